What follows belongs to an exercise in optimizing a design on an open flow for small area; a production flow would make more cautious choices. At most, simulation tests tie the RTL to the original design; equivalence was not proved. Runs are listed by start time; runs that overlapped did not see each other's results, and the first one shown may already differ from the original design. Some runs may be left out. An edit can pass the tests and still lose a function that they never use. Function not checked in runs 2 to 5 and 8: the RTL went through the layout flow alone. Power is estimated from default activity; no workload was simulated.

`flow/design.v`:
```
`timescale 1ns / 1ps
module adder#(parameter WIDTH = 9, parameter DW = 2 * WIDTH)
(
	input clk,
	input rst_n,
    input signed [DW - 1:0] a,
    input signed [DW - 1:0] b,
    output wire signed [DW - 1:0] out
);
reg [DW - 1:0] sum;
always@(posedge clk)
begin
	if(rst_n)
	begin
		if(a[DW - 1] ^ b[DW - 1] == 0)
		begin
			sum[DW - 2:0] <= b[DW - 2:0] + a[DW - 2:0];
			sum[DW - 1] <= a[DW - 1];
		end
		if(a[DW - 1] ^ b[DW - 1] == 1)
		begin
			sum[DW - 2:0] <= (b[DW - 2:0] > a[DW - 2:0])?(b[DW - 2:0] - a[DW - 2:0]):(a[DW - 2:0] - b[DW - 2:0]);
			sum[DW - 1] <= (b[DW - 2:0] > a[DW - 2:0])?(b[DW - 1]):(a[DW - 1]);
		end
	end
end
assign out = sum;
endmodule
`timescale 1ns / 1ps
module mul#(parameter WIDTH = 9)
(
	input clk,
	input rst_n,
    input signed [WIDTH - 1 : 0] a,
	input signed [WIDTH - 1 : 0] b,
	output wire [2 * WIDTH -1 : 0] out
);
wire [WIDTH - 1 : 0] mag_a = a[WIDTH - 1] ? (~a + 1'b1) : a;
wire [WIDTH - 1 : 0] mag_b = b[WIDTH - 1] ? (~b + 1'b1) : b;
wire [2 * WIDTH - 2 : 0] mag_p = mag_a * mag_b;
reg [2 * WIDTH -1 : 0] product;
always@(posedge clk)
begin
	if(rst_n)
		product <= {a[WIDTH - 1] ^ b[WIDTH - 1], mag_p};
end
assign out = product;
endmodule
`timescale 1ns / 1ps
module adder_tree#(parameter WIDTH = 9, parameter DW = 2 * WIDTH + 3)
(
    input clk,
    input rst_n,
    input [2 * WIDTH - 1:0] a0,
    input [2 * WIDTH - 1:0] a1,
    input [2 * WIDTH - 1:0] b0,
    input [2 * WIDTH - 1:0] b1,
    input [2 * WIDTH - 1:0] c0,
    input [2 * WIDTH - 1:0] c1,
    input [2 * WIDTH - 1:0] d0,
    input [2 * WIDTH - 1:0] d1,
    input [2 * WIDTH - 1:0] e,
    output [DW - 1:0] sum
);
function [DW - 1:0] ext;
    input [2 * WIDTH - 1:0] p;
    begin
        ext = {p[2 * WIDTH - 1], {(DW - 2 * WIDTH){1'b0}}, p[2 * WIDTH - 2:0]};
    end
endfunction
wire [DW - 1:0] s10;
wire [DW - 1:0] s11;
wire [DW - 1:0] s12;
wire [DW - 1:0] s13;
wire [DW - 1:0] s20;
wire [DW - 1:0] s21;
wire [DW - 1:0] s3;
reg [2 * WIDTH - 1:0] e_d1;
reg [2 * WIDTH - 1:0] e_d2;
reg [2 * WIDTH - 1:0] e_d3;
always@(posedge clk)
begin
    if(rst_n)
    begin
        e_d1 <= e;
        e_d2 <= e_d1;
        e_d3 <= e_d2;
    end
end
wire [DW - 1:0] out_buffer;
adder #(.WIDTH(WIDTH),.DW(DW)) adder_a(.clk(clk),.rst_n(rst_n),.a(ext(a0)),.b(ext(a1)),.out(s10));
adder #(.WIDTH(WIDTH),.DW(DW)) adder_b(.clk(clk),.rst_n(rst_n),.a(ext(b0)),.b(ext(b1)),.out(s11));
adder #(.WIDTH(WIDTH),.DW(DW)) adder_c(.clk(clk),.rst_n(rst_n),.a(ext(c0)),.b(ext(c1)),.out(s12));
adder #(.WIDTH(WIDTH),.DW(DW)) adder_d(.clk(clk),.rst_n(rst_n),.a(ext(d0)),.b(ext(d1)),.out(s13));
adder #(.WIDTH(WIDTH),.DW(DW)) adder_s20(.clk(clk),.rst_n(rst_n),.a(s10),.b(s11),.out(s20));
adder #(.WIDTH(WIDTH),.DW(DW)) adder_s21(.clk(clk),.rst_n(rst_n),.a(s12),.b(s13),.out(s21));
adder #(.WIDTH(WIDTH),.DW(DW)) adder_s3(.clk(clk),.rst_n(rst_n),.a(s20),.b(s21),.out(s3));
adder #(.WIDTH(WIDTH),.DW(DW)) adder_sum(.clk(clk),.rst_n(rst_n),.a(s3),.b(ext(e_d3)),.out(out_buffer));
assign sum = out_buffer;
endmodule
`timescale 1ns / 1ps
module conv_unit#(parameter WIDTH = 9, parameter DW = 2 * WIDTH + 3)
(
    input clk,
    input rst_n,
    input [WIDTH - 1:0] a00, input [WIDTH - 1:0] a01, input [WIDTH - 1:0] a02,
    input [WIDTH - 1:0] a10, input [WIDTH - 1:0] a11, input [WIDTH - 1:0] a12,
    input [WIDTH - 1:0] a20, input [WIDTH - 1:0] a21, input [WIDTH - 1:0] a22,
    input [WIDTH - 1:0] b00, input [WIDTH - 1:0] b01, input [WIDTH - 1:0] b02,
    input [WIDTH - 1:0] b10, input [WIDTH - 1:0] b11, input [WIDTH - 1:0] b12,
    input [WIDTH - 1:0] b20, input [WIDTH - 1:0] b21, input [WIDTH - 1:0] b22,
    output [DW - 1:0] out
);
wire [2 * WIDTH - 1:0] p0;
wire [2 * WIDTH - 1:0] p1;
wire [2 * WIDTH - 1:0] p2;
wire [2 * WIDTH - 1:0] p3;
wire [2 * WIDTH - 1:0] p4;
wire [2 * WIDTH - 1:0] p5;
wire [2 * WIDTH - 1:0] p6;
wire [2 * WIDTH - 1:0] p7;
wire [2 * WIDTH - 1:0] p8;
wire [DW - 1:0] out_buffer;
mul #(.WIDTH(WIDTH)) mul0(.clk(clk),.rst_n(rst_n),.a(a00),.b(b00),.out(p0));
mul #(.WIDTH(WIDTH)) mul1(.clk(clk),.rst_n(rst_n),.a(a01),.b(b01),.out(p1));
mul #(.WIDTH(WIDTH)) mul2(.clk(clk),.rst_n(rst_n),.a(a02),.b(b02),.out(p2));
mul #(.WIDTH(WIDTH)) mul3(.clk(clk),.rst_n(rst_n),.a(a10),.b(b10),.out(p3));
mul #(.WIDTH(WIDTH)) mul4(.clk(clk),.rst_n(rst_n),.a(a11),.b(b11),.out(p4));
mul #(.WIDTH(WIDTH)) mul5(.clk(clk),.rst_n(rst_n),.a(a12),.b(b12),.out(p5));
mul #(.WIDTH(WIDTH)) mul6(.clk(clk),.rst_n(rst_n),.a(a20),.b(b20),.out(p6));
mul #(.WIDTH(WIDTH)) mul7(.clk(clk),.rst_n(rst_n),.a(a21),.b(b21),.out(p7));
mul #(.WIDTH(WIDTH)) mul8(.clk(clk),.rst_n(rst_n),.a(a22),.b(b22),.out(p8));
adder_tree #(.WIDTH(WIDTH),.DW(DW)) adder_tree0(.clk(clk),.rst_n(rst_n),.a0(p0),.a1(p1),.b0(p2),.b1(p3),.c0(p4),.c1(p5),.d0(p6),.d1(p7),.e(p8),.sum(out_buffer));
assign out = out_buffer;
endmodule
`timescale 1ns / 1ps
module shift_reg#(parameter WIDTH = 9)
(
    input clk,
    input rst_n,
    input en,                
    input [WIDTH-1:0] data_in,
    output [WIDTH-1:0] data_out0,
    output [WIDTH-1:0] data_out1,
    output [WIDTH-1:0] data_out2,
    output [WIDTH-1:0] data_out3,
    output [WIDTH-1:0] data_out4,
    output [WIDTH-1:0] data_out5,
    output [WIDTH-1:0] data_out6,
    output [WIDTH-1:0] data_out7,
    output [WIDTH-1:0] data_out8
);
reg [WIDTH-1:0] r0 [31:0];
reg [WIDTH-1:0] r1 [31:0];
reg [WIDTH-1:0] r2 [31:0];
reg [WIDTH-1:0] input_buffer;
always@(posedge clk) if(rst_n && en) input_buffer <= data_in;
always@(posedge clk)
begin
	if(rst_n && en)
    begin
        r0[0] <= r0[1];     r0[1] <= r0[2];     r0[2] <= r0[3];     r0[3] <= r0[4];
        r0[4] <= r0[5];     r0[5] <= r0[6];     r0[6] <= r0[7];     r0[7] <= r0[8];
        r0[8] <= r0[9];     r0[9] <= r0[10];    r0[10] <= r0[11];   r0[11] <= r0[12];
        r0[12] <= r0[13];   r0[13] <= r0[14];   r0[14] <= r0[15];   r0[15] <= r0[16];
        r0[16] <= r0[17];   r0[17] <= r0[18];   r0[18] <= r0[19];   r0[19] <= r0[20];
        r0[20] <= r0[21];   r0[21] <= r0[22];   r0[22] <= r0[23];   r0[23] <= r0[24];
        r0[24] <= r0[25];   r0[25] <= r0[26];   r0[26] <= r0[27];   r0[27] <= r0[28];
        r0[28] <= r0[29];   r0[29] <= r0[30];   r0[30] <= r0[31];   r0[31] <= r1[0];
        r1[0] <= r1[1];     r1[1] <= r1[2];     r1[2] <= r1[3];     r1[3] <= r1[4];
        r1[4] <= r1[5];     r1[5] <= r1[6];     r1[6] <= r1[7];     r1[7] <= r1[8];
        r1[8] <= r1[9];     r1[9] <= r1[10];    r1[10] <= r1[11];   r1[11] <= r1[12];
        r1[12] <= r1[13];   r1[13] <= r1[14];   r1[14] <= r1[15];   r1[15] <= r1[16];
        r1[16] <= r1[17];   r1[17] <= r1[18];   r1[18] <= r1[19];   r1[19] <= r1[20];
        r1[20] <= r1[21];   r1[21] <= r1[22];   r1[22] <= r1[23];   r1[23] <= r1[24];
        r1[24] <= r1[25];   r1[25] <= r1[26];   r1[26] <= r1[27];   r1[27] <= r1[28];
        r1[28] <= r1[29];   r1[29] <= r1[30];   r1[30] <= r1[31];   r1[31] <= r2[0];
        r2[0] <= r2[1];     r2[1] <= r2[2];     r2[2] <= r2[3];     r2[3] <= r2[4];
        r2[4] <= r2[5];     r2[5] <= r2[6];     r2[6] <= r2[7];     r2[7] <= r2[8];
        r2[8] <= r2[9];     r2[9] <= r2[10];    r2[10] <= r2[11];   r2[11] <= r2[12];
        r2[12] <= r2[13];   r2[13] <= r2[14];   r2[14] <= r2[15];   r2[15] <= r2[16];
        r2[16] <= r2[17];   r2[17] <= r2[18];   r2[18] <= r2[19];   r2[19] <= r2[20];
        r2[20] <= r2[21];   r2[21] <= r2[22];   r2[22] <= r2[23];   r2[23] <= r2[24];
        r2[24] <= r2[25];   r2[25] <= r2[26];   r2[26] <= r2[27];   r2[27] <= r2[28];
        r2[28] <= r2[29];   r2[29] <= r2[30];   r2[30] <= r2[31];
        r2[31] <= input_buffer;
    end
end
wire [WIDTH-1:0] w0;
wire [WIDTH-1:0] w1;
wire [WIDTH-1:0] w2;
wire [WIDTH-1:0] w3;
wire [WIDTH-1:0] w4;
wire [WIDTH-1:0] w5;
wire [WIDTH-1:0] w6;
wire [WIDTH-1:0] w7;
wire [WIDTH-1:0] w8;
reg [9*WIDTH-1:0] out_buffer;
assign w0 = r0[0];
assign w1 = r0[1];
assign w2 = r0[2];
assign w3 = r1[0];
assign w4 = r1[1];
assign w5 = r1[2];
assign w6 = r2[0];
assign w7 = r2[1];
assign w8 = r2[2];
always@(*)
begin
	out_buffer = {w0,w1,w2,w3,w4,w5,w6,w7,w8};
end
assign {data_out0,data_out1,data_out2,data_out3,data_out4,data_out5,data_out6,data_out7,data_out8} = out_buffer;
endmodule
`timescale 1ns / 1ps
module conv_pe_sr#(parameter WIDTH = 9, parameter DW = 2 * WIDTH + 3)
(
    input clk,
    input rst_n,
    input [WIDTH-1:0] data_in,
    input data_valid,
    input [WIDTH-1:0] weight_in,
    input weight_valid,
    output [DW-1:0] data_out,
    output out_valid
);
reg [3:0] weight_counter;
reg [WIDTH-1:0] weight_buffer0;
reg [WIDTH-1:0] weight_buffer1;
reg [WIDTH-1:0] weight_buffer2;
reg [WIDTH-1:0] weight_buffer3;
reg [WIDTH-1:0] weight_buffer4;
reg [WIDTH-1:0] weight_buffer5;
reg [WIDTH-1:0] weight_buffer6;
reg [WIDTH-1:0] weight_buffer7;
reg [WIDTH-1:0] weight_buffer8;
reg [4:0] col_counter;
reg [1:0] row_counter;
reg [5:0] valid;
always@(posedge clk)
begin
    if(!rst_n)
        weight_counter <= 0;
    else if(weight_valid)
    begin
        case (weight_counter)
            0: weight_buffer0 <= weight_in;
            1: weight_buffer1 <= weight_in;
            2: weight_buffer2 <= weight_in;
            3: weight_buffer3 <= weight_in;
            4: weight_buffer4 <= weight_in;
            5: weight_buffer5 <= weight_in;
            6: weight_buffer6 <= weight_in;
            7: weight_buffer7 <= weight_in;
            8: weight_buffer8 <= weight_in;
            default: ;
        endcase
        weight_counter <= (weight_counter == 8) ? 0 : (weight_counter + 1);
    end
end
always@(posedge clk)
begin
    if(!rst_n)
    begin
        col_counter <= 0;
        row_counter <= 0;
    end
    else if(data_valid)
    begin
        col_counter <= col_counter + 1;
        if(col_counter == 31 && row_counter != 3)
            row_counter <= row_counter + 1;
    end
end
always@(posedge clk)
begin
    if(!rst_n)
        valid <= 6'b000000;
    else
        valid <= {valid[4:0], data_valid && (row_counter == 3) && (col_counter < 30)};
end
assign out_valid = valid[5];
wire [WIDTH-1:0] sr_out0; 
wire [WIDTH-1:0] sr_out1;
wire [WIDTH-1:0] sr_out2;
wire [WIDTH-1:0] sr_out3;
wire [WIDTH-1:0] sr_out4;
wire [WIDTH-1:0] sr_out5;
wire [WIDTH-1:0] sr_out6;
wire [WIDTH-1:0] sr_out7;
wire [WIDTH-1:0] sr_out8;
shift_reg #(.WIDTH(WIDTH)) sr0(.clk(clk),
              .rst_n(rst_n),
              .en(data_valid),
              .data_in(data_in),
              .data_out0(sr_out0),
              .data_out1(sr_out1),
              .data_out2(sr_out2),
              .data_out3(sr_out3),
              .data_out4(sr_out4),
              .data_out5(sr_out5),
              .data_out6(sr_out6),
              .data_out7(sr_out7),
              .data_out8(sr_out8));
wire [DW-1:0] sm_out;
conv_unit #(.WIDTH(WIDTH),.DW(DW)) cu0(.clk(clk),
              .rst_n(rst_n),
              .a00(sr_out0),.a01(sr_out1),.a02(sr_out2),
              .a10(sr_out3),.a11(sr_out4),.a12(sr_out5),
              .a20(sr_out6),.a21(sr_out7),.a22(sr_out8),
              .b00(weight_buffer0),.b01(weight_buffer1),.b02(weight_buffer2),
              .b10(weight_buffer3),.b11(weight_buffer4),.b12(weight_buffer5),
              .b20(weight_buffer6),.b21(weight_buffer7),.b22(weight_buffer8),
              .out(sm_out));
assign data_out = sm_out[DW-1] ? (~{1'b0, sm_out[DW-2:0]} + 1'b1) : {1'b0, sm_out[DW-2:0]};
endmodule
```
`flow/constraint.sdc`:
```
create_clock -name core_clock -period 10.0 [get_ports {clk}]
set_input_delay 2.0000 -clock core_clock [delete_from_list [all_inputs] [get_ports {clk}]]
set_output_delay 2.0000 -clock core_clock [all_outputs]
set_load 0.01 [all_outputs]
```
`flow/config.mk`:
```
export PLATFORM = sky130hd
export DESIGN_NAME = conv_pe_sr
export DESIGN_NICKNAME = conv_pe_sr
export VERILOG_FILES = /design/flow/design.v
export SDC_FILE = /design/flow/constraint.sdc
export NUM_CORES = 8
export LEC_CHECK = 0
export CAP_MARGIN = 20
export CORE_MARGIN = 2
export CORE_UTILIZATION = 40
export SLEW_MARGIN = 20
```
`flow/run.sh`:
```
#!/bin/bash
# synth_recipe.tcl (not shown) runs the flow's synth.tcl, then flattens the netlist and writes it again
# the make line also repeats each setting of config.mk as NAME=value (left out here)
make -C /OpenROAD-flow-scripts/flow DESIGN_CONFIG=/design/flow/config.mk WORK_HOME=/design/flow/orfs CLKGATE_MAP_FILE= SYNTH_SCRIPT=/design/flow/synth_recipe.tcl finish
```
==> key figures, run 1 <==
Power and ir drop
  – Sw frac: between 30 and 40%
  – Logic gate share of total power: 45.1%
  – Peak VDD IR: 0.000213 V
  – Pwr Density: 260 nW/um2
  – Static Leakage: 40.2 nW
  – Pint: between 15 and 20 mW
  – Sequential share of power: 32.4%
  – P_sw: 9.80 mW
  – Final Power: 24.8 mW
  – Clock network fraction of design power: 22.5%

Logic synthesis
  – Syn. warnings: 8
  – Synth top area share: a little under half
  – Sequential-to-total area share from yosys stat: approximately 47%
  – Synth Register Bits: 1351
  – Asr flop ratio synth: 0%
  – Number of synthesized flops with an enable pin: 1334
  – Synth Flop Type: edfxtp_1
  – Synth area leaders: edfxtp_1, ha_1, fa_1
  – Library cells used by synthesis: 93
  – Yosys top cell by area: edfxtp_1
  – Area of the mapped netlist: 86800 um2
  – Synth Instances: 7693
  – Syn Area/Cell: 11.3 um2

STA
  – Worst hold margin: around 0.38 ns
  – Post-route setup slack: 3.49 ns
  – Worst-Margin Slew: 1.07 ns
  – Tmin final: 6.51 ns
  – Setup violators final: 0
  – Slew headroom: around 29%
  – Max-slew violation count: 0
  – Fin. Hold Viols: 0
  – RSZ-0062 raised after global routing: false
  – TNS Setup: 0 ns
  – Maximum clock rate: ~150 MHz
  – Final cycle utilization of the critical path: 65.1%
  – Clock skew: 0.0734 ns

Worst setup path
  – CP required: roughly 11 ns
  – R2R Setup Slk: 3.49 ns
  – Crit. Startpoint: sr0.r1[0][0]
  – CP Cell Sequence: clkinv_1 -> ha_1 -> nand2_1 -> or3_1 -> or4b_2 -> or2_2 -> fa_1 -> inv_1 -> fa_1 -> fa_1 -> inv_1 -> fa_1 -> inv_1 -> ha_1 -> a21boi_0 -> o21ai_0 -> nand2b_1 -> a21o_1 -> a41o_1 -> o41a_1 -> xnor2_1
  – Crit path top cell by count: fa_1
  – CP max-delay cell: or4b_2
  – Crit path DAT: 7.07 ns
  – CP Capture Point: cu0.mul3.product[16]
  – Critical path peak fanout: 9
  – R2r endpoint: cu0.mul3.product[16]
  – Worst Path Class, Setup: flip-flop to flip-flop
  – Worst Reg-to-Reg Cells: 21
  – Slowest Stage Delay on Critical Path: just under 0.8 ns
  – Worst Setup Start Kind: flip-flop
  – FF-to-FF Start: sr0.r1[0][0]
  – Crit end category: flip-flop

Cells and area
  – Final Util: 44.1%
  – Synthesis-to-finish area growth: 10.0%
  – Share of layout cells above drive strength 1: 5.36%
  – Final nets: around 9000

Drt
  – Routed Antenna Nets: 0
  – Routed vias: 54900
  – Wire per inst: 17.5 um
  – WL final: 187000 um
  – DR DRC count: 0
  – Initial DRC count: 4545
  – DR vias/cell: between 5 and 6
  – Drt first pass iters: 6

Clock network
  – Clock Latency Late Sink: 0.85 ns
  – Clk root buf: clkbuf_16
  – Clock-pin slew on the worst setup and hold paths: 0.06 ns
  – Max clock buf depth: 3
  – Hold_buf cts: 0
  – H-Tree Depth: 4
  – CTS Buf Count: between 150 and 200
  – Setup Buffers After CTS: 0
  – CTS tree: built
  – Clock sinks: 1351
  – Post-CTS Resized: 0

Worst hold path
  – Worst Hold Class: flip-flop to flip-flop

Floorplan
  – Starting Density: 40.1%
  – Die area: approximately 220000 um2
  – Die width: between 400 and 500 um
  – Die Span Y: between 400 and 500 um
  – CORE AREA: 217000 um2
  – Std-Cell Rows: 171
  – IO Count: 44

Place
  – Port Buffers: 43
  – GP Congestion: 0.888
  – Pre-CTS setup slack: 3.54 ns
  – Dpl hpwl: ~140000 um

Global route
  – Largest net degree at the start of global routing: 204
  – Initial antenna violation count: 9
  – Global-route wire length before repair: between 200000 and 300000 um
  – Total track usage: 16.8%
  – Number of global-route vias before repair: 54800
  – Total congestion overflow: 0

Status
  – Status: finished clean

Run
  – Max_cap viols: 0
Yosys cell counts (14+ instances only):
| library cell | number |
|---|---|
| or3_1 | 37 |
| or2_2 | 62 |
| nor2_1 | 749 |
| o22ai_1 | 14 |
| a21o_1 | 103 |
| nor2b_1 | 90 |
| nor4_1 | 18 |
| o31a_1 | 17 |
| edfxtp_1 | 1334 |
| clkbuf_1 | 163 |
| xnor2_1 | 295 |
| o211ai_1 | 36 |
| fa_1 | 465 |
| a21boi_0 | 17 |
| a21oi_1 | 301 |
| nand4_1 | 26 |
| buf_2 | 24 |
| nand2b_1 | 126 |
| o41ai_1 | 15 |
| inv_1 | 1165 |
| nor3_1 | 118 |
| o311ai_0 | 16 |
| o31ai_1 | 56 |
| mux2_2 | 22 |
| o41a_1 | 15 |
| a221oi_1 | 24 |
| nand2_1 | 521 |
| a2111oi_0 | 15 |
| or4b_2 | 15 |
| xor2_1 | 162 |
| ha_1 | 779 |
| o21bai_1 | 49 |
| nand3_1 | 77 |
| nand3b_1 | 20 |
| o21ai_0 | 220 |
| and3_1 | 24 |
| a31oi_1 | 63 |
| dfxtp_1 | 17 |
| and2_1 | 54 |
| mux2i_1 | 64 |
| a211oi_1 | 45 |
| o21a_1 | 35 |
layer usage:
metal | up-vias | routed length [um] | global-route usage (%) | part of all wire (%)
met3 | 279 | 8810 | 2.43 | 4.7
li1 | 26300 | - | - | -
met4 | 2 | 4620 | 4.91 | 2.5
met5 | - | 13 | 0 | 0.0069
met1 | 27000 | 88800 | 24.0 | 47
met2 | 1307 | 85000 | 26.5 | 45
cell type report:
| cell class | instances | area [um2] |
|---|---|---|
| fill | 20000 | 121000 |
| antenna | 4 | 10.0 |
| multi-input combinational | 4974 | 41300 |
| timing repair buffer | 73 | 728 |
| clock buffer | 163 | 3840 |
| inverter | 1169 | 4390 |
| sequential | 1351 | 40400 |
| tap | 2854 | 3570 |
| clock inverter | 108 | 1280 |
sequential cells by signal, indices dropped and copies added (netlist names), 20 cells and up:
signal	cells
cu0.adder_tree0.adder_s21.sum	21
sr0.r2	288
cu0.adder_tree0.adder_c.sum	20
sr0.r1	288
cu0.adder_tree0.adder_sum.sum	21
cu0.adder_tree0.adder_b.sum	20
cu0.adder_tree0.adder_s20.sum	21
cu0.adder_tree0.adder_s3.sum	21
cu0.adder_tree0.adder_a.sum	20
sr0.r0	288
cu0.adder_tree0.adder_d.sum	20
power by group through the flow:
| stage | combinational, mW | sequential (mW) | clock (mW) |
|---|---|---|---|
| 6_report | 11.2 | 8.04 | 5.59 |
| 5_1_grt | 12.5 | 8.13 | 6.01 |
| 4_1_cts | 11.2 | 8.06 | 5.80 |
| 3_5_place_dp | 11.1 | 8.17 | 0 |
| 3_3_place_gp | 11.0 | 8.15 | 0 |
| 2_1_floorplan | 8.34 | 7.87 | 0 |
critical path, delay by kind of cell (launching register included):
kind	cells	cell delay, ns
adder cells (fa/ha/maj)	6	2.53
AND/OR/NAND/NOR	5	1.63
AO/OA/AOI/OAI	5	1.13
flip-flops	1	0.50
buffers and inverters	4	0.36
XOR/XNOR	1	0.14
per-stage QoR:
step,cell area [um2],cells
floorplan,86800,7693
global placement,90300,10400
detailed placement,90300,10400
CTS,95500,10700
global route,95500,10700
finish,95500,10700
worst min-delay path by stage:
stage / slack (ns) / cells past startpoint / start / to
6_report: 0.38 / 0 / sr0.r0[11][8] / sr0.r0[10][8]
5_1_grt: 0.39 / 0 / sr0.r0[31][6] / sr0.r0[30][6]
4_1_cts: 0.36 / 0 / sr0.r0[11][8] / sr0.r0[10][8]
3_5_place_dp: 0.40 / 0 / cu0.mul8.product[2] / cu0.adder_tree0.e_d1[2]
3_3_place_gp: 0.40 / 0 / sr0.r2[11][0] / sr0.r2[10][0]
2_1_floorplan: 0.40 / 0 / cu0.mul8.product[0] / cu0.adder_tree0.e_d1[0]
logic make-up after synthesis:
group	Yosys count	synth area share, %
simple gates	1980	10.5
buf+inv	1368	5.99
flops	1351	46.5
fa+ha+maj	1244	21.9
compound gates	1206	9.34
xor+xnor	457	4.61
mux	87	1.04
cells in the final DEF, fill, tap and decap left out, types with 63 or more instances in the layout:
| cell | count |
|---|---|
| nand2b_1 | 126 |
| nor2_1 | 749 |
| a21o_1 | 103 |
| nand3_1 | 77 |
| edfxtp_1 | 1334 |
| nand2_1 | 521 |
| nor2b_1 | 90 |
| xnor2_1 | 294 |
| ha_1 | 779 |
| fa_1 | 465 |
| inv_1 | 1165 |
| nor3_1 | 118 |
| a21oi_1 | 301 |
| xor2_1 | 159 |
| a31oi_1 | 63 |
| clkbuf_16 | 152 |
| mux2i_1 | 64 |
| o21ai_0 | 219 |
==> run 2: changes to the inputs <==
==> flow/design.v (replaced) <==
`timescale 1ns / 1ps
module conv_pe_sr#(parameter WIDTH = 9, parameter DW = 2 * WIDTH + 3)
(
    input clk,
    input rst_n,
    input [WIDTH-1:0] data_in,
    input data_valid,
    input [WIDTH-1:0] weight_in,
    input weight_valid,
    output [DW-1:0] data_out,
    output out_valid
);
localparam NPIX = 67;
reg [9*WIDTH-1:0] wreg;
always @(posedge clk)
    if (weight_valid)
        wreg <= {weight_in, wreg[9*WIDTH-1:WIDTH]};
reg [NPIX*WIDTH-1:0] pix;
always @(posedge clk)
    if (data_valid)
        pix <= {pix[(NPIX-1)*WIDTH-1:0], data_in};
reg [4:0] col;
reg [1:0] row;
reg ov;
always @(posedge clk)
begin
    if (!rst_n)
    begin
        col <= 0;
        row <= 0;
        ov <= 1'b0;
    end
    else
    begin
        ov <= data_valid && row[1] && (col >= 2);
        if (data_valid)
        begin
            col <= col + 1'b1;
            if (col == 31 && !row[1])
                row <= row + 1'b1;
        end
    end
end
assign out_valid = ov;
function signed [DW-1:0] prod;
    input [WIDTH-1:0] x;
    input [WIDTH-1:0] w;
    begin
        prod = $signed(x) * $signed(w);
    end
endfunction
wire signed [WIDTH-1:0] x [0:8];
wire signed [WIDTH-1:0] w [0:8];
genvar g;
generate
    for (g = 0; g < 9; g = g + 1)
    begin : taps
        assign x[g] = pix[(32*(2-g/3) + (2-g%3))*WIDTH +: WIDTH];
        assign w[g] = wreg[g*WIDTH +: WIDTH];
    end
endgenerate
wire [DW-1:0] acc =
    {1'b0, 1'b0, 1'b0, 1'b0, 1'b0, 1'b0, 1'b0, 1'b0, 1'b0, 1'b0, 1'b0, 1'b0, ~(x[0][8] & w[0][0]), (x[0][7] & w[0][0]), (x[0][6] & w[0][0]), (x[0][5] & w[0][0]), (x[0][4] & w[0][0]), (x[0][3] & w[0][0]), (x[0][2] & w[0][0]), (x[0][1] & w[0][0]), (x[0][0] & w[0][0])}
  + {1'b0, 1'b0, 1'b0, 1'b0, 1'b0, 1'b0, 1'b0, 1'b0, 1'b0, 1'b0, 1'b0, ~(x[0][8] & w[0][1]), (x[0][7] & w[0][1]), (x[0][6] & w[0][1]), (x[0][5] & w[0][1]), (x[0][4] & w[0][1]), (x[0][3] & w[0][1]), (x[0][2] & w[0][1]), (x[0][1] & w[0][1]), (x[0][0] & w[0][1]), 1'b0}
  + {1'b0, 1'b0, 1'b0, 1'b0, 1'b0, 1'b0, 1'b0, 1'b0, 1'b0, 1'b0, ~(x[0][8] & w[0][2]), (x[0][7] & w[0][2]), (x[0][6] & w[0][2]), (x[0][5] & w[0][2]), (x[0][4] & w[0][2]), (x[0][3] & w[0][2]), (x[0][2] & w[0][2]), (x[0][1] & w[0][2]), (x[0][0] & w[0][2]), 1'b0, 1'b0}
  + {1'b0, 1'b0, 1'b0, 1'b0, 1'b0, 1'b0, 1'b0, 1'b0, 1'b0, ~(x[0][8] & w[0][3]), (x[0][7] & w[0][3]), (x[0][6] & w[0][3]), (x[0][5] & w[0][3]), (x[0][4] & w[0][3]), (x[0][3] & w[0][3]), (x[0][2] & w[0][3]), (x[0][1] & w[0][3]), (x[0][0] & w[0][3]), 1'b0, 1'b0, 1'b0}
  + {1'b0, 1'b0, 1'b0, 1'b0, 1'b0, 1'b0, 1'b0, 1'b0, ~(x[0][8] & w[0][4]), (x[0][7] & w[0][4]), (x[0][6] & w[0][4]), (x[0][5] & w[0][4]), (x[0][4] & w[0][4]), (x[0][3] & w[0][4]), (x[0][2] & w[0][4]), (x[0][1] & w[0][4]), (x[0][0] & w[0][4]), 1'b0, 1'b0, 1'b0, 1'b0}
  + {1'b0, 1'b0, 1'b0, 1'b0, 1'b0, 1'b0, 1'b0, ~(x[0][8] & w[0][5]), (x[0][7] & w[0][5]), (x[0][6] & w[0][5]), (x[0][5] & w[0][5]), (x[0][4] & w[0][5]), (x[0][3] & w[0][5]), (x[0][2] & w[0][5]), (x[0][1] & w[0][5]), (x[0][0] & w[0][5]), 1'b0, 1'b0, 1'b0, 1'b0, 1'b0}
  + {1'b0, 1'b0, 1'b0, 1'b0, 1'b0, 1'b0, ~(x[0][8] & w[0][6]), (x[0][7] & w[0][6]), (x[0][6] & w[0][6]), (x[0][5] & w[0][6]), (x[0][4] & w[0][6]), (x[0][3] & w[0][6]), (x[0][2] & w[0][6]), (x[0][1] & w[0][6]), (x[0][0] & w[0][6]), 1'b0, 1'b0, 1'b0, 1'b0, 1'b0, 1'b0}
  + {1'b0, 1'b0, 1'b0, 1'b0, 1'b0, ~(x[0][8] & w[0][7]), (x[0][7] & w[0][7]), (x[0][6] & w[0][7]), (x[0][5] & w[0][7]), (x[0][4] & w[0][7]), (x[0][3] & w[0][7]), (x[0][2] & w[0][7]), (x[0][1] & w[0][7]), (x[0][0] & w[0][7]), 1'b0, 1'b0, 1'b0, 1'b0, 1'b0, 1'b0, 1'b0}
  + {1'b0, 1'b0, 1'b0, 1'b0, (x[0][8] & w[0][8]), ~(x[0][7] & w[0][8]), ~(x[0][6] & w[0][8]), ~(x[0][5] & w[0][8]), ~(x[0][4] & w[0][8]), ~(x[0][3] & w[0][8]), ~(x[0][2] & w[0][8]), ~(x[0][1] & w[0][8]), ~(x[0][0] & w[0][8]), 1'b0, 1'b0, 1'b0, 1'b0, 1'b0, 1'b0, 1'b0, 1'b0}
  + {1'b0, 1'b0, 1'b0, 1'b0, 1'b0, 1'b0, 1'b0, 1'b0, 1'b0, 1'b0, 1'b0, 1'b0, ~(x[1][8] & w[1][0]), (x[1][7] & w[1][0]), (x[1][6] & w[1][0]), (x[1][5] & w[1][0]), (x[1][4] & w[1][0]), (x[1][3] & w[1][0]), (x[1][2] & w[1][0]), (x[1][1] & w[1][0]), (x[1][0] & w[1][0])}
  + {1'b0, 1'b0, 1'b0, 1'b0, 1'b0, 1'b0, 1'b0, 1'b0, 1'b0, 1'b0, 1'b0, ~(x[1][8] & w[1][1]), (x[1][7] & w[1][1]), (x[1][6] & w[1][1]), (x[1][5] & w[1][1]), (x[1][4] & w[1][1]), (x[1][3] & w[1][1]), (x[1][2] & w[1][1]), (x[1][1] & w[1][1]), (x[1][0] & w[1][1]), 1'b0}
  + {1'b0, 1'b0, 1'b0, 1'b0, 1'b0, 1'b0, 1'b0, 1'b0, 1'b0, 1'b0, ~(x[1][8] & w[1][2]), (x[1][7] & w[1][2]), (x[1][6] & w[1][2]), (x[1][5] & w[1][2]), (x[1][4] & w[1][2]), (x[1][3] & w[1][2]), (x[1][2] & w[1][2]), (x[1][1] & w[1][2]), (x[1][0] & w[1][2]), 1'b0, 1'b0}
  + {1'b0, 1'b0, 1'b0, 1'b0, 1'b0, 1'b0, 1'b0, 1'b0, 1'b0, ~(x[1][8] & w[1][3]), (x[1][7] & w[1][3]), (x[1][6] & w[1][3]), (x[1][5] & w[1][3]), (x[1][4] & w[1][3]), (x[1][3] & w[1][3]), (x[1][2] & w[1][3]), (x[1][1] & w[1][3]), (x[1][0] & w[1][3]), 1'b0, 1'b0, 1'b0}
  + {1'b0, 1'b0, 1'b0, 1'b0, 1'b0, 1'b0, 1'b0, 1'b0, ~(x[1][8] & w[1][4]), (x[1][7] & w[1][4]), (x[1][6] & w[1][4]), (x[1][5] & w[1][4]), (x[1][4] & w[1][4]), (x[1][3] & w[1][4]), (x[1][2] & w[1][4]), (x[1][1] & w[1][4]), (x[1][0] & w[1][4]), 1'b0, 1'b0, 1'b0, 1'b0}
  + {1'b0, 1'b0, 1'b0, 1'b0, 1'b0, 1'b0, 1'b0, ~(x[1][8] & w[1][5]), (x[1][7] & w[1][5]), (x[1][6] & w[1][5]), (x[1][5] & w[1][5]), (x[1][4] & w[1][5]), (x[1][3] & w[1][5]), (x[1][2] & w[1][5]), (x[1][1] & w[1][5]), (x[1][0] & w[1][5]), 1'b0, 1'b0, 1'b0, 1'b0, 1'b0}
  + {1'b0, 1'b0, 1'b0, 1'b0, 1'b0, 1'b0, ~(x[1][8] & w[1][6]), (x[1][7] & w[1][6]), (x[1][6] & w[1][6]), (x[1][5] & w[1][6]), (x[1][4] & w[1][6]), (x[1][3] & w[1][6]), (x[1][2] & w[1][6]), (x[1][1] & w[1][6]), (x[1][0] & w[1][6]), 1'b0, 1'b0, 1'b0, 1'b0, 1'b0, 1'b0}
  + {1'b0, 1'b0, 1'b0, 1'b0, 1'b0, ~(x[1][8] & w[1][7]), (x[1][7] & w[1][7]), (x[1][6] & w[1][7]), (x[1][5] & w[1][7]), (x[1][4] & w[1][7]), (x[1][3] & w[1][7]), (x[1][2] & w[1][7]), (x[1][1] & w[1][7]), (x[1][0] & w[1][7]), 1'b0, 1'b0, 1'b0, 1'b0, 1'b0, 1'b0, 1'b0}
  + {1'b0, 1'b0, 1'b0, 1'b0, (x[1][8] & w[1][8]), ~(x[1][7] & w[1][8]), ~(x[1][6] & w[1][8]), ~(x[1][5] & w[1][8]), ~(x[1][4] & w[1][8]), ~(x[1][3] & w[1][8]), ~(x[1][2] & w[1][8]), ~(x[1][1] & w[1][8]), ~(x[1][0] & w[1][8]), 1'b0, 1'b0, 1'b0, 1'b0, 1'b0, 1'b0, 1'b0, 1'b0}
  + {1'b0, 1'b0, 1'b0, 1'b0, 1'b0, 1'b0, 1'b0, 1'b0, 1'b0, 1'b0, 1'b0, 1'b0, ~(x[2][8] & w[2][0]), (x[2][7] & w[2][0]), (x[2][6] & w[2][0]), (x[2][5] & w[2][0]), (x[2][4] & w[2][0]), (x[2][3] & w[2][0]), (x[2][2] & w[2][0]), (x[2][1] & w[2][0]), (x[2][0] & w[2][0])}
  + {1'b0, 1'b0, 1'b0, 1'b0, 1'b0, 1'b0, 1'b0, 1'b0, 1'b0, 1'b0, 1'b0, ~(x[2][8] & w[2][1]), (x[2][7] & w[2][1]), (x[2][6] & w[2][1]), (x[2][5] & w[2][1]), (x[2][4] & w[2][1]), (x[2][3] & w[2][1]), (x[2][2] & w[2][1]), (x[2][1] & w[2][1]), (x[2][0] & w[2][1]), 1'b0}
  + {1'b0, 1'b0, 1'b0, 1'b0, 1'b0, 1'b0, 1'b0, 1'b0, 1'b0, 1'b0, ~(x[2][8] & w[2][2]), (x[2][7] & w[2][2]), (x[2][6] & w[2][2]), (x[2][5] & w[2][2]), (x[2][4] & w[2][2]), (x[2][3] & w[2][2]), (x[2][2] & w[2][2]), (x[2][1] & w[2][2]), (x[2][0] & w[2][2]), 1'b0, 1'b0}
  + {1'b0, 1'b0, 1'b0, 1'b0, 1'b0, 1'b0, 1'b0, 1'b0, 1'b0, ~(x[2][8] & w[2][3]), (x[2][7] & w[2][3]), (x[2][6] & w[2][3]), (x[2][5] & w[2][3]), (x[2][4] & w[2][3]), (x[2][3] & w[2][3]), (x[2][2] & w[2][3]), (x[2][1] & w[2][3]), (x[2][0] & w[2][3]), 1'b0, 1'b0, 1'b0}
  + {1'b0, 1'b0, 1'b0, 1'b0, 1'b0, 1'b0, 1'b0, 1'b0, ~(x[2][8] & w[2][4]), (x[2][7] & w[2][4]), (x[2][6] & w[2][4]), (x[2][5] & w[2][4]), (x[2][4] & w[2][4]), (x[2][3] & w[2][4]), (x[2][2] & w[2][4]), (x[2][1] & w[2][4]), (x[2][0] & w[2][4]), 1'b0, 1'b0, 1'b0, 1'b0}
  + {1'b0, 1'b0, 1'b0, 1'b0, 1'b0, 1'b0, 1'b0, ~(x[2][8] & w[2][5]), (x[2][7] & w[2][5]), (x[2][6] & w[2][5]), (x[2][5] & w[2][5]), (x[2][4] & w[2][5]), (x[2][3] & w[2][5]), (x[2][2] & w[2][5]), (x[2][1] & w[2][5]), (x[2][0] & w[2][5]), 1'b0, 1'b0, 1'b0, 1'b0, 1'b0}
  + {1'b0, 1'b0, 1'b0, 1'b0, 1'b0, 1'b0, ~(x[2][8] & w[2][6]), (x[2][7] & w[2][6]), (x[2][6] & w[2][6]), (x[2][5] & w[2][6]), (x[2][4] & w[2][6]), (x[2][3] & w[2][6]), (x[2][2] & w[2][6]), (x[2][1] & w[2][6]), (x[2][0] & w[2][6]), 1'b0, 1'b0, 1'b0, 1'b0, 1'b0, 1'b0}
  + {1'b0, 1'b0, 1'b0, 1'b0, 1'b0, ~(x[2][8] & w[2][7]), (x[2][7] & w[2][7]), (x[2][6] & w[2][7]), (x[2][5] & w[2][7]), (x[2][4] & w[2][7]), (x[2][3] & w[2][7]), (x[2][2] & w[2][7]), (x[2][1] & w[2][7]), (x[2][0] & w[2][7]), 1'b0, 1'b0, 1'b0, 1'b0, 1'b0, 1'b0, 1'b0}
  + {1'b0, 1'b0, 1'b0, 1'b0, (x[2][8] & w[2][8]), ~(x[2][7] & w[2][8]), ~(x[2][6] & w[2][8]), ~(x[2][5] & w[2][8]), ~(x[2][4] & w[2][8]), ~(x[2][3] & w[2][8]), ~(x[2][2] & w[2][8]), ~(x[2][1] & w[2][8]), ~(x[2][0] & w[2][8]), 1'b0, 1'b0, 1'b0, 1'b0, 1'b0, 1'b0, 1'b0, 1'b0}
  + {1'b0, 1'b0, 1'b0, 1'b0, 1'b0, 1'b0, 1'b0, 1'b0, 1'b0, 1'b0, 1'b0, 1'b0, ~(x[3][8] & w[3][0]), (x[3][7] & w[3][0]), (x[3][6] & w[3][0]), (x[3][5] & w[3][0]), (x[3][4] & w[3][0]), (x[3][3] & w[3][0]), (x[3][2] & w[3][0]), (x[3][1] & w[3][0]), (x[3][0] & w[3][0])}
  + {1'b0, 1'b0, 1'b0, 1'b0, 1'b0, 1'b0, 1'b0, 1'b0, 1'b0, 1'b0, 1'b0, ~(x[3][8] & w[3][1]), (x[3][7] & w[3][1]), (x[3][6] & w[3][1]), (x[3][5] & w[3][1]), (x[3][4] & w[3][1]), (x[3][3] & w[3][1]), (x[3][2] & w[3][1]), (x[3][1] & w[3][1]), (x[3][0] & w[3][1]), 1'b0}
  + {1'b0, 1'b0, 1'b0, 1'b0, 1'b0, 1'b0, 1'b0, 1'b0, 1'b0, 1'b0, ~(x[3][8] & w[3][2]), (x[3][7] & w[3][2]), (x[3][6] & w[3][2]), (x[3][5] & w[3][2]), (x[3][4] & w[3][2]), (x[3][3] & w[3][2]), (x[3][2] & w[3][2]), (x[3][1] & w[3][2]), (x[3][0] & w[3][2]), 1'b0, 1'b0}
  + {1'b0, 1'b0, 1'b0, 1'b0, 1'b0, 1'b0, 1'b0, 1'b0, 1'b0, ~(x[3][8] & w[3][3]), (x[3][7] & w[3][3]), (x[3][6] & w[3][3]), (x[3][5] & w[3][3]), (x[3][4] & w[3][3]), (x[3][3] & w[3][3]), (x[3][2] & w[3][3]), (x[3][1] & w[3][3]), (x[3][0] & w[3][3]), 1'b0, 1'b0, 1'b0}
  + {1'b0, 1'b0, 1'b0, 1'b0, 1'b0, 1'b0, 1'b0, 1'b0, ~(x[3][8] & w[3][4]), (x[3][7] & w[3][4]), (x[3][6] & w[3][4]), (x[3][5] & w[3][4]), (x[3][4] & w[3][4]), (x[3][3] & w[3][4]), (x[3][2] & w[3][4]), (x[3][1] & w[3][4]), (x[3][0] & w[3][4]), 1'b0, 1'b0, 1'b0, 1'b0}
  + {1'b0, 1'b0, 1'b0, 1'b0, 1'b0, 1'b0, 1'b0, ~(x[3][8] & w[3][5]), (x[3][7] & w[3][5]), (x[3][6] & w[3][5]), (x[3][5] & w[3][5]), (x[3][4] & w[3][5]), (x[3][3] & w[3][5]), (x[3][2] & w[3][5]), (x[3][1] & w[3][5]), (x[3][0] & w[3][5]), 1'b0, 1'b0, 1'b0, 1'b0, 1'b0}
  + {1'b0, 1'b0, 1'b0, 1'b0, 1'b0, 1'b0, ~(x[3][8] & w[3][6]), (x[3][7] & w[3][6]), (x[3][6] & w[3][6]), (x[3][5] & w[3][6]), (x[3][4] & w[3][6]), (x[3][3] & w[3][6]), (x[3][2] & w[3][6]), (x[3][1] & w[3][6]), (x[3][0] & w[3][6]), 1'b0, 1'b0, 1'b0, 1'b0, 1'b0, 1'b0}
  + {1'b0, 1'b0, 1'b0, 1'b0, 1'b0, ~(x[3][8] & w[3][7]), (x[3][7] & w[3][7]), (x[3][6] & w[3][7]), (x[3][5] & w[3][7]), (x[3][4] & w[3][7]), (x[3][3] & w[3][7]), (x[3][2] & w[3][7]), (x[3][1] & w[3][7]), (x[3][0] & w[3][7]), 1'b0, 1'b0, 1'b0, 1'b0, 1'b0, 1'b0, 1'b0}
  + {1'b0, 1'b0, 1'b0, 1'b0, (x[3][8] & w[3][8]), ~(x[3][7] & w[3][8]), ~(x[3][6] & w[3][8]), ~(x[3][5] & w[3][8]), ~(x[3][4] & w[3][8]), ~(x[3][3] & w[3][8]), ~(x[3][2] & w[3][8]), ~(x[3][1] & w[3][8]), ~(x[3][0] & w[3][8]), 1'b0, 1'b0, 1'b0, 1'b0, 1'b0, 1'b0, 1'b0, 1'b0}
  + {1'b0, 1'b0, 1'b0, 1'b0, 1'b0, 1'b0, 1'b0, 1'b0, 1'b0, 1'b0, 1'b0, 1'b0, ~(x[4][8] & w[4][0]), (x[4][7] & w[4][0]), (x[4][6] & w[4][0]), (x[4][5] & w[4][0]), (x[4][4] & w[4][0]), (x[4][3] & w[4][0]), (x[4][2] & w[4][0]), (x[4][1] & w[4][0]), (x[4][0] & w[4][0])}
  + {1'b0, 1'b0, 1'b0, 1'b0, 1'b0, 1'b0, 1'b0, 1'b0, 1'b0, 1'b0, 1'b0, ~(x[4][8] & w[4][1]), (x[4][7] & w[4][1]), (x[4][6] & w[4][1]), (x[4][5] & w[4][1]), (x[4][4] & w[4][1]), (x[4][3] & w[4][1]), (x[4][2] & w[4][1]), (x[4][1] & w[4][1]), (x[4][0] & w[4][1]), 1'b0}
  + {1'b0, 1'b0, 1'b0, 1'b0, 1'b0, 1'b0, 1'b0, 1'b0, 1'b0, 1'b0, ~(x[4][8] & w[4][2]), (x[4][7] & w[4][2]), (x[4][6] & w[4][2]), (x[4][5] & w[4][2]), (x[4][4] & w[4][2]), (x[4][3] & w[4][2]), (x[4][2] & w[4][2]), (x[4][1] & w[4][2]), (x[4][0] & w[4][2]), 1'b0, 1'b0}
  + {1'b0, 1'b0, 1'b0, 1'b0, 1'b0, 1'b0, 1'b0, 1'b0, 1'b0, ~(x[4][8] & w[4][3]), (x[4][7] & w[4][3]), (x[4][6] & w[4][3]), (x[4][5] & w[4][3]), (x[4][4] & w[4][3]), (x[4][3] & w[4][3]), (x[4][2] & w[4][3]), (x[4][1] & w[4][3]), (x[4][0] & w[4][3]), 1'b0, 1'b0, 1'b0}
  + {1'b0, 1'b0, 1'b0, 1'b0, 1'b0, 1'b0, 1'b0, 1'b0, ~(x[4][8] & w[4][4]), (x[4][7] & w[4][4]), (x[4][6] & w[4][4]), (x[4][5] & w[4][4]), (x[4][4] & w[4][4]), (x[4][3] & w[4][4]), (x[4][2] & w[4][4]), (x[4][1] & w[4][4]), (x[4][0] & w[4][4]), 1'b0, 1'b0, 1'b0, 1'b0}
  + {1'b0, 1'b0, 1'b0, 1'b0, 1'b0, 1'b0, 1'b0, ~(x[4][8] & w[4][5]), (x[4][7] & w[4][5]), (x[4][6] & w[4][5]), (x[4][5] & w[4][5]), (x[4][4] & w[4][5]), (x[4][3] & w[4][5]), (x[4][2] & w[4][5]), (x[4][1] & w[4][5]), (x[4][0] & w[4][5]), 1'b0, 1'b0, 1'b0, 1'b0, 1'b0}
  + {1'b0, 1'b0, 1'b0, 1'b0, 1'b0, 1'b0, ~(x[4][8] & w[4][6]), (x[4][7] & w[4][6]), (x[4][6] & w[4][6]), (x[4][5] & w[4][6]), (x[4][4] & w[4][6]), (x[4][3] & w[4][6]), (x[4][2] & w[4][6]), (x[4][1] & w[4][6]), (x[4][0] & w[4][6]), 1'b0, 1'b0, 1'b0, 1'b0, 1'b0, 1'b0}
  + {1'b0, 1'b0, 1'b0, 1'b0, 1'b0, ~(x[4][8] & w[4][7]), (x[4][7] & w[4][7]), (x[4][6] & w[4][7]), (x[4][5] & w[4][7]), (x[4][4] & w[4][7]), (x[4][3] & w[4][7]), (x[4][2] & w[4][7]), (x[4][1] & w[4][7]), (x[4][0] & w[4][7]), 1'b0, 1'b0, 1'b0, 1'b0, 1'b0, 1'b0, 1'b0}
  + {1'b0, 1'b0, 1'b0, 1'b0, (x[4][8] & w[4][8]), ~(x[4][7] & w[4][8]), ~(x[4][6] & w[4][8]), ~(x[4][5] & w[4][8]), ~(x[4][4] & w[4][8]), ~(x[4][3] & w[4][8]), ~(x[4][2] & w[4][8]), ~(x[4][1] & w[4][8]), ~(x[4][0] & w[4][8]), 1'b0, 1'b0, 1'b0, 1'b0, 1'b0, 1'b0, 1'b0, 1'b0}
  + {1'b0, 1'b0, 1'b0, 1'b0, 1'b0, 1'b0, 1'b0, 1'b0, 1'b0, 1'b0, 1'b0, 1'b0, ~(x[5][8] & w[5][0]), (x[5][7] & w[5][0]), (x[5][6] & w[5][0]), (x[5][5] & w[5][0]), (x[5][4] & w[5][0]), (x[5][3] & w[5][0]), (x[5][2] & w[5][0]), (x[5][1] & w[5][0]), (x[5][0] & w[5][0])}
  + {1'b0, 1'b0, 1'b0, 1'b0, 1'b0, 1'b0, 1'b0, 1'b0, 1'b0, 1'b0, 1'b0, ~(x[5][8] & w[5][1]), (x[5][7] & w[5][1]), (x[5][6] & w[5][1]), (x[5][5] & w[5][1]), (x[5][4] & w[5][1]), (x[5][3] & w[5][1]), (x[5][2] & w[5][1]), (x[5][1] & w[5][1]), (x[5][0] & w[5][1]), 1'b0}
  + {1'b0, 1'b0, 1'b0, 1'b0, 1'b0, 1'b0, 1'b0, 1'b0, 1'b0, 1'b0, ~(x[5][8] & w[5][2]), (x[5][7] & w[5][2]), (x[5][6] & w[5][2]), (x[5][5] & w[5][2]), (x[5][4] & w[5][2]), (x[5][3] & w[5][2]), (x[5][2] & w[5][2]), (x[5][1] & w[5][2]), (x[5][0] & w[5][2]), 1'b0, 1'b0}
  + {1'b0, 1'b0, 1'b0, 1'b0, 1'b0, 1'b0, 1'b0, 1'b0, 1'b0, ~(x[5][8] & w[5][3]), (x[5][7] & w[5][3]), (x[5][6] & w[5][3]), (x[5][5] & w[5][3]), (x[5][4] & w[5][3]), (x[5][3] & w[5][3]), (x[5][2] & w[5][3]), (x[5][1] & w[5][3]), (x[5][0] & w[5][3]), 1'b0, 1'b0, 1'b0}
  + {1'b0, 1'b0, 1'b0, 1'b0, 1'b0, 1'b0, 1'b0, 1'b0, ~(x[5][8] & w[5][4]), (x[5][7] & w[5][4]), (x[5][6] & w[5][4]), (x[5][5] & w[5][4]), (x[5][4] & w[5][4]), (x[5][3] & w[5][4]), (x[5][2] & w[5][4]), (x[5][1] & w[5][4]), (x[5][0] & w[5][4]), 1'b0, 1'b0, 1'b0, 1'b0}
  + {1'b0, 1'b0, 1'b0, 1'b0, 1'b0, 1'b0, 1'b0, ~(x[5][8] & w[5][5]), (x[5][7] & w[5][5]), (x[5][6] & w[5][5]), (x[5][5] & w[5][5]), (x[5][4] & w[5][5]), (x[5][3] & w[5][5]), (x[5][2] & w[5][5]), (x[5][1] & w[5][5]), (x[5][0] & w[5][5]), 1'b0, 1'b0, 1'b0, 1'b0, 1'b0}
  + {1'b0, 1'b0, 1'b0, 1'b0, 1'b0, 1'b0, ~(x[5][8] & w[5][6]), (x[5][7] & w[5][6]), (x[5][6] & w[5][6]), (x[5][5] & w[5][6]), (x[5][4] & w[5][6]), (x[5][3] & w[5][6]), (x[5][2] & w[5][6]), (x[5][1] & w[5][6]), (x[5][0] & w[5][6]), 1'b0, 1'b0, 1'b0, 1'b0, 1'b0, 1'b0}
  + {1'b0, 1'b0, 1'b0, 1'b0, 1'b0, ~(x[5][8] & w[5][7]), (x[5][7] & w[5][7]), (x[5][6] & w[5][7]), (x[5][5] & w[5][7]), (x[5][4] & w[5][7]), (x[5][3] & w[5][7]), (x[5][2] & w[5][7]), (x[5][1] & w[5][7]), (x[5][0] & w[5][7]), 1'b0, 1'b0, 1'b0, 1'b0, 1'b0, 1'b0, 1'b0}
  + {1'b0, 1'b0, 1'b0, 1'b0, (x[5][8] & w[5][8]), ~(x[5][7] & w[5][8]), ~(x[5][6] & w[5][8]), ~(x[5][5] & w[5][8]), ~(x[5][4] & w[5][8]), ~(x[5][3] & w[5][8]), ~(x[5][2] & w[5][8]), ~(x[5][1] & w[5][8]), ~(x[5][0] & w[5][8]), 1'b0, 1'b0, 1'b0, 1'b0, 1'b0, 1'b0, 1'b0, 1'b0}
  + {1'b0, 1'b0, 1'b0, 1'b0, 1'b0, 1'b0, 1'b0, 1'b0, 1'b0, 1'b0, 1'b0, 1'b0, ~(x[6][8] & w[6][0]), (x[6][7] & w[6][0]), (x[6][6] & w[6][0]), (x[6][5] & w[6][0]), (x[6][4] & w[6][0]), (x[6][3] & w[6][0]), (x[6][2] & w[6][0]), (x[6][1] & w[6][0]), (x[6][0] & w[6][0])}
  + {1'b0, 1'b0, 1'b0, 1'b0, 1'b0, 1'b0, 1'b0, 1'b0, 1'b0, 1'b0, 1'b0, ~(x[6][8] & w[6][1]), (x[6][7] & w[6][1]), (x[6][6] & w[6][1]), (x[6][5] & w[6][1]), (x[6][4] & w[6][1]), (x[6][3] & w[6][1]), (x[6][2] & w[6][1]), (x[6][1] & w[6][1]), (x[6][0] & w[6][1]), 1'b0}
  + {1'b0, 1'b0, 1'b0, 1'b0, 1'b0, 1'b0, 1'b0, 1'b0, 1'b0, 1'b0, ~(x[6][8] & w[6][2]), (x[6][7] & w[6][2]), (x[6][6] & w[6][2]), (x[6][5] & w[6][2]), (x[6][4] & w[6][2]), (x[6][3] & w[6][2]), (x[6][2] & w[6][2]), (x[6][1] & w[6][2]), (x[6][0] & w[6][2]), 1'b0, 1'b0}
  + {1'b0, 1'b0, 1'b0, 1'b0, 1'b0, 1'b0, 1'b0, 1'b0, 1'b0, ~(x[6][8] & w[6][3]), (x[6][7] & w[6][3]), (x[6][6] & w[6][3]), (x[6][5] & w[6][3]), (x[6][4] & w[6][3]), (x[6][3] & w[6][3]), (x[6][2] & w[6][3]), (x[6][1] & w[6][3]), (x[6][0] & w[6][3]), 1'b0, 1'b0, 1'b0}
  + {1'b0, 1'b0, 1'b0, 1'b0, 1'b0, 1'b0, 1'b0, 1'b0, ~(x[6][8] & w[6][4]), (x[6][7] & w[6][4]), (x[6][6] & w[6][4]), (x[6][5] & w[6][4]), (x[6][4] & w[6][4]), (x[6][3] & w[6][4]), (x[6][2] & w[6][4]), (x[6][1] & w[6][4]), (x[6][0] & w[6][4]), 1'b0, 1'b0, 1'b0, 1'b0}
  + {1'b0, 1'b0, 1'b0, 1'b0, 1'b0, 1'b0, 1'b0, ~(x[6][8] & w[6][5]), (x[6][7] & w[6][5]), (x[6][6] & w[6][5]), (x[6][5] & w[6][5]), (x[6][4] & w[6][5]), (x[6][3] & w[6][5]), (x[6][2] & w[6][5]), (x[6][1] & w[6][5]), (x[6][0] & w[6][5]), 1'b0, 1'b0, 1'b0, 1'b0, 1'b0}
  + {1'b0, 1'b0, 1'b0, 1'b0, 1'b0, 1'b0, ~(x[6][8] & w[6][6]), (x[6][7] & w[6][6]), (x[6][6] & w[6][6]), (x[6][5] & w[6][6]), (x[6][4] & w[6][6]), (x[6][3] & w[6][6]), (x[6][2] & w[6][6]), (x[6][1] & w[6][6]), (x[6][0] & w[6][6]), 1'b0, 1'b0, 1'b0, 1'b0, 1'b0, 1'b0}
  + {1'b0, 1'b0, 1'b0, 1'b0, 1'b0, ~(x[6][8] & w[6][7]), (x[6][7] & w[6][7]), (x[6][6] & w[6][7]), (x[6][5] & w[6][7]), (x[6][4] & w[6][7]), (x[6][3] & w[6][7]), (x[6][2] & w[6][7]), (x[6][1] & w[6][7]), (x[6][0] & w[6][7]), 1'b0, 1'b0, 1'b0, 1'b0, 1'b0, 1'b0, 1'b0}
  + {1'b0, 1'b0, 1'b0, 1'b0, (x[6][8] & w[6][8]), ~(x[6][7] & w[6][8]), ~(x[6][6] & w[6][8]), ~(x[6][5] & w[6][8]), ~(x[6][4] & w[6][8]), ~(x[6][3] & w[6][8]), ~(x[6][2] & w[6][8]), ~(x[6][1] & w[6][8]), ~(x[6][0] & w[6][8]), 1'b0, 1'b0, 1'b0, 1'b0, 1'b0, 1'b0, 1'b0, 1'b0}
  + {1'b0, 1'b0, 1'b0, 1'b0, 1'b0, 1'b0, 1'b0, 1'b0, 1'b0, 1'b0, 1'b0, 1'b0, ~(x[7][8] & w[7][0]), (x[7][7] & w[7][0]), (x[7][6] & w[7][0]), (x[7][5] & w[7][0]), (x[7][4] & w[7][0]), (x[7][3] & w[7][0]), (x[7][2] & w[7][0]), (x[7][1] & w[7][0]), (x[7][0] & w[7][0])}
  + {1'b0, 1'b0, 1'b0, 1'b0, 1'b0, 1'b0, 1'b0, 1'b0, 1'b0, 1'b0, 1'b0, ~(x[7][8] & w[7][1]), (x[7][7] & w[7][1]), (x[7][6] & w[7][1]), (x[7][5] & w[7][1]), (x[7][4] & w[7][1]), (x[7][3] & w[7][1]), (x[7][2] & w[7][1]), (x[7][1] & w[7][1]), (x[7][0] & w[7][1]), 1'b0}
  + {1'b0, 1'b0, 1'b0, 1'b0, 1'b0, 1'b0, 1'b0, 1'b0, 1'b0, 1'b0, ~(x[7][8] & w[7][2]), (x[7][7] & w[7][2]), (x[7][6] & w[7][2]), (x[7][5] & w[7][2]), (x[7][4] & w[7][2]), (x[7][3] & w[7][2]), (x[7][2] & w[7][2]), (x[7][1] & w[7][2]), (x[7][0] & w[7][2]), 1'b0, 1'b0}
  + {1'b0, 1'b0, 1'b0, 1'b0, 1'b0, 1'b0, 1'b0, 1'b0, 1'b0, ~(x[7][8] & w[7][3]), (x[7][7] & w[7][3]), (x[7][6] & w[7][3]), (x[7][5] & w[7][3]), (x[7][4] & w[7][3]), (x[7][3] & w[7][3]), (x[7][2] & w[7][3]), (x[7][1] & w[7][3]), (x[7][0] & w[7][3]), 1'b0, 1'b0, 1'b0}
  + {1'b0, 1'b0, 1'b0, 1'b0, 1'b0, 1'b0, 1'b0, 1'b0, ~(x[7][8] & w[7][4]), (x[7][7] & w[7][4]), (x[7][6] & w[7][4]), (x[7][5] & w[7][4]), (x[7][4] & w[7][4]), (x[7][3] & w[7][4]), (x[7][2] & w[7][4]), (x[7][1] & w[7][4]), (x[7][0] & w[7][4]), 1'b0, 1'b0, 1'b0, 1'b0}
  + {1'b0, 1'b0, 1'b0, 1'b0, 1'b0, 1'b0, 1'b0, ~(x[7][8] & w[7][5]), (x[7][7] & w[7][5]), (x[7][6] & w[7][5]), (x[7][5] & w[7][5]), (x[7][4] & w[7][5]), (x[7][3] & w[7][5]), (x[7][2] & w[7][5]), (x[7][1] & w[7][5]), (x[7][0] & w[7][5]), 1'b0, 1'b0, 1'b0, 1'b0, 1'b0}
  + {1'b0, 1'b0, 1'b0, 1'b0, 1'b0, 1'b0, ~(x[7][8] & w[7][6]), (x[7][7] & w[7][6]), (x[7][6] & w[7][6]), (x[7][5] & w[7][6]), (x[7][4] & w[7][6]), (x[7][3] & w[7][6]), (x[7][2] & w[7][6]), (x[7][1] & w[7][6]), (x[7][0] & w[7][6]), 1'b0, 1'b0, 1'b0, 1'b0, 1'b0, 1'b0}
  + {1'b0, 1'b0, 1'b0, 1'b0, 1'b0, ~(x[7][8] & w[7][7]), (x[7][7] & w[7][7]), (x[7][6] & w[7][7]), (x[7][5] & w[7][7]), (x[7][4] & w[7][7]), (x[7][3] & w[7][7]), (x[7][2] & w[7][7]), (x[7][1] & w[7][7]), (x[7][0] & w[7][7]), 1'b0, 1'b0, 1'b0, 1'b0, 1'b0, 1'b0, 1'b0}
  + {1'b0, 1'b0, 1'b0, 1'b0, (x[7][8] & w[7][8]), ~(x[7][7] & w[7][8]), ~(x[7][6] & w[7][8]), ~(x[7][5] & w[7][8]), ~(x[7][4] & w[7][8]), ~(x[7][3] & w[7][8]), ~(x[7][2] & w[7][8]), ~(x[7][1] & w[7][8]), ~(x[7][0] & w[7][8]), 1'b0, 1'b0, 1'b0, 1'b0, 1'b0, 1'b0, 1'b0, 1'b0}
  + {1'b0, 1'b0, 1'b0, 1'b0, 1'b0, 1'b0, 1'b0, 1'b0, 1'b0, 1'b0, 1'b0, 1'b0, ~(x[8][8] & w[8][0]), (x[8][7] & w[8][0]), (x[8][6] & w[8][0]), (x[8][5] & w[8][0]), (x[8][4] & w[8][0]), (x[8][3] & w[8][0]), (x[8][2] & w[8][0]), (x[8][1] & w[8][0]), (x[8][0] & w[8][0])}
  + {1'b0, 1'b0, 1'b0, 1'b0, 1'b0, 1'b0, 1'b0, 1'b0, 1'b0, 1'b0, 1'b0, ~(x[8][8] & w[8][1]), (x[8][7] & w[8][1]), (x[8][6] & w[8][1]), (x[8][5] & w[8][1]), (x[8][4] & w[8][1]), (x[8][3] & w[8][1]), (x[8][2] & w[8][1]), (x[8][1] & w[8][1]), (x[8][0] & w[8][1]), 1'b0}
  + {1'b0, 1'b0, 1'b0, 1'b0, 1'b0, 1'b0, 1'b0, 1'b0, 1'b0, 1'b0, ~(x[8][8] & w[8][2]), (x[8][7] & w[8][2]), (x[8][6] & w[8][2]), (x[8][5] & w[8][2]), (x[8][4] & w[8][2]), (x[8][3] & w[8][2]), (x[8][2] & w[8][2]), (x[8][1] & w[8][2]), (x[8][0] & w[8][2]), 1'b0, 1'b0}
  + {1'b0, 1'b0, 1'b0, 1'b0, 1'b0, 1'b0, 1'b0, 1'b0, 1'b0, ~(x[8][8] & w[8][3]), (x[8][7] & w[8][3]), (x[8][6] & w[8][3]), (x[8][5] & w[8][3]), (x[8][4] & w[8][3]), (x[8][3] & w[8][3]), (x[8][2] & w[8][3]), (x[8][1] & w[8][3]), (x[8][0] & w[8][3]), 1'b0, 1'b0, 1'b0}
  + {1'b0, 1'b0, 1'b0, 1'b0, 1'b0, 1'b0, 1'b0, 1'b0, ~(x[8][8] & w[8][4]), (x[8][7] & w[8][4]), (x[8][6] & w[8][4]), (x[8][5] & w[8][4]), (x[8][4] & w[8][4]), (x[8][3] & w[8][4]), (x[8][2] & w[8][4]), (x[8][1] & w[8][4]), (x[8][0] & w[8][4]), 1'b0, 1'b0, 1'b0, 1'b0}
  + {1'b0, 1'b0, 1'b0, 1'b0, 1'b0, 1'b0, 1'b0, ~(x[8][8] & w[8][5]), (x[8][7] & w[8][5]), (x[8][6] & w[8][5]), (x[8][5] & w[8][5]), (x[8][4] & w[8][5]), (x[8][3] & w[8][5]), (x[8][2] & w[8][5]), (x[8][1] & w[8][5]), (x[8][0] & w[8][5]), 1'b0, 1'b0, 1'b0, 1'b0, 1'b0}
  + {1'b0, 1'b0, 1'b0, 1'b0, 1'b0, 1'b0, ~(x[8][8] & w[8][6]), (x[8][7] & w[8][6]), (x[8][6] & w[8][6]), (x[8][5] & w[8][6]), (x[8][4] & w[8][6]), (x[8][3] & w[8][6]), (x[8][2] & w[8][6]), (x[8][1] & w[8][6]), (x[8][0] & w[8][6]), 1'b0, 1'b0, 1'b0, 1'b0, 1'b0, 1'b0}
  + {1'b0, 1'b0, 1'b0, 1'b0, 1'b0, ~(x[8][8] & w[8][7]), (x[8][7] & w[8][7]), (x[8][6] & w[8][7]), (x[8][5] & w[8][7]), (x[8][4] & w[8][7]), (x[8][3] & w[8][7]), (x[8][2] & w[8][7]), (x[8][1] & w[8][7]), (x[8][0] & w[8][7]), 1'b0, 1'b0, 1'b0, 1'b0, 1'b0, 1'b0, 1'b0}
  + {1'b0, 1'b0, 1'b0, 1'b0, (x[8][8] & w[8][8]), ~(x[8][7] & w[8][8]), ~(x[8][6] & w[8][8]), ~(x[8][5] & w[8][8]), ~(x[8][4] & w[8][8]), ~(x[8][3] & w[8][8]), ~(x[8][2] & w[8][8]), ~(x[8][1] & w[8][8]), ~(x[8][0] & w[8][8]), 1'b0, 1'b0, 1'b0, 1'b0, 1'b0, 1'b0, 1'b0, 1'b0}
  + 21'd922112;
assign data_out = acc;
endmodule
==> run 2 against run 1 <==
Compared with the run above:
- the layout now fails its checks (negative setup slack)
- synthesized cell count decreased by 61%
- first-iteration DRC count down 67%
- via count shrank 58%
- sequential cell count shrank 659
- clock skew shrank 0.044 ns
- register-to-register slack better by 5.0 ns
- critical endpoint is now data_out[18]
- largest cell class is now sequential cells
- highest routed layer is now met4
==> key figures, run 2 <==
STA
  – Max-slew violation count: 0 (unchanged)
  – Clock skew: 0.0292 ns (-0.0442 ns)
  – Post-route setup slack: -0.415 ns (-3.90 ns)
  – Setup violators final: 9 (+9)
  – RSZ-0062 raised after global routing: true
  – Tmin final: 10.41 ns (+3.90 ns)
  – Worst-Margin Slew: 1.07 ns (+0.0000517 ns)
  – Slew headroom: 28.6% (about the same)
  – Final cycle utilization of the critical path: 104% (+39 points)
  – Maximum clock rate: 96.0 MHz (-37%)
  – Fin. Hold Viols: 0 (unchanged)

Logic synthesis
  – Top cells by count, synth: fa_1, edfxtp_1, inv_1, nand2_1, and2_1
  – Asr flop ratio synth: 0% (unchanged)
  – Syn. warnings: 1 (-7)
  – Yosys top cell by area: edfxtp_1
  – Most numerous cell in the Yosys netlist: fa_1
  – Sequential-to-total area share from yosys stat: 48.5% (+2.0 points)
  – Synth area leaders: edfxtp_1, fa_1, inv_1
  – Number of synthesized flops with an enable pin: 684 (-49%)
  – Library cells used by synthesis: 36 (-61%)
  – Synth Instances: 3019 (-61%)
  – Synth Flop Type: edfxtp_1
  – Syn Area/Cell: 14.1 um2 (+25%)
  – Synth Register Bits: 692 (-49%)
  – Area of the mapped netlist: 42600 um2 (-51%)
  – Synth top area share: 48.2% (+2.0 points)

Global route
  – Initial antenna violation count: 1 (-8)
  – Total congestion overflow: 0 (unchanged)
  – Number of global-route vias before repair: 25500 (-54%)
  – Total track usage: 18.2% (+1.4 points)
  – Largest net degree at the start of global routing: 169 (-17%)
  – Global-route wire length before repair: 149000 um (-50%)

Cells and area
  – Most frequent cells in the layout: edfxtp_1, fa_1, inv_1
  – Synthesis-to-finish area growth: 19.0%
  – Final nets: 4313 (-52%)
  – Final Util: 48.1% (+4.0 points)
  – Max reg flops: ~600
  – # diodes: 0 (-4)
  – Largest registers: pix x603, wreg x81, col x5
  – Share of layout cells above drive strength 1: 18.0% (+13 points)
  – Commonest non-fill, non-tap cell in the layout: edfxtp_1
  – Largest register by flop count: pix

Drt
  – Routed Antenna Nets: 0 (unchanged)
  – Wire per inst: 19.1 um (+9.3%)
  – DR DRC count: 0 (unchanged)
  – Routed vias: 22900 (-58%)
  – WL final: 94600 um (-49%)
  – Drt first pass iters: 5 (-1)
  – Initial DRC count: 1500 (-67%)
  – DR vias/cell: 4.63 (-9.8%)

Clock network
  – CTS Buf Count: 76 (-50%)
  – Clock sinks: 692 (-49%)
  – Hold_buf cts: 0 (unchanged)
  – CTS tree: built
  – Max clock buf depth: 3 (unchanged)
  – Clock-pin slew on the worst setup and hold paths: 0.06 ns (about the same)
  – H-Tree Depth: 3 (-1)
  – Clock Latency Late Sink: 0.66 ns (-0.19 ns)
  – Clk root buf: clkbuf_16

Worst setup path
  – R2R Setup Slk: 8.46 ns (+4.97 ns)
  – Worst Reg-to-Reg Cells: 6 (-71%)
  – Critical path peak fanout: 5 (-4)
  – FF-to-FF Start: col[1]
  – Worst Setup Start Kind: flip-flop
  – R2r endpoint: row[0]
  – Worst Path Class, Setup: flip-flop to output pin
  – Crit path DAT: 8.41 ns (+1.34 ns)
  – CP required: 8.00 ns (-2.56 ns)
  – Crit end category: output pin

Run
  – Max_cap viols: 0 (unchanged)

Worst hold path
  – Worst min-delay path startpoint: pix[427]
  – Hold endpoint: pix[436]
  – Hold Crit Depth: 0 (unchanged)
  – Worst Hold Class: flip-flop to flip-flop

Floorplan
  – CORE AREA: 106000 um2 (-51%)
  – Starting Density: 40.4% (+0.31 points)
  – Die Span Y: 331 um (-30%)
  – Std-Cell Rows: 119 (-30%)
  – Die width: 331 um (-30%)
  – Die area: 109000 um2 (-51%)
  – IO Count: 44 (unchanged)

Place
  – Dpl hpwl: 74200 um (-47%)
  – GP Congestion: 0.877 (-1.2%)
  – Port Buffers: 43 (unchanged)
  – Pre-CTS setup slack: -0.593 ns (-4.14 ns)

Status
  – Status: complete, but fails checks
  – Fail Reasons: negative setup slack
## run 2: worst max-delay path, stage by stage, from the launching register on
cell      delay, ns
edfxtp_1       0.45
buf_6          0.17
and2_1         0.14
fa_1           0.54
inv_2          0.06
fa_1           0.54
inv_1          0.05
fa_1           0.48
fa_1           0.58
inv_2          0.05
fa_1           0.49
inv_2          0.04
fa_1           0.51
fa_2           0.63
fa_2           0.44
fa_1           0.61
ha_4           0.23
ha_4           0.23
a21oi_2        0.16
buf_4          0.15
nand4b_1       0.20
a21oi_2        0.11
buf_4          0.15
o2111a_1       0.22
a311oi_1       0.24
buf_4          0.16
buf_6          0.09
## run 2: logic make-up (layout without fill, tap and decap cells)
family | count (synthesis) | count (layout) | synth area share [%]
adder cells (fa/ha/maj) | 797 | 797 | 35.6
AND/OR/NAND/NOR | 767 | 767 | 8.70
buffers and inverters | 706 | 1240 | 6.21
flip-flops | 692 | 692 | 48.5
AO/OA/AOI/OAI | 40 | 40 | 0.607
XOR/XNOR | 16 | 16 | 0.329
multiplexers | 1 | 1 | 0.0235
## run 2: stage by stage
step	area [um2]	hold slack (ns)	std cells	TNS, ns
2_1_floorplan	42600	0.400	3019	0
3_3_place_gp	47200	0.400	4728	-3.30
3_5_place_dp	47200	0.405	4728	-3.49
4_1_cts	50400	0.393	4918	-3.75
5_1_grt	50800	0.412	4944	-4.75
6_report	50800	0.402	4944	-2.62
## run 2: timing repair
item | CTS | global route
endpoints found under the setup margin | 13 | 13
pin swaps | 52 | 69
endpoints found under the hold margin | 0 | 0
gates resized for setup | 127 | 55
buffers inserted | 57 | 26
gates cloned | 0 | 1
## run 2: metal layers
metal | routed length (um) | GRT usage [%] | vias to the layer above
met1 | 42000 | 25.1 | 12000
li1 | - | - | 10300
met5 | 0 | 0 | -
met4 | 3030 | 6.03 | 0
met2 | 45100 | 29.6 | 472
met3 | 4500 | 3.23 | 156
## run 2: worst max path at each step
stage / from / to / cells past startpoint
6_report: pix[295] / data_out[18] / 26
5_1_grt: pix[295] / data_out[20] / 26
4_1_cts: wreg[2] / data_out[18] / 24
3_5_place_dp: pix[288] / data_out[13] / 25
3_3_place_gp: pix[288] / data_out[13] / 25
2_1_floorplan: wreg[56] / data_out[17] / 24
## run 2: layout make-up
type	count	area (um2)
fillers	9174	54800
flip-flops and latches	692	20700
multi-input cells	1621	19700
repair buffers	471	3760
inverters	632	2370
clock buffers	88	1950
well taps	1391	1740
clock inverters	49	564
Power of run 2 is not shown: default switching activity piles up to over one toggle a cycle in this logic, so the estimate is an artifact.
## Run 3: large edit since run 2, in outline
flow/design.v: 146 -> 1538 lines; modules unchanged: 0
  fa: new, 4 lines
  ha: new, 4 lines
  conv_pe_sr: edited, 145 -> 1528 lines, shown in part
  code outside the modules changed too, not shown
==> module fa as of run 3 <==
module fa(input a, input b, input ci, output s, output co);
assign s = a ^ b ^ ci;
assign co = (a & b) | (a & ci) | (b & ci);
endmodule
==> module ha as of run 3 <==
module ha(input a, input b, output s, output co);
assign s = a ^ b;
assign co = a & b;
endmodule
==> module conv_pe_sr, changes in run 3, first 57 of 1600 lines <==
@@ -9,7 +9,7 @@
     output [DW-1:0] data_out,
     output out_valid
 );
-localparam NPIX = 67;
+localparam NPIX = 66;
 reg [9*WIDTH-1:0] wreg;
 always @(posedge clk)
     if (weight_valid)
@@ -40,106 +40,1489 @@
         end
     end
 end
+wire [WIDTH-1:0] x0 = pix[585 +: WIDTH];
+wire [WIDTH-1:0] w0 = wreg[0 +: WIDTH];
+wire [WIDTH-1:0] x1 = pix[576 +: WIDTH];
+wire [WIDTH-1:0] w1 = wreg[9 +: WIDTH];
+wire [WIDTH-1:0] x2 = pix[567 +: WIDTH];
+wire [WIDTH-1:0] w2 = wreg[18 +: WIDTH];
+wire [WIDTH-1:0] x3 = pix[297 +: WIDTH];
+wire [WIDTH-1:0] w3 = wreg[27 +: WIDTH];
+wire [WIDTH-1:0] x4 = pix[288 +: WIDTH];
+wire [WIDTH-1:0] w4 = wreg[36 +: WIDTH];
+wire [WIDTH-1:0] x5 = pix[279 +: WIDTH];
+wire [WIDTH-1:0] w5 = wreg[45 +: WIDTH];
+wire [WIDTH-1:0] x6 = pix[9 +: WIDTH];
+wire [WIDTH-1:0] w6 = wreg[54 +: WIDTH];
+wire [WIDTH-1:0] x7 = pix[0 +: WIDTH];
+wire [WIDTH-1:0] w7 = wreg[63 +: WIDTH];
+wire [WIDTH-1:0] x8 = data_in;
+wire [WIDTH-1:0] w8 = wreg[72 +: WIDTH];
+wire pp1 = ~(x0[0] & w0[0]);
+wire pp2 = ~(x0[1] & w0[0]);
+wire pp3 = ~(x0[2] & w0[0]);
+wire pp4 = ~(x0[3] & w0[0]);
+wire pp5 = ~(x0[4] & w0[0]);
+wire pp6 = ~(x0[5] & w0[0]);
+wire pp7 = ~(x0[6] & w0[0]);
+wire pp8 = ~(x0[7] & w0[0]);
+wire pp9 = ~(x0[8] & w0[0]);
+wire pp10 = ~(x0[0] & w0[1]);
+wire pp11 = ~(x0[1] & w0[1]);
+wire pp12 = ~(x0[2] & w0[1]);
+wire pp13 = ~(x0[3] & w0[1]);
+wire pp14 = ~(x0[4] & w0[1]);
+wire pp15 = ~(x0[5] & w0[1]);
+wire pp16 = ~(x0[6] & w0[1]);
+wire pp17 = ~(x0[7] & w0[1]);
+wire pp18 = ~(x0[8] & w0[1]);
+wire pp19 = ~(x0[0] & w0[2]);
+wire pp20 = ~(x0[1] & w0[2]);
+wire pp21 = ~(x0[2] & w0[2]);
+wire pp22 = ~(x0[3] & w0[2]);
+wire pp23 = ~(x0[4] & w0[2]);
+wire pp24 = ~(x0[5] & w0[2]);
+wire pp25 = ~(x0[6] & w0[2]);
+wire pp26 = ~(x0[7] & w0[2]);
--- a/flow/config.mk
+++ b/flow/config.mk
@@ -9,3 +9,5 @@
 export CORE_MARGIN = 2
 export CORE_UTILIZATION = 40
 export SLEW_MARGIN = 20
+export SYNTH_HIERARCHICAL = 1
+export SYNTH_MINIMUM_KEEP_SIZE = 0
==> run 3 against run 2 <==
Compared with the run above:
- now clean on timing, DRC and antenna
- setup slack gained 1.2 ns
- final area shrank 14%
- maximum frequency up 13%
- sequential share of layout area is 6.9 points higher
- count of clock-buffer cells in the layout shrank 3
- core utilization shrank 3.3 points
- register-to-register slack got worse by 7.7 ns
- first-iteration DRC count increased by 37%
- highest routed layer is now met5
==> key figures, run 3 <==
Status
  – Status: finished clean

STA
  – Slew headroom: 35.2% (+6.5 points)
  – Tmin final: 9.23 ns (-1.18 ns)
  – RSZ-0062 raised after global routing: false
  – TNS Setup: 0 ns (+2.62 ns)
  – Setup violators final: 0 (-9)
  – Maximum clock rate: 108 MHz (+13%)
  – Clock skew: 0.0352 ns (+0.00602 ns)
  – Worst-Margin Slew: 0.973 ns (-0.0978 ns)
  – Fin. Hold Viols: 0 (unchanged)
  – Max-slew violation count: 0 (unchanged)
  – Final cycle utilization of the critical path: 92.3% (-12 points)

Clock network
  – Clk root buf: clkbuf_16
  – CTS Buf Count: 73 (-3.9%)
  – Post-CTS Resized: 0 (-100%)
  – Max clock buf depth: 3 (unchanged)
  – Clock sinks: 707 (+2.2%)
  – Clock-pin slew on the worst setup and hold paths: 0.06 ns (about the same)
  – Setup Buffers After CTS: 0 (-100%)
  – Clock Latency Late Sink: 0.65 ns (about the same)
  – CTS tree: built
  – H-Tree Depth: 3 (unchanged)
  – Hold_buf cts: 0 (unchanged)

Drt
  – WL final: 107000 um (+14%)
  – Initial DRC count: 2055 (+37%)
  – Routed Antenna Nets: 0 (unchanged)
  – DR vias/cell: 5.27 (+14%)
  – Drt first pass iters: 6 (+1)
  – DR DRC count: 0 (unchanged)
  – Wire per inst: 28.0 um (+47%)
  – Routed vias: 20200 (-12%)

Global route
  – Largest net degree at the start of global routing: 188 (+11%)
  – Global-route wire length before repair: 158000 um (+5.9%)
  – Number of global-route vias before repair: 22700 (-11%)
  – Initial antenna violation count: 1 (unchanged)
  – Total congestion overflow: 0 (unchanged)
  – Total track usage: 21.9% (+3.7 points)

Logic synthesis
  – Combinational family with the most area after synthesis: adder cells
  – Synth Area in Compound Gates: 0.108% (-0.50 points)
  – Simple-gate portion of the synthesized area: 7.22% (-1.5 points)
  – Adder-Cell Fraction of Synth Area: 36.7% (+1.1 points)
  – Synth Area in XOR/XNOR: 0.0223% (-0.31 points)
  – Synth Instances: 2417 (-20%)
  – Syn Area/Cell: 16.3 um2 (+15%)
  – Syn. warnings: 7 (+6)
  – Asr flop ratio synth: 0% (unchanged)
  – Most numerous cell in the Yosys netlist: nand2_1
  – Number of synthesized flops with an enable pin: 675 (-1.3%)
  – Sequential-to-total area share from yosys stat: 53.2% (+4.6 points)
  – Mux share of post-synthesis cell area: 0.0764% (+0.053 points)
  – Synth Flop Type: edfxtp_1
  – Top cells by count, synth: nand2_1, fa_1, edfxtp_1, buf_2, inv_1
  – Library cells used by synthesis: 26 (-28%)
  – Area of the mapped netlist: 39300 um2 (-7.8%)
  – Synth Register Bits: 707 (+2.2%)
  – Yosys top cell by area: edfxtp_1
  – Synth top area share: 51.5% (+3.4 points)
  – Synth area leaders: edfxtp_1, fa_1, nand2_1

Run
  – Max_cap viols: 0 (unchanged)

Worst setup path
  – Crit path top cell by count: fa_1
  – Crit path DAT: 9.76 ns (+1.35 ns)
  – CP top delay family: adder cells
  – Worst Path Class, Setup: flip-flop to flip-flop
  – Critical path peak fanout: 10 (+5)
  – Buf+Inv Stages, Crit Path: 5 (-4)
  – CP required: 10.53 ns (+2.53 ns)
  – CP max-delay cell: edfxtp_1
  – Crit end category: flip-flop
  – Worst Setup Start Kind: flip-flop
  – Slowest Stage Delay on Critical Path: 0.72 ns (+0.09 ns)

Cells and area
  – # diodes: 0 (unchanged)
  – Commonest non-fill, non-tap cell in the layout: nand2_1
  – Largest register by flop count: pix
  – Share of layout cells above drive strength 1: 8.73% (-9.3 points)
  – Filler Cell Count: 8526 (-7.1%)
  – Max reg flops: 594 (-1.5%)
  – Synthesis-to-finish area growth: 11.5%
  – Final nets: 3237 (-25%)
  – Most frequent cells in the layout: nand2_1, fa_1, edfxtp_1
  – Largest registers: pix x594, wreg x81, res_lo x16

Place
  – Port Buffers: 43 (unchanged)
  – GP Congestion: 1.00 (+14%)
  – Dpl hpwl: 81700 um (+10%)

Floorplan
  – Die area: 101000 um2 (-7.7%)
  – IO Count: 44 (unchanged)
  – Die width: 318 um (-3.9%)
  – Std-Cell Rows: 115 (-3.4%)
  – Starting Density: 40.2% (-0.21 points)
  – Die Span Y: 318 um (-3.9%)
  – CORE AREA: 97800 um2 (-7.3%)

Worst hold path
  – Worst Hold Class: flip-flop to flip-flop
==> run 3: metal layers <==
metal / global-route usage, % / routed length, um / vias up / share of wire, %
met3: 4.49 / 8400 / 267 / 7.8
met2: 33.3 / 49200 / 986 / 46
met5: 0 / 13 / - / 0.012
li1: - / - / 7955 / -
met1: 30.3 / 43800 / 11000 / 41
met4: 10.9 / 6020 / 2 / 5.6
==> run 3: per-stage QoR <==
step                hold WS [ns]  setup WS [ns]  util (%)  cell area, um2  std cells
global route               0.413          0.478      44.8           43900       3830
floorplan                  0.400           1.48         -           39300       2419
detailed placement         0.405          0.462      42.3           41400       3701
global placement           0.401          0.452      42.3           41400       3701
finish                     0.409          0.765      44.8           43900       3830
CTS                        0.406          0.695      44.8           43900       3830
==> run 3: per-module statistics from Yosys, one instance, submodules excluded <==
module	area, um2	flops+latches	copies in the design	cells inside
conv_pe_sr	25000	707	1	1702
fa	20.0	0	710	1
ha	12.5	0	5	1
==> run 3: area by class of cell <==
type / count / area, um2 / share of cell area [%]
sequential: 707 / 20900 / 47.7
multi-input combinational: 1482 / 17300 / 39.5
clock buffer: 85 / 1870 / 4.27
tap: 1287 / 1610 / 3.67
timing repair buffer: 158 / 1310 / 2.98
clock inverter: 44 / 562 / 1.28
inverter: 67 / 251 / 0.573
==> run 3: logic make-up (layout without fill, tap and decap cells) <==
group                    Yosys count  count (layout)
XOR/XNOR                           1               1
other                              1               3
adder cells (fa/ha/maj)          726             726
AND/OR/NAND/NOR                  744             744
flip-flops                       707             707
buffers and inverters            230             354
AO/OA/AOI/OAI                      5               5
multiplexers                       3               3
==> run 3: final timing paths <==
path / from / end / slack, ns / cells after the start
worst min-delay path: pix[191] / pix[200] / 0.41 / 0
worst max register to register: pix[577] / res_lo[15] / 0.77 / 25
worst min register to register: pix[191] / pix[200] / 0.41 / 0
worst max-delay path: pix[577] / res_lo[15] / 0.77 / 25
==> run 3: worst reg2reg max path, stage by stage (launching register included) <==
cell      delay (ns)
edfxtp_1        0.72
nand2_1         0.18
fa_1            0.54
fa_1            0.47
fa_1            0.45
fa_1            0.45
fa_1            0.51
fa_1            0.46
fa_1            0.54
fa_1            0.43
fa_1            0.40
fa_1            0.53
fa_1            0.42
inv_1           0.07
ha_1            0.15
inv_1           0.05
fa_1            0.38
fa_1            0.42
fa_1            0.39
inv_1           0.07
ha_1            0.14
inv_1           0.05
fa_1            0.38
fa_1            0.39
fa_1            0.49
inv_1           0.04
Power of run 3 is left out for the same reason.
==> run 4: changes to the inputs <==
--- a/flow/config.mk
+++ b/flow/config.mk
@@ -7,7 +7,8 @@
 export LEC_CHECK = 0
 export CAP_MARGIN = 20
 export CORE_MARGIN = 2
-export CORE_UTILIZATION = 40
+export CORE_UTILIZATION = 60
+export CTS_BUF_LIST = sky130_fd_sc_hd__clkbuf_4
 export SLEW_MARGIN = 20
 export SYNTH_HIERARCHICAL = 1
 export SYNTH_MINIMUM_KEEP_SIZE = 0
==> run 4 against run 3 <==
Compared with the run above:
- still clean on timing, DRC and antenna
- non-clock buffer count is 11 lower
- via count is 5.3% higher
- synthesized area stayed put
- global-route usage is 12 points higher
- first-iteration DRC count is 26% higher
- sequential cell count stayed put
==> key figures, run 4 <==
Status
  – Status: finished clean

Worst setup path
  – Buf+Inv Stages, Crit Path: 5 (unchanged)
  – Slowest Stage Delay on Critical Path: 0.84 ns (+0.12 ns)
  – Crit. Startpoint: wreg[36]
  – R2r endpoint: res_lo[15]
  – CP required: 10.90 ns (+0.37 ns)
  – CP top delay family: adder cells
  – R2R Setup Slk: 0.69 ns (-0.08 ns)
  – Crit path DAT: 10.21 ns (+0.45 ns)
  – Crit path top cell by count: fa_1
  – Critical Path Stages: 25 (unchanged)
  – CP max-delay cell: edfxtp_1
  – Worst Setup Start Kind: flip-flop
  – Critical path peak fanout: 10 (unchanged)
  – CP Capture Point: res_lo[15]
  – Worst Reg-to-Reg Cells: 25 (unchanged)
  – Worst Path Class, Setup: flip-flop to flip-flop
  – FF-to-FF Start: wreg[36]
  – Crit end category: flip-flop

Cells and area
  – Most frequent cells in the layout: nand2_1, fa_1, edfxtp_1
  – Largest register by flop count: pix
  – Synthesis-to-finish area growth: 9.70%
  – Final nets: 3326 (+2.7%)
  – Reg area: 20900 um2 (unchanged)
  – Area occupied by multi-input gates: 17300 um2 (unchanged)
  – Share of layout cells above drive strength 1: 14.1% (+5.4 points)
  – Commonest non-fill, non-tap cell in the layout: nand2_1
  – Max reg flops: 594 (unchanged)
  – Largest registers: pix x594, wreg x81, res_lo x16
  – Filler Cell Count: 4436 (-48%)

Drt
  – WL final: 106000 um (-0.93%)
  – Drt first pass iters: 6 (unchanged)
  – DR vias/cell: 5.93 (+13%)
  – Initial DRC count: 2581 (+26%)
  – Wire per inst: 29.7 um (+5.9%)
  – Routed vias: 21200 (+5.3%)
  – DR DRC count: 0 (unchanged)
  – Routed Antenna Nets: 0 (unchanged)

Clock network
  – Clock sinks: 707 (unchanged)
  – Hold_buf cts: 0 (unchanged)
  – Clock Latency Late Sink: 1.05 ns (+0.40 ns)
  – Post-CTS Resized: 0 (unchanged)
  – CTS tree: built
  – Setup Buffers After CTS: 0 (unchanged)
  – CTS Buf Count: 173 (+140%)
  – Max clock buf depth: 3 (unchanged)
  – H-Tree Depth: 4 (+1)
  – Clk root buf: clkbuf_4
  – Clock-pin slew on the worst setup and hold paths: 0.07 ns (about the same)

Global route
  – Number of global-route vias before repair: 24200 (+6.6%)
  – Total track usage: 33.7% (+12 points)
  – Initial antenna violation count: 1 (unchanged)
  – Global-route wire length before repair: 157000 um (-0.40%)
  – Largest net degree at the start of global routing: 162 (-14%)
  – Total congestion overflow: 0 (unchanged)

Logic synthesis
  – Synth Area in Compound Gates: 0.108% (unchanged)
  – Synth top area share: 51.5% (unchanged)
  – Asr flop ratio synth: 0% (unchanged)
  – Adder-Cell Fraction of Synth Area: 36.7% (unchanged)
  – Yosys top cell by area: edfxtp_1
  – Sequential-to-total area share from yosys stat: 53.2% (unchanged)
  – Synth Register Bits: 707 (unchanged)
  – Synth Instances: 2417 (unchanged)
  – Syn Area/Cell: 16.3 um2 (unchanged)
  – Top cells by count, synth: nand2_1, fa_1, edfxtp_1, buf_2, inv_1
  – Synth area leaders: edfxtp_1, fa_1, nand2_1
  – Combinational family with the most area after synthesis: adder cells
  – Synth Flop Type: edfxtp_1
  – Synth Area in XOR/XNOR: 0.0223% (unchanged)
  – Mux share of post-synthesis cell area: 0.0764% (unchanged)
  – Library cells used by synthesis: 26 (unchanged)
  – Most numerous cell in the Yosys netlist: nand2_1
  – Number of synthesized flops with an enable pin: 675 (unchanged)
  – Simple-gate portion of the synthesized area: 7.22% (unchanged)
  – Area of the mapped netlist: 39300 um2 (unchanged)
  – Syn. warnings: 7 (unchanged)

Place
  – Port Buffers: 43 (unchanged)
  – Dpl hpwl: 77700 um (-4.9%)
  – GP Congestion: 1.03 (+2.4%)

STA
  – Worst-Margin Slew: 0.991 ns (+0.0179 ns)
  – Setup violators final: 0 (unchanged)
  – Maximum clock rate: 107 MHz (-0.82%)
  – Final cycle utilization of the critical path: 93.1% (+0.76 points)
  – Clock skew: 0.0994 ns (+0.0642 ns)
  – Max-slew violation count: 0 (unchanged)
  – Slew headroom: 34.0% (-1.2 points)
  – RSZ-0062 raised after global routing: false
  – Fin. Hold Viols: 0 (unchanged)
  – TNS Setup: 0 ns (unchanged)
  – Tmin final: 9.31 ns (+0.0759 ns)

Floorplan
  – Starting Density: 60.9% (+21 points)
  – Die width: 260 um (-18%)
  – Std-Cell Rows: 93 (-19%)
  – CORE AREA: 64600 um2 (-34%)
  – Die area: 67600 um2 (-33%)
  – Die Span Y: 260 um (-18%)
  – IO Count: 44 (unchanged)

Run
  – Max_cap viols: 0 (unchanged)

Worst hold path
  – Worst Hold Class: flip-flop to flip-flop
## run 4: worst register-to-register path: cells and delay by family, from the launching register on
kind / cells / cell delay, ns
fa+ha+maj: 19 / 7.86
buf+inv: 5 / 0.29
flops: 1 / 0.84
simple gates: 1 / 0.23
## run 4: cell families after synthesis
group / after synthesis
flip-flops: 707
AO/OA/AOI/OAI: 5
adder cells (fa/ha/maj): 726
other: 1
buffers and inverters: 230
XOR/XNOR: 1
multiplexers: 3
AND/OR/NAND/NOR: 744
## run 4: worst min path at each step
stage / startpoint / endpoint / slack, ns / cells after the start
after floorplan: pix[91] / pix[100] / 0.40 / 0
after global placement: pix[158] / pix[167] / 0.40 / 0
after detailed placement: pix[176] / pix[185] / 0.40 / 0
after CTS: pix[171] / pix[180] / 0.34 / 0
after global routing: pix[155] / pix[164] / 0.35 / 0
final: pix[355] / pix[364] / 0.34 / 0
## run 4: final cells by class
| class | count | area share, % |
|---|---|---|
| Tap cell | 855 | 2.48 |
| Sequential cell | 707 | 48.5 |
| Clock inverter | 69 | 0.972 |
| Antenna cell | 4 | 0.0232 |
| Inverter | 67 | 0.583 |
| Multi-Input combinational cell | 1482 | 40.2 |
| Timing Repair Buffer | 147 | 2.87 |
| Clock buffer | 252 | 4.39 |
## run 4: layer usage
metal  share of wire [%]  wire (um)  track usage [%]  up-vias
li1                    -          -                -     8277
met1                  36      38600             44.6    11000
met2                  44      46500             47.6     1524
met3                  12      12700             11.6      430
met4                 8.0       8500             23.5        0
met5                   0          0                0        -
## run 4: through the flow
step	std cells	hold slack [ns]	util, %	cell area (um2)	worst slack, ns
finish	3583	0.340	66.8	43100	0.690
floorplan	2419	0.400	-	39300	1.48
global route	3581	0.347	66.8	43100	0.351
detailed placement	3258	0.405	63.2	40800	0.491
global placement	3258	0.400	63.2	40800	0.473
CTS	3579	0.340	66.8	43100	0.639
## run 4: Yosys stat by module (local to each module, per instance)
module	cells inside	area, um2	times used	flip-flops and latches
ha	1	12.5	5	0
fa	1	20.0	710	0
conv_pe_sr	1702	25000	1	707
Power of run 4 is left out for the same reason.
==> run 5: changes to the inputs <==
--- a/flow/config.mk
+++ b/flow/config.mk
@@ -8,7 +8,9 @@
 export CAP_MARGIN = 20
 export CORE_MARGIN = 2
 export CORE_UTILIZATION = 60
-export CTS_BUF_LIST = sky130_fd_sc_hd__clkbuf_4
+export CTS_BUF_LIST = sky130_fd_sc_hd__clkbuf_8
+export CTS_CLUSTER_DIAMETER = 60
+export CTS_CLUSTER_SIZE = 20
 export SLEW_MARGIN = 20
 export SYNTH_HIERARCHICAL = 1
 export SYNTH_MINIMUM_KEEP_SIZE = 0
==> run 5 against run 4 <==
Compared with the run above:
- final cell count shrank 6.8%
- synthesized area is the same
- die area is the same
- clock skew shrank 0.054 ns
- routed wire length shrank 2.6%
- register-to-register slack lost 0.03 ns
- maximum frequency shrank 0.37%
- via count shrank 4.6%
- critical endpoint unchanged
- largest cell class unchanged
==> key figures, run 5 <==
Status
  – Status: finished clean

Drt
  – Drt first pass iters: 6 (unchanged)
  – DR vias/cell: 6.07 (+2.4%)
  – Initial DRC count: 2360 (-8.6%)
  – Routed vias: 20300 (-4.6%)
  – DR DRC count: 0 (unchanged)
  – Routed Antenna Nets: 0 (unchanged)
  – WL final: 104000 um (-2.6%)
  – Wire per inst: 31.0 um (+4.5%)

Cells and area
  – Most frequent cells in the layout: nand2_1, fa_1, edfxtp_1
  – Final nets: 3205 (-3.6%)
  – Share of layout cells above drive strength 1: 7.50% (-6.6 points)
  – Synthesis-to-finish area growth: 6.45%
  – Commonest non-fill, non-tap cell in the layout: nand2_1
  – Largest register by flop count: pix
  – Largest registers: pix x594, wreg x81, res_lo x16
  – Filler Cell Count: 4536 (+2.3%)
  – Final design area excluding fillers: 41900 um2 (-3.0%)
  – Max reg flops: 594 (unchanged)

Floorplan
  – IO Count: 44 (unchanged)
  – Die Span Y: 260 um (unchanged)
  – Die area: 67600 um2 (unchanged)
  – Std-Cell Rows: 93 (unchanged)
  – Die width: 260 um (unchanged)
  – Starting Density: 60.9% (unchanged)
  – CORE AREA: 64600 um2 (unchanged)

Global route
  – Initial antenna violation count: 2 (+1)
  – Total congestion overflow: 0 (unchanged)
  – Largest net degree at the start of global routing: 162 (unchanged)
  – Global-route wire length before repair: 152000 um (-3.1%)
  – Number of global-route vias before repair: 22900 (-5.3%)
  – Total track usage: 32.5% (-1.2 points)

Place
  – Dpl hpwl: 77700 um (unchanged)
  – Dpl cell area: 40800 um2 (unchanged)
  – GP Congestion: 1.03 (unchanged)
  – Port Buffers: 43 (unchanged)

STA
  – Slew headroom: 34.6% (+0.59 points)
  – TNS Setup: 0 ns (unchanged)
  – Setup violators final: 0 (unchanged)
  – Worst hold margin: 0.406 ns (+0.0654 ns)
  – Maximum clock rate: 107 MHz (-0.37%)
  – Clock skew: 0.0449 ns (-0.0545 ns)
  – RSZ-0062 raised after global routing: false
  – Worst-Margin Slew: 0.982 ns (-0.00890 ns)
  – Final cycle utilization of the critical path: 93.5% (+0.35 points)
  – Max-slew violation count: 0 (unchanged)
  – Tmin final: 9.35 ns (+0.0348 ns)
  – Fin. Hold Viols: 0 (unchanged)

Logic synthesis
  – Syn. warnings: 7 (unchanged)
  – Library cells used by synthesis: 26 (unchanged)
  – Synth Register Bits: 707 (unchanged)
  – Adder-Cell Fraction of Synth Area: 36.7% (unchanged)
  – Mux share of post-synthesis cell area: 0.0764% (unchanged)
  – Synth Area in XOR/XNOR: 0.0223% (unchanged)
  – Synth Instances: 2417 (unchanged)
  – Combinational family with the most area after synthesis: adder cells
  – Sequential-to-total area share from yosys stat: 53.2% (unchanged)
  – Most numerous cell in the Yosys netlist: nand2_1
  – Synth Area in Compound Gates: 0.108% (unchanged)
  – Area of the mapped netlist: 39300 um2 (unchanged)
  – Synth Flop Type: edfxtp_1
  – Synth area leaders: edfxtp_1, fa_1, nand2_1
  – Simple-gate portion of the synthesized area: 7.22% (unchanged)
  – Number of synthesized flops with an enable pin: 675 (unchanged)
  – Synth top area share: 51.5% (unchanged)
  – Asr flop ratio synth: 0% (unchanged)
  – Top cells by count, synth: nand2_1, fa_1, edfxtp_1, buf_2, inv_1
  – Yosys top cell by area: edfxtp_1
  – Syn Area/Cell: 16.3 um2 (unchanged)

Clock network
  – H-Tree Depth: 2 (-2)
  – CTS Buf Count: 52 (-70%)
  – Clock Latency Late Sink: 0.72 ns (-0.33 ns)
  – CTS tree: built
  – Clock-pin slew on the worst setup and hold paths: 0.12 ns (+0.05 ns)
  – Clk root buf: clkbuf_8
  – Max clock buf depth: 3 (unchanged)
  – Post-CTS Resized: 0 (unchanged)
  – Clock sinks: 707 (unchanged)
  – Hold_buf cts: 0 (unchanged)
  – Setup Buffers After CTS: 0 (unchanged)

Worst setup path
  – Worst Setup Start Kind: flip-flop
  – CP required: 10.63 ns (-0.27 ns)
  – Crit end category: flip-flop
  – Critical path peak fanout: 10 (unchanged)
  – Crit path DAT: 9.97 ns (-0.24 ns)
  – Worst Path Class, Setup: flip-flop to flip-flop

Run
  – Max_cap viols: 0 (unchanged)

Worst hold path
  – Worst Hold Class: flip-flop to flip-flop
[run 5: changes by cell type in the layout (fill, tap and decap cells not counted), moves of 3 or more]
cell	delta
clkbuf_8	+52
inv_16	+3
clkinv_2	-5
clkinv_1	-46
clkbuf_4	-252
inv_12	+3
[run 5: modules after synthesis (local to each module, per instance)]
module	area, um2	copies in the design	cells inside
fa	20.0	710	1
conv_pe_sr	25000	1	1702
ha	12.5	5	1
[run 5: stage by stage]
step	utilization (%)	std cells	setup slack (ns)
after floorplan	-	2419	1.48
after global placement	63.2	3258	0.473
after detailed placement	63.2	3258	0.491
after CTS	64.8	3335	0.639
after global routing	64.8	3336	0.385
final	64.8	3339	0.655
[run 5: worst paths after layout]
check	from	end	slack (ns)	cells after the start
hold reg to reg	pix[63]	pix[72]	0.41	0
setup reg to reg	pix[289]	res_lo[15]	0.65	25
hold / removal	pix[63]	pix[72]	0.41	0
setup / recovery	pix[289]	res_lo[15]	0.65	25
[run 5: logic make-up (layout without fill, tap and decap cells)]
| group | after synthesis | after routing |
|---|---|---|
| AO/OA/AOI/OAI | 5 | 5 |
| XOR/XNOR | 1 | 1 |
| adder cells (fa/ha/maj) | 726 | 726 |
| buffers and inverters | 230 | 291 |
| flip-flops | 707 | 707 |
| multiplexers | 3 | 3 |
| other | 1 | 7 |
| AND/OR/NAND/NOR | 744 | 744 |
[run 5: area by class of cell]
type                       count  area, um2  area share, %
multi-input combinational   1482      17300           41.4
sequential                   707      20900           50.0
inverter                      67        251          0.601
clock inverter                25        317          0.756
clock buffer                  52        716           1.71
timing repair buffer         147       1240           2.96
tap                          855       1070           2.56
antenna                        4       10.0         0.0239
[run 5: routing by layer]
metal | vias up | share of wire (%) | GRT usage (%)
met5 | - | 0 | 0
met1 | 10700 | 37 | 43.9
li1 | 7850 | - | -
met4 | 0 | 7.7 | 20.1
met2 | 1351 | 44 | 47.1
met3 | 404 | 12 | 9.88
[run 5: worst max-delay path, stage by stage (launching register included)]
cell and delay [ns]:
edfxtp_1 0.90, nand2_1 0.21, fa_1 0.63, fa_1 0.45
fa_1 0.41, fa_1 0.46, fa_1 0.57, fa_1 0.46
fa_1 0.42, fa_1 0.47, fa_1 0.41, fa_1 0.39
fa_1 0.43, inv_1 0.07, ha_1 0.14, inv_1 0.05
fa_1 0.38, fa_1 0.43, fa_1 0.41, inv_1 0.07
ha_1 0.14, inv_1 0.06, fa_1 0.38, fa_1 0.39
fa_1 0.49, inv_1 0.04
Power of run 5 is left out for the same reason.
--- run 6: outline of the changes from run 5 ---
flow/design.v: 1538 -> 1019 lines; modules unchanged: 2
  sel3: new, 3 lines
  conv_pe_sr: edited, 1528 -> 1006 lines, shown in part
==> module sel3 as of run 6 <==
module sel3(input a1, input a2, input b1, input b2, input c1, input c2, output y);
assign y = ~((a1 & a2) | (b1 & b2) | (c1 & c2));
endmodule
==> module conv_pe_sr, changes in run 6, first 59 of 2400 lines <==
@@ -14,6 +14,18 @@
 always @(posedge clk)
     if (weight_valid)
         wreg <= {weight_in, wreg[9*WIDTH-1:WIDTH]};
+reg odd;
+reg [4*(WIDTH+1)-1:0] psum;
+wire [WIDTH:0] pair_sum = {weight_in[WIDTH-1], weight_in} + {wreg[9*WIDTH-1], wreg[9*WIDTH-1:8*WIDTH]};
+always @(posedge clk)
+begin
+    if (!rst_n)
+        odd <= 1'b0;
+    else if (weight_valid)
+        odd <= ~odd;
+    if (weight_valid && odd)
+        psum <= {pair_sum, psum[4*(WIDTH+1)-1:WIDTH+1]};
+end
 reg [NPIX*WIDTH-1:0] pix;
 always @(posedge clk)
     if (data_valid)
@@ -58,1463 +70,929 @@
 wire [WIDTH-1:0] w7 = wreg[63 +: WIDTH];
 wire [WIDTH-1:0] x8 = data_in;
 wire [WIDTH-1:0] w8 = wreg[72 +: WIDTH];
-wire pp1 = ~(x0[0] & w0[0]);
-wire pp2 = ~(x0[1] & w0[0]);
-wire pp3 = ~(x0[2] & w0[0]);
-wire pp4 = ~(x0[3] & w0[0]);
-wire pp5 = ~(x0[4] & w0[0]);
-wire pp6 = ~(x0[5] & w0[0]);
-wire pp7 = ~(x0[6] & w0[0]);
-wire pp8 = ~(x0[7] & w0[0]);
-wire pp9 = ~(x0[8] & w0[0]);
-wire pp10 = ~(x0[0] & w0[1]);
-wire pp11 = ~(x0[1] & w0[1]);
-wire pp12 = ~(x0[2] & w0[1]);
-wire pp13 = ~(x0[3] & w0[1]);
-wire pp14 = ~(x0[4] & w0[1]);
-wire pp15 = ~(x0[5] & w0[1]);
-wire pp16 = ~(x0[6] & w0[1]);
-wire pp17 = ~(x0[7] & w0[1]);
-wire pp18 = ~(x0[8] & w0[1]);
-wire pp19 = ~(x0[0] & w0[2]);
-wire pp20 = ~(x0[1] & w0[2]);
-wire pp21 = ~(x0[2] & w0[2]);
-wire pp22 = ~(x0[3] & w0[2]);
-wire pp23 = ~(x0[4] & w0[2]);
-wire pp24 = ~(x0[5] & w0[2]);
-wire pp25 = ~(x0[6] & w0[2]);
-wire pp26 = ~(x0[7] & w0[2]);
-wire pp27 = ~(x0[8] & w0[2]);
-wire pp28 = ~(x0[0] & w0[3]);
-wire pp29 = ~(x0[1] & w0[3]);
-wire pp30 = ~(x0[2] & w0[3]);
-wire pp31 = ~(x0[3] & w0[3]);
-wire pp32 = ~(x0[4] & w0[3]);
-wire pp33 = ~(x0[5] & w0[3]);
-wire pp34 = ~(x0[6] & w0[3]);
-wire pp35 = ~(x0[7] & w0[3]);
-wire pp36 = ~(x0[8] & w0[3]);
--- a/flow/config.mk
+++ b/flow/config.mk
@@ -7,10 +7,10 @@
 export LEC_CHECK = 0
 export CAP_MARGIN = 20
 export CORE_MARGIN = 2
-export CORE_UTILIZATION = 60
+export CORE_UTILIZATION = 40
 export CTS_BUF_LIST = sky130_fd_sc_hd__clkbuf_8
 export CTS_CLUSTER_DIAMETER = 60
-export CTS_CLUSTER_SIZE = 20
+export CTS_CLUSTER_SIZE = 16
 export SLEW_MARGIN = 20
 export SYNTH_HIERARCHICAL = 1
 export SYNTH_MINIMUM_KEEP_SIZE = 0
==> run 6 against run 5 <==
Compared with the run above:
- register-to-register slack better by 0.18 ns
- still clean
- routed wire length increased by 0.83%
- maximum frequency rose by 1.9%
- synthesized cell count fell by 21%
- hold slack lost 0.0035 ns
- sequential share of layout area is 5.4 points higher
- core utilization is 20 points lower
- largest cell class unchanged
- global-route usage is 10 points lower
- critical path type unchanged
==> key figures, run 6 <==
Worst setup path
  – Worst Setup Start Kind: flip-flop
  – Critical Path Stages: 25 (unchanged)
  – Critical path peak fanout: 10 (unchanged)
  – CP top delay family: adder cells
  – Buf+Inv Stages, Crit Path: 5 (unchanged)
  – Worst Reg-to-Reg Cells: 25 (unchanged)
  – Worst Path Class, Setup: flip-flop to flip-flop
  – Crit path top cell by count: fa_1
  – CP max-delay cell: nor2b_1
  – Crit end category: flip-flop
  – Slowest Stage Delay on Critical Path: 0.69 ns (-0.21 ns)
  – CP required: 10.57 ns (-0.06 ns)
  – Crit path DAT: 9.74 ns (-0.23 ns)

Logic synthesis
  – Syn. warnings: 7 (unchanged)
  – Sequential-to-total area share from yosys stat: 61.0% (+7.9 points)
  – Syn Area/Cell: 19.1 um2 (+17%)
  – Synth top area share: 59.2% (+7.7 points)
  – Synth area leaders: edfxtp_1, fa_1, a222oi_1
  – Synth Flop Type: edfxtp_1
  – Synth Instances: 1901 (-21%)
  – Top cells by count, synth: edfxtp_1, fa_1, a222oi_1, nand2_1, nor2b_1
  – Synth Register Bits: 748 (+5.8%)
  – Area of the mapped netlist: 36300 um2 (-7.8%)
  – Library cells used by synthesis: 35 (+35%)
  – Number of synthesized flops with an enable pin: 715 (+5.9%)
  – Yosys top cell by area: edfxtp_1
  – Most numerous cell in the Yosys netlist: edfxtp_1
  – Asr flop ratio synth: 0% (unchanged)

Cells and area
  – Largest registers: pix x594, wreg x81, psum x40
  – Synthesis-to-finish area growth: 10.2%
  – Final nets: 2526 (-21%)
  – Share of layout cells above drive strength 1: 7.76% (+0.26 points)
  – Largest register by flop count: pix
  – Commonest non-fill, non-tap cell in the layout: edfxtp_1
  – Max reg flops: 594 (unchanged)
  – Most frequent cells in the layout: edfxtp_1, fa_1, a222oi_1

Clock network
  – Setup Buffers After CTS: 0 (unchanged)
  – H-Tree Depth: 3 (+1)
  – Clock sinks: 748 (+5.8%)
  – Clock Latency Late Sink: 0.74 ns (+0.02 ns)
  – CTS Buf Count: 71 (+37%)
  – CTS tree: built
  – Clock-pin slew on the worst setup and hold paths: 0.09 ns (-0.03 ns)
  – Post-CTS Resized: 0 (unchanged)
  – Hold_buf cts: 0 (unchanged)
  – Clk root buf: clkbuf_8
  – Max clock buf depth: 3 (unchanged)

Place
  – Dpl hpwl: 75100 um (-3.3%)
  – GP Congestion: 0.975 (-4.9%)
  – Port Buffers: 43 (unchanged)

Drt
  – DR DRC count: 0 (unchanged)
  – Initial DRC count: 5161 (+120%)
  – DR vias/cell: 6.35 (+4.7%)
  – Wire per inst: 31.8 um (+2.6%)
  – Routed vias: 20800 (+2.9%)
  – Routed Antenna Nets: 0 (unchanged)
  – WL final: 104000 um (+0.83%)
  – Drt first pass iters: 17 (+11)

Global route
  – Largest net degree at the start of global routing: 181 (+12%)
  – Met3 GRT Util: 5.92% (-4.0 points)
  – Initial antenna violation count: 3 (+1)
  – Global-route wire length before repair: 152000 um (about the same)
  – Met2 Resource Use GR: 32.8% (-14 points)
  – Grt met1 use: 32.1% (-12 points)
  – Total track usage: 22.5% (-10 points)
  – Gr busiest metal: met2
  – Number of global-route vias before repair: 21200 (-7.4%)
  – Total congestion overflow: 0 (unchanged)

Floorplan
  – Die width: 305 um (+17%)
  – Starting Density: 40.3% (-21 points)
  – Std-Cell Rows: 110 (+18%)
  – IO Count: 44 (unchanged)
  – Die Span Y: 305 um (+17%)
  – CORE AREA: 89900 um2 (+39%)
  – Die area: 93100 um2 (+38%)

STA
  – TNS Setup: 0 ns (unchanged)
  – Final cycle utilization of the critical path: 91.7% (-1.8 points)
  – RSZ-0062 raised after global routing: false
  – Fin. Hold Viols: 0 (unchanged)
  – Clock skew: 0.0719 ns (+0.0270 ns)
  – Slew headroom: 13.7% (-21 points)
  – Setup violators final: 0 (unchanged)
  – Maximum clock rate: 109 MHz (+1.9%)
  – Worst-Margin Slew: 1.29 ns (+0.312 ns)
  – Max-slew violation count: 0 (unchanged)
  – Tmin final: 9.17 ns (-0.175 ns)

Run
  – Max_cap viols: 0 (unchanged)

Worst hold path
  – Worst Hold Class: flip-flop to flip-flop
  – Hold Crit Depth: 0 (unchanged)

Status
  – Status: finished clean
## run 6: cell count changes after synthesis, sizes merged, moves of 34 or more
cell,change
edfxtp,+40
and2,+34
fa,-287
nor2b,+74
a222oi,+360
nand2,-637
buf,-161
## run 6: final timing paths
kind | from | to | slack (ns)
setup reg to reg | pix[9] | res_lo[15] | 0.83
hold / removal | pix[108] | pix[117] | 0.40
hold reg to reg | pix[108] | pix[117] | 0.40
setup / recovery | pix[9] | res_lo[15] | 0.83
## run 6: cell families after synthesis
logic type	after synthesis	synth area share [%]
muxes	1	0.0276
other	1	0.0103
xor gates and xnor gates	10	0.242
adders and majority gates	450	24.3
buffers and inverters	92	0.963
and+or+nand+nor	218	3.12
DFF	748	61.0
AOI/OAI and AO/OA	381	10.3
## run 6: layer usage
layer,vias to the layer above,wire length (um)
li1,8212,-
met1,11000,42700
met2,1438,45300
met3,217,11700
met4,2,4690
met5,-,104
## run 6: per-stage QoR
step           std cells  worst slack (ns)  instance area, um2  hold WS (ns)  utilization, %
2_1_floorplan       1903              1.68               36300         0.400               -
3_3_place_gp        3157             0.771               38500         0.401            42.9
3_5_place_dp        3157             0.824               38500         0.405            42.9
4_1_cts             3277             0.927               39900         0.403            44.4
5_1_grt             3280             0.607               40000         0.402            44.5
6_report            3281             0.830               40000         0.402            44.5
## run 6: final cells by class
| class | count | area [um2] |
|---|---|---|
| Fill cell | 7743 | 49900 |
| Clock buffer | 71 | 977 |
| Multi-Input combinational cell | 1063 | 13800 |
| Clock inverter | 49 | 452 |
| Inverter | 73 | 274 |
| Antenna cell | 4 | 10.0 |
| Tap cell | 1176 | 1470 |
| Timing Repair Buffer | 97 | 851 |
| Sequential cell | 748 | 22100 |
## run 6: modules after synthesis (local to each module, per instance)
| module | times used | area, um2 | cells |
|---|---|---|---|
| sel3 | 360 | 10.0 | 1 |
| ha | 6 | 12.5 | 1 |
| conv_pe_sr | 1 | 24100 | 1113 |
| fa | 422 | 20.0 | 1 |
Power of run 6 is left out for the same reason.
==> run 7: changes to the inputs <==
--- a/flow/config.mk
+++ b/flow/config.mk
@@ -7,7 +7,7 @@
 export LEC_CHECK = 0
 export CAP_MARGIN = 20
 export CORE_MARGIN = 2
-export CORE_UTILIZATION = 40
+export CORE_UTILIZATION = 60
 export CTS_BUF_LIST = sky130_fd_sc_hd__clkbuf_8
 export CTS_CLUSTER_DIAMETER = 60
 export CTS_CLUSTER_SIZE = 16
==> run 7 against run 6 <==
Compared with the run above:
- via count is 0.19% lower
- die area is 33% lower
- largest cell class unchanged
- final area is 2.1% lower
- register-to-register slack better by 0.20 ns
- setup slack better by 0.20 ns
- routed wire length is 5.6% lower
- final cell count is 13% lower
- synthesized area stayed put
==> key figures, run 7 <==
Status
  – Status: finished clean

Worst setup path
  – Crit end category: flip-flop
  – Crit. Startpoint: pix[576]
  – Worst Reg-to-Reg Cells: 25 (unchanged)
  – Worst Path Class, Setup: flip-flop to flip-flop
  – Critical path peak fanout: 10 (unchanged)
  – CP required: 10.60 ns (+0.03 ns)
  – R2r endpoint: res_lo[15]
  – Critical Path Stages: 25 (unchanged)
  – Crit path DAT: 9.57 ns (-0.17 ns)
  – CP Capture Point: res_lo[15]
  – FF-to-FF Start: pix[576]
  – R2R Setup Slk: 1.03 ns (+0.20 ns)
  – Crit path top cell by count: fa_1
  – Buf+Inv Stages, Crit Path: 5 (unchanged)
  – CP top delay family: adder cells
  – CP max-delay cell: nor2b_1
  – Slowest Stage Delay on Critical Path: 0.69 ns (about the same)
  – Worst Setup Start Kind: flip-flop

STA
  – Clock skew: 0.0242 ns (-0.0477 ns)
  – Final cycle utilization of the critical path: 89.7% (-2.0 points)
  – RSZ-0062 raised after global routing: false
  – Maximum clock rate: 111 MHz (+2.2%)
  – Tmin final: 8.97 ns (-0.199 ns)
  – Max-slew violation count: 0 (unchanged)
  – Fin. Hold Viols: 0 (unchanged)
  – TNS Setup: 0 ns (unchanged)
  – Worst hold margin: 0.409 ns (+0.00677 ns)
  – Worst-Margin Slew: 1.09 ns (-0.200 ns)
  – Setup violators final: 0 (unchanged)
  – Slew headroom: 27.1% (+13 points)

Worst hold path
  – Worst Hold Class: flip-flop to flip-flop

Clock network
  – CTS Buf Count: 60 (-15%)
  – H-Tree Depth: 2 (-1)
  – Setup Buffers After CTS: 0 (unchanged)
  – Post-CTS Resized: 0 (unchanged)
  – CTS tree: built
  – Clock Latency Late Sink: 0.73 ns (about the same)
  – Max clock buf depth: 3 (unchanged)
  – Clock-pin slew on the worst setup and hold paths: 0.10 ns (about the same)
  – Clk root buf: clkbuf_8
  – Clock sinks: 748 (unchanged)
  – Hold_buf cts: 0 (unchanged)

Logic synthesis
  – Synth top area share: 59.2% (unchanged)
  – Yosys top cell by area: edfxtp_1
  – Syn Area/Cell: 19.1 um2 (unchanged)
  – Top cells by count, synth: edfxtp_1, fa_1, a222oi_1, nand2_1, nor2b_1
  – Synth Flop Type: edfxtp_1
  – Syn. warnings: 7 (unchanged)
  – Library cells used by synthesis: 35 (unchanged)
  – Most numerous cell in the Yosys netlist: edfxtp_1
  – Synth Instances: 1901 (unchanged)
  – Area of the mapped netlist: 36300 um2 (unchanged)
  – Sequential-to-total area share from yosys stat: 61.0% (unchanged)
  – Synth area leaders: edfxtp_1, fa_1, a222oi_1
  – Number of synthesized flops with an enable pin: 715 (unchanged)
  – Asr flop ratio synth: 0% (unchanged)
  – Synth Register Bits: 748 (unchanged)

Floorplan
  – IO Count: 44 (unchanged)
  – Die Span Y: 250 um (-18%)
  – CORE AREA: 60000 um2 (-33%)
  – Starting Density: 60.4% (+20 points)
  – Die area: 62400 um2 (-33%)
  – Die width: 250 um (-18%)
  – Std-Cell Rows: 90 (-18%)

Cells and area
  – Share of layout cells above drive strength 1: 6.36% (-1.4 points)
  – Most frequent cells in the layout: edfxtp_1, fa_1, a222oi_1
  – Largest registers: pix x594, wreg x81, psum x40
  – Synthesis-to-finish area growth: 7.93%
  – Commonest non-fill, non-tap cell in the layout: edfxtp_1
  – Largest register by flop count: pix
  – Max reg flops: 594 (unchanged)
  – Final nets: 2509 (-0.67%)

Global route
  – Total congestion overflow: 0 (unchanged)
  – Number of global-route vias before repair: 20900 (-1.2%)
  – Global-route wire length before repair: 145000 um (-4.6%)
  – Total track usage: 32.3% (+9.8 points)
  – Largest net degree at the start of global routing: 192 (+6.1%)
  – Initial antenna violation count: 3 (unchanged)

Drt
  – Routed vias: 20800 (-0.19%)
  – DR DRC count: 0 (unchanged)
  – WL final: 98700 um (-5.6%)
  – Wire per inst: 34.5 um (+8.4%)
  – DR vias/cell: 7.28 (+15%)
  – Initial DRC count: 5301 (+2.7%)
  – Drt first pass iters: 23 (+6)
  – Routed Antenna Nets: 0 (unchanged)

Run
  – Max_cap viols: 0 (unchanged)

Place
  – GP Congestion: 1.05 (+7.2%)
  – Dpl hpwl: 69800 um (-7.1%)
  – Port Buffers: 43 (unchanged)
## run 7: cell counts after synthesis
Identical to the previous run, type by type.
## run 7: logic make-up after synthesis
family | count (synthesis) | share of synthesized area, %
flops | 748 | 61.0
other cells | 1 | 0.0103
simple gates | 218 | 3.12
xor+xnor | 10 | 0.242
mux | 1 | 0.0276
compound gates | 381 | 10.3
buf+inv | 92 | 0.963
fa+ha+maj | 450 | 24.3
## run 7: cell type report
| class | instances | area [um2] |
|---|---|---|
| clock inverters | 40 | 313 |
| clock buffers | 60 | 826 |
| repair buffers | 91 | 818 |
| flip-flops and latches | 748 | 22100 |
| fillers | 3983 | 20900 |
| multi-input cells | 1063 | 13800 |
| diodes | 2 | 5.00 |
| inverters | 73 | 274 |
| well taps | 782 | 978 |
## run 7: how the worst min path moves through the flow
stage,from,to,cells after the start
floorplan,pix[91],pix[100],0
global placement,pix[63],pix[72],0
detailed placement,pix[120],pix[129],0
CTS,pix[177],pix[186],0
global route,pix[177],pix[186],0
finish,pix[177],pix[186],0
## run 7: per-stage QoR
| stage | instances | instance area (um2) | util [%] | worst slack, ns |
|---|---|---|---|---|
| after detailed placement | 2756 | 38000 | 63.3 | 0.870 |
| after floorplan | 1903 | 36300 | - | 1.68 |
| after global placement | 2756 | 38000 | 63.3 | 0.940 |
| final | 2859 | 39100 | 65.2 | 1.03 |
| after CTS | 2856 | 39100 | 65.2 | 1.05 |
| after global routing | 2858 | 39100 | 65.2 | 0.769 |
## run 7: per-module statistics from Yosys, one instance, submodules excluded
module / cells / area, um2 / flip-flops and latches / times used
conv_pe_sr: 1113 / 24100 / 748 / 1
fa: 1 / 20.0 / 0 / 422
ha: 1 / 12.5 / 0 / 6
sel3: 1 / 10.0 / 0 / 360
## run 7: layer usage
layer / vias to the layer above / GRT usage [%] / wire length (um)
met5: - / 0 / 13
met4: 2 / 11.8 / 4810
met3: 317 / 11.2 / 13200
met2: 1648 / 46.1 / 42600
met1: 10700 / 46.8 / 38000
li1: 8152 / - / -
Power of run 7 is left out for the same reason.
==> run 8: changes to the inputs <==
==> flow/design.v: back to that of run 3 <==
==> flow/config.mk (replaced) <==
export PLATFORM = sky130hd
export DESIGN_NAME = conv_pe_sr
export DESIGN_NICKNAME = conv_pe_sr
export VERILOG_FILES = /design/flow/design.v
export SDC_FILE = /design/flow/constraint.sdc
export NUM_CORES = 8
export LEC_CHECK = 0
export CAP_MARGIN = 20
export CORE_MARGIN = 2
export CORE_UTILIZATION = 40
export CTS_BUF_LIST = sky130_fd_sc_hd__clkbuf_16
export CTS_CLUSTER_DIAMETER = 80
export CTS_CLUSTER_SIZE = 30
export SLEW_MARGIN = 20
export SYNTH_HIERARCHICAL = 1
export SYNTH_MINIMUM_KEEP_SIZE = 0
==> run 8 against run 7 <==
Compared with the run above:
- first-iteration DRC count down 58%
- non-clock buffer count up 67
- core utilization down 21 points
- final cell count up 32%
- die area up 62%
- sequential share of layout area down 7.7 points
- critical path depth unchanged
- sequential cell count down 41
- final area up 9.4%
- maximum frequency down 2.9%
- global-route usage down 11 points
- still clean on timing, DRC and antenna
- hold slack worse by 0.0061 ns
==> key figures, run 8 <==
Status
  – Status: finished clean

Logic synthesis
  – Syn. warnings: 7 (unchanged)
  – Top cells by count, synth: nand2_1, fa_1, edfxtp_1, buf_2, inv_1
  – Synth Instances: 2417 (+27%)
  – Most numerous cell in the Yosys netlist: nand2_1
  – Synth area leaders: edfxtp_1, fa_1, nand2_1
  – Area of the mapped netlist: 39300 um2 (+8.4%)
  – Library cells used by synthesis: 26 (-26%)
  – Sequential-to-total area share from yosys stat: 53.2% (-7.9 points)
  – Number of synthesized flops with an enable pin: 675 (-5.6%)
  – Syn Area/Cell: 16.3 um2 (-15%)
  – Synth top area share: 51.5% (-7.7 points)
  – Yosys top cell by area: edfxtp_1
  – Asr flop ratio synth: 0% (unchanged)
  – Synth Register Bits: 707 (-5.5%)
  – Synth Flop Type: edfxtp_1

Global route
  – Total congestion overflow: 0 (unchanged)
  – Global-route wire length before repair: 155000 um (+7.1%)
  – Total track usage: 21.6% (-11 points)
  – Number of global-route vias before repair: 22200 (+6.2%)
  – Largest net degree at the start of global routing: 188 (-2.1%)
  – Initial antenna violation count: 0 (-3)

Floorplan
  – Die area: 101000 um2 (+62%)
  – Die width: 318 um (+27%)
  – Starting Density: 40.2% (-20 points)
  – IO Count: 44 (unchanged)
  – CORE AREA: 97800 um2 (+63%)
  – Std-Cell Rows: 115 (+28%)
  – Die Span Y: 318 um (+27%)

Worst hold path
  – Worst Hold Class: flip-flop to flip-flop

Clock network
  – Hold_buf cts: 0 (unchanged)
  – Clock-pin slew on the worst setup and hold paths: 0.10 ns (about the same)
  – Clock Latency Late Sink: 0.63 ns (-0.10 ns)
  – Clk root buf: clkbuf_16
  – CTS Buf Count: 40 (-33%)
  – Max clock buf depth: 3 (unchanged)
  – CTS tree: built
  – Post-CTS Resized: 0 (unchanged)
  – H-Tree Depth: 2 (unchanged)
  – Clock sinks: 707 (-5.5%)
  – Setup Buffers After CTS: 0 (unchanged)

STA
  – Final cycle utilization of the critical path: 92.4% (+2.7 points)
  – Worst hold margin: 0.403 ns (-0.00608 ns)
  – Fin. Hold Viols: 0 (unchanged)
  – Maximum clock rate: 108 MHz (-2.9%)
  – Slew headroom: 36.6% (+9.5 points)
  – Setup violators final: 0 (unchanged)
  – RSZ-0062 raised after global routing: false
  – TNS Setup: 0 ns (unchanged)
  – Tmin final: 9.24 ns (+0.269 ns)
  – Clock skew: 0.0376 ns (+0.0134 ns)
  – Worst-Margin Slew: 0.951 ns (-0.143 ns)
  – Max-slew violation count: 0 (unchanged)

Drt
  – Wire per inst: 28.2 um (-18%)
  – Routed vias: 19900 (-4.4%)
  – DR vias/cell: 5.28 (-27%)
  – DR DRC count: 0 (unchanged)
  – Drt first pass iters: 6 (-74%)
  – WL final: 106000 um (+7.7%)
  – Routed Antenna Nets: 0 (unchanged)
  – Initial DRC count: 2250 (-58%)

Cells and area
  – Most frequent cells in the layout: nand2_1, fa_1, edfxtp_1
  – Max reg flops: 594 (unchanged)
  – # diodes: 0 (-2)
  – Largest registers: pix x594, wreg x81, res_lo x16
  – Commonest non-fill, non-tap cell in the layout: nand2_1
  – Final nets: 3204 (+28%)
  – Synthesis-to-finish area growth: 8.90%
  – Largest register by flop count: pix
  – Filler Cell Count: 8627 (+120%)
  – Share of layout cells above drive strength 1: 7.31% (+0.95 points)

Place
  – GP Congestion: 1.00 (-4.2%)
  – Port Buffers: 43 (unchanged)
  – Dpl hpwl: 81700 um (+17%)

Worst setup path
  – Crit end category: flip-flop
  – Worst Path Class, Setup: flip-flop to flip-flop
  – Crit path DAT: 9.77 ns (+0.20 ns)
  – CP required: 10.53 ns (-0.07 ns)
  – Critical path peak fanout: 10 (unchanged)
  – Worst Setup Start Kind: flip-flop

Run
  – Max_cap viols: 0 (unchanged)
[run 8: per-module statistics from Yosys (local to each module, per instance)]
module	cell area, um2	cells	flops+latches
conv_pe_sr	25000	1702	707
fa	20.0	1	0
ha	12.5	1	0
[run 8: cell type report]
cell class	instances	area, um2	area share [%]
sequential	707	20900	48.8
multi-input combinational	1482	17300	40.5
tap	1287	1610	3.76
timing repair buffer	158	1310	3.06
clock buffer	40	1000	2.34
clock inverter	23	394	0.920
inverter	67	251	0.587
[run 8: cell families after synthesis]
group | Yosys count | share of synthesized area [%]
AO/OA/AOI/OAI | 5 | 0.108
flip-flops | 707 | 53.2
multiplexers | 3 | 0.0764
adder cells (fa/ha/maj) | 726 | 36.7
buffers and inverters | 230 | 2.73
XOR/XNOR | 1 | 0.0223
other | 1 | 0.00954
AND/OR/NAND/NOR | 744 | 7.22
[run 8: path summary, 6_finish.rpt]
| check | startpoint | endpoint | slack (ns) | depth (start not counted) |
|---|---|---|---|---|
| setup / recovery | pix[577] | res_lo[15] | 0.76 | 25 |
| hold / removal | pix[207] | pix[216] | 0.40 | 0 |
| setup reg to reg | pix[577] | res_lo[15] | 0.76 | 25 |
| hold reg to reg | pix[207] | pix[216] | 0.40 | 0 |
[run 8: per-stage QoR]
stage | std cells | worst slack, ns | utilization, % | instance area [um2]
after floorplan | 2419 | 1.48 | - | 39300
after global placement | 3701 | 0.452 | 42.3 | 41400
after detailed placement | 3701 | 0.462 | 42.3 | 41400
after CTS | 3764 | 0.693 | 43.8 | 42800
after global routing | 3764 | 0.464 | 43.8 | 42800
final | 3764 | 0.760 | 43.8 | 42800
[run 8: critical path, stage by stage (launching register included)]
cell,delay [ns]
edfxtp_1,0.74
nand2_1,0.18
fa_1,0.54
fa_1,0.47
fa_1,0.45
fa_1,0.45
fa_1,0.51
fa_1,0.47
fa_1,0.55
fa_1,0.43
fa_1,0.40
fa_1,0.53
fa_1,0.42
inv_1,0.07
ha_1,0.15
inv_1,0.05
fa_1,0.38
fa_1,0.42
fa_1,0.39
inv_1,0.07
ha_1,0.14
inv_1,0.05
fa_1,0.38
fa_1,0.39
fa_1,0.49
inv_1,0.04
[run 8: metal layers]
layer | track usage [%] | routed length, um | up-vias
li1 | - | - | 7845
met1 | 30.0 | 43300 | 10800
met2 | 33.3 | 48800 | 1015
met3 | 3.99 | 8290 | 275
met4 | 9.88 | 5930 | 0
met5 | 0 | 0 | -
Power of run 8 is left out for the same reason.
--- run 9: outline of the changes from run 8 ---
flow/design.v: 1538 -> 1019 lines; modules unchanged: 2
  sel3: new, 3 lines
  conv_pe_sr: edited, 1528 -> 1006 lines, shown in part
==> module sel3 as of run 9 <==
module sel3(input a1, input a2, input b1, input b2, input c1, input c2, output y);
assign y = ~((a1 & a2) | (b1 & b2) | (c1 & c2));
endmodule
==> module conv_pe_sr, changes in run 9, first 59 of 2418 lines <==
@@ -14,6 +14,18 @@
 always @(posedge clk)
     if (weight_valid)
         wreg <= {weight_in, wreg[9*WIDTH-1:WIDTH]};
+reg odd;
+reg [4*(WIDTH+1)-1:0] psum;
+wire [WIDTH:0] pair_sum = {weight_in[WIDTH-1], weight_in} + {wreg[9*WIDTH-1], wreg[9*WIDTH-1:8*WIDTH]};
+always @(posedge clk)
+begin
+    if (!rst_n)
+        odd <= 1'b0;
+    else if (weight_valid)
+        odd <= ~odd;
+    if (weight_valid && odd)
+        psum <= {pair_sum, psum[4*(WIDTH+1)-1:WIDTH+1]};
+end
 reg [NPIX*WIDTH-1:0] pix;
 always @(posedge clk)
     if (data_valid)
@@ -58,1471 +70,937 @@
 wire [WIDTH-1:0] w7 = wreg[63 +: WIDTH];
 wire [WIDTH-1:0] x8 = data_in;
 wire [WIDTH-1:0] w8 = wreg[72 +: WIDTH];
-wire pp1 = ~(x0[0] & w0[0]);
-wire pp2 = ~(x0[1] & w0[0]);
-wire pp3 = ~(x0[2] & w0[0]);
-wire pp4 = ~(x0[3] & w0[0]);
-wire pp5 = ~(x0[4] & w0[0]);
-wire pp6 = ~(x0[5] & w0[0]);
-wire pp7 = ~(x0[6] & w0[0]);
-wire pp8 = ~(x0[7] & w0[0]);
-wire pp9 = ~(x0[8] & w0[0]);
-wire pp10 = ~(x0[0] & w0[1]);
-wire pp11 = ~(x0[1] & w0[1]);
-wire pp12 = ~(x0[2] & w0[1]);
-wire pp13 = ~(x0[3] & w0[1]);
-wire pp14 = ~(x0[4] & w0[1]);
-wire pp15 = ~(x0[5] & w0[1]);
-wire pp16 = ~(x0[6] & w0[1]);
-wire pp17 = ~(x0[7] & w0[1]);
-wire pp18 = ~(x0[8] & w0[1]);
-wire pp19 = ~(x0[0] & w0[2]);
-wire pp20 = ~(x0[1] & w0[2]);
-wire pp21 = ~(x0[2] & w0[2]);
-wire pp22 = ~(x0[3] & w0[2]);
-wire pp23 = ~(x0[4] & w0[2]);
-wire pp24 = ~(x0[5] & w0[2]);
-wire pp25 = ~(x0[6] & w0[2]);
-wire pp26 = ~(x0[7] & w0[2]);
-wire pp27 = ~(x0[8] & w0[2]);
-wire pp28 = ~(x0[0] & w0[3]);
-wire pp29 = ~(x0[1] & w0[3]);
-wire pp30 = ~(x0[2] & w0[3]);
-wire pp31 = ~(x0[3] & w0[3]);
-wire pp32 = ~(x0[4] & w0[3]);
-wire pp33 = ~(x0[5] & w0[3]);
-wire pp34 = ~(x0[6] & w0[3]);
-wire pp35 = ~(x0[7] & w0[3]);
-wire pp36 = ~(x0[8] & w0[3]);
--- a/flow/config.mk
+++ b/flow/config.mk
@@ -8,9 +8,10 @@
 export CAP_MARGIN = 20
 export CORE_MARGIN = 2
 export CORE_UTILIZATION = 40
-export CTS_BUF_LIST = sky130_fd_sc_hd__clkbuf_16
-export CTS_CLUSTER_DIAMETER = 80
-export CTS_CLUSTER_SIZE = 30
+export CTS_BUF_LIST = sky130_fd_sc_hd__clkbuf_8
+export CTS_CLUSTER_DIAMETER = 60
+export CTS_CLUSTER_SIZE = 16
+export PLACE_DENSITY = 0.45
 export SLEW_MARGIN = 20
 export SYNTH_HIERARCHICAL = 1
 export SYNTH_MINIMUM_KEEP_SIZE = 0
==> run 9 against run 8 <==
Compared with the run above:
- hold slack gained 0.0084 ns
- via count grew 4.7%
- synthesized area shrank 8.0%
- still clean
- sequential cell count grew 40
- setup slack lost 0.34 ns
- count of clock-buffer cells in the layout grew 39
- die area shrank 7.9%
- first-iteration DRC count grew 120%
==> key figures, run 9 <==
Status
  – Status: finished clean

Worst setup path
  – Crit end category: flip-flop
  – Critical path peak fanout: 10 (unchanged)
  – CP required: 10.65 ns (+0.12 ns)
  – Worst Path Class, Setup: flip-flop to flip-flop
  – Worst Setup Start Kind: flip-flop
  – Crit path DAT: 10.23 ns (+0.46 ns)

STA
  – Setup violators final: 0 (unchanged)
  – Clock skew: 0.0266 ns (-0.0110 ns)
  – Slew headroom: 19.4% (-17 points)
  – TNS Setup: 0 ns (unchanged)
  – Final cycle utilization of the critical path: 95.8% (+3.4 points)
  – Tmin final: 9.58 ns (+0.343 ns)
  – Maximum clock rate: 104 MHz (-3.6%)
  – Max-slew violation count: 0 (unchanged)
  – RSZ-0062 raised after global routing: false
  – Fin. Hold Viols: 0 (unchanged)
  – Worst-Margin Slew: 1.21 ns (+0.257 ns)

Logic synthesis
  – Synth Instances: 1883 (-22%)
  – Synth top area share: 59.3% (+7.8 points)
  – Yosys top cell by area: edfxtp_1
  – Synth area leaders: edfxtp_1, fa_1, a222oi_1
  – Syn. warnings: 7 (unchanged)
  – Asr flop ratio synth: 0% (unchanged)
  – Mux share of post-synthesis cell area: 0.0277% (-0.049 points)
  – Area of the mapped netlist: 36200 um2 (-8.0%)
  – Adder-Cell Fraction of Synth Area: 24.3% (-12 points)
  – Most numerous cell in the Yosys netlist: edfxtp_1
  – Syn Area/Cell: 19.2 um2 (+18%)
  – Synth Flop Type: edfxtp_1
  – Synth Area in XOR/XNOR: 0.266% (+0.24 points)
  – Synth Area in Compound Gates: 10.4% (+10 points)
  – Top cells by count, synth: edfxtp_1, fa_1, a222oi_1, nand2_1, nor2b_1
  – Library cells used by synthesis: 34 (+31%)
  – Simple-gate portion of the synthesized area: 3.02% (-4.2 points)
  – Sequential-to-total area share from yosys stat: 61.1% (+7.9 points)
  – Number of synthesized flops with an enable pin: 715 (+5.9%)
  – Synth Register Bits: 747 (+5.7%)
  – Combinational family with the most area after synthesis: adder cells

Global route
  – Number of global-route vias before repair: 21300 (-4.1%)
  – Total congestion overflow: 0 (unchanged)
  – Global-route wire length before repair: 164000 um (+5.8%)
  – Initial antenna violation count: 1 (+1)
  – Total track usage: 25.0% (+3.5 points)
  – Largest net degree at the start of global routing: 195 (+3.7%)

Clock network
  – Clock Latency Late Sink: 0.74 ns (+0.11 ns)
  – Clk root buf: clkbuf_8
  – CTS Buf Count: 75 (+88%)
  – Hold_buf cts: 0 (unchanged)
  – Max clock buf depth: 3 (unchanged)
  – Setup Buffers After CTS: 0 (unchanged)
  – Clock-pin slew on the worst setup and hold paths: 0.10 ns (about the same)
  – Post-CTS Resized: 0 (unchanged)
  – H-Tree Depth: 3 (+1)
  – Clock sinks: 747 (+5.7%)
  – CTS tree: built

Place
  – GP Congestion: 0.939 (-6.2%)
  – Port Buffers: 43 (unchanged)
  – Cells after DPL: 3186 (-14%)
  – Dpl hpwl: 83500 um (+2.2%)

Drt
  – Routed vias: 20800 (+4.7%)
  – DR vias/cell: 6.28 (+19%)
  – Drt first pass iters: 17 (+11)
  – Initial DRC count: 4928 (+120%)
  – DR DRC count: 0 (unchanged)
  – Wire per inst: 34.7 um (+23%)
  – WL final: 115000 um (+8.3%)
  – Routed Antenna Nets: 0 (unchanged)

Cells and area
  – Commonest non-fill, non-tap cell in the layout: edfxtp_1
  – Final nets: 2560 (-20%)
  – Final Util: 45.0% (+1.2 points)
  – Area occupied by multi-input gates: 13800 um2 (-21%)
  – Reg area: 22100 um2 (+5.7%)
  – Post-route insts no fill: 3317 (-12%)
  – Max reg flops: 594 (unchanged)
  – Largest registers: pix x594, wreg x81, psum x40
  – Largest register by flop count: pix
  – Synthesis-to-finish area growth: 11.7%
  – Filler Cell Count: 7855 (-8.9%)
  – Most frequent cells in the layout: edfxtp_1, fa_1, a222oi_1
  – Share of layout cells above drive strength 1: 10.5% (+3.2 points)

Floorplan
  – Die area: 92900 um2 (-7.9%)
  – Die Span Y: 305 um (-4.0%)
  – IO Count: 44 (unchanged)
  – Std-Cell Rows: 110 (-4.3%)
  – Starting Density: 40.3% (+0.070 points)
  – CORE AREA: 89900 um2 (-8.1%)
  – Die width: 305 um (-4.0%)

Run
  – Max_cap viols: 0 (unchanged)

Worst hold path
  – Worst Hold Class: flip-flop to flip-flop
-- run 9: changes by cell type after synthesis, sizes merged, moves of 34 or more --
cell    delta
a222oi   +360
and2      +34
buf      -162
edfxtp    +40
fa       -287
nand2    -639
nor2b     +77
-- run 9: per-layer routing --
| metal | global-route usage (%) | part of all wire, % | vias up |
|---|---|---|---|
| li1 | - | - | 8264 |
| met5 | 0 | 0 | - |
| met3 | 6.31 | 9.7 | 194 |
| met2 | 36.5 | 44 | 1249 |
| met1 | 36.7 | 43 | 11100 |
| met4 | 8.24 | 3.4 | 0 |
-- run 9: cell type report --
cell class | count | share of cell area, %
Tap cell | 1176 | 3.64
Timing Repair Buffer | 145 | 3.04
Antenna cell | 4 | 0.0248
Inverter | 64 | 0.595
Sequential cell | 747 | 54.7
Multi-Input combinational cell | 1055 | 34.1
Clock inverter | 47 | 1.20
Clock buffer | 79 | 2.69
-- run 9: logic make-up (layout without fill, tap and decap cells) --
group	Yosys count	in the layout
AND/OR/NAND/NOR	210	210
flip-flops	747	747
adder cells (fa/ha/maj)	450	450
other	1	7
buffers and inverters	83	335
AO/OA/AOI/OAI	380	380
XOR/XNOR	11	11
multiplexers	1	1
-- run 9: final timing paths --
kind	start	to	slack (ns)	cells after the start
setup / recovery	pix[300]	res_lo[16]	0.42	23
setup reg to reg	pix[300]	res_lo[16]	0.42	23
hold / removal	pix[342]	pix[351]	0.41	0
hold reg to reg	pix[342]	pix[351]	0.41	0
-- run 9: critical path: stages (launching register included) --
cell and delay, ns:
edfxtp_1 0.49, and2_1 0.35, a222oi_1 0.65, fa_1 0.61, fa_1 0.50, fa_1 0.42, fa_1 0.46, fa_1 0.47
fa_1 0.53, fa_1 0.43, fa_1 0.40, fa_1 0.51, inv_1 0.05, fa_1 0.38, fa_1 0.43, fa_1 0.52
ha_1 0.18, fa_1 0.19, inv_1 0.05, fa_1 0.49, fa_1 0.43, fa_1 0.39, fa_1 0.50, inv_1 0.04
-- run 9: modules after synthesis (local to each module, per instance) --
module      flip-flops and latches  cells inside
ha                               0             1
sel3                             0             1
conv_pe_sr                     747          1099
fa                               0             1
-- run 9: stage by stage --
| step | hold slack [ns] | setup WS [ns] | area, um2 |
|---|---|---|---|
| CTS | 0.411 | 0.382 | 40400 |
| global route | 0.403 | 0.115 | 40400 |
| floorplan | 0.400 | 1.45 | 36200 |
| finish | 0.411 | 0.417 | 40400 |
| detailed placement | 0.405 | 0.258 | 38800 |
| global placement | 0.401 | 0.291 | 38800 |
Power of run 9 is left out for the same reason.
==> run 10: changes to the inputs <==
--- a/flow/design.v
+++ b/flow/design.v
@@ -7,6 +7,18 @@
 assign s = a ^ b;
 assign co = a & b;
 endmodule
+module g_xr2(input a, input b, output y);
+assign y = a ^ b;
+endmodule
+module g_xn2(input a, input b, output y);
+assign y = ~(a ^ b);
+endmodule
+module g_nr2(input a, input b, output y);
+assign y = ~(a | b);
+endmodule
+module g_nd2(input a, input b, output y);
+assign y = ~(a & b);
+endmodule
 module sel3(input a1, input a2, input b1, input b2, input c1, input c2, output y);
 assign y = ~((a1 & a2) | (b1 & b2) | (c1 & c2));
 endmodule
@@ -739,7 +751,7 @@
 wire s894, c895; fa us894 (.a(s890), .b(c817), .ci(s892), .s(s894), .co(c895));
 wire s896, c897; fa us896 (.a(pp541), .b(s868), .ci(~c819), .s(s896), .co(c897));
 wire s898, c899; fa us898 (.a(s894), .b(~s896), .ci(c821), .s(s898), .co(c899));
-wire s900 = ~(pp13 ^ pp109); wire c901 = pp13 | pp109;
+wire s900, c901; g_xn2 us900 (.a(pp13), .b(pp109), .y(s900)); g_nr2 uc901 (.a(pp13), .b(pp109), .y(c901));
 wire s902, c903; fa us902 (.a(pp130), .b(pp226), .ci(pp247), .s(s902), .co(c903));
 wire s904, c905; fa us904 (.a(pp343), .b(pp364), .ci(pp460), .s(s904), .co(c905));
 wire s906, c907; fa us906 (.a(pp25), .b(pp37), .ci(pp49), .s(s906), .co(c907));
@@ -780,7 +792,7 @@
 wire s976, c977; fa us976 (.a(c891), .b(s972), .ci(c893), .s(s976), .co(c977));
 wire s978, c979; fa us978 (.a(s974), .b(c895), .ci(s976), .s(s978), .co(c979));
 wire s980, c981; fa us980 (.a(s962), .b(c897), .ci(~s978), .s(s980), .co(c981));
-wire s982 = ~(pp26 ^ pp110); wire c983 = pp26 | pp110;
+wire s982, c983; g_xn2 us982 (.a(pp26), .b(pp110), .y(s982)); g_nr2 uc983 (.a(pp26), .b(pp110), .y(c983));
 wire s984, c985; fa us984 (.a(pp143), .b(pp227), .ci(pp260), .s(s984), .co(c985));
 wire s986, c987; fa us986 (.a(pp344), .b(pp377), .ci(pp461), .s(s986), .co(c987));
 wire s988, c989; fa us988 (.a(pp38), .b(pp50), .ci(pp62), .s(s988), .co(c989));
@@ -791,36 +803,36 @@
 wire s998, c999; fa us998 (.a(pp308), .b(pp320), .ci(pp332), .s(s998), .co(c999));
 wire s1000, c1001; fa us1000 (.a(pp389), .b(pp401), .ci(pp413), .s(s1000), .co(c1001));
 wire s1002, c1003; fa us1002 (.a(pp425), .b(pp437), .ci(pp449), .s(s1002), .co(c1003));
-wire s1004, c1005; fa us1004 (.a(c901), .b(s982), .ci(c903), .s(s1004), .co(c1005));
-wire s1006, c1007; fa us1006 (.a(c907), .b(c909), .ci(c911), .s(s1006), .co(c1007));
-wire s1008, c1009; fa us1008 (.a(c913), .b(c915), .ci(c917), .s(s1008), .co(c1009));
-wire s1010, c1011; fa us1010 (.a(c919), .b(c921), .ci(c923), .s(s1010), .co(c1011));
-wire s1012, c1013; fa us1012 (.a(c905), .b(s984), .ci(s986), .s(s1012), .co(c1013));
-wire s1014, c1015; fa us1014 (.a(s988), .b(s990), .ci(s992), .s(s1014), .co(c1015));
-wire s1016, c1017; fa us1016 (.a(s994), .b(s996), .ci(s998), .s(s1016), .co(c1017));
-wire s1018, c1019; fa us1018 (.a(s1000), .b(s1002), .ci(c925), .s(s1018), .co(c1019));
-wire s1020, c1021; fa us1020 (.a(c927), .b(c929), .ci(c933), .s(s1020), .co(c1021));
-wire s1022, c1023; fa us1022 (.a(c935), .b(c937), .ci(s1006), .s(s1022), .co(c1023));
-wire s1024, c1025; fa us1024 (.a(c931), .b(s1004), .ci(s1012), .s(s1024), .co(c1025));
-wire s1026, c1027; fa us1026 (.a(s1008), .b(s1010), .ci(s1014), .s(s1026), .co(c1027));
-wire s1028, c1029; fa us1028 (.a(s1016), .b(c939), .ci(c941), .s(s1028), .co(c1029));
-wire s1030, c1031; fa us1030 (.a(pp503), .b(pp511), .ci(pp519), .s(s1030), .co(c1031));
-wire s1032, c1033; fa us1032 (.a(pp527), .b(pp535), .ci(s1018), .s(s1032), .co(c1033));
-wire s1034, c1035; fa us1034 (.a(c943), .b(c945), .ci(s1020), .s(s1034), .co(c1035));
-wire s1036, c1037; fa us1036 (.a(pp495), .b(pp543), .ci(s1024), .s(s1036), .co(c1037));
-wire s1038, c1039; fa us1038 (.a(c947), .b(s1022), .ci(s1026), .s(s1038), .co(c1039));
-wire s1040, c1041; fa us1040 (.a(c951), .b(c953), .ci(c955), .s(s1040), .co(c1041));
-wire s1042, c1043; fa us1042 (.a(s1028), .b(c957), .ci(s1030), .s(s1042), .co(c1043));
-wire s1044, c1045; fa us1044 (.a(s1032), .b(c959), .ci(s1034), .s(s1044), .co(c1045));
-wire s1046, c1047; fa us1046 (.a(c949), .b(s1036), .ci(c963), .s(s1046), .co(c1047));
-wire s1048, c1049; fa us1048 (.a(s1038), .b(c961), .ci(c965), .s(s1048), .co(c1049));
-wire s1050, c1051; fa us1050 (.a(s1040), .b(c967), .ci(s1042), .s(s1050), .co(c1051));
-wire s1052, c1053; fa us1052 (.a(s1044), .b(c969), .ci(c971), .s(s1052), .co(c1053));
-wire s1054, c1055; fa us1054 (.a(s1048), .b(c973), .ci(s1050), .s(s1054), .co(c1055));
-wire s1056, c1057; fa us1056 (.a(c975), .b(s1052), .ci(s1054), .s(s1056), .co(c1057));
-wire s1058, c1059; fa us1058 (.a(c977), .b(s1056), .ci(c979), .s(s1058), .co(c1059));
-wire s1060, c1061; fa us1060 (.a(s1046), .b(c981), .ci(~s1058), .s(s1060), .co(c1061));
-wire s1062 = ~(pp39 ^ pp111); wire c1063 = pp39 | pp111;
+wire s1004, c1005; fa us1004 (.a(s982), .b(c903), .ci(c905), .s(s1004), .co(c1005));
+wire s1006, c1007; fa us1006 (.a(c901), .b(c907), .ci(c909), .s(s1006), .co(c1007));
+wire s1008, c1009; fa us1008 (.a(c911), .b(c913), .ci(c915), .s(s1008), .co(c1009));
+wire s1010, c1011; fa us1010 (.a(c917), .b(c919), .ci(c921), .s(s1010), .co(c1011));
+wire s1012, c1013; fa us1012 (.a(c923), .b(s988), .ci(s990), .s(s1012), .co(c1013));
+wire s1014, c1015; fa us1014 (.a(s992), .b(s994), .ci(s996), .s(s1014), .co(c1015));
+wire s1016, c1017; fa us1016 (.a(s998), .b(s1000), .ci(s1002), .s(s1016), .co(c1017));
+wire s1018, c1019; fa us1018 (.a(c925), .b(c927), .ci(c929), .s(s1018), .co(c1019));
+wire s1020, c1021; fa us1020 (.a(s984), .b(s986), .ci(c931), .s(s1020), .co(c1021));
+wire s1022, c1023; fa us1022 (.a(c933), .b(c935), .ci(c937), .s(s1022), .co(c1023));
+wire s1024, c1025; fa us1024 (.a(s1006), .b(s1008), .ci(s1010), .s(s1024), .co(c1025));
+wire s1026, c1027; fa us1026 (.a(s1012), .b(s1014), .ci(s1016), .s(s1026), .co(c1027));
+wire s1028, c1029; fa us1028 (.a(s1004), .b(pp495), .ci(pp543), .s(s1028), .co(c1029));
+wire s1030, c1031; fa us1030 (.a(c939), .b(c941), .ci(pp503), .s(s1030), .co(c1031));
+wire s1032, c1033; fa us1032 (.a(pp511), .b(pp519), .ci(pp527), .s(s1032), .co(c1033));
+wire s1034, c1035; fa us1034 (.a(pp535), .b(s1018), .ci(c943), .s(s1034), .co(c1035));
+wire s1036, c1037; fa us1036 (.a(c945), .b(c947), .ci(s1022), .s(s1036), .co(c1037));
+wire s1038, c1039; fa us1038 (.a(s1024), .b(s1026), .ci(c951), .s(s1038), .co(c1039));
+wire s1040, c1041; fa us1040 (.a(c953), .b(c955), .ci(c957), .s(s1040), .co(c1041));
+wire s1042, c1043; fa us1042 (.a(s1020), .b(c949), .ci(s1028), .s(s1042), .co(c1043));
+wire s1044, c1045; fa us1044 (.a(s1030), .b(s1032), .ci(c959), .s(s1044), .co(c1045));
+wire s1046, c1047; fa us1046 (.a(s1034), .b(s1036), .ci(c961), .s(s1046), .co(c1047));
+wire s1048, c1049; fa us1048 (.a(c965), .b(s1038), .ci(c967), .s(s1048), .co(c1049));
+wire s1050, c1051; fa us1050 (.a(s1040), .b(s1044), .ci(c969), .s(s1050), .co(c1051));
+wire s1052, c1053; fa us1052 (.a(s1046), .b(c971), .ci(s1048), .s(s1052), .co(c1053));
+wire s1054, c1055; fa us1054 (.a(c973), .b(s1050), .ci(c975), .s(s1054), .co(c1055));
+wire s1056, c1057; fa us1056 (.a(s1052), .b(c977), .ci(s1054), .s(s1056), .co(c1057));
+wire s1058, c1059; fa us1058 (.a(c963), .b(s1042), .ci(c981), .s(s1058), .co(c1059));
+wire s1060, c1061; fa us1060 (.a(c979), .b(s1056), .ci(~s1058), .s(s1060), .co(c1061));
+wire s1062, c1063; g_xn2 us1062 (.a(pp39), .b(pp111), .y(s1062)); g_nr2 uc1063 (.a(pp39), .b(pp111), .y(c1063));
 wire s1064, c1065; fa us1064 (.a(pp156), .b(pp228), .ci(pp273), .s(s1064), .co(c1065));
 wire s1066, c1067; fa us1066 (.a(pp345), .b(pp390), .ci(pp462), .s(s1066), .co(c1067));
 wire s1068, c1069; fa us1068 (.a(pp51), .b(pp63), .ci(pp75), .s(s1068), .co(c1069));
@@ -829,34 +841,34 @@
 wire s1074, c1075; fa us1074 (.a(pp216), .b(pp285), .ci(pp297), .s(s1074), .co(c1075));
 wire s1076, c1077; fa us1076 (.a(pp309), .b(pp321), .ci(pp333), .s(s1076), .co(c1077));
 wire s1078, c1079; fa us1078 (.a(pp402), .b(pp414), .ci(pp426), .s(s1078), .co(c1079));
-wire s1080, c1081; fa us1080 (.a(c983), .b(s1062), .ci(c985), .s(s1080), .co(c1081));
-wire s1082, c1083; fa us1082 (.a(pp438), .b(pp450), .ci(c989), .s(s1082), .co(c1083));
-wire s1084, c1085; fa us1084 (.a(c991), .b(c993), .ci(c995), .s(s1084), .co(c1085));
-wire s1086, c1087; fa us1086 (.a(c997), .b(c999), .ci(c1001), .s(s1086), .co(c1087));
-wire s1088, c1089; fa us1088 (.a(c987), .b(s1064), .ci(s1066), .s(s1088), .co(c1089));
-wire s1090, c1091; fa us1090 (.a(c1003), .b(s1068), .ci(s1070), .s(s1090), .co(c1091));
-wire s1092, c1093; fa us1092 (.a(s1072), .b(s1074), .ci(s1076), .s(s1092), .co(c1093));
-wire s1094, c1095; fa us1094 (.a(s1078), .b(c1007), .ci(c1009), .s(s1094), .co(c1095));
-wire s1096, c1097; fa us1096 (.a(c1005), .b(c1013), .ci(s1080), .s(s1096), .co(c1097));
-wire s1098, c1099; fa us1098 (.a(c1011), .b(c1015), .ci(c1017), .s(s1098), .co(c1099));
-wire s1100, c1101; fa us1100 (.a(s1082), .b(s1084), .ci(s1086), .s(s1100), .co(c1101));
+wire s1080, c1081; fa us1080 (.a(pp438), .b(pp450), .ci(c983), .s(s1080), .co(c1081));
+wire s1082, c1083; fa us1082 (.a(s1062), .b(c985), .ci(c987), .s(s1082), .co(c1083));
+wire s1084, c1085; fa us1084 (.a(c989), .b(c991), .ci(c993), .s(s1084), .co(c1085));
+wire s1086, c1087; fa us1086 (.a(c995), .b(c997), .ci(c999), .s(s1086), .co(c1087));
+wire s1088, c1089; fa us1088 (.a(c1001), .b(c1003), .ci(s1068), .s(s1088), .co(c1089));
+wire s1090, c1091; fa us1090 (.a(s1070), .b(s1072), .ci(s1074), .s(s1090), .co(c1091));
+wire s1092, c1093; fa us1092 (.a(s1076), .b(s1078), .ci(s1080), .s(s1092), .co(c1093));
+wire s1094, c1095; fa us1094 (.a(s1064), .b(s1066), .ci(c1005), .s(s1094), .co(c1095));
+wire s1096, c1097; fa us1096 (.a(c1007), .b(c1009), .ci(c1011), .s(s1096), .co(c1097));
+wire s1098, c1099; fa us1098 (.a(c1013), .b(c1015), .ci(c1017), .s(s1098), .co(c1099));
+wire s1100, c1101; fa us1100 (.a(s1084), .b(s1086), .ci(s1088), .s(s1100), .co(c1101));
 wire s1102, c1103; fa us1102 (.a(s1090), .b(s1092), .ci(c1019), .s(s1102), .co(c1103));
-wire s1104, c1105; fa us1104 (.a(s1088), .b(pp504), .ci(pp544), .s(s1104), .co(c1105));
-wire s1106, c1107; fa us1106 (.a(c1021), .b(pp512), .ci(pp520), .s(s1106), .co(c1107));
-wire s1108, c1109; fa us1108 (.a(pp528), .b(pp536), .ci(s1094), .s(s1108), .co(c1109));
-wire s1110, c1111; fa us1110 (.a(c1023), .b(c1027), .ci(s1098), .s(s1110), .co(c1111));
-wire s1112, c1113; fa us1112 (.a(s1100), .b(c1029), .ci(c1031), .s(s1112), .co(c1113));
-wire s1114, c1115; fa us1114 (.a(c1033), .b(s1102), .ci(c1035), .s(s1114), .co(c1115));
-wire s1116, c1117; fa us1116 (.a(c1025), .b(s1096), .ci(s1104), .s(s1116), .co(c1117));
-wire s1118, c1119; fa us1118 (.a(s1106), .b(s1108), .ci(c1039), .s(s1118), .co(c1119));
-wire s1120, c1121; fa us1120 (.a(s1110), .b(c1041), .ci(c1043), .s(s1120), .co(c1121));
-wire s1122, c1123; fa us1122 (.a(s1112), .b(c1045), .ci(s1114), .s(s1122), .co(c1123));
-wire s1124, c1125; fa us1124 (.a(c1037), .b(s1116), .ci(c1047), .s(s1124), .co(c1125));
-wire s1126, c1127; fa us1126 (.a(s1118), .b(c1049), .ci(c1051), .s(s1126), .co(c1127));
-wire s1128, c1129; fa us1128 (.a(s1120), .b(s1122), .ci(c1053), .s(s1128), .co(c1129));
+wire s1104, c1105; fa us1104 (.a(s1082), .b(c1021), .ci(pp504), .s(s1104), .co(c1105));
+wire s1106, c1107; fa us1106 (.a(pp512), .b(pp520), .ci(pp528), .s(s1106), .co(c1107));
+wire s1108, c1109; fa us1108 (.a(pp536), .b(s1096), .ci(c1023), .s(s1108), .co(c1109));
+wire s1110, c1111; fa us1110 (.a(c1025), .b(c1027), .ci(s1098), .s(s1110), .co(c1111));
+wire s1112, c1113; fa us1112 (.a(pp544), .b(s1094), .ci(c1029), .s(s1112), .co(c1113));
+wire s1114, c1115; fa us1114 (.a(s1100), .b(c1031), .ci(c1033), .s(s1114), .co(c1115));
+wire s1116, c1117; fa us1116 (.a(c1035), .b(s1102), .ci(s1106), .s(s1116), .co(c1117));
+wire s1118, c1119; fa us1118 (.a(c1037), .b(s1108), .ci(s1110), .s(s1118), .co(c1119));
+wire s1120, c1121; fa us1120 (.a(s1104), .b(c1043), .ci(s1112), .s(s1120), .co(c1121));
+wire s1122, c1123; fa us1122 (.a(c1039), .b(c1041), .ci(s1114), .s(s1122), .co(c1123));
+wire s1124, c1125; fa us1124 (.a(c1045), .b(s1116), .ci(s1118), .s(s1124), .co(c1125));
+wire s1126, c1127; fa us1126 (.a(c1047), .b(c1049), .ci(s1122), .s(s1126), .co(c1127));
+wire s1128, c1129; fa us1128 (.a(c1051), .b(s1124), .ci(c1053), .s(s1128), .co(c1129));
 wire s1130, c1131; fa us1130 (.a(s1126), .b(c1055), .ci(s1128), .s(s1130), .co(c1131));
-wire s1132, c1133; fa us1132 (.a(c1057), .b(s1130), .ci(c1059), .s(s1132), .co(c1133));
-wire s1134, c1135; fa us1134 (.a(s1124), .b(c1061), .ci(~s1132), .s(s1134), .co(c1135));
+wire s1132, c1133; fa us1132 (.a(~s1120), .b(c1057), .ci(s1130), .s(s1132), .co(c1133));
+wire s1134, c1135; fa us1134 (.a(s1132), .b(~c1059), .ci(c1061), .s(s1134), .co(c1135));
 wire s1136, c1137; fa us1136 (.a(pp52), .b(pp112), .ci(pp169), .s(s1136), .co(c1137));
 wire s1138, c1139; fa us1138 (.a(pp229), .b(pp286), .ci(pp346), .s(s1138), .co(c1139));
 wire s1140, c1141; fa us1140 (.a(pp64), .b(pp76), .ci(pp88), .s(s1140), .co(c1141));
@@ -864,31 +876,31 @@
 wire s1144, c1145; fa us1144 (.a(pp205), .b(pp217), .ci(pp298), .s(s1144), .co(c1145));
 wire s1146, c1147; fa us1146 (.a(pp310), .b(pp322), .ci(pp334), .s(s1146), .co(c1147));
 wire s1148, c1149; fa us1148 (.a(pp415), .b(pp427), .ci(pp439), .s(s1148), .co(c1149));
-wire s1150, c1151; fa us1150 (.a(pp403), .b(pp463), .ci(c1063), .s(s1150), .co(c1151));
-wire s1152, c1153; fa us1152 (.a(pp451), .b(c1069), .ci(c1071), .s(s1152), .co(c1153));
-wire s1154, c1155; fa us1154 (.a(c1073), .b(c1075), .ci(c1077), .s(s1154), .co(c1155));
-wire s1156, c1157; fa us1156 (.a(c1065), .b(c1067), .ci(s1136), .s(s1156), .co(c1157));
-wire s1158, c1159; fa us1158 (.a(c1079), .b(s1140), .ci(s1142), .s(s1158), .co(c1159));
-wire s1160, c1161; fa us1160 (.a(s1144), .b(s1146), .ci(s1148), .s(s1160), .co(c1161));
-wire s1162, c1163; fa us1162 (.a(s1138), .b(s1150), .ci(c1081), .s(s1162), .co(c1163));
-wire s1164, c1165; fa us1164 (.a(c1083), .b(c1085), .ci(c1087), .s(s1164), .co(c1165));
-wire s1166, c1167; fa us1166 (.a(c1091), .b(c1093), .ci(s1152), .s(s1166), .co(c1167));
-wire s1168, c1169; fa us1168 (.a(s1154), .b(s1158), .ci(s1160), .s(s1168), .co(c1169));
-wire s1170, c1171; fa us1170 (.a(c1089), .b(s1156), .ci(pp513), .s(s1170), .co(c1171));
-wire s1172, c1173; fa us1172 (.a(c1095), .b(pp521), .ci(pp529), .s(s1172), .co(c1173));
-wire s1174, c1175; fa us1174 (.a(pp545), .b(s1162), .ci(c1097), .s(s1174), .co(c1175));
-wire s1176, c1177; fa us1176 (.a(pp537), .b(s1164), .ci(c1099), .s(s1176), .co(c1177));
-wire s1178, c1179; fa us1178 (.a(c1101), .b(s1166), .ci(s1168), .s(s1178), .co(c1179));
-wire s1180, c1181; fa us1180 (.a(c1103), .b(c1107), .ci(c1109), .s(s1180), .co(c1181));
-wire s1182, c1183; fa us1182 (.a(c1105), .b(s1170), .ci(s1174), .s(s1182), .co(c1183));
-wire s1184, c1185; fa us1184 (.a(s1172), .b(c1111), .ci(s1176), .s(s1184), .co(c1185));
-wire s1186, c1187; fa us1186 (.a(s1178), .b(c1113), .ci(c1115), .s(s1186), .co(c1187));
+wire s1150, c1151; fa us1150 (.a(pp403), .b(pp463), .ci(c1065), .s(s1150), .co(c1151));
+wire s1152, c1153; fa us1152 (.a(pp451), .b(c1063), .ci(c1069), .s(s1152), .co(c1153));
+wire s1154, c1155; fa us1154 (.a(c1071), .b(c1073), .ci(c1075), .s(s1154), .co(c1155));
+wire s1156, c1157; fa us1156 (.a(c1067), .b(s1136), .ci(s1138), .s(s1156), .co(c1157));
+wire s1158, c1159; fa us1158 (.a(c1077), .b(c1079), .ci(s1140), .s(s1158), .co(c1159));
+wire s1160, c1161; fa us1160 (.a(s1142), .b(s1144), .ci(s1146), .s(s1160), .co(c1161));
+wire s1162, c1163; fa us1162 (.a(s1148), .b(c1081), .ci(c1085), .s(s1162), .co(c1163));
+wire s1164, c1165; fa us1164 (.a(c1087), .b(c1089), .ci(c1091), .s(s1164), .co(c1165));
+wire s1166, c1167; fa us1166 (.a(c1083), .b(s1150), .ci(s1156), .s(s1166), .co(c1167));
+wire s1168, c1169; fa us1168 (.a(s1152), .b(s1154), .ci(s1158), .s(s1168), .co(c1169));
+wire s1170, c1171; fa us1170 (.a(s1160), .b(c1093), .ci(c1097), .s(s1170), .co(c1171));
+wire s1172, c1173; fa us1172 (.a(c1095), .b(pp513), .ci(pp545), .s(s1172), .co(c1173));
+wire s1174, c1175; fa us1174 (.a(pp521), .b(pp529), .ci(pp537), .s(s1174), .co(c1175));
+wire s1176, c1177; fa us1176 (.a(s1162), .b(c1099), .ci(c1101), .s(s1176), .co(c1177));
+wire s1178, c1179; fa us1178 (.a(s1164), .b(s1168), .ci(c1103), .s(s1178), .co(c1179));
+wire s1180, c1181; fa us1180 (.a(c1107), .b(c1109), .ci(s1170), .s(s1180), .co(c1181));
+wire s1182, c1183; fa us1182 (.a(s1166), .b(c1105), .ci(s1172), .s(s1182), .co(c1183));
+wire s1184, c1185; fa us1184 (.a(s1174), .b(c1111), .ci(s1176), .s(s1184), .co(c1185));
+wire s1186, c1187; fa us1186 (.a(c1115), .b(s1178), .ci(c1117), .s(s1186), .co(c1187));
 wire s1188, c1189; fa us1188 (.a(s1180), .b(c1119), .ci(s1184), .s(s1188), .co(c1189));
-wire s1190, c1191; fa us1190 (.a(c1121), .b(s1186), .ci(c1123), .s(s1190), .co(c1191));
-wire s1192, c1193; fa us1192 (.a(c1117), .b(s1182), .ci(c1125), .s(s1192), .co(c1193));
-wire s1194, c1195; fa us1194 (.a(s1188), .b(c1127), .ci(s1190), .s(s1194), .co(c1195));
+wire s1190, c1191; fa us1190 (.a(c1113), .b(s1182), .ci(c1121), .s(s1190), .co(c1191));
+wire s1192, c1193; fa us1192 (.a(c1123), .b(s1186), .ci(c1125), .s(s1192), .co(c1193));
+wire s1194, c1195; fa us1194 (.a(s1188), .b(c1127), .ci(s1192), .s(s1194), .co(c1195));
 wire s1196, c1197; fa us1196 (.a(c1129), .b(s1194), .ci(c1131), .s(s1196), .co(c1197));
-wire s1198, c1199; fa us1198 (.a(~s1192), .b(s1196), .ci(c1133), .s(s1198), .co(c1199));
+wire s1198, c1199; fa us1198 (.a(~s1190), .b(c1133), .ci(s1196), .s(s1198), .co(c1199));
 wire s1200, c1201; fa us1200 (.a(pp65), .b(pp113), .ci(pp182), .s(s1200), .co(c1201));
 wire s1202, c1203; fa us1202 (.a(pp230), .b(pp299), .ci(pp347), .s(s1202), .co(c1203));
 wire s1204, c1205; fa us1204 (.a(pp77), .b(pp89), .ci(pp101), .s(s1204), .co(c1205));
@@ -900,22 +912,22 @@
 wire s1216, c1217; fa us1216 (.a(c1139), .b(s1200), .ci(s1202), .s(s1216), .co(c1217));
 wire s1218, c1219; fa us1218 (.a(c1147), .b(c1149), .ci(s1204), .s(s1218), .co(c1219));
 wire s1220, c1221; fa us1220 (.a(s1206), .b(s1208), .ci(s1210), .s(s1220), .co(c1221));
-wire s1222, c1223; fa us1222 (.a(c1151), .b(c1157), .ci(s1212), .s(s1222), .co(c1223));
-wire s1224, c1225; fa us1224 (.a(c1153), .b(c1155), .ci(c1159), .s(s1224), .co(c1225));
+wire s1222, c1223; fa us1222 (.a(c1153), .b(c1155), .ci(c1159), .s(s1222), .co(c1223));
+wire s1224, c1225; fa us1224 (.a(c1151), .b(c1157), .ci(s1212), .s(s1224), .co(c1225));
 wire s1226, c1227; fa us1226 (.a(c1161), .b(s1214), .ci(s1218), .s(s1226), .co(c1227));
-wire s1228, c1229; fa us1228 (.a(s1216), .b(c1163), .ci(pp522), .s(s1228), .co(c1229));
-wire s1230, c1231; fa us1230 (.a(s1220), .b(c1165), .ci(pp530), .s(s1230), .co(c1231));
-wire s1232, c1233; fa us1232 (.a(pp538), .b(c1167), .ci(c1169), .s(s1232), .co(c1233));
-wire s1234, c1235; fa us1234 (.a(pp546), .b(s1222), .ci(c1171), .s(s1234), .co(c1235));
-wire s1236, c1237; fa us1236 (.a(s1224), .b(s1226), .ci(c1173), .s(s1236), .co(c1237));
-wire s1238, c1239; fa us1238 (.a(c1177), .b(s1230), .ci(c1179), .s(s1238), .co(c1239));
-wire s1240, c1241; fa us1240 (.a(c1175), .b(s1228), .ci(s1234), .s(s1240), .co(c1241));
-wire s1242, c1243; fa us1242 (.a(s1232), .b(c1181), .ci(s1236), .s(s1242), .co(c1243));
-wire s1244, c1245; fa us1244 (.a(c1185), .b(s1238), .ci(c1187), .s(s1244), .co(c1245));
-wire s1246, c1247; fa us1246 (.a(s1242), .b(c1189), .ci(s1244), .s(s1246), .co(c1247));
-wire s1248, c1249; fa us1248 (.a(c1183), .b(s1240), .ci(c1193), .s(s1248), .co(c1249));
-wire s1250, c1251; fa us1250 (.a(c1191), .b(s1246), .ci(c1195), .s(s1250), .co(c1251));
-wire s1252, c1253; fa us1252 (.a(~s1248), .b(s1250), .ci(c1197), .s(s1252), .co(c1253));
+wire s1228, c1229; fa us1228 (.a(s1216), .b(pp522), .ci(pp546), .s(s1228), .co(c1229));
+wire s1230, c1231; fa us1230 (.a(s1220), .b(c1163), .ci(pp530), .s(s1230), .co(c1231));
+wire s1232, c1233; fa us1232 (.a(pp538), .b(c1165), .ci(c1169), .s(s1232), .co(c1233));
+wire s1234, c1235; fa us1234 (.a(s1222), .b(s1226), .ci(c1171), .s(s1234), .co(c1235));
+wire s1236, c1237; fa us1236 (.a(c1167), .b(s1224), .ci(c1173), .s(s1236), .co(c1237));
+wire s1238, c1239; fa us1238 (.a(c1175), .b(c1177), .ci(s1230), .s(s1238), .co(c1239));
+wire s1240, c1241; fa us1240 (.a(s1232), .b(c1179), .ci(s1234), .s(s1240), .co(c1241));
+wire s1242, c1243; fa us1242 (.a(s1228), .b(c1183), .ci(s1236), .s(s1242), .co(c1243));
+wire s1244, c1245; fa us1244 (.a(c1181), .b(c1185), .ci(s1238), .s(s1244), .co(c1245));
+wire s1246, c1247; fa us1246 (.a(c1187), .b(s1240), .ci(c1189), .s(s1246), .co(c1247));
+wire s1248, c1249; fa us1248 (.a(s1244), .b(c1193), .ci(s1246), .s(s1248), .co(c1249));
+wire s1250, c1251; fa us1250 (.a(s1242), .b(c1191), .ci(~c1195), .s(s1250), .co(c1251));
+wire s1252, c1253; fa us1252 (.a(s1248), .b(c1197), .ci(c1199), .s(s1252), .co(c1253));
 wire s1254, c1255; fa us1254 (.a(pp78), .b(pp114), .ci(pp195), .s(s1254), .co(c1255));
 wire s1256, c1257; fa us1256 (.a(pp231), .b(pp312), .ci(pp348), .s(s1256), .co(c1257));
 wire s1258, c1259; fa us1258 (.a(pp90), .b(pp102), .ci(pp207), .s(s1258), .co(c1259));
@@ -928,16 +940,16 @@
 wire s1272, c1273; fa us1272 (.a(c1213), .b(c1217), .ci(s1262), .s(s1272), .co(c1273));
 wire s1274, c1275; fa us1274 (.a(c1219), .b(c1221), .ci(s1264), .s(s1274), .co(c1275));
 wire s1276, c1277; fa us1276 (.a(s1268), .b(pp531), .ci(pp547), .s(s1276), .co(c1277));
-wire s1278, c1279; fa us1278 (.a(s1266), .b(pp539), .ci(c1225), .s(s1278), .co(c1279));
+wire s1278, c1279; fa us1278 (.a(s1266), .b(c1223), .ci(pp539), .s(s1278), .co(c1279));
 wire s1280, c1281; fa us1280 (.a(s1270), .b(c1227), .ci(s1274), .s(s1280), .co(c1281));
-wire s1282, c1283; fa us1282 (.a(c1223), .b(s1272), .ci(c1229), .s(s1282), .co(c1283));
-wire s1284, c1285; fa us1284 (.a(c1231), .b(s1278), .ci(c1233), .s(s1284), .co(c1285));
-wire s1286, c1287; fa us1286 (.a(s1276), .b(c1235), .ci(s1282), .s(s1286), .co(c1287));
-wire s1288, c1289; fa us1288 (.a(s1280), .b(c1237), .ci(c1239), .s(s1288), .co(c1289));
-wire s1290, c1291; fa us1290 (.a(s1284), .b(c1243), .ci(s1288), .s(s1290), .co(c1291));
-wire s1292, c1293; fa us1292 (.a(c1245), .b(s1290), .ci(c1247), .s(s1292), .co(c1293));
-wire s1294, c1295; fa us1294 (.a(c1241), .b(s1286), .ci(c1249), .s(s1294), .co(c1295));
-wire s1296, c1297; fa us1296 (.a(s1292), .b(c1251), .ci(c1253), .s(s1296), .co(c1297));
+wire s1282, c1283; fa us1282 (.a(c1225), .b(s1272), .ci(c1229), .s(s1282), .co(c1283));
+wire s1284, c1285; fa us1284 (.a(c1231), .b(c1233), .ci(s1278), .s(s1284), .co(c1285));
+wire s1286, c1287; fa us1286 (.a(s1280), .b(c1235), .ci(c1239), .s(s1286), .co(c1287));
+wire s1288, c1289; fa us1288 (.a(s1276), .b(c1237), .ci(s1282), .s(s1288), .co(c1289));
+wire s1290, c1291; fa us1290 (.a(s1284), .b(c1241), .ci(c1245), .s(s1290), .co(c1291));
+wire s1292, c1293; fa us1292 (.a(s1286), .b(c1247), .ci(s1290), .s(s1292), .co(c1293));
+wire s1294, c1295; fa us1294 (.a(c1243), .b(s1288), .ci(c1251), .s(s1294), .co(c1295));
+wire s1296, c1297; fa us1296 (.a(c1249), .b(s1292), .ci(~s1294), .s(s1296), .co(c1297));
 wire s1298, c1299; fa us1298 (.a(pp91), .b(pp115), .ci(pp208), .s(s1298), .co(c1299));
 wire s1300, c1301; fa us1300 (.a(pp232), .b(pp325), .ci(pp349), .s(s1300), .co(c1301));
 wire s1302, c1303; fa us1302 (.a(pp103), .b(pp220), .ci(pp337), .s(s1302), .co(c1303));
@@ -952,9 +964,9 @@
 wire s1320, c1321; fa us1320 (.a(c1275), .b(c1279), .ci(c1281), .s(s1320), .co(c1321));
 wire s1322, c1323; fa us1322 (.a(s1314), .b(c1283), .ci(s1318), .s(s1322), .co(c1323));
 wire s1324, c1325; fa us1324 (.a(s1316), .b(c1285), .ci(s1320), .s(s1324), .co(c1325));
-wire s1326, c1327; fa us1326 (.a(c1289), .b(s1324), .ci(c1291), .s(s1326), .co(c1327));
-wire s1328, c1329; fa us1328 (.a(c1287), .b(s1322), .ci(c1295), .s(s1328), .co(c1329));
-wire s1330, c1331; fa us1330 (.a(s1326), .b(c1293), .ci(c1297), .s(s1330), .co(c1331));
+wire s1326, c1327; fa us1326 (.a(c1287), .b(s1324), .ci(c1291), .s(s1326), .co(c1327));
+wire s1328, c1329; fa us1328 (.a(c1289), .b(s1322), .ci(~c1293), .s(s1328), .co(c1329));
+wire s1330, c1331; fa us1330 (.a(~s1326), .b(s1328), .ci(c1295), .s(s1330), .co(c1331));
 wire s1332, c1333; fa us1332 (.a(pp104), .b(pp116), .ci(pp221), .s(s1332), .co(c1333));
 wire s1334, c1335; fa us1334 (.a(pp233), .b(pp338), .ci(pp350), .s(s1334), .co(c1335));
 wire s1336, c1337; fa us1336 (.a(pp455), .b(pp467), .ci(c1299), .s(s1336), .co(c1337));
@@ -967,7 +979,7 @@
 wire s1350, c1351; fa us1350 (.a(c1321), .b(s1346), .ci(c1325), .s(s1350), .co(c1351));
 wire s1352, c1353; fa us1352 (.a(s1348), .b(c1323), .ci(~s1350), .s(s1352), .co(c1353));
 wire s1354, c1355; fa us1354 (.a(~c1327), .b(s1352), .ci(c1329), .s(s1354), .co(c1355));
-wire s1356 = ~(~pp117 ^ ~pp234); wire c1357 = ~pp117 | ~pp234;
+wire s1356, c1357; g_xn2 us1356 (.a(pp117), .b(pp234), .y(s1356)); g_nd2 uc1357 (.a(pp117), .b(pp234), .y(c1357));
 wire s1358, c1359; fa us1358 (.a(s1356), .b(c1333), .ci(c1335), .s(s1358), .co(c1359));
 wire s1360, c1361; fa us1360 (.a(c1337), .b(c1339), .ci(s1358), .s(s1360), .co(c1361));
 wire s1362, c1363; fa us1362 (.a(pp351), .b(pp468), .ci(c1343), .s(s1362), .co(c1363));
@@ -975,45 +987,45 @@
 wire s1366, c1367; fa us1366 (.a(s1362), .b(c1347), .ci(~s1364), .s(s1366), .co(c1367));
 wire s1368, c1369; fa us1368 (.a(~c1349), .b(s1366), .ci(c1351), .s(s1368), .co(c1369));
 wire s1370, c1371; fa us1370 (.a(c1353), .b(~s1368), .ci(c1355), .s(s1370), .co(c1371));
-wire s1372 = ~(c1357 ^ c1359); wire c1373 = c1357 | c1359;
+wire s1372, c1373; g_xn2 us1372 (.a(c1357), .b(c1359), .y(s1372)); g_nr2 uc1373 (.a(c1357), .b(c1359), .y(c1373));
 wire s1374, c1375; fa us1374 (.a(s1372), .b(c1361), .ci(c1365), .s(s1374), .co(c1375));
 wire s1376, c1377; fa us1376 (.a(c1363), .b(~s1374), .ci(c1367), .s(s1376), .co(c1377));
 wire s1378, c1379; fa us1378 (.a(s1376), .b(c1369), .ci(~c1371), .s(s1378), .co(c1379));
-wire s1380 = ~(c1373 ^ c1375); wire c1381 = c1373 | c1375;
-wire s1382, c1383; fa us1382 (.a(~s1380), .b(c1377), .ci(c1379), .s(s1382), .co(c1383));
-wire s1384 = c553 ^ s562; wire c1385 = ~(c553 | s562);
+wire s1380, c1381; g_xn2 us1380 (.a(c1373), .b(c1377), .y(s1380)); g_nd2 uc1381 (.a(c1373), .b(c1377), .y(c1381));
+wire s1382, c1383; fa us1382 (.a(c1375), .b(s1380), .ci(~c1379), .s(s1382), .co(c1383));
+wire s1384, c1385; g_xr2 us1384 (.a(c553), .b(s562), .y(s1384)); g_nr2 uc1385 (.a(c553), .b(s562), .y(c1385));
 wire s1386, c1387; fa us1386 (.a(c563), .b(s580), .ci(~c1385), .s(s1386), .co(c1387));
-wire s1388 = s608 ^ c1387; wire c1389 = ~(s608 | c1387);
-wire s1390 = ~s646 ^ c1389; wire c1391 = ~s646 & c1389;
-wire s1392 = ~s694 ^ c1391; wire c1393 = ~s694 & c1391;
-wire s1394 = ~s752 ^ c1393; wire c1395 = ~s752 & c1393;
-wire s1396 = ~s820 ^ c1395; wire c1397 = ~s820 & c1395;
-wire s1398 = ~s898 ^ c1397; wire c1399 = ~s898 & c1397;
+wire s1388, c1389; g_xr2 us1388 (.a(s608), .b(c1387), .y(s1388)); g_nr2 uc1389 (.a(s608), .b(c1387), .y(c1389));
+wire s1390, c1391; g_xn2 us1390 (.a(c1389), .b(s646), .y(s1390)); assign c1391 = c1389 & ~s646;
+wire s1392, c1393; g_xn2 us1392 (.a(c1391), .b(s694), .y(s1392)); assign c1393 = c1391 & ~s694;
+wire s1394, c1395; g_xn2 us1394 (.a(c1393), .b(s752), .y(s1394)); assign c1395 = c1393 & ~s752;
+wire s1396, c1397; g_xn2 us1396 (.a(c1395), .b(s820), .y(s1396)); assign c1397 = c1395 & ~s820;
+wire s1398, c1399; g_xn2 us1398 (.a(c1397), .b(s898), .y(s1398)); assign c1399 = c1397 & ~s898;
 wire s1400, c1401; fa us1400 (.a(~c899), .b(s980), .ci(c1399), .s(s1400), .co(c1401));
-wire s1402, c1403; ha us1402 (.a(s1060), .b(c1401), .s(s1402), .co(c1403));
-wire s1404, c1405; ha us1404 (.a(s1134), .b(c1403), .s(s1404), .co(c1405));
-wire s1406, c1407; fa us1406 (.a(c1135), .b(~s1198), .ci(c1405), .s(s1406), .co(c1407));
-wire s1408, c1409; fa us1408 (.a(c1199), .b(s1252), .ci(~c1407), .s(s1408), .co(c1409));
-wire s1410, c1411; fa us1410 (.a(~s1294), .b(s1296), .ci(c1409), .s(s1410), .co(c1411));
-wire s1412, c1413; fa us1412 (.a(~s1328), .b(s1330), .ci(c1411), .s(s1412), .co(c1413));
-wire s1414, c1415; fa us1414 (.a(c1331), .b(~s1354), .ci(c1413), .s(s1414), .co(c1415));
-reg [16:0] res_lo;
-reg [3:0] res_a;
-reg [3:0] res_b;
+wire s1402, c1403; g_xn2 us1402 (.a(c1401), .b(s1060), .y(s1402)); assign c1403 = c1401 & ~s1060;
+wire s1404, c1405; g_xn2 us1404 (.a(c1403), .b(s1134), .y(s1404)); assign c1405 = c1403 & ~s1134;
+wire s1406, c1407; fa us1406 (.a(c1135), .b(s1198), .ci(~c1405), .s(s1406), .co(c1407));
+wire s1408, c1409; fa us1408 (.a(~s1250), .b(s1252), .ci(c1407), .s(s1408), .co(c1409));
+wire s1410, c1411; fa us1410 (.a(c1253), .b(s1296), .ci(c1409), .s(s1410), .co(c1411));
+reg [14:0] res_lo;
+reg [5:0] res_a;
+reg [5:0] res_b;
 reg res_c;
 always @(posedge clk)
 begin
-    res_lo <= {~s1414, ~s1412, ~s1410, ~s1408, s1406, s1404, s1402, s1400, s1398, s1396, s1394, s1392, s1390, s1388, ~s1386, s1384, ~s552};
-    res_a <= {c1381, ~s1382, ~s1378, s1370};
-    res_b <= {~c1383, 1'b0, 1'b0, 1'b0};
-    res_c <= ~c1415;
+    res_lo <= {~s1410, ~s1408, ~s1406, s1404, s1402, s1400, s1398, s1396, s1394, s1392, s1390, s1388, ~s1386, s1384, ~s552};
+    res_a <= {c1381, s1382, ~s1378, s1370, c1331, ~c1297};
+    res_b <= {c1383, 1'b0, 1'b0, 1'b0, s1354, s1330};
+    res_c <= ~c1411;
 end
 assign out_valid = ov;
-wire [4:0] hi_c;
+wire [6:0] hi_c;
 assign hi_c[0] = res_c;
-fa uh0 (.a(res_a[0]), .b(res_b[0]), .ci(hi_c[0]), .s(data_out[17]), .co(hi_c[1]));
-fa uh1 (.a(res_a[1]), .b(res_b[1]), .ci(hi_c[1]), .s(data_out[18]), .co(hi_c[2]));
-fa uh2 (.a(res_a[2]), .b(res_b[2]), .ci(hi_c[2]), .s(data_out[19]), .co(hi_c[3]));
-fa uh3 (.a(res_a[3]), .b(res_b[3]), .ci(hi_c[3]), .s(data_out[20]), .co(hi_c[4]));
-assign data_out[16:0] = res_lo;
+fa uh0 (.a(res_a[0]), .b(res_b[0]), .ci(hi_c[0]), .s(data_out[15]), .co(hi_c[1]));
+fa uh1 (.a(res_a[1]), .b(res_b[1]), .ci(hi_c[1]), .s(data_out[16]), .co(hi_c[2]));
+fa uh2 (.a(res_a[2]), .b(res_b[2]), .ci(hi_c[2]), .s(data_out[17]), .co(hi_c[3]));
+fa uh3 (.a(res_a[3]), .b(res_b[3]), .ci(hi_c[3]), .s(data_out[18]), .co(hi_c[4]));
+fa uh4 (.a(res_a[4]), .b(res_b[4]), .ci(hi_c[4]), .s(data_out[19]), .co(hi_c[5]));
+fa uh5 (.a(res_a[5]), .b(res_b[5]), .ci(hi_c[5]), .s(data_out[20]), .co(hi_c[6]));
+assign data_out[14:0] = res_lo;
 endmodule
==> flow/flow/run.sh (new file) <==
#!/bin/bash
# Layout: the standard flow (standard.sh, its synthesis unchanged), with
# plain buf_1 cells as the port buffers and clock tree synthesis given its own
# buffer (clkbuf_8), sink clustering and no dummy loads. The tools' logs are
# in orfs/logs/; standard.sh's own output goes to standard.log here.
set -euo pipefail
CTS="-sink_clustering_enable -repair_clock_nets -dont_use_dummy_load -buf_list sky130_fd_sc_hd__clkbuf_8 -sink_clustering_size 16 -sink_clustering_max_diameter 60"
bash standard.sh "BUFFER_PORTS_ARGS=-buffer_cell sky130_fd_sc_hd__buf_1" "CTS_ARGS=$CTS" finish > standard.log 2>&1
==> flow/standard.sh (new file) <==
#!/bin/bash
# synth_recipe.tcl (not shown) runs the flow's synth.tcl, then flattens the netlist and writes it again
# the make line also repeats each setting of config.mk as NAME=value (left out here)
make -C /OpenROAD-flow-scripts/flow DESIGN_CONFIG=/design/flow/config.mk WORK_HOME=/design/flow/orfs CLKGATE_MAP_FILE= SYNTH_SCRIPT=/design/flow/synth_recipe.tcl "${@:-finish}"
==> flow/config.mk (replaced) <==
export PLATFORM = sky130hd
export DESIGN_NAME = conv_pe_sr
export DESIGN_NICKNAME = conv_pe_sr
export VERILOG_FILES = /design/flow/design.v
export SDC_FILE = /design/flow/constraint.sdc
export NUM_CORES = 8
export LEC_CHECK = 0
export CAP_MARGIN = 20
export CORE_MARGIN = 2
export CORE_UTILIZATION = 70
export SLEW_MARGIN = 20
export SYNTH_HIERARCHICAL = 1
export SYNTH_MINIMUM_KEEP_SIZE = 0
removed: flow/run.sh
==> run 10 against run 9 <==
Compared with the run above:
- still clean on timing, DRC and antenna
- register-to-register slack gained 0.09 ns
- count of clock-buffer cells in the layout shrank 22
- sequential cell count grew 2
- via count grew 6.2%
- synthesized area is essentially flat
- hold slack lost 0.0013 ns
- non-clock buffer count shrank 54
- routed wire length shrank 7.4%
- sequential share of layout area grew 3.0 points
- core utilization grew 30 points
- final area shrank 5.1%
- largest cell class unchanged
==> key figures, run 10 <==
Status
  – Status: finished clean

Worst setup path
  – Critical path peak fanout: 10 (unchanged)
  – Worst Setup Start Kind: flip-flop
  – CP required: 10.55 ns (-0.10 ns)
  – R2R Setup Slk: 0.51 ns (+0.09 ns)
  – Worst Path Class, Setup: flip-flop to flip-flop
  – Crit end category: flip-flop
  – Crit path DAT: 10.05 ns (-0.18 ns)

STA
  – Post-route setup slack: 0.508 ns (+0.0910 ns)
  – Clock skew: 0.0833 ns (+0.0566 ns)
  – Worst-Margin Slew: 1.16 ns (-0.0482 ns)
  – TNS Setup: 0 ns (unchanged)
  – Final cycle utilization of the critical path: 94.9% (-0.91 points)
  – Slew headroom: 22.6% (+3.2 points)
  – Tmin final: 9.49 ns (-0.0910 ns)
  – Max-slew violation count: 0 (unchanged)
  – Setup violators final: 0 (unchanged)
  – Maximum clock rate: 105 MHz (+0.96%)
  – RSZ-0062 raised after global routing: false
  – Fin. Hold Viols: 0 (unchanged)

Clock network
  – Setup Buffers After CTS: 0 (unchanged)
  – CTS Buf Count: 57 (-24%)
  – Clock-pin slew on the worst setup and hold paths: 0.09 ns (about the same)
  – Max clock buf depth: 3 (unchanged)
  – CTS tree: built
  – Clk root buf: clkbuf_8
  – Clock Latency Late Sink: 0.71 ns (-0.03 ns)
  – H-Tree Depth: 2 (-1)
  – Post-CTS Resized: 0 (unchanged)
  – Hold_buf cts: 0 (unchanged)
  – Clock sinks: 749 (+0.27%)

Logic synthesis
  – Simple-gate portion of the synthesized area: 3.48% (+0.46 points)
  – Asr flop ratio synth: 0% (unchanged)
  – Synth Instances: 1886 (+0.16%)
  – Synth area leaders: edfxtp_1, fa_1, a222oi_1
  – Yosys top cell by area: edfxtp_1
  – Synth top area share: 59.3% (about the same)
  – Most numerous cell in the Yosys netlist: edfxtp_1
  – Top cells by count, synth: edfxtp_1, fa_1, a222oi_1, nand2_1, nor2b_1
  – Number of synthesized flops with an enable pin: 715 (unchanged)
  – Synth Register Bits: 749 (+0.27%)
  – Mux share of post-synthesis cell area: 0.0553% (+0.028 points)
  – Combinational family with the most area after synthesis: adder cells
  – Area of the mapped netlist: 36200 um2 (about the same)
  – Synth Area in XOR/XNOR: 0.605% (+0.34 points)
  – Synth Flop Type: edfxtp_1
  – Adder-Cell Fraction of Synth Area: 23.8% (-0.53 points)
  – Library cells used by synthesis: 36 (+5.9%)
  – Syn. warnings: 7 (unchanged)
  – Sequential-to-total area share from yosys stat: 61.2% (+0.085 points)
  – Synth Area in Compound Gates: 10.3% (-0.11 points)
  – Syn Area/Cell: 19.2 um2 (-0.12%)

Worst hold path
  – Worst Hold Class: flip-flop to flip-flop

Place
  – Pre-CTS setup slack: 0.746 ns (+0.488 ns)
  – Cells after DPL: 2640 (-17%)
  – Dpl cell area: 37600 um2 (-3.2%)
  – Dpl hpwl: 76400 um (-8.5%)
  – Port Buffers: 43 (unchanged)
  – GP Congestion: 1.08 (+15%)

Drt
  – Routed Antenna Nets: 0 (unchanged)
  – Initial DRC count: 6738 (+37%)
  – Wire per inst: 39.5 um (+14%)
  – Drt first pass iters: 29 (+12)
  – DR vias/cell: 8.20 (+31%)
  – DR DRC count: 0 (unchanged)
  – WL final: 107000 um (-7.4%)
  – Routed vias: 22100 (+6.2%)

Cells and area
  – Synthesis-to-finish area growth: 5.92%
  – Final design area excluding fillers: 38300 um2 (-5.1%)
  – Max reg flops: 594 (unchanged)
  – Post-route insts no fill: 2698 (-19%)
  – Largest register by flop count: pix
  – Largest registers: pix x594, wreg x81, psum x40
  – Share of layout cells above drive strength 1: 5.50% (-5.0 points)
  – Final nets: 2476 (-3.3%)
  – Filler Cell Count: 2819 (-64%)
  – Most frequent cells in the layout: edfxtp_1, fa_1, a222oi_1
  – Commonest non-fill, non-tap cell in the layout: edfxtp_1

Floorplan
  – Die width: 231 um (-24%)
  – Die area: 53500 um2 (-42%)
  – Std-Cell Rows: 83 (-25%)
  – Die Span Y: 231 um (-24%)
  – Starting Density: 70.7% (+30 points)
  – IO Count: 44 (unchanged)
  – CORE AREA: 51200 um2 (-43%)

Global route
  – Global-route wire length before repair: 153000 um (-6.6%)
  – Largest net degree at the start of global routing: 204 (+4.6%)
  – Number of global-route vias before repair: 22300 (+4.4%)
  – Total track usage: 41.2% (+16 points)
  – Initial antenna violation count: 3 (+2)
  – Total congestion overflow: 0 (unchanged)

Run
  – Max_cap viols: 0 (unchanged)
[run 10: stage by stage]
step                      utilization [%]  hold slack (ns)
after floorplan                         -            0.400
after global placement               73.3            0.401
after detailed placement             73.3            0.405
after CTS                            74.9            0.418
after global routing                 74.9            0.415
final                                74.9            0.410
[run 10: cells by family after synthesis]
logic type,Yosys count
compound gates,376
xor+xnor,25
fa+ha+maj,435
buf+inv,57
flops,749
mux,2
other cells,1
simple gates,241
[run 10: routing by layer]
metal  global-route usage (%)  routed length [um]  vias up
li1                         -                   -     8093
met1                     53.8               34100    11000
met2                     60.5               46700     2351
met3                     16.6               17400      646
met4                     21.0                8090       10
met5                    0.827                 145        -
[run 10: worst paths after layout]
kind / from / to / cells past startpoint
setup / recovery: pix[569] / res_lo[14] / 22
hold / removal: pix[339] / pix[348] / 0
setup reg to reg: pix[569] / res_lo[14] / 22
hold reg to reg: pix[339] / pix[348] / 0
[run 10: critical path, stage by stage, from the launching register on]
cell,delay [ns]
edfxtp_1,0.62
nor2b_1,0.67
a222oi_1,0.33
fa_1,0.66
fa_1,0.55
fa_1,0.50
fa_1,0.45
fa_1,0.40
fa_1,0.44
fa_1,0.49
fa_1,0.40
fa_1,0.52
inv_1,0.05
fa_1,0.38
fa_1,0.49
inv_1,0.05
fa_1,0.37
fa_1,0.48
nand2b_1,0.19
fa_1,0.38
fa_1,0.39
fa_1,0.49
inv_1,0.05
[run 10: cell type report]
class	count	area (um2)	share of cell area (%)
repair buffers	91	567	1.48
multi-input cells	1082	13800	36.1
inverters	38	143	0.372
well taps	680	851	2.22
flip-flops and latches	749	22200	57.8
clock buffers	57	785	2.05
diodes	1	2.50	0.00653
[run 10: per-module statistics from Yosys, one instance, submodules excluded]
module,flops+latches,copies in the design
conv_pe_sr,749,1
g_nr2,0,6
g_xr2,0,2
g_xn2,0,13
g_nd2,0,2
fa,0,422
sel3,0,360
Power of run 10 is left out for the same reason.
==> run 11: changes to the inputs <==
==> flow/flow/run.sh (replaced) <==
#!/bin/bash
# Layout: the standard flow (standard.sh, its synthesis unchanged), with
# plain buf_1 cells as the port buffers, global placement that keeps none of
# its trial resizing, and clock tree synthesis given its own
# buffer (clkbuf_8), sink clustering and no dummy loads. The tools' logs are
# in orfs/logs/; standard.sh's own output goes to standard.log here.
set -euo pipefail
CTS="-sink_clustering_enable -repair_clock_nets -dont_use_dummy_load -buf_list sky130_fd_sc_hd__clkbuf_8 -sink_clustering_size 16 -sink_clustering_max_diameter 60"
bash standard.sh "BUFFER_PORTS_ARGS=-buffer_cell sky130_fd_sc_hd__buf_1" "CTS_ARGS=$CTS" GPL_KEEP_OVERFLOW=0 finish > standard.log 2>&1
==> run 11 against run 10 <==
Compared with the run above:
- non-clock buffer count decreased by 27
- die area unchanged
- synthesized cell count unchanged
- sequential share of layout area about the same
- global-route usage increased by 0.60 points
- maximum frequency increased by 2.1%
- via count decreased by 0.21%
- count of clock-buffer cells in the layout unchanged
- setup slack improved by 0.20 ns
- hold slack got worse by 0.027 ns
- core utilization increased by 0.051 points
- clock skew increased by 0.043 ns
==> key figures, run 11 <==
Clock network
  – Clock Latency Late Sink: 0.73 ns (+0.02 ns)
  – Clk root buf: clkbuf_8
  – CTS Buf Count: 57 (unchanged)
  – CTS tree: built
  – Clock-pin slew on the worst setup and hold paths: 0.11 ns (+0.02 ns)
  – H-Tree Depth: 2 (unchanged)
  – Hold_buf cts: 0 (unchanged)
  – Clock sinks: 749 (unchanged)
  – Post-CTS Resized: 0 (unchanged)
  – Setup Buffers After CTS: 0 (unchanged)
  – Max clock buf depth: 3 (unchanged)

Worst setup path
  – Worst Path Class, Setup: flip-flop to flip-flop
  – Crit path top cell by count: fa_1
  – CP max-delay cell: nor2b_1
  – Worst Setup Start Kind: flip-flop
  – CP required: 10.58 ns (+0.03 ns)
  – Slowest Stage Delay on Critical Path: 0.78 ns (+0.11 ns)
  – Critical path peak fanout: 10 (unchanged)
  – Crit end category: flip-flop
  – CP Cell Sequence: nor2b_1 -> a222oi_1 -> fa_1 -> fa_1 -> fa_1 -> fa_1 -> fa_1 -> fa_1 -> fa_1 -> fa_1 -> fa_1 -> inv_1 -> fa_1 -> fa_1 -> inv_1 -> fa_1 -> fa_1 -> nand2b_1 -> fa_1 -> fa_1 -> fa_1 -> inv_1
  – Crit path DAT: 9.87 ns (-0.18 ns)

Worst hold path
  – Worst Hold Class: flip-flop to flip-flop

Global route
  – Number of global-route vias before repair: 22200 (-0.20%)
  – Total congestion overflow: 0 (unchanged)
  – Largest net degree at the start of global routing: 42 (-79%)
  – Global-route wire length before repair: 155000 um (+1.3%)
  – Total track usage: 41.8% (+0.60 points)
  – Initial antenna violation count: 2 (-1)

Floorplan
  – IO Count: 44 (unchanged)
  – Die Span Y: 231 um (unchanged)
  – Die area: 53500 um2 (unchanged)
  – CORE AREA: 51200 um2 (unchanged)
  – Starting Density: 70.7% (unchanged)
  – Std-Cell Rows: 83 (unchanged)
  – Die width: 231 um (unchanged)

Drt
  – Routed Antenna Nets: 0 (unchanged)
  – DR DRC count: 0 (unchanged)
  – Drt first pass iters: 22 (-24%)
  – Wire per inst: 40.3 um (+2.1%)
  – DR vias/cell: 8.26 (+0.80%)
  – Initial DRC count: 6648 (-1.3%)
  – WL final: 108000 um (+1.0%)
  – Routed vias: 22100 (-0.21%)

Cells and area
  – Max reg flops: 594 (unchanged)
  – Most frequent cells in the layout: edfxtp_1, fa_1, a222oi_1
  – Synthesis-to-finish area growth: 5.99% (about the same)
  – Largest register by flop count: pix
  – Post-route insts no fill: 2671 (-1.0%)
  – Final nets: 2449 (-1.1%)
  – Commonest non-fill, non-tap cell in the layout: edfxtp_1
  – Share of layout cells above drive strength 1: 4.22% (-1.3 points)
  – Final design area excluding fillers: 38400 um2 (about the same)
  – Filler Cell Count: 2832 (+0.46%)
  – Largest registers: pix x594, wreg x81, psum x40

STA
  – Worst hold margin: 0.383 ns (-0.0273 ns)
  – Clock skew: 0.126 ns (+0.0428 ns)
  – Maximum clock rate: 108 MHz (+2.1%)
  – Worst-Margin Slew: 1.08 ns (-0.0827 ns)
  – Max-slew violation count: 0 (unchanged)
  – Setup violators final: 0 (unchanged)
  – Fin. Hold Viols: 0 (unchanged)
  – Final cycle utilization of the critical path: 92.9% (-2.0 points)
  – RSZ-0062 raised after global routing: false
  – Tmin final: 9.29 ns (-0.198 ns)
  – Slew headroom: 28.2% (+5.5 points)

Place
  – Port Buffers: 43 (unchanged)
  – GP Congestion: 1.05 (-3.1%)
  – Cells after DPL: 2612 (-1.1%)
  – Dpl cell area: 37600 um2 (about the same)
  – Dpl hpwl: 78200 um (+2.4%)

Logic synthesis
  – Yosys top cell by area: edfxtp_1
  – Syn Area/Cell: 19.2 um2 (unchanged)
  – Library cells used by synthesis: 36 (unchanged)
  – Synth Flop Type: edfxtp_1
  – Synth area leaders: edfxtp_1, fa_1, a222oi_1
  – Most numerous cell in the Yosys netlist: edfxtp_1
  – Top cells by count, synth: edfxtp_1, fa_1, a222oi_1, nand2_1, nor2b_1
  – Synth top area share: 59.3% (unchanged)
  – Sequential-to-total area share from yosys stat: 61.2% (unchanged)
  – Asr flop ratio synth: 0% (unchanged)
  – Syn. warnings: 7 (unchanged)
  – Synth Instances: 1886 (unchanged)
  – Area of the mapped netlist: 36200 um2 (unchanged)
  – Number of synthesized flops with an enable pin: 715 (unchanged)
  – Synth Register Bits: 749 (unchanged)

Status
  – Status: finished clean

Run
  – Max_cap viols: 0 (unchanged)
[run 11: changes by cell type in the layout (fill, tap and decap cells not counted)]
cell	before	now
buf_4	45	0
and2_4	1	0
clkbuf_4	2	1
buf_16	0	3
buf_12	3	17
buf_2	0	2
and2_2	0	1
[run 11: modules after synthesis (local to each module, per instance), a selection]
| module | times used | area [um2] | cells inside | flip-flops and latches |
|---|---|---|---|---|
| conv_pe_sr | 1 | 24000 | 1081 | 749 |
| fa | 422 | 20.0 | 1 | 0 |
| sel3 | 360 | 10.0 | 1 | 0 |
| g_xr2 | 2 | 8.76 | 1 | 0 |
| g_xn2 | 13 | 8.76 | 1 | 0 |
| g_nd2 | 2 | 3.75 | 1 | 0 |
[run 11: cells by family (layout without fill, tap and decap cells)]
| family | count (synthesis) | count (layout) | share of synthesized area [%] |
|---|---|---|---|
| AND/OR/NAND/NOR | 241 | 241 | 3.48 |
| XOR/XNOR | 25 | 25 | 0.605 |
| flip-flops | 749 | 749 | 61.2 |
| multiplexers | 2 | 2 | 0.0553 |
| adder cells (fa/ha/maj) | 435 | 435 | 23.8 |
| AO/OA/AOI/OAI | 376 | 376 | 10.3 |
| buffers and inverters | 57 | 159 | 0.595 |
| other | 1 | 4 | 0.0104 |
[run 11: routing by layer]
metal  track usage, %  wire, um
met1             54.4     34100
met2             61.1     47200
met3             14.7     16600
met4             25.9      9630
met5            0.184        23
[run 11: worst max-delay path, delay by kind of cell (launching register included)]
family | cells | cell delay [ns]
fa+ha+maj | 16 | 7.30
buf+inv | 3 | 0.14
flops | 1 | 0.50
compound gates | 1 | 0.30
simple gates | 2 | 0.96
[run 11: per-stage QoR]
step	TNS, ns	util, %	setup slack (ns)
floorplan	0	-	1.59
global placement	-8215.65	72.6	-14.52
detailed placement	0	73.4	0.802
CTS	0	74.9	0.721
global route	0	74.9	0.453
finish	0	74.9	0.706
[run 11: final cells by class]
type / count / area [um2] / share of cell area, %
Antenna cell: 1 / 2.50 / 0.00652
Sequential cell: 749 / 22200 / 57.7
Multi-Input combinational cell: 1082 / 13800 / 36.1
Clock buffer: 57 / 785 / 2.04
Timing Repair Buffer: 64 / 594 / 1.55
Tap cell: 680 / 851 / 2.22
Inverter: 38 / 143 / 0.372
[run 11: final timing paths]
kind                            startpoint         end  slack [ns]  cells after the start
worst min-delay path               pix[70]     pix[79]        0.38                      0
worst min register to register     pix[70]     pix[79]        0.38                      0
worst max register to register    pix[570]  res_lo[14]        0.71                     22
worst max-delay path              pix[570]  res_lo[14]        0.71                     22
Power of run 11 is left out for the same reason.
==> run 12: changes to the inputs <==
--- a/flow/design.v
+++ b/flow/design.v
@@ -1008,24 +1008,20 @@
 wire s1408, c1409; fa us1408 (.a(~s1250), .b(s1252), .ci(c1407), .s(s1408), .co(c1409));
 wire s1410, c1411; fa us1410 (.a(c1253), .b(s1296), .ci(c1409), .s(s1410), .co(c1411));
 reg [14:0] res_lo;
-reg [5:0] res_a;
-reg [5:0] res_b;
+reg [8:0] res_hi;
 reg res_c;
 always @(posedge clk)
 begin
-    res_lo <= {~s1410, ~s1408, ~s1406, s1404, s1402, s1400, s1398, s1396, s1394, s1392, s1390, s1388, ~s1386, s1384, ~s552};
-    res_a <= {c1381, s1382, ~s1378, s1370, c1331, ~c1297};
-    res_b <= {c1383, 1'b0, 1'b0, 1'b0, s1354, s1330};
-    res_c <= ~c1411;
+    res_lo <= {s1410, s1408, s1406, s1404, s1402, s1400, s1398, s1396, s1394, s1392, s1390, s1388, s1386, s1384, s552};
+    res_hi <= {c1383, c1381, s1382, s1378, s1370, s1354, c1331, s1330, c1297};
+    res_c <= c1411;
 end
 assign out_valid = ov;
-wire [6:0] hi_c;
-assign hi_c[0] = res_c;
-fa uh0 (.a(res_a[0]), .b(res_b[0]), .ci(hi_c[0]), .s(data_out[15]), .co(hi_c[1]));
-fa uh1 (.a(res_a[1]), .b(res_b[1]), .ci(hi_c[1]), .s(data_out[16]), .co(hi_c[2]));
-fa uh2 (.a(res_a[2]), .b(res_b[2]), .ci(hi_c[2]), .s(data_out[17]), .co(hi_c[3]));
-fa uh3 (.a(res_a[3]), .b(res_b[3]), .ci(hi_c[3]), .s(data_out[18]), .co(hi_c[4]));
-fa uh4 (.a(res_a[4]), .b(res_b[4]), .ci(hi_c[4]), .s(data_out[19]), .co(hi_c[5]));
-fa uh5 (.a(res_a[5]), .b(res_b[5]), .ci(hi_c[5]), .s(data_out[20]), .co(hi_c[6]));
-assign data_out[14:0] = res_lo;
+wire s1412, c1413; fa us1412 (.a(~res_hi[0]), .b(res_hi[1]), .ci(~res_c), .s(s1412), .co(c1413));
+wire s1414, c1415; fa us1414 (.a(res_hi[2]), .b(res_hi[3]), .ci(c1413), .s(s1414), .co(c1415));
+wire s1416, c1417; ha us1416 (.a(res_hi[4]), .b(c1415), .s(s1416), .co(c1417));
+wire s1418, c1419; g_xn2 us1418 (.a(c1417), .b(res_hi[5]), .y(s1418)); assign c1419 = c1417 & ~res_hi[5];
+wire s1420, c1421; ha us1420 (.a(res_hi[6]), .b(c1419), .s(s1420), .co(c1421));
+wire s1422, c1423; fa us1422 (.a(res_hi[7]), .b(res_hi[8]), .ci(c1421), .s(s1422), .co(c1423));
+assign data_out = {s1422, s1420, s1418, s1416, s1414, s1412, ~res_lo[14], ~res_lo[13], ~res_lo[12], res_lo[11], res_lo[10], res_lo[9], res_lo[8], res_lo[7], res_lo[6], res_lo[5], res_lo[4], res_lo[3], ~res_lo[2], res_lo[1], ~res_lo[0]};
 endmodule
==> flow/flow/run.sh (replaced) <==
#!/bin/bash
# Layout: the standard flow (standard.sh, its synthesis unchanged), with
# plain buf_1 cells as the port buffers and clock tree synthesis given its own
# buffer (clkbuf_8), sink clustering and no dummy loads. The tools' logs are
# in orfs/logs/; standard.sh's own output goes to standard.log here.
set -euo pipefail
CTS="-sink_clustering_enable -repair_clock_nets -dont_use_dummy_load -buf_list sky130_fd_sc_hd__clkbuf_8 -sink_clustering_size 16 -sink_clustering_max_diameter 60"
bash standard.sh "BUFFER_PORTS_ARGS=-buffer_cell sky130_fd_sc_hd__buf_1" "CTS_ARGS=$CTS" finish > standard.log 2>&1
==> run 12 against run 11 <==
Compared with the run above:
- die area grew 0.25%
- hold slack is essentially flat
- setup slack lost 0.061 ns
- count of clock-buffer cells in the layout is the same
==> key figures, run 12 <==
Status
  – Status: finished clean

Logic synthesis
  – Synth top area share: 59.2% (-0.15 points)
  – Syn Area/Cell: 19.1 um2 (-0.54%)
  – Synth Instances: 1901 (+0.80%)
  – Syn. warnings: 7 (unchanged)
  – Top cells by count, synth: edfxtp_1, fa_1, a222oi_1, nand2_1, nor2b_1
  – Most numerous cell in the Yosys netlist: edfxtp_1
  – Synth area leaders: edfxtp_1, fa_1, a222oi_1
  – Synth Register Bits: 749 (unchanged)
  – Sequential-to-total area share from yosys stat: 61.0% (-0.16 points)
  – Synth Flop Type: edfxtp_1
  – Area of the mapped netlist: 36300 um2 (+0.26%)
  – Number of synthesized flops with an enable pin: 715 (unchanged)
  – Asr flop ratio synth: 0% (unchanged)
  – Yosys top cell by area: edfxtp_1
  – Library cells used by synthesis: 36 (unchanged)

Floorplan
  – Die area: 53700 um2 (+0.25%)
  – IO Count: 44 (unchanged)
  – Starting Density: 70.7% (about the same)
  – Die width: 232 um (+0.13%)
  – CORE AREA: 51300 um2 (+0.20%)
  – Die Span Y: 232 um (+0.13%)
  – Std-Cell Rows: 83 (unchanged)

Global route
  – Initial antenna violation count: 3 (+1)
  – Total congestion overflow: 0 (unchanged)
  – Largest net degree at the start of global routing: 183 (+340%)
  – Number of global-route vias before repair: 21800 (-1.7%)
  – Global-route wire length before repair: 153000 um (-1.7%)
  – Total track usage: 40.6% (-1.1 points)

Worst setup path
  – CP top delay family: adder cells
  – Slowest Stage Delay on Critical Path: 0.72 ns (-0.06 ns)
  – Buf+Inv Stages, Crit Path: 2 (-1)
  – Critical path peak fanout: 10 (unchanged)
  – Worst Path Class, Setup: flip-flop to flip-flop
  – CP required: 10.51 ns (-0.07 ns)
  – Crit path top cell by count: fa_1
  – CP Cell Sequence: nor2b_1 -> a222oi_1 -> fa_1 -> fa_1 -> fa_1 -> fa_1 -> fa_1 -> fa_1 -> fa_1 -> fa_1 -> fa_1 -> inv_1 -> fa_1 -> fa_1 -> inv_1 -> fa_1 -> fa_1 -> nand2b_1 -> fa_1 -> fa_1 -> fa_1
  – Worst Setup Start Kind: flip-flop
  – CP max-delay cell: nor2b_1
  – Crit end category: flip-flop
  – Crit path DAT: 9.87 ns (about the same)

Clock network
  – Clock-pin slew on the worst setup and hold paths: 0.10 ns (about the same)
  – Clock Latency Late Sink: 0.73 ns (about the same)
  – Clock sinks: 749 (unchanged)
  – CTS Buf Count: 57 (unchanged)
  – Hold_buf cts: 0 (unchanged)
  – CTS tree: built
  – Clk root buf: clkbuf_8
  – Setup Buffers After CTS: 0 (unchanged)
  – Post-CTS Resized: 0 (unchanged)
  – Max clock buf depth: 3 (unchanged)
  – H-Tree Depth: 2 (unchanged)

Cells and area
  – Synthesis-to-finish area growth: 5.61%
  – Most frequent cells in the layout: edfxtp_1, fa_1, a222oi_1
  – Largest registers: pix x594, wreg x81, psum x40
  – Post-route insts no fill: 2699 (+1.0%)
  – Commonest non-fill, non-tap cell in the layout: edfxtp_1
  – Final design area excluding fillers: 38300 um2 (-0.10%)
  – Final nets: 2476 (+1.1%)
  – Largest register by flop count: pix
  – Share of layout cells above drive strength 1: 5.70% (+1.5 points)
  – Max reg flops: 594 (unchanged)

Drt
  – Wire per inst: 39.1 um (-3.0%)
  – Initial DRC count: 6970 (+4.8%)
  – DR DRC count: 0 (unchanged)
  – WL final: 106000 um (-1.9%)
  – DR vias/cell: 8.10 (-1.9%)
  – Routed Antenna Nets: 0 (unchanged)
  – Routed vias: 21900 (-0.92%)
  – Drt first pass iters: 20 (-9.1%)

STA
  – Maximum clock rate: 107 MHz (-0.65%)
  – Fin. Hold Viols: 0 (unchanged)
  – RSZ-0062 raised after global routing: false
  – Setup violators final: 0 (unchanged)
  – Slew headroom: 18.0% (-10 points)
  – TNS Setup: 0 ns (unchanged)
  – Clock skew: 0.104 ns (-0.0220 ns)
  – Final cycle utilization of the critical path: 93.5% (+0.61 points)
  – Worst-Margin Slew: 1.23 ns (+0.152 ns)
  – Tmin final: 9.35 ns (+0.0606 ns)
  – Max-slew violation count: 0 (unchanged)
  – Post-route setup slack: 0.646 ns (-0.0606 ns)

Place
  – Dpl hpwl: 74700 um (-4.5%)
  – Dpl cell area: 37500 um2 (-0.11%)
  – GP Congestion: 1.10 (+4.8%)
  – Pre-CTS setup slack: 0.829 ns (+0.0271 ns)
  – Port Buffers: 43 (unchanged)
  – Cells after DPL: 2641 (+1.1%)

Run
  – Max_cap viols: 0 (unchanged)

Worst hold path
  – Worst Hold Class: flip-flop to flip-flop
## run 12: per-module statistics from Yosys, one instance, submodules excluded
module / area, um2 / flip-flops and latches / times used / cells
sel3: 10.0 / 0 / 360 / 1
g_xn2: 8.76 / 0 / 14 / 1
conv_pe_sr: 24100 / 749 / 1 / 1096
g_nr2: 3.75 / 0 / 6 / 1
ha: 12.5 / 0 / 2 / 1
g_xr2: 8.76 / 0 / 2 / 1
fa: 20.0 / 0 / 419 / 1
g_nd2: 3.75 / 0 / 2 / 1
## run 12: cell type report
type                    instances  area [um2]
inverters                      37         139
clock buffers                  57         785
multi-input cells            1080       13800
well taps                     680         851
fillers                      2861       13000
diodes                          1        2.50
repair buffers                 95         589
flip-flops and latches        749       22200
## run 12: worst paths after layout
check	from	endpoint	slack, ns	cells after the start
hold / removal	pix[91]	pix[100]	0.38	0
setup reg to reg	pix[571]	res_lo[14]	0.65	21
hold reg to reg	pix[91]	pix[100]	0.38	0
setup / recovery	pix[571]	res_lo[14]	0.65	21
## run 12: cells by family (layout without fill, tap and decap cells)
group / Yosys count / after routing / synth area share, %
AOI/OAI and AO/OA: 376 / 376 / 10.2
xor gates and xnor gates: 26 / 26 / 0.627
adders and majority gates: 434 / 434 / 23.7
buffers and inverters: 72 / 189 / 0.914
DFF: 749 / 749 / 61.0
muxes: 2 / 2 / 0.0552
other: 0 / 1 / 0
and+or+nand+nor: 242 / 242 / 3.49
## run 12: layer usage
metal | vias to the layer above | track usage, % | share of wire [%] | wire, um
met4 | 6 | 19.6 | 7.3 | 7740
met5 | - | 0.735 | 0.074 | 78
met2 | 2346 | 59.6 | 44 | 46400
met1 | 10800 | 54.8 | 33 | 34900
li1 | 8113 | - | - | -
met3 | 583 | 15.1 | 16 | 16400
## run 12: metrics by stage
| stage | hold slack (ns) | utilization [%] |
|---|---|---|
| 2_1_floorplan | 0.400 | - |
| 3_3_place_gp | 0.402 | 73.1 |
| 3_5_place_dp | 0.405 | 73.2 |
| 4_1_cts | 0.348 | 74.7 |
| 5_1_grt | 0.353 | 74.7 |
| 6_report | 0.383 | 74.7 |
Power of run 12 is left out for the same reason.
==> run 13: changes to the inputs <==
==> flow/flow/run.sh (replaced) <==
#!/bin/bash
# Layout: the standard flow (standard.sh, its synthesis unchanged), with
# plain buf_1 cells as the port buffers and clock tree synthesis given its own
# buffer (clkbuf_8), sink clustering and no dummy loads. The tools' logs are
# in orfs/logs/; standard.sh's own output goes to standard.log here.
set -euo pipefail
CTS="-sink_clustering_enable -repair_clock_nets -dont_use_dummy_load -buf_list sky130_fd_sc_hd__clkbuf_8 -sink_clustering_size 18 -sink_clustering_max_diameter 60"
bash standard.sh "BUFFER_PORTS_ARGS=-buffer_cell sky130_fd_sc_hd__buf_1" "CTS_ARGS=$CTS" finish > standard.log 2>&1
==> run 13 against run 12 <==
Compared with the run above:
- die area is the same
- global-route usage is 0.087 points higher
- synthesized area is the same
- non-clock buffer count is 1 higher
- count of clock-buffer cells in the layout fell by 4
- hold slack worse by 0.0012 ns
- first-iteration DRC count fell by 4.7%
- via count about the same
- final area hardly changed
==> key figures, run 13 <==
Status
  – Status: finished clean

Run
  – Max_cap viols: 0 (unchanged)

Logic synthesis
  – Synth Area in XOR/XNOR: 0.627% (unchanged)
  – Synth Flop Type: edfxtp_1
  – Synth Instances: 1901 (unchanged)
  – Asr flop ratio synth: 0% (unchanged)
  – Simple-gate portion of the synthesized area: 3.49% (unchanged)
  – Most numerous cell in the Yosys netlist: edfxtp_1
  – Mux share of post-synthesis cell area: 0.0552% (unchanged)
  – Adder-Cell Fraction of Synth Area: 23.7% (unchanged)
  – Top cells by count, synth: edfxtp_1, fa_1, a222oi_1, nand2_1, nor2b_1
  – Synth area leaders: edfxtp_1, fa_1, a222oi_1
  – Yosys top cell by area: edfxtp_1
  – Syn. warnings: 7 (unchanged)
  – Combinational family with the most area after synthesis: adder cells
  – Library cells used by synthesis: 36 (unchanged)
  – Synth top area share: 59.2% (unchanged)
  – Synth Register Bits: 749 (unchanged)
  – Area of the mapped netlist: 36300 um2 (unchanged)
  – Syn Area/Cell: 19.1 um2 (unchanged)
  – Sequential-to-total area share from yosys stat: 61.0% (unchanged)
  – Number of synthesized flops with an enable pin: 715 (unchanged)
  – Synth Area in Compound Gates: 10.2% (unchanged)

Cells and area
  – Reg area: 22200 um2 (unchanged)
  – Synthesis-to-finish area growth: 5.53% (about the same)
  – Commonest non-fill, non-tap cell in the layout: edfxtp_1
  – Final nets: 2473 (-0.12%)
  – Area occupied by multi-input gates: 13800 um2 (unchanged)
  – Largest register by flop count: pix
  – Most frequent cells in the layout: edfxtp_1, fa_1, a222oi_1
  – Largest registers: pix x594, wreg x81, psum x40
  – Share of layout cells above drive strength 1: 5.56% (-0.14 points)
  – Filler Cell Count: 2870 (+0.31%)
  – Max reg flops: 594 (unchanged)

Worst hold path
  – Hold endpoint: pix[369]
  – Worst Hold Class: flip-flop to flip-flop
  – Hold Crit Depth: 0 (unchanged)
  – Worst min-delay path startpoint: pix[360]

Floorplan
  – Std-Cell Rows: 83 (unchanged)
  – Die Span Y: 232 um (unchanged)
  – Die area: 53700 um2 (unchanged)
  – Starting Density: 70.7% (unchanged)
  – IO Count: 44 (unchanged)
  – CORE AREA: 51300 um2 (unchanged)
  – Die width: 232 um (unchanged)

Drt
  – Initial DRC count: 6639 (-4.7%)
  – WL final: 106000 um (+0.19%)
  – Wire per inst: 39.2 um (+0.30%)
  – DR vias/cell: 8.10 (about the same)
  – Routed Antenna Nets: 0 (unchanged)
  – DR DRC count: 0 (unchanged)
  – Routed vias: 21800 (-0.082%)
  – Drt first pass iters: 27 (+35%)

Clock network
  – Hold_buf cts: 0 (unchanged)
  – Post-CTS Resized: 0 (unchanged)
  – CTS Buf Count: 53 (-7.0%)
  – Clock sinks: 749 (unchanged)
  – Setup Buffers After CTS: 0 (unchanged)
  – H-Tree Depth: 2 (unchanged)
  – Clock Latency Late Sink: 0.72 ns (about the same)
  – Clk root buf: clkbuf_8
  – Max clock buf depth: 3 (unchanged)
  – Clock-pin slew on the worst setup and hold paths: 0.12 ns (+0.02 ns)
  – CTS tree: built

Global route
  – Number of global-route vias before repair: 21800 (-0.16%)
  – Largest net degree at the start of global routing: 183 (unchanged)
  – Global-route wire length before repair: 153000 um (+0.19%)
  – Total congestion overflow: 0 (unchanged)
  – Total track usage: 40.7% (+0.087 points)
  – Initial antenna violation count: 1 (-2)

Worst setup path
  – Slowest Stage Delay on Critical Path: 0.75 ns (+0.03 ns)
  – Crit end category: flip-flop
  – R2r endpoint: res_lo[14]
  – Crit path DAT: 9.96 ns (+0.09 ns)
  – Crit path top cell by count: fa_1
  – Critical path peak fanout: 10 (unchanged)
  – Worst Reg-to-Reg Cells: 21 (unchanged)
  – CP required: 10.54 ns (+0.03 ns)
  – Worst Path Class, Setup: flip-flop to flip-flop
  – R2R Setup Slk: 0.57 ns (-0.07 ns)
  – FF-to-FF Start: pix[571]
  – CP Cell Sequence: nor2b_1 -> a222oi_1 -> fa_1 -> fa_1 -> fa_1 -> fa_1 -> fa_1 -> fa_1 -> fa_1 -> fa_1 -> fa_1 -> inv_1 -> fa_1 -> fa_1 -> inv_1 -> fa_1 -> fa_1 -> nand2b_1 -> fa_1 -> fa_1 -> fa_1
  – Worst Setup Start Kind: flip-flop
  – CP max-delay cell: nor2b_1

STA
  – Setup violators final: 0 (unchanged)
  – Max-slew violation count: 0 (unchanged)
  – RSZ-0062 raised after global routing: false
  – Final cycle utilization of the critical path: 94.3% (+0.73 points)
  – Worst-Margin Slew: 1.21 ns (-0.0204 ns)
  – Maximum clock rate: 106 MHz (-0.77%)
  – TNS Setup: 0 ns (unchanged)
  – Clock skew: 0.117 ns (+0.0132 ns)
  – Fin. Hold Viols: 0 (unchanged)
  – Slew headroom: 19.4% (+1.4 points)
  – Tmin final: 9.43 ns (+0.0728 ns)
  – Post-route setup slack: 0.573 ns (-0.0728 ns)

Place
  – Port Buffers: 43 (unchanged)
  – GP Congestion: 1.10 (unchanged)
  – Pre-CTS setup slack: 0.829 ns (unchanged)
  – Dpl hpwl: 74700 um (unchanged)
run 13: worst max-delay path by stage:
stage,start,to,slack [ns],cells after the start
4_1_cts,pix[571],res_lo[14],0.75,21
2_1_floorplan,data_in[2],res_lo[14],1.67,18
5_1_grt,pix[571],res_lo[14],0.46,21
3_3_place_gp,pix[571],res_lo[14],0.85,21
3_5_place_dp,pix[571],res_lo[14],0.83,21
6_report,pix[571],res_lo[14],0.57,21
run 13: cell families (layout without fill, tap and decap cells):
group | Yosys count | count (layout)
DFF | 749 | 749
muxes | 2 | 2
xor gates and xnor gates | 26 | 26
adders and majority gates | 434 | 434
AOI/OAI and AO/OA | 376 | 376
other | 0 | 1
buffers and inverters | 72 | 186
and+or+nand+nor | 242 | 242
run 13: cell type report:
class | count | share of cell area (%)
flip-flops and latches | 749 | 57.8
diodes | 1 | 0.00653
inverters | 37 | 0.363
clock buffers | 53 | 1.90
repair buffers | 96 | 1.61
well taps | 680 | 2.22
multi-input cells | 1080 | 36.1
run 13: worst max-delay path: cells and delay by family, from the launching register on:
| kind | cells | cell delay [ns] |
|---|---|---|
| adder cells (fa/ha/maj) | 16 | 7.35 |
| AND/OR/NAND/NOR | 2 | 0.94 |
| flip-flops | 1 | 0.58 |
| AO/OA/AOI/OAI | 1 | 0.33 |
| buffers and inverters | 2 | 0.10 |
run 13: per-layer routing:
| metal | vias to the layer above | global-route usage, % | share of wire [%] |
|---|---|---|---|
| met5 | - | 0 | 0.011 |
| met4 | 2 | 20.3 | 7.8 |
| met3 | 575 | 16.1 | 15 |
| met2 | 2299 | 59.5 | 43 |
| met1 | 10900 | 54.2 | 33 |
| li1 | 8091 | - | - |
run 13: metrics by stage:
step / util, % / hold WS [ns] / instances / area (um2)
after floorplan: - / 0.400 / 1901 / 36300
after global placement: 73.1 / 0.402 / 2640 / 37500
after detailed placement: 73.2 / 0.405 / 2641 / 37500
after CTS: 74.6 / 0.395 / 2694 / 38300
after global routing: 74.6 / 0.385 / 2695 / 38300
final: 74.7 / 0.382 / 2696 / 38300
run 13: modules after synthesis, one instance, submodules excluded:
| module | cells | cell area (um2) | flops+latches |
|---|---|---|---|
| conv_pe_sr | 1096 | 24100 | 749 |
| ha | 1 | 12.5 | 0 |
| g_xn2 | 1 | 8.76 | 0 |
| g_nr2 | 1 | 3.75 | 0 |
| sel3 | 1 | 10.0 | 0 |
| g_nd2 | 1 | 3.75 | 0 |
| g_xr2 | 1 | 8.76 | 0 |
| fa | 1 | 20.0 | 0 |
Power of run 13 is left out for the same reason.
==> run 14: changes to the inputs <==
--- a/flow/config.mk
+++ b/flow/config.mk
@@ -7,7 +7,7 @@
 export LEC_CHECK = 0
 export CAP_MARGIN = 20
 export CORE_MARGIN = 2
-export CORE_UTILIZATION = 70
+export CORE_UTILIZATION = 75
 export SLEW_MARGIN = 20
 export SYNTH_HIERARCHICAL = 1
 export SYNTH_MINIMUM_KEEP_SIZE = 0
==> run 14 against run 13 <==
Compared with the run above:
- synthesized area unchanged
- largest cell class unchanged
- final cell count down 2.1%
- routed wire length down 2.7%
==> key figures, run 14 <==
Logic synthesis
  – Mux share of post-synthesis cell area: 0.0552% (unchanged)
  – Combinational family with the most area after synthesis: adder cells
  – Synth top area share: 59.2% (unchanged)
  – Area of the mapped netlist: 36300 um2 (unchanged)
  – Top cells by count, synth: edfxtp_1, fa_1, a222oi_1, nand2_1, nor2b_1
  – Number of synthesized flops with an enable pin: 715 (unchanged)
  – Synth area leaders: edfxtp_1, fa_1, a222oi_1
  – Synth Register Bits: 749 (unchanged)
  – Sequential-to-total area share from yosys stat: 61.0% (unchanged)
  – Synth Instances: 1901 (unchanged)
  – Synth Area in XOR/XNOR: 0.627% (unchanged)
  – Yosys top cell by area: edfxtp_1
  – Simple-gate portion of the synthesized area: 3.49% (unchanged)
  – Asr flop ratio synth: 0% (unchanged)
  – Synth Area in Compound Gates: 10.2% (unchanged)
  – Most numerous cell in the Yosys netlist: edfxtp_1
  – Synth Flop Type: edfxtp_1
  – Syn Area/Cell: 19.1 um2 (unchanged)
  – Adder-Cell Fraction of Synth Area: 23.7% (unchanged)
  – Syn. warnings: 7 (unchanged)
  – Library cells used by synthesis: 36 (unchanged)

Global route
  – Global-route wire length before repair: 149000 um (-2.9%)
  – Total track usage: 42.1% (+1.4 points)
  – Initial antenna violation count: 1 (unchanged)
  – Total congestion overflow: 0 (unchanged)
  – Number of global-route vias before repair: 22300 (+2.4%)
  – Largest net degree at the start of global routing: 220 (+20%)

Cells and area
  – Final nets: 2479 (+0.24%)
  – Synthesis-to-finish area growth: 5.43%
  – Max reg flops: 594 (unchanged)
  – Filler Cell Count: 2316 (-19%)
  – Most frequent cells in the layout: edfxtp_1, fa_1, a222oi_1
  – Commonest non-fill, non-tap cell in the layout: edfxtp_1
  – Share of layout cells above drive strength 1: 5.84% (+0.28 points)
  – Largest register by flop count: pix
  – Largest registers: pix x594, wreg x81, psum x40

Place
  – GP Congestion: 1.12 (+2.2%)
  – Port Buffers: 43 (unchanged)
  – Dpl hpwl: 72500 um (-3.0%)

STA
  – Slew headroom: 27.4% (+8.1 points)
  – Setup violators final: 0 (unchanged)
  – RSZ-0062 raised after global routing: false
  – TNS Setup: 0 ns (unchanged)
  – Max-slew violation count: 0 (unchanged)
  – Clock skew: 0.118 ns (+0.00102 ns)
  – Worst-Margin Slew: 1.09 ns (-0.121 ns)
  – Final cycle utilization of the critical path: 91.9% (-2.4 points)
  – Tmin final: 9.19 ns (-0.238 ns)
  – Maximum clock rate: 109 MHz (+2.6%)
  – Fin. Hold Viols: 0 (unchanged)

Worst setup path
  – FF-to-FF Start: pix[569]
  – Worst Reg-to-Reg Cells: 21 (unchanged)
  – Crit path DAT: 9.74 ns (-0.22 ns)
  – Worst Setup Start Kind: flip-flop
  – CP Cell Sequence: nor2b_1 -> a222oi_1 -> fa_1 -> fa_1 -> fa_1 -> fa_1 -> fa_1 -> fa_1 -> fa_1 -> fa_1 -> fa_1 -> inv_1 -> fa_1 -> fa_1 -> inv_1 -> fa_1 -> fa_1 -> nand2b_1 -> fa_1 -> fa_1 -> fa_1
  – Critical path peak fanout: 10 (unchanged)
  – CP max-delay cell: nor2b_1
  – Worst Path Class, Setup: flip-flop to flip-flop
  – CP required: 10.55 ns (about the same)
  – Slowest Stage Delay on Critical Path: 0.76 ns (about the same)
  – Crit. Startpoint: pix[569]
  – Crit path top cell by count: fa_1
  – Crit end category: flip-flop

Floorplan
  – Std-Cell Rows: 80 (-3.6%)
  – Die Span Y: 224 um (-3.3%)
  – IO Count: 44 (unchanged)
  – Die area: 50200 um2 (-6.6%)
  – Die width: 224 um (-3.3%)
  – Starting Density: 76.0% (+5.3 points)
  – CORE AREA: 47700 um2 (-6.9%)

Drt
  – Routed vias: 22200 (+1.4%)
  – DR vias/cell: 8.39 (+3.6%)
  – Drt first pass iters: 29 (+7.4%)
  – DR DRC count: 0 (unchanged)
  – Wire per inst: 39.0 um (-0.60%)
  – WL final: 103000 um (-2.7%)
  – Initial DRC count: 7136 (+7.5%)
  – Routed Antenna Nets: 0 (unchanged)

Run
  – Max_cap viols: 0 (unchanged)

Clock network
  – CTS Buf Count: 54 (+1.9%)
  – H-Tree Depth: 2 (unchanged)
  – CTS tree: built
  – Clock sinks: 749 (unchanged)
  – Clock-pin slew on the worst setup and hold paths: 0.10 ns (-0.02 ns)
  – Post-CTS Resized: 0 (unchanged)
  – Clock Latency Late Sink: 0.71 ns (about the same)
  – Clk root buf: clkbuf_8
  – Setup Buffers After CTS: 0 (unchanged)
  – Max clock buf depth: 3 (unchanged)
  – Hold_buf cts: 0 (unchanged)

Worst hold path
  – Worst Hold Class: flip-flop to flip-flop
  – Worst min-delay path startpoint: pix[477]
  – Hold Crit Depth: 0 (unchanged)

Status
  – Status: finished clean
## run 14: cell counts after synthesis
Identical to the previous run, type by type.
## run 14: logic make-up after synthesis
family	after synthesis
DFF	749
adders and majority gates	434
AOI/OAI and AO/OA	376
and+or+nand+nor	242
buffers and inverters	72
xor gates and xnor gates	26
muxes	2
## run 14: cell type report
class / count / area [um2] / share of cell area [%]
antenna: 3 / 7.51 / 0.0196
sequential: 749 / 22200 / 57.9
clock buffer: 54 / 743 / 1.94
timing repair buffer: 101 / 641 / 1.67
multi-input combinational: 1080 / 13800 / 36.1
tap: 615 / 769 / 2.01
inverter: 37 / 139 / 0.363
## run 14: layer usage
layer / vias up / global-route usage [%] / share of wire (%)
li1: 8113 / - / -
met1: 10800 / 54.2 / 32
met2: 2553 / 59.9 / 42
met3: 718 / 18.9 / 17
met4: 4 / 25.3 / 8.8
met5: - / 0.196 / 0.059
## run 14: modules after synthesis, one instance, submodules excluded
module      cells inside  cell area [um2]
fa                     1             20.0
sel3                   1             10.0
conv_pe_sr          1096            24100
g_xr2                  1             8.76
g_nd2                  1             3.75
g_xn2                  1             8.76
ha                     1             12.5
g_nr2                  1             3.75
## run 14: final timing paths
kind	end	slack, ns
setup / recovery	res_lo[14]	0.81
hold / removal	pix[486]	0.40
setup reg to reg	res_lo[14]	0.81
hold reg to reg	pix[486]	0.40
## run 14: critical path, delay by kind of cell (launching register included)
| family | cells | cell delay, ns |
|---|---|---|
| buf+inv | 2 | 0.10 |
| simple gates | 2 | 0.94 |
| flops | 1 | 0.55 |
| compound gates | 1 | 0.29 |
| fa+ha+maj | 16 | 7.16 |
## run 14: per-stage QoR
stage               area, um2  setup WS (ns)  instances  utilization, %  hold WS [ns]
floorplan               36300           1.67       1901               -         0.400
global placement        37500           1.02       2581            78.5         0.400
detailed placement      37500          0.981       2581            78.5         0.405
CTS                     38200          0.872       2635            80.0         0.387
global route            38300          0.565       2637            80.1         0.402
finish                  38300          0.811       2639            80.1         0.400
Power of run 14 is left out for the same reason.

## static timing again, ports no longer ideal
Ports are ideal in the flow. The routed layouts listed here were re-timed in OpenROAD.
Step 1 assumes that a clkbuf_16 drives the clock port and a buf_2 every other input.
Step 2 moves the port delays by t, midway between the first and last clock arrival at a register: inputs arrive t later, outputs are due t later. That takes back most of the time a late clock gives input paths.
Slacks: no drivers / after step 1 / after step 2; pairs: no drivers / after step 1.
run	t (ns)	slack for setup (ns)	hold WS [ns]	latest minus earliest clock arrival (ns)	slew at the worst register clock pin (ns)
run 1	0.900	3.489 / 3.489 / 3.489	0.379 / 0.379 / 0.379	0.088 / 0.088	0.07 / 0.07
run 2	0.718	-0.415 / -0.485 / 0.233	0.402 / 0.402 / 0.402	0.039 / 0.040	0.06 / 0.06
run 3	0.699	0.765 / 0.765 / 0.468	0.409 / 0.409 / 0.409	0.036 / 0.036	0.07 / 0.07
run 4	1.062	0.690 / 0.690 / 0.522	0.340 / 0.340 / 0.340	0.137 / 0.138	0.10 / 0.10
run 5	0.756	0.655 / 0.655 / 0.528	0.406 / 0.406 / 0.406	0.046 / 0.046	0.12 / 0.12
run 6	0.762	0.830 / 0.830 / 0.803	0.402 / 0.402 / 0.402	0.075 / 0.075	0.10 / 0.10
run 7	0.772	1.029 / 1.029 / 0.857	0.409 / 0.409 / 0.409	0.038 / 0.037	0.11 / 0.11
run 8	0.674	0.760 / 0.760 / 0.500	0.403 / 0.403 / 0.403	0.042 / 0.041	0.11 / 0.11
run 9	0.796	0.417 / 0.417 / 0.296	0.411 / 0.411 / 0.411	0.032 / 0.031	0.10 / 0.10
run 10	0.724	0.508 / 0.508 / 0.508	0.410 / 0.410 / 0.410	0.084 / 0.084	0.11 / 0.11
run 11	0.726	0.706 / 0.706 / 0.706	0.383 / 0.383 / 0.383	0.130 / 0.129	0.11 / 0.11
run 12	0.733	0.646 / 0.646 / 0.646	0.383 / 0.383 / 0.383	0.104 / 0.104	0.11 / 0.11
run 13	0.719	0.573 / 0.573 / 0.573	0.382 / 0.382 / 0.382	0.117 / 0.117	0.12 / 0.12
run 14	0.713	0.811 / 0.811 / 0.811	0.400 / 0.400 / 0.400	0.118 / 0.118	0.12 / 0.12
The setup slack of run 3, which loses most, moves by 0.000 ns with the drivers and by -0.297 ns with both steps.
